This design comes from an exercise in tuning for a short achievable clock period and few clock cycles on the open sky130 flow, not from production work.
RTL that was checked went through simulation tests only; none was proved equivalent to the original.
The runs stand in the order in which they began. Some may have run side by side, so a run need not build on the results above it, and the first need not be the original design.
Not every run is shown, and edits may drop behaviour that the tests do not exercise.
Function not checked in runs 5, 8 and 9: the RTL went through the layout flow alone.

<file path="flow/config.mk">
export PLATFORM = sky130hd
export DESIGN_NAME = proj1
export DESIGN_NICKNAME = proj1
export VERILOG_FILES = /design/flow/design.v
export SDC_FILE = /design/flow/constraint.sdc
export NUM_CORES = 4
export LEC_CHECK = 0
export CAP_MARGIN = 20
export CORE_MARGIN = 2
export CORE_UTILIZATION = 40
export SLEW_MARGIN = 20
</file>
<file path="flow/run.sh">
#!/bin/bash
# synth_recipe.tcl (not shown) runs the flow's synth.tcl, then flattens the netlist and writes it again
# the make line also repeats each setting of config.mk as NAME=value (left out here)
make -C /OpenROAD-flow-scripts/flow DESIGN_CONFIG=/design/flow/config.mk WORK_HOME=/design/flow/orfs CLKGATE_MAP_FILE= SYNTH_SCRIPT=/design/flow/synth_recipe.tcl finish
</file>
<file path="flow/design.v">
module alu(input [15:0]A, input [15:0]B, input [1:0]opALU, output reg [15:0]Rout, input Clk, input Rst, input mulStart, output mulDone);
wire [15:0]Rout_temp;
wire Cout, Done;
assign mulDone = Done;
my8bitmultiplier m1(Rout_temp, Done, Cout, A[7:0], B[7:0], mulStart, Clk, Rst, (1'b0));
always@(*)
begin
case(opALU)
	0:begin
	  Rout = A | B;
	  end
	1:begin
	  Rout = A + B;
	  end
	2:begin
	  Rout = Rout_temp;
	  end
	3:begin
	  Rout = ~A;
	  end
	endcase
end
endmodule
module half_adder(A, B, S, C);
    input A;
    input B;
    output S;
    output C;
     xor x1(S,A,B);  
     and a1(C,A,B);  
 endmodule
module full_adder( A, B, Cin, S, Cout);  
    input A;
    input B;
    input Cin;
    output S;
    output Cout;
    wire Sa1, Ca1, Ca2;    
     half_adder a1(.A(A),.B(B),.S(Sa1),.C(Ca1));  
     half_adder a2(.A(Sa1),.B(Cin),.S(S),.C(Ca2));
     or  o1(Cout,Ca1,Ca2);
 endmodule
module my16bitadder(output [15:0] O, output c, input [15:0] A, B, input S);
	wire Cout0in1, Cout1in2, Cout2in3, Cout3in4, Cout4in5, Cout5in6, Cout6in7, Cout7in8,
 	Cout8in9, Cout9in10, Cout10in11, Cout11in12, Cout12in13, Cout13in14, Cout14in15;
	full_adder Add0 ( A[0], B[0], S, O[0], Cout0in1); 
	full_adder Add1 ( A[1], B[1], Cout0in1, O[1], Cout1in2); 
	full_adder Add2 ( A[2], B[2], Cout1in2, O[2], Cout2in3); 
	full_adder Add3 ( A[3], B[3], Cout2in3, O[3], Cout3in4); 
	full_adder Add4 ( A[4], B[4], Cout3in4, O[4], Cout4in5); 
	full_adder Add5 ( A[5], B[5], Cout4in5, O[5], Cout5in6); 
	full_adder Add6 ( A[6], B[6], Cout5in6, O[6], Cout6in7); 
	full_adder Add7 ( A[7], B[7], Cout6in7, O[7], Cout7in8); 
	full_adder Add8 ( A[8], B[8], Cout7in8, O[8], Cout8in9); 
	full_adder Add9 ( A[9], B[9], Cout8in9, O[9], Cout9in10); 
	full_adder Add10 ( A[10], B[10], Cout9in10, O[10], Cout10in11); 
	full_adder Add11 ( A[11], B[11], Cout10in11, O[11], Cout11in12);
	full_adder Add12 ( A[12], B[12], Cout11in12, O[12], Cout12in13); 
	full_adder Add13 ( A[13], B[13], Cout12in13, O[13], Cout13in14); 
	full_adder Add14 ( A[14], B[14], Cout13in14, O[14], Cout14in15);  
	full_adder Add15 ( A[15], B[15], Cout14in15, O[15], c);
endmodule
module my8bitmultiplier(output reg[15:0] O, output reg Done, output Cout, input [7:0] A, B, input Load,Clk,Reset,Cin);
reg[1:0] state;
reg[15:0] A_reg, B_reg, A_temp, O_reg, B_temp;
wire[15:0] O_temp;
my16bitadder dut1(O_temp, Cout, A_temp, B_temp, Cin);
always@(posedge Clk)
begin
if(Reset)
	begin
	state <= 0;
	Done <= 0;
	end
else
case(state)
	0: if(Load)begin
		A_reg <= {8'b0, A};
		B_reg <= {8'b0, B};
		O_reg <= 0;
		state <= 1;
                Done <= 0;
                O <= 0;
		end
	1: begin
		A_temp <= A_reg; 
		B_temp <= O_reg; 
		if(B_reg == 0) begin
			state <= 3;
			Done <= 1;
			O <= O_reg;
			end
		else begin
			B_reg <= B_reg - 1; 
			state <= 2;
			end
		end
	2: begin
		O_reg <= O_temp;
		state <= 1;
		end
	3: begin
		Done <= 0; 
		state <= 0;
		end
endcase
end
endmodule
module registers(Clk, Rst, PC_reg, PC_next, IR_reg, IR_next, ACC_reg, ACC_next, MDR_reg, MDR_next, MAR_reg, MAR_next, Zflag_reg, Zflag_next);
input wire Clk;
input wire Rst;
output reg [7:0]PC_reg;
input wire [7:0]PC_next;
output reg [15:0]IR_reg;
input wire [15:0]IR_next;
output reg [15:0]ACC_reg;
input wire [15:0]ACC_next;
output reg [15:0]MDR_reg;
input wire [15:0]MDR_next;
output reg [7:0]MAR_reg;
input wire [7:0]MAR_next;
output reg Zflag_reg;
input wire Zflag_next;
always @(posedge Clk)
begin
	if(Rst)
		begin
		PC_reg <= 0;
		IR_reg <= 0;
		ACC_reg <= 0;
		MDR_reg <= 0;
		MAR_reg <= 0;
		Zflag_reg <= 0;
		end
	else
		begin
		PC_reg <= PC_next;
		IR_reg <= IR_next;
		ACC_reg <= ACC_next;
		MDR_reg <= MDR_next;
		MAR_reg <= MAR_next;
		Zflag_reg <= Zflag_next;
		end
	end
endmodule
module datapath(Clk, Rst, muxPC, muxMAR, muxACC, loadMAR, loadPC, loadACC, loadMDR, loadIR, opALU, mulStart, Zflag, mulDone, opcode, MemAddr, MemD, MemQ);
input Clk;
input  Rst;
input  muxPC;
input  muxMAR;
input  muxACC;
input  loadMAR;
input  loadPC;
input  loadACC;
input  loadMDR;
input  loadIR;
input [1:0]opALU; 
input mulStart;
output mulDone;
output reg Zflag;
output reg[7:0]opcode;
output reg[7:0]MemAddr;
output reg[15:0]MemD;
input	[15:0]MemQ;
reg  [7:0]PC_next;
reg  [15:0]IR_next;  
reg  [15:0]ACC_next;  
reg  [15:0]MDR_next;  
reg  [7:0]MAR_next;  
reg Zflag_next;
wire  [7:0]PC_reg;
wire  [15:0]IR_reg;  
wire  [15:0]ACC_reg;  
wire  [15:0]MDR_reg;  
wire  [7:0]MAR_reg;  
wire Zflag_reg;
wire  [15:0]ALU_out;  
registers m1(Clk, Rst, PC_reg, PC_next, IR_reg, IR_next, ACC_reg, ACC_next, MDR_reg, MDR_next, MAR_reg, MAR_next, Zflag_reg, Zflag_next);
alu m2(ACC_reg, MDR_reg, opALU, ALU_out, Clk, Rst, mulStart, mulDone);
always @(*)
begin
if(loadPC)
	begin
	PC_next = muxPC ? IR_reg[15:8] : (1 + PC_reg);
	end
else
	begin
	PC_next = PC_reg;
	end
if(loadIR)
	begin
	IR_next = MDR_reg;
	end
else
	begin
	IR_next = IR_reg;
	end
if(loadACC)
	begin
	ACC_next = muxACC ? MDR_reg : ALU_out; 
	end
else
	begin
	ACC_next = ACC_reg;
	end
if(loadMDR)
	begin
	MDR_next = MemQ;
	end
else
	begin
	MDR_next = MDR_reg;
	end
if(loadMAR)
	begin
	MAR_next = muxMAR ? IR_reg[15:8] : PC_reg;
	end
else
	begin
	MAR_next = MAR_reg;
	end
if(ACC_reg == 0)						 
	begin
	Zflag_next = 0;
	end
else
	begin
	Zflag_next = 1;
	end
Zflag = (ACC_reg == 0);
opcode=IR_reg[7:0];
MemAddr = MAR_reg;
MemD = ACC_reg;
end
endmodule
module ctr(Clk, Rst, Zflag, opcode, mulDone, muxPC, muxMAR, muxACC, loadMAR, loadPC, loadACC, loadMDR, loadIR, opALU, MemRW, mulStart);
input Clk;
input Rst;
input Zflag;
input [7:0]opcode;
input mulDone;
output reg muxPC;
output reg muxMAR;
output reg muxACC;
output reg loadMAR;
output reg loadPC;
output reg loadACC;
output reg loadMDR;
output reg loadIR;
output reg [1:0]opALU;
output reg MemRW;
output reg mulStart;
reg [3:0] cur_state;
reg [3:0] next_state;
parameter op_add=8'b001;
parameter op_or= 8'b010;
parameter op_jump=8'b011;
parameter op_jumpz=8'b100;
parameter op_load=8'b101;
parameter op_store=8'b110;
parameter op_mull=8'b1001;
parameter op_neg=8'b1010;
always @(posedge Clk)
begin
	if(Rst)
		begin
		cur_state <= 4'b0000;
		end
	else
		begin
		cur_state <= next_state;
		end
end
always@(*)  
begin
	case(cur_state)
	4'b0000:			 
		next_state = 4'b0001;
	4'b0001:			 
		next_state = 4'b0010;
	4'b0010:			 
		next_state = 4'b0011;
	4'b0011:			 
		begin
		case(opcode)
		op_add:
			next_state = 4'b0100;
		op_or:
			next_state = 4'b0110;
		op_jump:
			next_state = 4'b1111;
		op_jumpz:
			begin
			if(Zflag)
				begin
				next_state = 4'b1111;
				end
			else
				begin
				next_state = 4'b0000;
				end
			end
		op_load:
			next_state = 4'b1100;
		op_store:
			next_state = 4'b1110;
		op_mull:
			next_state = 4'b1000;
		op_neg:
			next_state = 4'b1010;
		default:			 
			next_state = 4'b0000;
		endcase
		end
	4'b0100:			 
		next_state = 4'b0101;
	4'b0101:			 
		next_state = 4'b0000;
	4'b0110:			 
		next_state = 4'b0111;
	4'b0111:			 
		next_state = 4'b0000;
	4'b1000:			 
		next_state = 4'b1001;
	4'b1001:			 
		next_state = mulDone ? 4'b0000 : 4'b1001;
	4'b1010:			 
		next_state = 4'b1011;
	4'b1011:			 
		next_state = 4'b0000;
	4'b1100:			 
		next_state = 4'b1101;
	4'b1101:			 
		next_state = 4'b0000;
	4'b1110:			 
		next_state = 4'b0000;
	4'b1111:			 
		next_state = 4'b0000;
	endcase
end
always@(*)
begin
mulStart = 0;
muxPC = 0; 
muxMAR = 0; 
muxACC = 0; 
loadMAR = 0; 
loadPC = 0; 
loadACC = 0; 
loadMDR = 0; 
loadIR = 0; 
opALU = 0; 
MemRW = 0; 
case(cur_state)
	4'b0000:		 
		begin
		muxPC = 0; 
		muxMAR = 0; 
		muxACC = 0; 
		loadMAR = 1; 
		loadPC = 1; 
		loadACC = 0; 
		loadMDR = 0; 
		loadIR = 0; 
		opALU = 0; 
		MemRW = 0; 
		end
	4'b0001:		 
		begin
		muxPC = 0; 
		muxMAR = 0; 
		muxACC = 0; 
		loadMAR = 0; 
		loadPC = 0; 
		loadACC = 0; 
		loadMDR = 1; 
		loadIR = 0; 
		opALU = 0; 
		MemRW = 0; 
		end
	4'b0010:		 
		begin
		muxPC = 0; 
		muxMAR = 0; 
		muxACC = 0; 
		loadMAR = 0; 
		loadPC = 0; 
		loadACC = 0; 
		loadMDR = 0; 
		loadIR = 1; 
		opALU = 0; 
		MemRW = 0; 
		end
	4'b0011:		 
		begin
		muxPC = 0; 
		muxMAR = 1; 
		muxACC = 0; 
		loadMAR = 1; 
		loadPC = 0; 
		loadACC = 0; 
		loadMDR = 0; 
		loadIR = 0; 
		opALU = 0; 
		MemRW = 0; 
		end
	4'b0100:		 
		begin
		muxPC = 0; 
		muxMAR = 0; 
		muxACC = 0; 
		loadMAR = 0; 
		loadPC = 0; 
		loadACC = 0; 
		loadMDR = 1; 
		loadIR = 0; 
		opALU = 0; 
		MemRW = 0; 
		end
	4'b0101:		 
		begin
		muxPC = 0; 
		muxMAR = 0; 
		muxACC = 0; 
		loadMAR = 0; 
		loadPC = 0; 
		loadACC = 1; 
		loadMDR = 0; 
		loadIR = 0; 
		opALU = 1; 
		MemRW = 0; 
		end
	4'b0110:		 
		begin
		muxPC = 0; 
		muxMAR = 0; 
		muxACC = 0; 
		loadMAR = 0; 
		loadPC = 0; 
		loadACC = 0; 
		loadMDR = 1; 
		loadIR = 0; 
		opALU = 0; 
		MemRW = 0; 
		end
	4'b0111:		 
		begin
		muxPC = 0; 
		muxMAR = 0; 
		muxACC = 0; 
		loadMAR = 0; 
		loadPC = 0; 
		loadACC = 1; 
		loadMDR = 0; 
		loadIR = 0; 
		opALU = 0; 
		MemRW = 0; 
		end
	4'b1000:		 
		begin
		muxPC = 0; 
		muxMAR = 0; 
		muxACC = 0; 
		loadMAR = 0; 
		loadPC = 0; 
		loadACC = 0; 
		loadMDR = 1; 
		loadIR = 0; 
		opALU = 0; 
		MemRW = 0; 
		end
	4'b1001:		 
		begin
		muxPC = 0; 
		muxMAR = 0; 
		muxACC = 0; 
		loadMAR = 0; 
		loadPC = 0; 
		loadACC = mulDone; 
		loadMDR = 0; 
		loadIR = 0; 
		opALU = 2; 
		MemRW = 0; 
		mulStart = 1;
		end
	4'b1010:		 
		begin
		muxPC = 0; 
		muxMAR = 0; 
		muxACC = 0; 
		loadMAR = 0; 
		loadPC = 0; 
		loadACC = 0; 
		loadMDR = 1; 
		loadIR = 0; 
		opALU = 0; 
		MemRW = 0; 
		end
	4'b1011:		 
		begin
		muxPC = 0; 
		muxMAR = 0; 
		muxACC = 0; 
		loadMAR = 0; 
		loadPC = 0; 
		loadACC = 1; 
		loadMDR = 0; 
		loadIR = 0; 
		opALU = 3; 
		MemRW = 0; 
		end
	4'b1100:		 
		begin
		muxPC = 0; 
		muxMAR = 0; 
		muxACC = 0; 
		loadMAR = 0; 
		loadPC = 0; 
		loadACC = 0; 
		loadMDR = 1; 
		loadIR = 0; 
		opALU = 0; 
		MemRW = 0; 
		end
	4'b1101:		 
		begin
		muxPC = 0; 
		muxMAR = 0; 
		muxACC = 1; 
		loadMAR = 0; 
		loadPC = 0; 
		loadACC = 1; 
		loadMDR = 0; 
		loadIR = 0; 
		opALU = 0; 
		MemRW = 0; 
		end
	4'b1110:		 
		begin
		muxPC = 0; 
		muxMAR = 0; 
		muxACC = 0; 
		loadMAR = 0; 
		loadPC = 0; 
		loadACC = 0; 
		loadMDR = 0; 
		loadIR = 0; 
		opALU = 0; 
		MemRW = 1; 
		end
	4'b1111:		 
		begin
		muxPC = 1; 
		muxMAR = 0; 
		muxACC = 0; 
		loadMAR = 0; 
		loadPC = 1; 
		loadACC = 0; 
		loadMDR = 0; 
		loadIR = 0; 
		opALU = 0; 
		MemRW = 0; 
		end
	endcase
end
endmodule
module proj1(Clk, Rst, MemQ_IO, MemRW_IO, MemAddr_IO,  MemD_IO);
input Clk;
input Rst;
input [15:0]MemQ_IO;
output MemRW_IO;
output [7:0]MemAddr_IO;
output [15:0]MemD_IO;
wire [7:0]opcode;
wire [7:0]MemAddr;
wire [15:0]MemD;
wire [15:0]MemQ;
wire Zflag, muxPC, muxMAR, muxACC, loadMAR, loadPC, loadACC, loadMDR, loadIR, MemRW;
wire [1:0]opALU;
wire mulStart, mulDone;
ctr cont1(Clk, Rst, Zflag, opcode, mulDone, muxPC, muxMAR, muxACC, loadMAR, loadPC, loadACC, loadMDR, loadIR, opALU, MemRW, mulStart);
datapath data1(Clk, Rst, muxPC, muxMAR, muxACC, loadMAR, loadPC, loadACC, loadMDR, loadIR, opALU, mulStart, Zflag, mulDone, opcode, MemAddr, MemD, MemQ);
assign MemQ = MemQ_IO;
assign MemAddr_IO = MemAddr;
assign MemD_IO = MemD;
assign MemRW_IO = MemRW;
endmodule
</file>
<file path="flow/constraint.sdc">
create_clock -name core_clock -period 7.0 [get_ports {Clk}]
set_input_delay 1.4000 -clock core_clock [delete_from_list [all_inputs] [get_ports {Clk}]]
set_output_delay 1.4000 -clock core_clock [all_outputs]
set_load 0.01 [all_outputs]
</file>
==> impl_metrics.ini, run 1 <==
[outcome]
status = complete, no violations

[global_routing]
overflow = 0
grt_usage_pct = 19.1
antenna_found_initial = 0
grt_pass1_vias = 5629
grt_pass1_wl_um = 30600
grt_max_degree = 69

[min_path]
holdPathEnd = data1.m2.m1.A_temp[4]
hold_path.class = flip-flop to flip-flop
hold_start = data1.m2.m1.A_reg[4]
hold_depth = 0

[clocking]
cts_made_buffers = 17
ctsResizeCount = 0
holdBufCountCts = 0
tritoncts = yes
clkSlewWorstSetupHoldPaths_ns = 0.07
clk_path_buf_depth = 2
cts.sinks = 151
ctsHtreeMaxLevel = 4
insertion_delay_ns = 0.43
clockRootBuffer = clkbuf_16
post_cts_buffers = 0

[timing]
hold_violations = 0
rsz0062_at_grt = false
tns_ns = 0
timing.slew.headroom_pct = 31.4
period_share_pct = 82.0
slew_violations = 0
worst_pin_slew_ns = 1.03
setup_viol = 0
fin_worst_skew_ns = 0.00985
finalCriticalPeriod_ns = 5.74
max_freq_ghz = 0.174

[logic_synthesis]
yosys.area_share.simple_pct = 17.2
synth.avg_cell_area_um2 = 9.79
ys_seq_elements = 151
yosysUniqueCellTypes = 64
synth_fa_ha_area_share_pct = 9.11
seq_area_frac_synth_pct = 48.2
syn_nets = 882
synth.area.mux_share_pct = 2.79
synth-compound-area-share_pct = 16.5
synthXorXnorAreaFrac_pct = 2.21
synthArstFlopShare_pct = 0
synthesis.area_um2 = 7940
yosys_warnings = 5
synth_top_family_by_area = simple AND/OR/NAND/NOR gates
synth-edff-count = 80
syn_inst = 811
synth_ff_type = edfxtp_1

[floorplan]
start_util_pct = 40.8
dieArea_um2 = 21000
die_h_um = 145
ios = 43
core_area_um2 = 19500
rows = 51
die_width_um = 145

[route]
ant_nets = 0
drt-initial-drc-count = 422
finalWirelength_um = 19100
viasPerCell = 5.42
routed-via-count = 6082
drc = 0
first_pass_iters = 5
detail_route.wl_per_cell_um = 17.0

[critical_path]
crit-reg2reg-launch = data1.m2.m1.B_temp[0]
worstReg2RegEnd = data1.m2.m1.O_reg[15]
path_max_fanout = 1
crit_path_end_kind = flip-flop
criticalPathCategory = flip-flop to flip-flop
critPathArrivalTime_ns = 5.93
crit_required_ns = 7.19
worstRegToRegCells = 17
start_kind = flip-flop
r2r_setup_slack_ns = 1.26

[finish]
largest_register_ff_count = 32
drive_above_1_share_pct = 6.65
area_growth_syn_to_layout_pct = 16.1
nets = 915
diodes = 0

[placement]
place.gp.congestion = 0.816
io_buffers = 42
place_hpwl_um = 13100

[flow_run]
max_cap_violations = 0
cells in the final DEF (no fill, tap or decap), drive strengths merged, types with 4 or more instances in the layout:
master and count:
o22ai 10, and2 40, ha 45, a311oi 8
a21o 9, nand3 11, buf 13, clkbuf 18
nor4 11, fa 8, xor2 9, and3 10
nand2b 7, nor2b 7, a21oi 71, o21ai 32
mux2i 21, a211oi 11, edfxtp 80, dfxtp 71
nand3b 4, a221oi 9, or3 7, nor2 81
o22a 5, inv 52, nand2 79, a22oi 6
o221ai 4, o211ai 7, nor3 10, xnor2 11
clkdlybuf4s50 41, a31oi 5
worst max path at each step:
stage | from | endpoint | slack (ns) | cells after the start
finish | data1.m2.m1.B_temp[0] | data1.m2.m1.O_reg[15] | 1.26 | 17
global route | data1.m2.m1.B_temp[0] | data1.m2.m1.O_reg[15] | 0.99 | 17
CTS | data1.m2.m1.B_temp[0] | data1.m2.m1.O_reg[15] | 1.21 | 17
detailed placement | data1.m2.m1.B_temp[0] | data1.m2.m1.O_reg[15] | 1.19 | 17
global placement | data1.m2.m1.B_temp[0] | data1.m2.m1.O_reg[15] | 1.25 | 17
floorplan | data1.m2.m1.B_temp[0] | data1.m2.m1.O_reg[15] | 1.43 | 17
cells in the mapped netlist, types with 8 or more instances:
master	count	area share [%]
clkbuf_1	31	1.5
nand2_1	79	3.7
o21ai_0	31	2.0
fa_1	8	2.0
nor2_1	81	3.8
xnor2_1	11	1.2
ha_1	45	7.1
a21oi_1	71	4.5
o22ai_1	10	0.79
a221oi_1	9	0.99
mux2i_1	21	2.6
dfxtp_1	71	18
and3_1	10	0.79
edfxtp_1	80	30
nor4_1	10	0.79
nor3_1	9	0.57
inv_1	43	2.0
a21o_1	9	0.85
a311oi_1	8	0.88
nand3_1	11	0.69
xor2_1	9	0.99
a211oi_1	11	1.0
and2_1	40	3.2
metrics by stage:
stage	hold WS (ns)	std cells	util [%]	setup WS (ns)	instance area, um^2
after global placement	0.404	1090	44.3	1.25	8630
after global routing	0.428	1122	47.4	0.993	9220
after detailed placement	0.406	1090	44.3	1.19	8630
final	0.420	1122	47.4	1.26	9220
after CTS	0.423	1122	47.4	1.21	9220
after floorplan	0.400	811	-	1.43	7940
cell families (layout without fill, tap and decap cells):
kind of cell    count (synthesis)  after routing
simple gates                  279            279
compound gates                203            203
xor+xnor                       20             20
flops                         151            151
buf+inv                        83            129
fa+ha+maj                      53             53
mux                            22             22
layer usage:
metal | up-vias | track usage [%] | wire length, um
met1 | 2928 | 27.5 | 9350
met3 | 16 | 4.11 | 867
li1 | 2994 | - | -
met5 | - | 0 | 0
met2 | 144 | 29.1 | 8670
met4 | 0 | 4.75 | 226
area by class of cell:
cell class,instances,area (um^2)
fillers,1850,10200
well taps,265,332
flip-flops and latches,151,3820
repair buffers,54,505
clock inverters,14,153
inverters,43,161
clock buffers,18,439
multi-input cells,577,3800
worst max-delay path, cell delays in order (launching register included):
cell and delay [ns]:
edfxtp_1 0.37, ha_1 0.23, fa_1 0.46, fa_1 0.47, fa_1 0.46, fa_1 0.46, fa_1 0.46, fa_1 0.46
fa_1 0.43, ha_1 0.21, ha_1 0.20, ha_1 0.20, ha_1 0.20, ha_1 0.20, ha_1 0.19, ha_1 0.20
xor2_1 0.16, and2_1 0.16
Testbench counts, summed over its fixed seeds: cycles 101,271.
Power of run 1 is not shown: the default activity estimate is doubtful for this run.
==> run 2: changes to the inputs <==
==> flow/design.v (replaced) <==
module proj1(Clk, Rst, MemQ_IO, MemRW_IO, MemAddr_IO, MemD_IO);
input Clk;
input Rst;
input [15:0] MemQ_IO;
output MemRW_IO;
output [7:0] MemAddr_IO;
output [15:0] MemD_IO;
reg [7:0]  pc;         
reg [7:0]  addr;       
reg        we;         
reg        opc;        
reg [15:0] acc;
reg [15:0] mdr;        
reg m_add, m_or, m_ld, m_mul;
reg x_add, x_or, x_ld, x_mul, x_neg;
reg [191:0] mt;       
assign MemAddr_IO = addr;
assign MemRW_IO = we;
assign MemD_IO = acc;
wire [11:0] t_lo = mt[12*mdr[3:0] +: 12];
wire [11:0] t_hi = mt[12*mdr[7:4] +: 12];
wire [15:0] prod = {t_lo[11:4] + t_hi, t_lo[3:0]};
wire [15:0] sum = acc + mdr;
wire idle = ~(x_add | x_or | x_ld | x_mul | x_neg);
wire [15:0] acc_nx = ({16{x_add}} & sum) | ({16{x_or}} & (acc | mdr)) | ({16{x_ld}} & mdr) |
                     ({16{x_mul}} & prod) | ({16{x_neg}} & ~acc) | ({16{idle}} & acc);
wire [15:0] cz = {acc[14:0] | mdr[14:0], 1'b0};
wire add_z = ((acc ^ mdr) == cz);
wire z = (idle & (acc == 16'd0)) | (x_neg & (acc == 16'hFFFF)) | (x_ld & (mdr == 16'd0)) |
         (x_or & ((acc | mdr) == 16'd0)) | (x_mul & ((acc[7:0] == 8'd0) | (mdr[7:0] == 8'd0))) |
         (x_add & add_z);
wire [7:0] op = MemQ_IO[7:0];
wire [7:0] a  = MemQ_IO[15:8];
wire hi0    = (op[7:4] == 4'd0);
wire d_add  = hi0 & (op[3:0] == 4'd1);
wire d_or   = hi0 & (op[3:0] == 4'd2);
wire d_jmp  = hi0 & (op[3:0] == 4'd3);
wire d_jz   = hi0 & (op[3:0] == 4'd4);
wire d_ld   = hi0 & (op[3:0] == 4'd5);
wire d_st   = hi0 & (op[3:0] == 4'd6);
wire d_mul  = hi0 & (op[3:0] == 4'd9);
wire d_neg  = hi0 & (op[3:0] == 4'd10);
wire d_mem  = d_add | d_or | d_ld | d_mul;
wire take   = d_jmp | (d_jz & z);
wire [7:0] pc1 = pc + 8'd1;
wire fetch  = ~opc & ~we;
integer j;
always @(posedge Clk) begin
	mdr <= MemQ_IO;
	for (j = 0; j < 16; j = j + 1)
		mt[12*j +: 12] <= acc[7:0] * j;
	m_add <= d_add;
	m_or  <= d_or;
	m_ld  <= d_ld;
	m_mul <= d_mul;
	if (Rst) begin
		pc <= 8'd0;
		addr <= 8'd0;
		we <= 1'b0;
		opc <= 1'b0;
		acc <= 16'd0;
		{x_add, x_or, x_ld, x_mul, x_neg} <= 5'd0;
	end else begin
		acc <= acc_nx;
		if (fetch) begin
			pc <= take ? a : pc1;
			addr <= (d_mem | d_st | take) ? a : pc1;
			opc <= d_mem;
			we <= d_st;
			{x_add, x_or, x_ld, x_mul, x_neg} <= {4'd0, d_neg};
		end else begin
			addr <= pc;
			opc <= 1'b0;
			we <= 1'b0;
			{x_add, x_or, x_ld, x_mul, x_neg} <= opc ? {m_add, m_or, m_ld, m_mul, 1'b0} : 5'd0;
		end
	end
end
endmodule
==> run 2 against run 1 <==
Effect of this change:
- register-to-register slack better by 1.5 ns
- first-iteration DRC count grew 61%
- setup slack improved by 1.5 ns
- final area rose by 29%
- global-route usage is 2.4 points higher
- still clean on timing, DRC and antenna
- synthesized cell count up 32%
- utilization decreased by 1.6 points
- routed wire length grew 54%
- via count up 38%
- largest cell class is now multi-input gates
- critical path type unchanged
==> impl_metrics.ini, run 2 <==
[logic_synthesis]
synth_fa_ha_area_share_pct = 20.2
yosys.area.top_type = dfxtp_1
synth.area.top_cells = dfxtp_1 25%, ha_1 13%, mux4_2 13%
synth.avg_cell_area_um2 = 9.88
synthXorXnorAreaFrac_pct = 6.46
synth_top_family_by_area = adder cells
synth_common_cells = 130 x dfxtp_1, 113 x ha_1, 81 x inv_1
yosys_warnings = 1
yosys.area.top_type_share_pct = 24.6
syn_inst = 1070
yosysMostFrequentCell = dfxtp_1
synth_ff_type = dfxtp_1
synth-edff-count = 0
synth-compound-area-share_pct = 15.5
synthesis.area_um2 = 10600
seq_area_frac_synth_pct = 24.6
syn_nets = 1237
synth.area.mux_share_pct = 15.5
synthArstFlopShare_pct = 0
yosys.area_share.simple_pct = 12.2
yosysUniqueCellTypes = 81
ys_seq_elements = 130

[timing]
timing.slew.headroom_pct = 31.7
hold_violations = 0
period_share_pct = 60.7
finalCriticalPeriod_ns = 4.25
rsz0062_at_grt = false
hold_slack_ns = 0.438
slew_violations = 0
worst_pin_slew_ns = 1.02
max_freq_ghz = 0.235
fin_worst_skew_ns = 0.00990
fin_ws_ns = 2.75
tns_ns = 0
setup_viol = 0

[global_routing]
grt_pass1_wl_um = 46800
grt_max_degree = 43
grt_usage_pct = 21.5
grt_pass1_vias = 8352
antenna_found_initial = 0
overflow = 0

[placement]
place.gp.congestion = 0.855
place_hpwl_um = 22200
postPlaceCellArea_um2 = 11300
dp_slack_ns = 2.81
io_buffers = 42

[floorplan]
start_util_pct = 40.7
die_width_um = 167
core_area_um2 = 26000
rows = 59
ios = 43
dieArea_um2 = 27700
die_h_um = 167

[critical_path]
path_delay_family = compound AO/OA/AOI/OAI gates
start_kind = flip-flop
critPathArrivalTime_ns = 4.56
path_max_fanout = 42
crit_path_end_kind = flip-flop
criticalPathCategory = flip-flop to flip-flop
critical_path.slowest_cell = nor2_1
worstPathCellList = buf_4 > inv_1 > nor2_1 > nand2_1 > o21ai_0 > mux4_2 > ha_1 > inv_1 > fa_1 > nor2b_1 > o31a_1 > o21ai_0 > a2111oi_2 > xnor2_1 > nor2_1 > o41a_1
critPathBufInv = 3
cpPeakStageDelay_ns = 0.51
crit_required_ns = 7.31

[finish]
final_common_cell = dfxtp_1
nets = 1270
drive_above_1_share_pct = 12.2
diodes = 0
largest_register_ff_count = 71
top_regs = mt (71), acc (16), mdr (16)
mostFrequentLayoutCells = 127 x dfxtp_1, 113 x ha_1, 81 x inv_1
num-fill-cells = 2483
regMostFlops = mt
area_growth_syn_to_layout_pct = 12.5
fin_area_um2 = 11900

[outcome]
status = complete, no violations

[min_path]
hold_path.class = flip-flop to flip-flop

[route]
ant_nets = 0
first_pass_iters = 5
drc = 0
routed-via-count = 8416
finalWirelength_um = 29500
viasPerCell = 5.80
drt-initial-drc-count = 679
detail_route.wl_per_cell_um = 20.3

[clocking]
insertion_delay_ns = 0.43
ctsHtreeMaxLevel = 4
clk_path_buf_depth = 2
cts_made_buffers = 17
holdBufCountCts = 0
clockRootBuffer = clkbuf_16
clkSlewWorstSetupHoldPaths_ns = 0.06
post_cts_buffers = 0
ctsResizeCount = 0
cts.sinks = 130
tritoncts = yes

[flow_run]
max_cap_violations = 0
-- run 2: cell types whose count changed in the layout (fill, tap and decap cells not counted), moves of 37 or more --
cell,before,now
dfxtp_1,71,127
xnor2_1,11,48
ha_1,45,113
mux4_2,0,59
inv_1,43,81
edfxtp_1,80,0
-- run 2: per-layer routing --
metal | up-vias | part of all wire, % | global-route usage, %
li1 | 3967 | - | -
met1 | 4147 | 45 | 28.6
met2 | 261 | 47 | 35.5
met3 | 41 | 5.6 | 3.87
met4 | 0 | 2.4 | 6.67
met5 | - | 0 | 0
-- run 2: final cells by class --
cell class	count	area (um^2)	share of cell area, %
clock inverters	14	199	1.67
multi-input cells	814	7380	62.1
inverters	83	312	2.62
repair buffers	57	533	4.48
flip-flops and latches	130	2610	21.9
well taps	335	419	3.53
clock buffers	18	439	3.69
-- run 2: worst paths after layout --
check             to  slack [ns]    from  depth (start not counted)
max          acc[14]        2.75  mdr[1]                         16
min            x_add        0.44   m_add                          1
min reg2reg    x_add        0.44   m_add                          1
max reg2reg  acc[14]        2.75  mdr[1]                         16
-- run 2: kinds of logic (layout without fill, tap and decap cells) --
family | Yosys count | count (layout)
xor+xnor | 78 | 78
simple gates | 257 | 257
fa+ha+maj | 149 | 149
flops | 130 | 130
mux | 89 | 89
buf+inv | 126 | 172
compound gates | 241 | 241
-- run 2: per-stage QoR --
stage / utilization [%] / cells
after floorplan: - / 1070
after global placement: 43.3 / 1419
after detailed placement: 43.3 / 1419
after CTS: 45.8 / 1451
after global routing: 45.8 / 1451
final: 45.8 / 1451
Testbench counts for the RTL of run 2, summed over its fixed seeds: cycles 14,256.
Power of run 2 is not shown: the default activity estimate is doubtful for this run.
==> run 3: changes to the inputs <==
--- a/flow/config.mk
+++ b/flow/config.mk
@@ -6,6 +6,9 @@
 export NUM_CORES = 4
 export LEC_CHECK = 0
+export ABC_CLOCK_PERIOD_IN_PS = 2000
 export CAP_MARGIN = 20
 export CORE_MARGIN = 2
 export CORE_UTILIZATION = 40
+export SETUP_SLACK_MARGIN = 5
 export SLEW_MARGIN = 20
+export TNS_END_PERCENT = 100
==> run 3 against run 2 <==
Effect of this change:
- still clean
- worst hold slack improved by 0.011 ns
- synthesized cell count did not move
- register-to-register slack improved by 0.76 ns
- routed wire length rose by 27%
- synthesized area did not move
- die area did not move
- setup slack improved by 0.76 ns
- first-iteration DRC count rose by 27%
- via count rose by 15%
- critical endpoint is now acc[12]
==> impl_metrics.ini, run 3 <==
[logic_synthesis]
yosysMostFrequentCell = dfxtp_1
yosys_warnings = 1
seq_area_frac_synth_pct = 24.6
synthArstFlopShare_pct = 0
yosys.area.top_type = dfxtp_1
ys_seq_elements = 130
synthesis.area_um2 = 10600
synth_common_cells = 130 x dfxtp_1, 113 x ha_1, 81 x inv_1
synth_ff_type = dfxtp_1
synth.area.top_cells = dfxtp_1 25%, ha_1 13%, mux4_2 13%
syn_inst = 1070
syn_nets = 1237
yosysUniqueCellTypes = 81
yosys.area.top_type_share_pct = 24.6
synth-edff-count = 0
synth.avg_cell_area_um2 = 9.88

[finish]
top_regs = mt (71), acc (16), mdr (16)
num-fill-cells = 2150
diodes = 0
largest_register_ff_count = 71
nets = 1441
area_growth_syn_to_layout_pct = 41.4
final_common_cell = buf_4
regArea_um2 = 2690
multi_input_area_um2 = 8630
drive_above_1_share_pct = 43.0
mostFrequentLayoutCells = 116 x buf_4, 104 x dfxtp_1, 72 x ha_1
regMostFlops = mt

[clocking]
clkSlewWorstSetupHoldPaths_ns = 0.07
cts_made_buffers = 17
ctsHtreeMaxLevel = 4
clk_path_buf_depth = 2
holdBufCountCts = 0
tritoncts = yes
cts.sinks = 130
insertion_delay_ns = 0.44
clockRootBuffer = clkbuf_16

[global_routing]
grt_usage_pct = 26.1
grt_pass1_vias = 9788
grt_max_degree = 22
antenna_found_initial = 0
grt_pass1_wl_um = 56100
overflow = 0

[floorplan]
ios = 43
rows = 59
start_util_pct = 40.7
die_width_um = 167
dieArea_um2 = 27700
core_area_um2 = 26000
die_h_um = 167

[placement]
place_hpwl_um = 22700
place.gp.congestion = 0.882
io_buffers = 42

[timing]
finalCriticalPeriod_ns = 3.49
rsz0062_at_grt = true
max_freq_ghz = 0.287
period_share_pct = 49.8
hold_violations = 0
slew_violations = 0
worst_pin_slew_ns = 0.915
tns_ns = 0
setup_viol = 0
timing.slew.headroom_pct = 38.9
fin_worst_skew_ns = 0.00971

[critical_path]
critical_path.slowest_cell = mux4_2
crit_top_cell = mux4_2
cpPeakStageDelay_ns = 0.52
path_max_fanout = 6
start_kind = flip-flop
critPathArrivalTime_ns = 3.81
crit_path_end_kind = flip-flop
crit_required_ns = 7.32
criticalPathCategory = flip-flop to flip-flop
worstPathCellList = buf_12 > buf_4 > mux4_2 > mux4_2 > ha_4 > nor2b_4 > o31a_1 > o21ai_2 > a21oi_2 > xnor2_1 > and2_1 > o41a_1

[min_path]
hold_path.class = flip-flop to flip-flop

[route]
first_pass_iters = 5
drc = 0
routed-via-count = 9653
drt-initial-drc-count = 865
finalWirelength_um = 37400
viasPerCell = 5.95
detail_route.wl_per_cell_um = 23.1
ant_nets = 0

[flow_run]
max_cap_violations = 0

[outcome]
status = complete, no violations
## run 3: cell counts after synthesis
Identical to the previous run, type by type.
## run 3: cell type report
cell class / count / area share [%]
multi-input combinational: 816 / 57.8
sequential: 130 / 18.0
clock inverter: 14 / 1.03
timing repair buffer: 226 / 15.1
tap: 335 / 2.80
inverter: 83 / 2.44
clock buffer: 18 / 2.94
## run 3: timing repair
| item | in CTS | in global routing |
|---|---|---|
| gates resized for setup | 311 | 100 |
| pin swaps | 99 | 69 |
| setup endpoints to repair | 109 | 113 |
| buffers inserted | 136 | 36 |
| cloned | 8 | 0 |
## run 3: kinds of logic (layout without fill, tap and decap cells)
group           after synthesis  count (layout)  synth area share [%]
buf+inv                     126             341                  5.55
xor+xnor                     78              78                  6.46
flops                       130             130                  24.6
mux                          89              89                  15.5
simple gates                257             257                  12.2
compound gates              241             243                  15.5
fa+ha+maj                   149             149                  20.2
## run 3: worst max-delay path, delay by kind of cell (launching register included)
kind | cells | cell delay, ns
AOI/OAI and AO/OA | 4 | 1.00
xor gates and xnor gates | 1 | 0.14
adders and majority gates | 1 | 0.27
buffers and inverters | 2 | 0.25
DFF | 1 | 0.39
muxes | 2 | 1.02
and+or+nand+nor | 2 | 0.30
## run 3: stage by stage
| step | area, um^2 | utilization [%] | std cells | hold slack (ns) | setup WS [ns] |
|---|---|---|---|---|---|
| floorplan | 11100 | - | 1070 | 0.406 | 3.57 |
| global placement | 11600 | 44.6 | 1410 | 0.412 | 3.11 |
| detailed placement | 11600 | 44.6 | 1410 | 0.420 | 3.06 |
| CTS | 14200 | 54.8 | 1586 | 0.433 | 3.59 |
| global route | 14900 | 57.5 | 1622 | 0.461 | 3.41 |
| finish | 14900 | 57.5 | 1622 | 0.449 | 3.51 |
## run 3: metal layers
metal	GRT usage, %	wire length (um)	vias up
met5	0	0	-
met2	43.6	18200	444
met4	10.5	1450	0
li1	-	-	4318
met3	4.94	2630	99
met1	33.4	15100	4792
## run 3: final timing paths
check | from | to | slack, ns | cells past startpoint
worst max-delay path | mdr[0] | acc[12] | 3.51 | 12
worst max register to register | mdr[0] | acc[12] | 3.51 | 12
worst min-delay path | m_mul | x_mul | 0.45 | 1
worst min register to register | m_mul | x_mul | 0.45 | 1
Power of run 3 is not shown: the default activity estimate is doubtful for this run.
==> run 4: changes to the inputs <==
--- a/flow/config.mk
+++ b/flow/config.mk
@@ -6,9 +6,9 @@
 export NUM_CORES = 4
 export LEC_CHECK = 0
-export ABC_CLOCK_PERIOD_IN_PS = 2000
+export ABC_CLOCK_PERIOD_IN_PS = 2500
 export CAP_MARGIN = 20
 export CORE_MARGIN = 2
 export CORE_UTILIZATION = 40
-export SETUP_SLACK_MARGIN = 5
+export SETUP_SLACK_MARGIN = 4.5
 export SLEW_MARGIN = 20
 export TNS_END_PERCENT = 100
==> run 4 against run 3 <==
Effect of this change:
- die area is the same
- via count fell by 4.7%
- count of clock-buffer cells in the layout is the same
- still clean
- sequential cell count unchanged
- critical path depth rose by 1
- first-iteration DRC count is 5.4% lower
- register-to-register slack improved by 0.07 ns
- final cell count down 3.0%
- fmax rose by 2.1%
- final area shrank 5.3%
==> impl_metrics.ini, run 4 <==
[logic_synthesis]
synth.area.top_cells = dfxtp_1 25%, ha_1 13%, mux4_2 13%
yosys.area.top_type_share_pct = 24.6
syn_nets = 1237
yosysMostFrequentCell = dfxtp_1
ys_seq_elements = 130
synth_ff_type = dfxtp_1
seq_area_frac_synth_pct = 24.6
synthArstFlopShare_pct = 0
yosysUniqueCellTypes = 81
synth_common_cells = 130 x dfxtp_1, 113 x ha_1, 81 x inv_1
synthesis.area_um2 = 10600
syn_inst = 1070
synth.avg_cell_area_um2 = 9.88
synth-edff-count = 0
yosys_warnings = 1
yosys.area.top_type = dfxtp_1

[finish]
area_growth_syn_to_layout_pct = 33.9
final_common_cell = dfxtp_1
mostFrequentLayoutCells = 107 x dfxtp_1, 91 x buf_4, 80 x ha_1
diodes = 0
fin_area_um2 = 14100
nets = 1393
top_regs = mt (71), acc (16), mdr (16)
largest_register_ff_count = 71
drive_above_1_share_pct = 35.2
regMostFlops = mt
finalNonFillerCells = 1573

[timing]
hold_slack_ns = 0.446
tns_ns = 0
period_share_pct = 48.8
slew_violations = 0
finalCriticalPeriod_ns = 3.42
max_freq_ghz = 0.293
fin_worst_skew_ns = 0.0102
timing.slew.headroom_pct = 39.3
worst_pin_slew_ns = 0.909
rsz0062_at_grt = true
setup_viol = 0
hold_violations = 0

[placement]
dp.cells = 1413
io_buffers = 42
place_hpwl_um = 22200
place.gp.congestion = 0.886
postPlaceCellArea_um2 = 11500

[route]
first_pass_iters = 5
ant_nets = 0
detail_route.wl_per_cell_um = 22.3
viasPerCell = 5.85
drc = 0
finalWirelength_um = 35100
routed-via-count = 9199
drt-initial-drc-count = 818

[global_routing]
grt_max_degree = 29
antenna_found_initial = 0
grt_usage_pct = 25.2
overflow = 0
grt_pass1_wl_um = 54100
grt_pass1_vias = 9400

[flow_run]
max_cap_violations = 0

[clocking]
holdBufCountCts = 0
insertion_delay_ns = 0.43
clockRootBuffer = clkbuf_16
cts.sinks = 130
tritoncts = yes
clkSlewWorstSetupHoldPaths_ns = 0.06
cts_made_buffers = 17
clk_path_buf_depth = 2
ctsHtreeMaxLevel = 4

[floorplan]
die_width_um = 167
start_util_pct = 40.7
ios = 43
dieArea_um2 = 27700
die_h_um = 167
rows = 59
core_area_um2 = 26000

[critical_path]
crit_path_end_kind = flip-flop
start_kind = flip-flop
worstRegToRegCells = 13
worstPathCellList = buf_12 > mux4_2 > mux4_2 > ha_4 > inv_2 > fa_2 > nor2b_2 > o31a_1 > o21a_1 > or3_1 > a31oi_1 > o22ai_1 > a41o_1
criticalPathCategory = flip-flop to flip-flop
critical_path.slowest_cell = mux4_2
critPathArrivalTime_ns = 3.74
path_max_fanout = 7
crit_required_ns = 7.32
crit_top_cell = mux4_2
cpPeakStageDelay_ns = 0.51

[outcome]
status = complete, no violations

[min_path]
hold_depth = 1
hold_path.class = flip-flop to flip-flop
[run 4: cell count changes in the layout (fill, tap and decap cells not counted), moves of 8 or more]
cell | previous run | this run
buf_6 | 68 | 28
buf_4 | 116 | 91
ha_4 | 39 | 30
dlygate4sd2_1 | 1 | 9
ha_1 | 72 | 80
inv_1 | 55 | 63
[run 4: worst max-delay path: cells and delay by family (launching register included)]
family,cells,cell delay [ns]
mux,2,1.01
compound gates,5,0.95
flops,1,0.40
fa+ha+maj,2,0.38
simple gates,2,0.36
buf+inv,2,0.20
[run 4: cell type report]
class | count | area, um^2
fill | 2255 | 11800
multi-input combinational | 815 | 8310
sequential | 130 | 2680
inverter | 83 | 360
clock buffer | 18 | 429
clock inverter | 13 | 136
timing repair buffer | 179 | 1820
tap | 335 | 419
[run 4: path summary, 6_finish.rpt]
path / from / to / slack (ns)
max: mdr[0] / acc[10] / 3.58
min: m_ld / x_ld / 0.45
max reg2reg: mdr[0] / acc[10] / 3.58
min reg2reg: m_ld / x_ld / 0.45
[run 4: cells by family after synthesis]
family,after synthesis,synth area share [%]
AND/OR/NAND/NOR,257,12.2
flip-flops,130,24.6
XOR/XNOR,78,6.46
buffers and inverters,126,5.55
multiplexers,89,15.5
AO/OA/AOI/OAI,241,15.5
adder cells (fa/ha/maj),149,20.2
[run 4: metrics by stage]
stage	setup WS (ns)	utilization, %
6_report	3.58	54.4
5_1_grt	3.47	54.4
4_1_cts	3.60	51.8
3_5_place_dp	3.00	44.2
3_3_place_gp	3.07	44.2
2_1_floorplan	3.57	-
[run 4: metal layers]
| layer | share of wire, % | global-route usage (%) | vias up |
|---|---|---|---|
| met4 | 3.4 | 9.48 | 0 |
| met2 | 47 | 40.6 | 359 |
| li1 | - | - | 4226 |
| met3 | 7.5 | 5.70 | 84 |
| met5 | 0 | 0 | - |
| met1 | 42 | 33.0 | 4530 |
[run 4: what timing repair did]
action	in CTS	in global routing
setup endpoints to repair	78	69
gates resized for setup	185	110
pin swaps	77	80
gates cloned	5	3
setup buffers	95	26
Power of run 4 is not shown: the default activity estimate is doubtful for this run.
==> run 5: changes to the inputs <==
==> flow/design.v (replaced) <==
module proj1(Clk, Rst, MemQ_IO, MemRW_IO, MemAddr_IO, MemD_IO);
input Clk;
input Rst;
input [15:0] MemQ_IO;
output MemRW_IO;
output [7:0] MemAddr_IO;
output [15:0] MemD_IO;
localparam CACHE = 0;    
localparam NE = 8;       
reg [7:0]  pc;         
reg [7:0]  addr;       
reg        we;         
reg        opc;        
reg [15:0] acc;
reg [15:0] mdr;        
reg m_add, m_or, m_ld, m_mul;
reg x_add, x_or, x_ld, x_mul, x_neg;
reg x_m;               
reg [11:0] pp_lo, pp_hi;   
reg [8*NE-1:0]  c_tag;
reg [16*NE-1:0] c_dat;
reg [NE-1:0] c_val;
reg [NE-1:0] c_sel;    
reg        c_hit;
reg [NE-1:0] c_sel_st;  
reg [NE-1:0] c_ptr;    
assign MemAddr_IO = addr;
assign MemRW_IO = we;
assign MemD_IO = acc;
integer k;
reg [15:0] opnd;
always @(*) begin
	opnd = {16{x_m}} & mdr;
	for (k = 0; k < NE; k = k + 1)
		opnd = opnd | ({16{c_sel[k]}} & c_dat[16*k +: 16]);
end
wire [15:0] prod = {pp_lo[11:4] + pp_hi, pp_lo[3:0]};
wire [15:0] sum = acc + opnd;
wire idle = ~(x_add | x_or | x_ld | x_mul | x_neg);
wire [15:0] acc_nx = ({16{x_add}} & sum) | ({16{x_or}} & (acc | opnd)) | ({16{x_ld}} & opnd) |
                     ({16{x_mul}} & prod) | ({16{x_neg}} & ~acc) | ({16{idle}} & acc);
wire [15:0] cz = {acc[14:0] | opnd[14:0], 1'b0};
wire add_z = ((acc ^ opnd) == cz);
wire z = (idle & (acc == 16'd0)) | (x_neg & (acc == 16'hFFFF)) | (x_ld & (opnd == 16'd0)) |
         (x_or & ((acc | opnd) == 16'd0)) | (x_mul & ((pp_lo == 12'd0) & (pp_hi == 12'd0))) |
         (x_add & add_z);
reg [11:0] mt [0:15];
reg [15:0] nlo, nhi;
reg [11:0] plo, phi;
always @(*) begin
	for (k = 0; k < 16; k = k + 1) begin
		mt[k] = acc[7:0] * k;
		nlo[k] = (MemQ_IO[3:0] == k);
		nhi[k] = (MemQ_IO[7:4] == k);
	end
	plo = 12'd0;
	phi = 12'd0;
	for (k = 1; k < 16; k = k + 1) begin
		plo = plo | ({12{nlo[k]}} & mt[k]);
		phi = phi | ({12{nhi[k]}} & mt[k]);
	end
end
wire [7:0] op = MemQ_IO[7:0];
wire [7:0] a  = MemQ_IO[15:8];
wire hi0    = (op[7:4] == 4'd0);
wire d_add  = hi0 & (op[3:0] == 4'd1);
wire d_or   = hi0 & (op[3:0] == 4'd2);
wire d_jmp  = hi0 & (op[3:0] == 4'd3);
wire d_jz   = hi0 & (op[3:0] == 4'd4);
wire d_ld   = hi0 & (op[3:0] == 4'd5);
wire d_st   = hi0 & (op[3:0] == 4'd6);
wire d_mul  = hi0 & (op[3:0] == 4'd9);
wire d_neg  = hi0 & (op[3:0] == 4'd10);
wire [7:0] pc1 = pc + 8'd1;
wire fetch  = ~opc & ~we;
reg [NE-1:0] hitv;
always @(*)
	for (k = 0; k < NE; k = k + 1)
		hitv[k] = (CACHE != 0) & c_val[k] & (c_tag[8*k +: 8] == a);
wire hit = |hitv;
wire d_hit  = (d_add | d_or | d_ld) & hit;
wire d_miss = ((d_add | d_or | d_ld) & ~hit) | d_mul;
wire take   = d_jmp | (d_jz & z);
wire sel_a  = d_miss | d_st | take;
always @(posedge Clk) begin
	mdr <= MemQ_IO;
	pp_lo <= plo;
	pp_hi <= phi;
	m_add <= d_add;
	m_or  <= d_or;
	m_ld  <= d_ld;
	m_mul <= d_mul;
	c_sel <= (fetch & d_hit) ? hitv : {NE{1'b0}};
	c_hit <= hit;
	for (k = 0; k < NE; k = k + 1) begin
		if (opc & ~c_hit & c_ptr[k]) begin
			c_tag[8*k +: 8] <= addr;
			c_dat[16*k +: 16] <= MemQ_IO;
		end
		if (we & (c_hit ? c_sel_st[k] : c_ptr[k])) begin
			c_tag[8*k +: 8] <= addr;
			c_dat[16*k +: 16] <= acc;
		end
	end
	c_sel_st <= hitv;
	if (Rst) begin
		pc <= 8'd0;
		addr <= 8'd0;
		we <= 1'b0;
		opc <= 1'b0;
		acc <= 16'd0;
		{x_add, x_or, x_ld, x_mul, x_neg} <= 5'd0;
		x_m <= 1'b0;
		c_val <= {NE{1'b0}};
		c_ptr <= {{(NE-1){1'b0}}, 1'b1};
	end else begin
		acc <= acc_nx;
		if ((opc | we) & ~c_hit) begin
			c_val <= c_val | c_ptr;
			c_ptr <= {c_ptr[NE-2:0], c_ptr[NE-1]};
		end
		if (fetch) begin
			pc <= take ? a : pc1;
			addr <= sel_a ? a : pc1;
			opc <= d_miss;
			we <= d_st;
			{x_add, x_or, x_ld, x_mul, x_neg} <= {d_add & hit, d_or & hit, d_ld & hit, 1'b0, d_neg};
			x_m <= 1'b0;
		end else begin
			addr <= pc;
			opc <= 1'b0;
			we <= 1'b0;
			{x_add, x_or, x_ld, x_mul, x_neg} <= opc ? {m_add, m_or, m_ld, m_mul, 1'b0} : 5'd0;
			x_m <= opc;
		end
	end
end
endmodule
--- a/flow/config.mk
+++ b/flow/config.mk
@@ -10,5 +10,5 @@
 export CORE_MARGIN = 2
 export CORE_UTILIZATION = 40
-export SETUP_SLACK_MARGIN = 4.5
+export SETUP_SLACK_MARGIN = 4.6
 export SLEW_MARGIN = 20
 export TNS_END_PERCENT = 100
==> run 5 against run 4 <==
Effect of this change:
- still clean
- setup slack worse by 0.44 ns
- count of clock-buffer cells in the layout shrank 9
- clock skew up 0.0044 ns
- final area down 4.1%
- critical path type unchanged
- critical endpoint is now pp_hi[11]
- largest cell class unchanged
==> impl_metrics.ini, run 5 <==
[outcome]
status = complete, no violations

[floorplan]
start_util_pct = 41.1
die_width_um = 160
rows = 56
dieArea_um2 = 25500
die_h_um = 160
ios = 43
core_area_um2 = 23600

[critical_path]
cpPeakStageDelay_ns = 0.56
worstPathCellList = fa_1 > inv_1 > fa_1 > inv_2 > ha_4 > a21oi_2 > o211ai_1 > o41ai_2 > buf_4 > buf_6 > buf_6 > buf_6 > buf_6 > buf_6 > o21ai_4 > xor2_2 > a22oi_2 > o211ai_1
crit_required_ns = 7.22
criticalPathCategory = flip-flop to flip-flop
path_max_fanout = 4
critPathArrivalTime_ns = 4.08
critical_path.slowest_cell = fa_1
crit_path_end_kind = flip-flop
crit_top_cell = buf_6
start_kind = flip-flop

[timing]
timing.slew.headroom_pct = 41.6
finalCriticalPeriod_ns = 3.86
tns_ns = 0
slew_violations = 0
rsz0062_at_grt = true
hold_violations = 0
worst_pin_slew_ns = 0.869
period_share_pct = 55.1
setup_viol = 0
max_freq_ghz = 0.259
fin_worst_skew_ns = 0.0146

[flow_run]
max_cap_violations = 0

[route]
drt-initial-drc-count = 1614
drc = 0
finalWirelength_um = 44100
detail_route.wl_per_cell_um = 25.7
viasPerCell = 6.37
routed-via-count = 10900
ant_nets = 0
first_pass_iters = 8

[min_path]
hold_path.class = flip-flop to flip-flop

[logic_synthesis]
synth-compound-area-share_pct = 26.7
synth.area.top_cells = dfxtp_1 17%, ha_1 15%, fa_1 7.4%
yosys_warnings = 2
synth-edff-count = 0
yosysMostFrequentCell = ha_1
synthXorXnorAreaFrac_pct = 7.13
yosys.area.top_type_share_pct = 17.3
synth_top_family_by_area = compound AO/OA/AOI/OAI gates
yosysUniqueCellTypes = 76
synthesis.area_um2 = 9700
syn_inst = 1228
synthArstFlopShare_pct = 0
synth_fa_ha_area_share_pct = 22.1
synth_common_cells = 114 x ha_1, 111 x nand2_1, 92 x nor2_1
ys_seq_elements = 84
yosys.area_share.simple_pct = 18.7
syn_nets = 1396
yosys.area.top_type = dfxtp_1
synth.avg_cell_area_um2 = 7.90
synth_ff_type = dfxtp_1
seq_area_frac_synth_pct = 17.3
synth.area.mux_share_pct = 2.21

[clocking]
tritoncts = yes
clockRootBuffer = clkbuf_16
clkSlewWorstSetupHoldPaths_ns = 0.07
cts.sinks = 84
insertion_delay_ns = 0.36
clk_path_buf_depth = 2
cts_made_buffers = 9
ctsHtreeMaxLevel = 3

[global_routing]
grt_max_degree = 44
grt_usage_pct = 33.3
use_met2_pct = 49.1
antenna_found_initial = 0
busiest_layer = met2
overflow = 0
use_met1_pct = 44.1
grt_pass1_wl_um = 64500
grt_pass1_vias = 10200
gr-usage-met3_pct = 10.7

[finish]
drive_above_1_share_pct = 30.5
num-fill-cells = 2103
area_growth_syn_to_layout_pct = 39.8
diodes = 0
nets = 1562
top_regs = acc (16), mdr (16)
mostFrequentLayoutCells = 102 x nand2_1, 102 x buf_4, 90 x ha_1

[placement]
io_buffers = 42
place_hpwl_um = 29000
place.gp.congestion = 1.02
-- run 5: cell types whose count changed after synthesis, moves of 12 or more --
cell and change:
mux2i_1 -14, clkbuf_1 +22, dfxtp_1 -46, nor2b_1 +12, o211ai_1 +12, nor2_1 +37, nand3_1 +20, a221oi_1 +15
a22oi_1 +28, mux4_2 -57, a21oi_1 +16, nor3_1 +21, nand2_1 +36, o22ai_1 +12
-- run 5: critical path, delay by kind of cell (launching register included) --
family	cells	cell delay (ns)
XOR/XNOR	1	0.18
AO/OA/AOI/OAI	6	1.08
flip-flops	1	0.38
adder cells (fa/ha/maj)	3	1.29
buffers and inverters	8	0.76
-- run 5: stage by stage --
stage	cell area (um^2)	setup slack, ns	utilization (%)	hold WS [ns]	std cells
CTS	12800	3.29	54.3	0.441	1676
global route	13600	3.05	57.4	0.456	1718
global placement	10700	2.73	45.5	0.417	1547
detailed placement	10700	2.72	45.5	0.417	1547
floorplan	10200	3.51	-	0.406	1228
finish	13600	3.14	57.4	0.439	1718
-- run 5: kinds of logic (layout without fill, tap and decap cells) --
group	after synthesis	in the layout
buffers and inverters	144	315
AOI/OAI and AO/OA	372	372
DFF	84	84
muxes	18	18
and+or+nand+nor	381	381
adders and majority gates	150	150
xor gates and xnor gates	79	79
-- run 5: final timing paths --
kind,slack [ns],endpoint,from,depth (start not counted)
worst max-delay path,3.14,pp_hi[11],acc[0],18
worst min-delay path,0.44,x_mul,m_mul,1
worst max register to register,3.14,pp_hi[11],acc[0],18
worst min register to register,0.44,x_mul,m_mul,1
-- run 5: metal layers --
layer / up-vias / wire length, um / part of all wire [%]
met5: - / 31 / 0.070
met2: 703 / 18300 / 41
li1: 4848 / - / -
met3: 175 / 5190 / 12
met1: 5213 / 17900 / 41
met4: 2 / 2740 / 6.2
-- run 5: area by class of cell --
class / instances / area (um^2) / share of cell area (%)
sequential: 84 / 1740 / 12.9
multi-input combinational: 1000 / 8600 / 63.4
inverter: 89 / 379 / 2.80
tap: 319 / 399 / 2.94
clock inverter: 7 / 88.8 / 0.655
clock buffer: 9 / 225 / 1.66
timing repair buffer: 210 / 2130 / 15.7
-- run 5: what timing repair did --
action / CTS / global route
setup endpoints to repair: 82 / 65
buffers inserted: 108 / 42
hold buffers: 0 / 0
gates resized for setup: 271 / 120
pin swaps: 69 / 67
gates cloned: 5 / 0
Power of run 5 is not shown: the default activity estimate is doubtful for this run.
==> run 6: changes to the inputs <==
--- a/flow/design.v
+++ b/flow/design.v
@@ -6,5 +6,5 @@
 output [7:0] MemAddr_IO;
 output [15:0] MemD_IO;
-localparam CACHE = 0;    
+localparam CACHE = 1;    
 localparam NE = 8;       
 reg [7:0]  pc;         
--- a/flow/config.mk
+++ b/flow/config.mk
@@ -6,5 +6,5 @@
 export NUM_CORES = 4
 export LEC_CHECK = 0
-export ABC_CLOCK_PERIOD_IN_PS = 2500
+export ABC_CLOCK_PERIOD_IN_PS = 300
 export CAP_MARGIN = 20
 export CORE_MARGIN = 2
==> run 6 against run 5 <==
Effect of this change:
- still clean on timing, DRC and antenna
- worst hold slack improved by 0.017 ns
- routed wire length increased by 76%
- sequential share of layout area up 19 points
- utilization shrank 4.1 points
- final area is 88% higher
- via count rose by 60%
- highest routed layer is now met4
==> impl_metrics.ini, run 6 <==
[outcome]
status = complete, no violations

[logic_synthesis]
yosysUniqueCellTypes = 74
yosys.area.top_type_share_pct = 29.8
synth_fa_ha_area_share_pct = 11.0
synth-compound-area-share_pct = 19.1
synth.area.mux_share_pct = 2.32
yosys.area.top_type = edfxtp_1
synth_ff_type = edfxtp_1
yosysMostFrequentCell = nand2_1
syn_nets = 2204
synth_top_family_by_area = compound AO/OA/AOI/OAI gates
synthesis.area_um2 = 19300
seq_area_frac_synth_pct = 41.9
synth.avg_cell_area_um2 = 9.49
synthXorXnorAreaFrac_pct = 6.48
synth.area.top_cells = edfxtp_1 30%, dfxtp_1 12%, ha_1 7.3%
synth-edff-count = 192
yosys_warnings = 2
synth_common_cells = 269 x nand2_1, 193 x o21ai_0, 192 x edfxtp_1
synthArstFlopShare_pct = 0
ys_seq_elements = 309
yosys.area_share.simple_pct = 14.2
syn_inst = 2037

[timing]
worst_pin_slew_ns = 1.13
hold_violations = 0
setup_viol = 0
hold_slack_ns = 0.455
tns_ns = 0
timing.slew.headroom_pct = 24.4
max_freq_ghz = 0.267
rsz0062_at_grt = true
finalCriticalPeriod_ns = 3.74
fin_worst_skew_ns = 0.0289
period_share_pct = 53.4
slew_violations = 0

[critical_path]
path_max_fanout = 6
critical_path.slowest_cell = fa_1
crit_start = acc[1]
r2r_setup_slack_ns = 3.26
crit-reg2reg-launch = acc[1]
crit_required_ns = 7.40
critPathBufInv = 4
crit_path_end_kind = flip-flop
worstPathCellList = fa_1 > inv_2 > fa_1 > inv_1 > ha_1 > a21o_1 > a21oi_4 > o21ai_4 > buf_4 > buf_6 > a21oi_4 > xnor2_2 > mux2i_2 > a211oi_2 > a211o_1
start_kind = flip-flop
worstRegToRegCells = 15
worstReg2RegEnd = pp_lo[7]
cpPeakStageDelay_ns = 0.60
criticalPathCategory = flip-flop to flip-flop
critPathArrivalTime_ns = 4.14
path_delay_family = adder cells

[clocking]
clkSlewWorstSetupHoldPaths_ns = 0.06
tritoncts = yes
holdBufCountCts = 0
clockRootBuffer = clkbuf_16
clk_path_buf_depth = 3
ctsHtreeMaxLevel = 2
cts.sinks = 309
insertion_delay_ns = 0.54
cts_made_buffers = 34

[route]
top_layer = met4
dr_wl_met3_um = 6180
drc = 0
dr_wl_met2_um = 36400
finalWirelength_um = 77500
first_pass_iters = 7
routed-via-count = 17500
wl_met1_um = 30100
viasPerCell = 6.16
drt-initial-drc-count = 2205
detail_route.wl_per_cell_um = 27.3
ant_nets = 0

[floorplan]
die_width_um = 224
core_area_um2 = 47700
dieArea_um2 = 50100
rows = 80
die_h_um = 224
ios = 43
start_util_pct = 40.5

[finish]
mostFrequentLayoutCells = 253 x nand2_1, 192 x edfxtp_1, 166 x o21ai_0
top_regs = c_dat (128), c_tag (64)
utilization_pct = 53.3
drive_above_1_share_pct = 29.1
nets = 2368
final_common_cell = nand2_1
largest_register_ff_count = 128
area_growth_syn_to_layout_pct = 31.6
diodes = 0
regMostFlops = c_dat

[flow_run]
max_cap_violations = 0

[global_routing]
antenna_found_initial = 0
grt_pass1_wl_um = 113000
grt_max_degree = 51
overflow = 0
grt_pass1_vias = 17100
grt_usage_pct = 30.3

[placement]
io_buffers = 42
place.gp.congestion = 1.06
place_hpwl_um = 48400

[min_path]
hold_path.class = flip-flop to flip-flop
holdPathEnd = x_ld
hold_depth = 1
hold_start = m_ld
## run 6: per-stage QoR
stage	instance area [um^2]	setup slack, ns	instances
2_1_floorplan	20000	3.30	2037
3_3_place_gp	20600	2.08	2596
3_5_place_dp	20600	1.98	2596
4_1_cts	24300	3.38	2799
5_1_grt	25500	3.19	2842
6_report	25500	3.26	2842
## run 6: layer usage
layer,global-route usage [%],vias to the layer above
li1,-,7773
met1,38.6,8607
met2,50.1,895
met3,4.12,224
met4,16.7,0
met5,0,-
## run 6: how the worst max path moves through the flow
| stage | endpoint | slack [ns] | cells after the start |
|---|---|---|---|
| 2_1_floorplan | addr[3] | 3.30 | 10 |
| 3_3_place_gp | addr[5] | 2.08 | 9 |
| 3_5_place_dp | addr[4] | 1.98 | 9 |
| 4_1_cts | pp_hi[11] | 3.38 | 14 |
| 5_1_grt | pp_hi[11] | 3.19 | 14 |
| 6_report | pp_lo[7] | 3.26 | 15 |
## run 6: cell families (layout without fill, tap and decap cells)
logic type	Yosys count	after routing
compound gates	565	565
xor+xnor	143	143
fa+ha+maj	149	149
buf+inv	235	425
flops	309	309
mux	40	40
simple gates	596	596
## run 6: final cells by class
type | count | area, um^2
clock buffer | 47 | 961
sequential | 309 | 8230
clock inverter | 15 | 224
timing repair buffer | 263 | 2800
inverter | 100 | 390
multi-input combinational | 1493 | 12100
fill | 4206 | 22300
tap | 615 | 769
## run 6: what timing repair did
action                     CTS  global route
setup buffers              132            42
setup endpoints to repair  330           108
pin swaps                  100            95
resized for setup          523           159
cloned                       9             1
## run 6: worst register-to-register path: cells and delay by family (launching register included)
family | cells | cell delay, ns
adder cells (fa/ha/maj) | 3 | 1.44
XOR/XNOR | 1 | 0.10
buffers and inverters | 4 | 0.37
flip-flops | 1 | 0.41
AO/OA/AOI/OAI | 6 | 1.04
multiplexers | 1 | 0.27
Testbench counts for the RTL of run 6, summed over its fixed seeds: cycles 12,651.
Power of run 6 is not shown: the default activity estimate is doubtful for this run.
==> run 7: changes to the inputs <==
--- a/flow/config.mk
+++ b/flow/config.mk
@@ -6,5 +6,5 @@
 export NUM_CORES = 4
 export LEC_CHECK = 0
-export ABC_CLOCK_PERIOD_IN_PS = 300
+export ABC_CLOCK_PERIOD_IN_PS = 1000
 export CAP_MARGIN = 20
 export CORE_MARGIN = 2
==> run 7 against run 6 <==
Effect of this change:
- critical path depth did not move
- utilization did not move
- clock skew did not move
- final cell count did not move
- synthesized cell count did not move
- synthesized area did not move
- via count did not move
- register-to-register slack barely moved
- worst hold slack did not move
==> impl_metrics.ini, run 7 <==
[critical_path]
cp.depth = 15
crit_path_end_kind = flip-flop
start_kind = flip-flop
worstPathCellList = fa_1 > inv_2 > fa_1 > inv_1 > ha_1 > a21o_1 > a21oi_4 > o21ai_4 > buf_4 > buf_6 > a21oi_4 > xnor2_2 > mux2i_2 > a211oi_2 > a211o_1
critPathArrivalTime_ns = 4.14
crit_required_ns = 7.40
criticalPathCategory = flip-flop to flip-flop
cpPeakStageDelay_ns = 0.60
r2r_setup_slack_ns = 3.26
critPathBufInv = 4
path_delay_family = adder cells
worstRegToRegCells = 15
crit-reg2reg-launch = acc[1]
worstReg2RegEnd = pp_lo[7]
critical_path.slowest_cell = fa_1
path_max_fanout = 6

[logic_synthesis]
synthArstFlopShare_pct = 0
synth_ff_type = edfxtp_1
yosysUniqueCellTypes = 74
yosys.area.top_type = edfxtp_1
synthesis.area_um2 = 19300
syn_nets = 2204
yosys_warnings = 2
synth.area.top_cells = edfxtp_1 30%, dfxtp_1 12%, ha_1 7.3%
syn_inst = 2037
yosys.area.top_type_share_pct = 29.8
ys_seq_elements = 309
seq_area_frac_synth_pct = 41.9
synth-edff-count = 192
synth.avg_cell_area_um2 = 9.49
yosysMostFrequentCell = nand2_1
synth_common_cells = 269 x nand2_1, 193 x o21ai_0, 192 x edfxtp_1

[min_path]
hold_start = m_ld
hold_path.class = flip-flop to flip-flop
holdPathEnd = x_ld
hold_depth = 1

[timing]
finalCriticalPeriod_ns = 3.74
fin_worst_skew_ns = 0.0289
slew_violations = 0
rsz0062_at_grt = true
timing.slew.headroom_pct = 24.4
worst_pin_slew_ns = 1.13
period_share_pct = 53.4
setup_viol = 0
tns_ns = 0
max_freq_ghz = 0.267
hold_violations = 0

[clocking]
holdBufCountCts = 0
cts.sinks = 309
ctsHtreeMaxLevel = 2
tritoncts = yes
clkSlewWorstSetupHoldPaths_ns = 0.06
cts_made_buffers = 34
insertion_delay_ns = 0.54
clockRootBuffer = clkbuf_16
clk_path_buf_depth = 3

[global_routing]
grt_usage_pct = 30.3
antenna_found_initial = 0
grt_pass1_wl_um = 113000
overflow = 0
grt_max_degree = 51
use_met1_pct = 38.6
grt_pass1_vias = 17100
use_met2_pct = 50.1
gr-usage-met3_pct = 4.12
busiest_layer = met2

[placement]
io_buffers = 42
place.gp.congestion = 1.06
place_hpwl_um = 48400

[finish]
largest_register_ff_count = 128
diodes = 0
final_common_cell = nand2_1
nets = 2368
drive_above_1_share_pct = 29.1
top_regs = c_dat (128), c_tag (64)
mostFrequentLayoutCells = 253 x nand2_1, 192 x edfxtp_1, 166 x o21ai_0
regMostFlops = c_dat
area_growth_syn_to_layout_pct = 31.6
utilization_pct = 53.3
num-fill-cells = 4206

[flow_run]
max_cap_violations = 0

[floorplan]
rows = 80
dieArea_um2 = 50100
core_area_um2 = 47700
die_width_um = 224
ios = 43
start_util_pct = 40.5
die_h_um = 224

[outcome]
status = complete, no violations

[route]
viasPerCell = 6.16
detail_route.wl_per_cell_um = 27.3
ant_nets = 0
drc = 0
routed-via-count = 17500
finalWirelength_um = 77500
drt-initial-drc-count = 2205
first_pass_iters = 7
## run 7: layer usage
metal	vias to the layer above	wire, um
li1	7773	-
met1	8607	30100
met5	-	0
met3	224	6180
met2	895	36400
met4	0	4700
## run 7: worst reg2reg max path, stage by stage (launching register included)
cell and delay (ns):
dfxtp_4 0.41, fa_1 0.61, inv_2 0.05, fa_1 0.52, inv_1 0.06, ha_1 0.31
a21o_1 0.21, a21oi_4 0.18, o21ai_4 0.10, buf_4 0.15, buf_6 0.11, a21oi_4 0.16
xnor2_2 0.10, mux2i_2 0.27, a211oi_2 0.12, a211o_1 0.27
## run 7: worst max path at each step
stage	start	end
6_report	acc[1]	pp_lo[7]
5_1_grt	acc[1]	pp_hi[11]
4_1_cts	acc[1]	pp_hi[11]
3_5_place_dp	MemQ_IO[1]	addr[4]
3_3_place_gp	MemQ_IO[1]	addr[5]
2_1_floorplan	MemQ_IO[6]	addr[3]
## run 7: cell families after synthesis
group                    count (synthesis)  synth area share, %
AND/OR/NAND/NOR                        596                 14.2
buffers and inverters                  235                 4.94
XOR/XNOR                               143                 6.48
multiplexers                            40                 2.32
AO/OA/AOI/OAI                          565                 19.1
flip-flops                             309                 41.9
adder cells (fa/ha/maj)                149                 11.0
## run 7: layout make-up
type	instances	area, um^2	share of cell area, %
clock inverters	15	224	0.880
flip-flops and latches	309	8230	32.3
repair buffers	263	2800	11.0
multi-input cells	1493	12100	47.4
inverters	100	390	1.53
well taps	615	769	3.02
clock buffers	47	961	3.77
## run 7: repair_timing
item | in CTS | in global routing
gates resized for setup | 523 | 159
buffers inserted | 132 | 42
pin swaps | 100 | 95
endpoints found under the setup margin | 330 | 108
gates cloned | 9 | 1
## run 7: per-stage QoR
step	hold WS [ns]	area [um^2]	std cells	setup WS, ns
finish	0.455	25500	2842	3.26
global route	0.473	25500	2842	3.19
CTS	0.453	24300	2799	3.38
detailed placement	0.453	20600	2596	1.98
global placement	0.452	20600	2596	2.08
floorplan	0.406	20000	2037	3.30
Power of run 7 is not shown: the default activity estimate is doubtful for this run.
==> run 8: changes to the inputs <==
==> flow/design.v (replaced) <==
module proj1(Clk, Rst, MemQ_IO, MemRW_IO, MemAddr_IO, MemD_IO);
input Clk;
input Rst;
input [15:0] MemQ_IO;
output MemRW_IO;
output [7:0] MemAddr_IO;
output [15:0] MemD_IO;
localparam NE = 8;       
localparam CACHE = 1;    
integer k;
reg [7:0]  addr;       
reg        we;         
reg        bf;         
reg        bo;         
reg [7:0]  npc;        
reg [15:0] iq0, iq1, iq2;
reg [1:0]  qn;         
reg e1_add, e1_or, e1_ld, e1_mul, e1_neg, e1_st, e1_jz, e1_hit;
reg [NE-1:0] e1_sel;
reg [7:0]  e1_a;
reg x_add, x_or, x_ld, x_mul, x_neg;
reg [15:0] od;         
reg x_mul2;
reg [11:0] pp_lo, pp_hi;
reg [15:0] acc;
reg [8*NE-1:0]  c_tag;
reg [16*NE-1:0] c_dat;
reg [NE-1:0] c_val;
reg [NE-1:0] c_ptr;    
assign MemAddr_IO = addr;
assign MemRW_IO = we;
assign MemD_IO = acc;
wire [15:0] prod = {pp_lo[11:4] + pp_hi, pp_lo[3:0]};
wire [15:0] sum = acc + od;
wire idle = ~(x_add | x_or | x_ld | x_neg | x_mul2);
wire [15:0] acc_nx = ({16{x_add}} & sum) | ({16{x_or}} & (acc | od)) | ({16{x_ld}} & od) |
                     ({16{x_mul2}} & prod) | ({16{x_neg}} & ~acc) | ({16{idle}} & acc);
reg [11:0] mt [0:15];
reg [11:0] plo, phi;
always @(*) begin
	plo = 12'd0;
	phi = 12'd0;
	for (k = 1; k < 16; k = k + 1) begin
		mt[k] = acc[7:0] * k;
		plo = plo | ({12{od[3:0] == k}} & mt[k]);
		phi = phi | ({12{od[7:4] == k}} & mt[k]);
	end
end
wire [15:0] cz = {acc[14:0] | od[14:0], 1'b0};
wire add_z = ((acc ^ od) == cz);
wire z = (idle & ~x_mul & (acc == 16'd0)) | (x_neg & (acc == 16'hFFFF)) | (x_ld & (od == 16'd0)) |
         (x_or & ((acc | od) == 16'd0)) | (x_add & add_z) |
         (x_mul & ((acc[7:0] == 8'd0) | (od[7:0] == 8'd0))) |
         (x_mul2 & (pp_lo == 12'd0) & (pp_hi == 12'd0));
wire redir = e1_jz & z;
reg [NE-1:0] s_hit;
reg [15:0] c_rd;
always @(*) begin
	c_rd = 16'd0;
	for (k = 0; k < NE; k = k + 1) begin
		s_hit[k] = c_val[k] & (c_tag[8*k +: 8] == addr);
		c_rd = c_rd | ({16{e1_sel[k]}} & c_dat[16*k +: 16]);
	end
end
wire c_alloc = bo | (we & ~(|s_hit));
wire [7:0] op = iq0[7:0];
wire [7:0] a  = iq0[15:8];
wire hi0    = (op[7:4] == 4'd0);
wire d_add  = hi0 & (op[3:0] == 4'd1);
wire d_or   = hi0 & (op[3:0] == 4'd2);
wire d_jz   = hi0 & (op[3:0] == 4'd4);
wire d_ld   = hi0 & (op[3:0] == 4'd5);
wire d_st   = hi0 & (op[3:0] == 4'd6);
wire d_mul  = hi0 & (op[3:0] == 4'd9);
wire d_neg  = hi0 & (op[3:0] == 4'd10);
wire d_mem  = d_add | d_or | d_ld | d_mul;
reg [NE-1:0] hitv;
always @(*)
	for (k = 0; k < NE; k = k + 1)
		hitv[k] = (CACHE != 0) & c_val[k] & (c_tag[8*k +: 8] == a) & ~(c_alloc & c_ptr[k]);
wire hit = |hitv;
wire blocked = (e1_st & (d_mem | d_st)) | (e1_mul & ~d_jz);
wire dec = (qn != 2'd0) & ~blocked & ~redir;
wire d_o = dec & d_mem & ~hit;      
wire        jmp_in = bf & (MemQ_IO[7:0] == 8'd3);    
wire [7:0]  ja     = MemQ_IO[15:8];
wire [7:0]  ja1    = ja + 8'd1;
wire [7:0]  npc1   = npc + 8'd1;
wire [7:0]  ra1    = e1_a + 8'd1;
wire        enq    = bf & ~redir & ~jmp_in;
wire [2:0]  qn_after = {1'b0, qn} - {2'b0, dec} + {2'b0, bf};
wire        may_fetch = (qn_after <= 3'd2) | redir;
wire        n_st  = e1_st;                  
wire        n_o   = ~n_st & d_o;
wire        n_f   = ~n_st & ~n_o & may_fetch;
always @(posedge Clk) begin
	if (Rst | redir) begin
		qn <= 2'd0;
	end else begin
		case ({dec, enq})
		2'b10: begin iq0 <= iq1; iq1 <= iq2; qn <= qn - 2'd1; end
		2'b01: begin
			if (qn == 2'd0) iq0 <= MemQ_IO;
			if (qn == 2'd1) iq1 <= MemQ_IO;
			if (qn == 2'd2) iq2 <= MemQ_IO;
			qn <= qn + 2'd1;
		end
		2'b11: begin
			iq0 <= (qn == 2'd1) ? MemQ_IO : iq1;
			iq1 <= (qn == 2'd2) ? MemQ_IO : iq2;
			iq2 <= MemQ_IO;
		end
		default: ;
		endcase
	end
	e1_a <= a;
	e1_sel <= hitv;
	e1_hit <= hit;
	if (Rst) begin
		{e1_add, e1_or, e1_ld, e1_mul, e1_neg, e1_st, e1_jz} <= 7'd0;
	end else begin
		{e1_add, e1_or, e1_ld, e1_mul, e1_neg, e1_st, e1_jz} <=
			{7{dec}} & {d_add, d_or, d_ld, d_mul, d_neg, d_st, d_jz};
	end
	od <= e1_hit ? c_rd : MemQ_IO;
	pp_lo <= plo;
	pp_hi <= phi;
	if (Rst) begin
		{x_add, x_or, x_ld, x_mul, x_neg, x_mul2} <= 6'd0;
		acc <= 16'd0;
	end else begin
		{x_add, x_or, x_ld, x_mul, x_neg} <= {e1_add, e1_or, e1_ld, e1_mul, e1_neg};
		x_mul2 <= x_mul;
		acc <= acc_nx;
	end
	if (Rst) begin
		addr <= 8'd0;
		npc <= 8'd1;
		we <= 1'b0;
		bo <= 1'b0;
		bf <= 1'b1;
	end else begin
		we <= n_st;
		bo <= n_o;
		bf <= n_f;
		if (n_st)
			addr <= e1_a;
		else if (n_o)
			addr <= a;
		else if (redir)
			addr <= e1_a;
		else if (jmp_in)
			addr <= ja;
		else
			addr <= npc;
		if (redir)
			npc <= n_f ? ra1 : e1_a;
		else if (jmp_in)
			npc <= n_f ? ja1 : ja;
		else if (n_f)
			npc <= npc1;
	end
	for (k = 0; k < NE; k = k + 1) begin
		if (c_alloc & c_ptr[k]) begin
			c_tag[8*k +: 8] <= addr;
			c_dat[16*k +: 16] <= bo ? MemQ_IO : acc;
		end
		if (we & s_hit[k])
			c_dat[16*k +: 16] <= acc;
	end
	if (Rst) begin
		c_val <= {NE{1'b0}};
		c_ptr <= {{(NE-1){1'b0}}, 1'b1};
	end else if (c_alloc) begin
		c_val <= c_val | c_ptr;
		c_ptr <= {c_ptr[NE-2:0], c_ptr[NE-1]};
	end
end
endmodule
--- a/flow/config.mk
+++ b/flow/config.mk
@@ -6,5 +6,5 @@
 export NUM_CORES = 4
 export LEC_CHECK = 0
-export ABC_CLOCK_PERIOD_IN_PS = 1000
+export ABC_CLOCK_PERIOD_IN_PS = 2500
 export CAP_MARGIN = 20
 export CORE_MARGIN = 2
==> run 8 against run 7 <==
Effect of this change:
- die area is 21% higher
- sequential share of layout area is 1.3 points lower
- critical path depth is 6 higher
- worst hold slack worse by 0.018 ns
- sequential cell count is 54 higher
- final area is 24% higher
- first-iteration DRC count is 17% higher
- setup slack worse by 0.51 ns
- via count is 25% higher
- critical path type unchanged
- synthesized area is 22% higher
- register-to-register slack worse by 0.51 ns
==> impl_metrics.ini, run 8 <==
[outcome]
status = complete, no violations

[clocking]
cts_made_buffers = 43
clockRootBuffer = clkbuf_16
cts.sinks = 363
tritoncts = yes
clkSlewWorstSetupHoldPaths_ns = 0.07
insertion_delay_ns = 0.60
clk_path_buf_depth = 3
ctsHtreeMaxLevel = 2
holdBufCountCts = 0

[floorplan]
ios = 43
dieArea_um2 = 60700
rows = 88
die_h_um = 246
die_width_um = 246
start_util_pct = 40.6
core_area_um2 = 57900

[finish]
drive_above_1_share_pct = 28.7
mostFrequentLayoutCells = 257 x nor2_1, 240 x edfxtp_1, 214 x a21oi_1
final_common_cell = nor2_1
diodes = 0
largest_register_ff_count = 128
finalNonFillerCells = 3521
area_growth_syn_to_layout_pct = 34.4
top_regs = c_dat (128), c_tag (64)
nets = 2899
regMostFlops = c_dat

[route]
drc = 0
first_pass_iters = 8
viasPerCell = 6.20
routed-via-count = 21800
drt-initial-drc-count = 2590
finalWirelength_um = 94800
detail_route.wl_per_cell_um = 26.9
ant_nets = 0

[timing]
setup_viol = 0
finalCriticalPeriod_ns = 4.25
period_share_pct = 60.8
timing.slew.headroom_pct = 21.2
worst_pin_slew_ns = 1.17
fin_ws_ns = 2.75
slew_violations = 0
tns_ns = 0
max_freq_ghz = 0.235
hold_violations = 0
fin_worst_skew_ns = 0.0306
rsz0062_at_grt = true

[logic_synthesis]
synth.avg_cell_area_um2 = 9.45
synthesis.area_um2 = 23500
syn_nets = 2665
synth-edff-count = 240
yosys.area.top_type_share_pct = 30.7
yosys_warnings = 2
synth.area.top_cells = edfxtp_1 31%, dfxtp_1 10%, ha_1 6.5%
synth_ff_type = edfxtp_1
yosys.area.top_type = edfxtp_1
synthArstFlopShare_pct = 0
synth_common_cells = 269 x nor2_1, 240 x edfxtp_1, 239 x a21oi_1
yosysMostFrequentCell = nor2_1
seq_area_frac_synth_pct = 41.1
yosysUniqueCellTypes = 88
ys_seq_elements = 363
syn_inst = 2487

[flow_run]
max_cap_violations = 0

[critical_path]
criticalPathCategory = flip-flop to flip-flop
crit_path_end_kind = flip-flop
crit_required_ns = 7.49
path_max_fanout = 6
start_kind = flip-flop
critPathArrivalTime_ns = 4.74

[min_path]
hold_path.class = flip-flop to flip-flop

[placement]
place.gp.congestion = 1.05
dp_slack_ns = 1.59
place_hpwl_um = 55800
io_buffers = 42
dp.cells = 3165

[global_routing]
grt_pass1_vias = 20600
overflow = 0
grt_usage_pct = 29.5
antenna_found_initial = 1
grt_max_degree = 64
grt_pass1_wl_um = 134000
## run 8: changes by cell type in the layout (fill, tap and decap cells not counted), sizes merged, moves of 39 or more
| cell | delta |
|---|---|
| nor2 | +173 |
| o21ai | -138 |
| a21oi | +136 |
| xnor2 | +58 |
| buf | +50 |
| edfxtp | +48 |
| mux2 | +39 |
## run 8: stage by stage
stage	instance area, um^2	hold slack, ns	utilization (%)
after detailed placement	24900	0.451	42.9
final	31600	0.437	54.5
after floorplan	24100	0.343	-
after global routing	31600	0.450	54.5
after CTS	30000	0.446	51.9
after global placement	24900	0.436	42.9
## run 8: kinds of logic after synthesis
logic type               synth area share [%]
XOR/XNOR                                 8.27
multiplexers                             3.77
AND/OR/NAND/NOR                          14.6
flip-flops                               41.1
AO/OA/AOI/OAI                            18.0
adder cells (fa/ha/maj)                  9.70
buffers and inverters                    4.59
## run 8: cell type report
type	count	area (um^2)
timing repair buffer	333	3950
fill	5010	26300
inverter	119	538
multi-input combinational	1858	14900
clock buffer	54	1180
tap	765	957
clock inverter	26	284
timing repair inverter	3	22.5
sequential	363	9790
## run 8: worst paths after layout
path | startpoint | endpoint | slack (ns) | cells after the start
worst max-delay path | acc[5] | npc[2] | 2.75 | 21
worst min-delay path | e1_add | x_add | 0.44 | 1
worst max register to register | acc[5] | npc[2] | 2.75 | 21
worst min register to register | e1_add | x_add | 0.44 | 1
## run 8: what timing repair did
item,4_1_cts,5_1_grt
hold endpoints to repair,0,0
resized for setup,467,185
setup endpoints to repair,477,483
buffers inserted,201,50
cloned,11,14
pin swaps,108,70
## run 8: layer usage
metal	up-vias	global-route usage [%]	wire, um
met5	-	0	8
li1	9525	-	-
met3	276	5.39	9300
met2	1328	48.3	44200
met1	10700	37.9	35900
met4	2	13.1	5430
## run 8: critical path, stage by stage, from the launching register on
cell,delay (ns)
dfxtp_4,0.38
clkinvlp_4,0.21
ha_4,0.30
xnor2_1,0.12
or4_4,0.49
nor4_4,0.23
o31ai_4,0.08
buf_6,0.14
inv_4,0.06
nor2_4,0.04
ha_4,0.26
inv_2,0.04
ha_4,0.14
inv_2,0.05
fa_2,0.46
o21ai_4,0.20
a21oi_2,0.10
o21ai_4,0.17
buf_6,0.17
o211ai_1,0.07
a21boi_2,0.19
a221oi_1,0.25
Power of run 8 is not shown: the default activity estimate is doubtful for this run.
==> run 9: changes to the inputs <==
--- a/flow/design.v
+++ b/flow/design.v
@@ -8,4 +8,5 @@
 localparam NE = 8;       
 localparam CACHE = 1;    
+localparam NI = 16;      
 integer k;
 reg [7:0]  addr;       
@@ -28,4 +29,8 @@
 reg [NE-1:0] c_val;
 reg [NE-1:0] c_ptr;    
+reg [8*NI-1:0]  i_tag;
+reg [16*NI-1:0] i_dat;
+reg [NI-1:0] i_val;
+reg [NI-1:0] i_ptr;    
 assign MemAddr_IO = addr;
 assign MemRW_IO = we;
@@ -53,5 +58,6 @@
          (x_mul & ((acc[7:0] == 8'd0) | (od[7:0] == 8'd0))) |
          (x_mul2 & (pp_lo == 12'd0) & (pp_hi == 12'd0));
-wire redir = e1_jz & z;
+reg        redir;
+reg [7:0]  jz_a;
 reg [NE-1:0] s_hit;
 reg [15:0] c_rd;
@@ -64,4 +70,5 @@
 end
 wire c_alloc = bo | (we & ~(|s_hit));
+wire c_busy = bo | we;     
 wire [7:0] op = iq0[7:0];
 wire [7:0] a  = iq0[15:8];
@@ -78,18 +85,36 @@
 always @(*)
 	for (k = 0; k < NE; k = k + 1)
-		hitv[k] = (CACHE != 0) & c_val[k] & (c_tag[8*k +: 8] == a) & ~(c_alloc & c_ptr[k]);
+		hitv[k] = (CACHE != 0) & c_val[k] & (c_tag[8*k +: 8] == a) & ~(c_busy & c_ptr[k]);
 wire hit = |hitv;
-wire blocked = (e1_st & (d_mem | d_st)) | (e1_mul & ~d_jz);
+wire blocked = (e1_st & d_mem & ~(hit & (a != e1_a))) | (e1_mul & ~d_jz);
 wire dec = (qn != 2'd0) & ~blocked & ~redir;
 wire d_o = dec & d_mem & ~hit;      
+reg [NI-1:0] ih_n, ih_r, ih_a;
+reg [15:0] iw;
+always @(*) begin
+	iw = 16'd0;
+	for (k = 0; k < NI; k = k + 1) begin
+		ih_n[k] = i_val[k] & (i_tag[8*k +: 8] == npc);     
+		ih_r[k] = i_val[k] & (i_tag[8*k +: 8] == jz_a);    
+		ih_a[k] = i_val[k] & (i_tag[8*k +: 8] == addr);    
+		iw = iw | ({16{ih_n[k]}} & i_dat[16*k +: 16]);
+	end
+end
+wire i_fill = bf & ~(|ih_a);
+wire i_jmp = (iw[7:0] == 8'd3);
 wire        jmp_in = bf & (MemQ_IO[7:0] == 8'd3);    
 wire [7:0]  ja     = MemQ_IO[15:8];
 wire [7:0]  ja1    = ja + 8'd1;
 wire [7:0]  npc1   = npc + 8'd1;
-wire [7:0]  ra1    = e1_a + 8'd1;
-wire        enq    = bf & ~redir & ~jmp_in;
-wire [2:0]  qn_after = {1'b0, qn} - {2'b0, dec} + {2'b0, bf};
-wire        may_fetch = (qn_after <= 3'd2) | redir;
-wire        n_st  = e1_st;                  
+wire [7:0]  ra1    = jz_a + 8'd1;
+wire        ie     = ~bf & (|ih_n) & ~redir & ((qn != 2'd3) | dec);
+wire        enq    = (bf & ~redir & ~jmp_in) | (ie & ~i_jmp);
+wire [15:0] qw     = bf ? MemQ_IO : iw;
+wire        room0  = (qn[1] == 1'b0) | ((qn == 2'd2) & ~bf);    
+wire        room1  = (qn != 2'd3) | ~bf;                         
+wire        room   = dec ? room1 : room0;
+wire        f_hit  = redir ? (|ih_r) : (~jmp_in & (|ih_n));
+wire        may_fetch = (room | redir) & ~ie & ~f_hit;
+wire        n_st  = e1_st & ~redir;         
 wire        n_o   = ~n_st & d_o;
 wire        n_f   = ~n_st & ~n_o & may_fetch;
@@ -101,17 +126,22 @@
 		2'b10: begin iq0 <= iq1; iq1 <= iq2; qn <= qn - 2'd1; end
 		2'b01: begin
-			if (qn == 2'd0) iq0 <= MemQ_IO;
-			if (qn == 2'd1) iq1 <= MemQ_IO;
-			if (qn == 2'd2) iq2 <= MemQ_IO;
+			if (qn == 2'd0) iq0 <= qw;
+			if (qn == 2'd1) iq1 <= qw;
+			if (qn == 2'd2) iq2 <= qw;
 			qn <= qn + 2'd1;
 		end
 		2'b11: begin
-			iq0 <= (qn == 2'd1) ? MemQ_IO : iq1;
-			iq1 <= (qn == 2'd2) ? MemQ_IO : iq2;
-			iq2 <= MemQ_IO;
+			iq0 <= (qn == 2'd1) ? qw : iq1;
+			iq1 <= (qn == 2'd2) ? qw : iq2;
+			iq2 <= qw;
 		end
 		default: ;
 		endcase
 	end
+	jz_a <= e1_a;
+	if (Rst)
+		redir <= 1'b0;
+	else
+		redir <= e1_jz & z & ~redir;
 	e1_a <= a;
 	e1_sel <= hitv;
@@ -130,5 +160,5 @@
 		acc <= 16'd0;
 	end else begin
-		{x_add, x_or, x_ld, x_mul, x_neg} <= {e1_add, e1_or, e1_ld, e1_mul, e1_neg};
+		{x_add, x_or, x_ld, x_mul, x_neg} <= {5{~redir}} & {e1_add, e1_or, e1_ld, e1_mul, e1_neg};
 		x_mul2 <= x_mul;
 		acc <= acc_nx;
@@ -149,5 +179,5 @@
 			addr <= a;
 		else if (redir)
-			addr <= e1_a;
+			addr <= jz_a;
 		else if (jmp_in)
 			addr <= ja;
@@ -155,7 +185,9 @@
 			addr <= npc;
 		if (redir)
-			npc <= n_f ? ra1 : e1_a;
+			npc <= n_f ? ra1 : jz_a;
 		else if (jmp_in)
 			npc <= n_f ? ja1 : ja;
+		else if (ie)
+			npc <= i_jmp ? iw[15:8] : npc1;
 		else if (n_f)
 			npc <= npc1;
@@ -169,4 +201,17 @@
 			c_dat[16*k +: 16] <= acc;
 	end
+	for (k = 0; k < NI; k = k + 1)
+		if (i_fill & i_ptr[k]) begin
+			i_tag[8*k +: 8] <= addr;
+			i_dat[16*k +: 16] <= MemQ_IO;
+		end
+	if (Rst) begin
+		i_val <= {NI{1'b0}};
+		i_ptr <= {{(NI-1){1'b0}}, 1'b1};
+	end else if (i_fill) begin
+		i_val <= i_val | i_ptr;
+		i_ptr <= {i_ptr[NI-2:0], i_ptr[NI-1]};
+	end else if (we)
+		i_val <= i_val & ~ih_a;
 	if (Rst) begin
 		c_val <= {NE{1'b0}};
==> run 9 against run 8 <==
Effect of this change:
- via count grew 71%
- non-clock buffer count rose by 403
- final area increased by 89%
- utilization grew 2.2 points
- clock skew grew 0.033 ns
- still clean on timing, DRC and antenna
- count of clock-buffer cells in the layout rose by 60
- sequential share of layout area increased by 6.0 points
- register-to-register slack gained 0.32 ns
- synthesized cell count grew 53%
- die area up 80%
- fmax increased by 8.2%
==> impl_metrics.ini, run 9 <==
[route]
viasPerCell = 6.34
routed-via-count = 37400
ant_nets = 0
detail_route.wl_per_cell_um = 31.5
drc = 0
first_pass_iters = 18
drt-initial-drc-count = 5440
finalWirelength_um = 186000

[finish]
area_growth_syn_to_layout_pct = 40.5
largest_register_ff_count = 256
mostFrequentLayoutCells = 624 x edfxtp_1, 426 x xnor2_1, 274 x buf_4
regArea_um2 = 22200
drive_above_1_share_pct = 34.1
finalNonFillerCells = 5900
top_regs = i_dat (256), c_dat (128), i_tag (128)
nets = 4612
num-fill-cells = 8226
final_common_cell = edfxtp_1
multi_input_area_um2 = 23100
fin_area_um2 = 59800
regMostFlops = i_dat

[floorplan]
core_area_um2 = 105000
ios = 43
start_util_pct = 40.4
dieArea_um2 = 109000
die_width_um = 330
die_h_um = 330
rows = 119

[critical_path]
crit_required_ns = 7.43
critPathArrivalTime_ns = 4.36
r2r_setup_slack_ns = 3.07
criticalPathCategory = flip-flop to flip-flop
path_max_fanout = 7
start_kind = flip-flop
crit_path_end_kind = flip-flop

[logic_synthesis]
ys_seq_elements = 788
synth-edff-count = 624
syn_inst = 3815
synth.avg_cell_area_um2 = 11.2
synth.area.top_cells = edfxtp_1 44%, xnor2_1 9.4%, dfxtp_1 7.7%
yosys.area.top_type_share_pct = 44.0
yosys_warnings = 2
syn_nets = 3991
yosys.area.top_type = edfxtp_1
yosysUniqueCellTypes = 83
seq_area_frac_synth_pct = 51.7
synth_ff_type = edfxtp_1
synthesis.area_um2 = 42600
yosysMostFrequentCell = edfxtp_1
synthArstFlopShare_pct = 0
synth_common_cells = 624 x edfxtp_1, 457 x xnor2_1, 343 x nor2_1

[global_routing]
grt_pass1_vias = 34800
antenna_found_initial = 9
grt_pass1_wl_um = 246000
grt_max_degree = 65
overflow = 0
grt_usage_pct = 31.0

[timing]
tns_ns = 0
period_share_pct = 56.2
slew_violations = 0
fin_worst_skew_ns = 0.0637
hold_violations = 0
max_freq_ghz = 0.254
timing.slew.headroom_pct = 16.4
finalCriticalPeriod_ns = 3.93
fin_ws_ns = 3.07
rsz0062_at_grt = true
setup_viol = 0
worst_pin_slew_ns = 1.25

[clocking]
insertion_delay_ns = 0.71
holdBufCountCts = 0
cts.sinks = 788
clk_path_buf_depth = 3
clkSlewWorstSetupHoldPaths_ns = 0.06
ctsHtreeMaxLevel = 3
cts_made_buffers = 85
clockRootBuffer = clkbuf_16
tritoncts = yes

[outcome]
status = complete, no violations

[placement]
dp_slack_ns = 1.65
dp.cells = 5129
postPlaceCellArea_um2 = 45400
io_buffers = 42
place_hpwl_um = 89800
place.gp.congestion = 0.929

[flow_run]
max_cap_violations = 0

[min_path]
hold_path.class = flip-flop to flip-flop
run 9: cell count changes after synthesis, moves of 34 or more:
cell and delta:
a22oi_1 +116, dfxtp_1 +41, edfxtp_1 +384, mux2i_1 +34
nand4_1 +81, nor2_1 +74, xnor2_1 +300, xor2_1 +97
run 9: repair_timing:
item                                    CTS  global route
pin swaps                               170           188
gates resized for setup                 803           524
hold endpoints to repair                  0             0
cloned                                   68            37
buffers inserted                        401           105
endpoints found under the setup margin  935           930
run 9: layout make-up:
cell class	count	share of cell area [%]
diodes	3	0.0125
repair buffers	736	16.1
flip-flops and latches	788	37.0
clock inverters	43	0.621
multi-input cells	2680	38.6
clock buffers	114	3.74
inverters	145	1.05
well taps	1391	2.91
run 9: path summary, 6_finish.rpt:
kind         startpoint  endpoint  cells past startpoint
min reg2reg     e1_a[4]   jz_a[4]                      0
max              npc[6]   iq1[13]                     22
min             e1_a[4]   jz_a[4]                      0
max reg2reg      npc[6]   iq1[13]                     22
run 9: layer usage:
layer	part of all wire (%)	GRT usage [%]	vias up
li1	-	-	15300
met1	35	39.9	18400
met2	44	48.7	2910
met3	12	6.92	811
met4	7.6	16.8	4
met5	0.013	0	-
run 9: critical path, cell delays in order (launching register included):
cell,delay (ns)
dfxtp_4,0.35
buf_12,0.14
buf_12,0.14
buf_6,0.11
xnor2_2,0.12
nand4_1,0.16
nor4_4,0.08
buf_12,0.16
a22oi_1,0.16
nand2_1,0.14
or4_4,0.53
nor4b_4,0.16
nand2_1,0.10
nand2_2,0.07
o21ai_4,0.12
ha_4,0.26
buf_6,0.13
nor2_4,0.04
buf_12,0.13
buf_4,0.13
buf_6,0.11
a22oi_2,0.19
o21ai_1,0.10
run 9: kinds of logic (layout without fill, tap and decap cells):
kind of cell,after synthesis,count (layout),synth area share [%]
AO/OA/AOI/OAI,812,812,12.8
XOR/XNOR,619,619,12.7
adder cells (fa/ha/maj),158,158,5.28
buffers and inverters,366,1038,3.78
flip-flops,788,788,51.7
multiplexers,110,110,2.81
other,0,3,0
AND/OR/NAND/NOR,962,981,10.8
run 9: per-stage QoR:
| stage | utilization [%] | hold slack [ns] |
|---|---|---|
| after floorplan | - | 0.349 |
| after global placement | 43.0 | 0.369 |
| after detailed placement | 43.1 | 0.370 |
| after CTS | 53.1 | 0.338 |
| after global routing | 56.8 | 0.363 |
| final | 56.8 | 0.349 |
Power of run 9 is not shown: the default activity estimate is doubtful for this run.
==> run 10: changes to the inputs <==
==> flow/design.v: back to that of run 6 <==
==> run 10 against run 9 <==
Effect of this change:
- final cell count is 52% lower
- setup slack better by 0.19 ns
- die area is 54% lower
- critical path type unchanged
- worst hold slack better by 0.11 ns
- synthesized area is 55% lower
- routed wire length is 58% lower
- largest cell class unchanged
- count of clock-buffer cells in the layout is 67 lower
==> impl_metrics.ini, run 10 <==
[placement]
place_hpwl_um = 48400
place.gp.congestion = 1.06
postPlaceCellArea_um2 = 20600
io_buffers = 42
dp.cells = 2596
dp_slack_ns = 1.98

[route]
first_pass_iters = 7
drt-initial-drc-count = 2205
detail_route.wl_per_cell_um = 27.3
routed-via-count = 17500
drc = 0
finalWirelength_um = 77500
ant_nets = 0
viasPerCell = 6.16

[timing]
timing.slew.headroom_pct = 24.4
max_freq_ghz = 0.267
fin_ws_ns = 3.26
rsz0062_at_grt = true
hold_violations = 0
worst_pin_slew_ns = 1.13
slew_violations = 0
finalCriticalPeriod_ns = 3.74
setup_viol = 0
period_share_pct = 53.4
tns_ns = 0
fin_worst_skew_ns = 0.0289

[logic_synthesis]
synth.avg_cell_area_um2 = 9.49
ys_seq_elements = 309
synth-edff-count = 192
seq_area_frac_synth_pct = 41.9
synthesis.area_um2 = 19300
synth.area.top_cells = edfxtp_1 30%, dfxtp_1 12%, ha_1 7.3%
yosys.area.top_type_share_pct = 29.8
synth_common_cells = 269 x nand2_1, 193 x o21ai_0, 192 x edfxtp_1
syn_inst = 2037
yosysMostFrequentCell = nand2_1
synthArstFlopShare_pct = 0
synth_ff_type = edfxtp_1
yosys_warnings = 2
yosysUniqueCellTypes = 74
syn_nets = 2204
yosys.area.top_type = edfxtp_1

[critical_path]
r2r_setup_slack_ns = 3.26
criticalPathCategory = flip-flop to flip-flop
worstRegToRegCells = 15
crit_required_ns = 7.40
worstReg2RegEnd = pp_lo[7]
critPathArrivalTime_ns = 4.14
crit-reg2reg-launch = acc[1]
path_max_fanout = 6
crit_path_end_kind = flip-flop
endpoint = pp_lo[7]
crit_start = acc[1]
start_kind = flip-flop

[floorplan]
dieArea_um2 = 50100
rows = 80
start_util_pct = 40.5
core_area_um2 = 47700
die_h_um = 224
ios = 43
die_width_um = 224

[clocking]
clk_path_buf_depth = 3
cts.sinks = 309
ctsHtreeMaxLevel = 2
cts_made_buffers = 34
holdBufCountCts = 0
tritoncts = yes
clkSlewWorstSetupHoldPaths_ns = 0.06
insertion_delay_ns = 0.54
clockRootBuffer = clkbuf_16

[global_routing]
grt_max_degree = 51
antenna_found_initial = 0
grt_pass1_wl_um = 113000
grt_usage_pct = 30.3
overflow = 0
grt_pass1_vias = 17100

[finish]
mostFrequentLayoutCells = 253 x nand2_1, 192 x edfxtp_1, 166 x o21ai_0
fin_area_um2 = 25500
regMostFlops = c_dat
largest_register_ff_count = 128
num-fill-cells = 4206
top_regs = c_dat (128), c_tag (64)
area_growth_syn_to_layout_pct = 31.6
drive_above_1_share_pct = 29.1
nets = 2368
regArea_um2 = 8230
diodes = 0
finalNonFillerCells = 2842
multi_input_area_um2 = 12100
final_common_cell = nand2_1

[flow_run]
max_cap_violations = 0

[min_path]
hold_path.class = flip-flop to flip-flop

[outcome]
status = complete, no violations
-- run 10: cell count changes after synthesis, moves of 47 or more --
cell / change
edfxtp_1: -432
xnor2_1: -358
nor2_1: -244
a21oi_1: -141
a22oi_1: -118
xor2_1: -118
o21ai_0: +104
nand4_1: -94
dfxtp_1: -47
-- run 10: cell families (layout without fill, tap and decap cells) --
group / Yosys count / after routing / share of synthesized area (%)
AO/OA/AOI/OAI: 565 / 565 / 19.1
XOR/XNOR: 143 / 143 / 6.48
adder cells (fa/ha/maj): 149 / 149 / 11.0
buffers and inverters: 235 / 425 / 4.94
flip-flops: 309 / 309 / 41.9
multiplexers: 40 / 40 / 2.32
AND/OR/NAND/NOR: 596 / 596 / 14.2
-- run 10: worst min path at each step --
stage	startpoint	endpoint	depth (start not counted)
global route	m_ld	x_ld	1
finish	m_ld	x_ld	1
global placement	c_val[5]	c_val[5]	2
detailed placement	m_ld	x_ld	1
CTS	m_ld	x_ld	1
floorplan	m_mul	x_mul	1
-- run 10: cell type report --
| class | count | area share, % |
|---|---|---|
| clock buffers | 47 | 3.77 |
| clock inverters | 15 | 0.880 |
| inverters | 100 | 1.53 |
| multi-input cells | 1493 | 47.4 |
| flip-flops and latches | 309 | 32.3 |
| well taps | 615 | 3.02 |
| repair buffers | 263 | 11.0 |
-- run 10: layer usage --
layer | track usage (%) | up-vias | part of all wire, %
met5 | 0 | - | 0
met4 | 16.7 | 0 | 6.1
met3 | 4.12 | 224 | 8.0
met2 | 50.1 | 895 | 47
met1 | 38.6 | 8607 | 39
li1 | - | 7773 | -
-- run 10: worst max-delay path, cell delays in order (launching register included) --
cell	delay, ns
dfxtp_4	0.41
fa_1	0.60
inv_2	0.04
fa_1	0.52
inv_1	0.06
ha_1	0.31
a21o_1	0.21
a21oi_4	0.18
o21ai_4	0.10
buf_4	0.15
buf_6	0.11
a21oi_4	0.16
xnor2_2	0.10
mux2i_2	0.27
a211oi_2	0.12
a211o_1	0.27
-- run 10: timing repair --
action / in CTS / in global routing
pin swaps: 100 / 95
hold endpoints to repair: 0 / 0
cloned: 9 / 1
setup endpoints to repair: 330 / 108
resized for setup: 523 / 159
setup buffers: 132 / 42
-- run 10: stage by stage --
step / utilization, % / hold WS (ns)
global placement: 43.1 / 0.452
finish: 53.3 / 0.455
CTS: 51.0 / 0.453
detailed placement: 43.1 / 0.453
floorplan: - / 0.406
global route: 53.3 / 0.473
Testbench counts for the RTL of run 10, summed over its fixed seeds: cycles 12,651.
Power of run 10 is not shown: the default activity estimate is doubtful for this run.
==> run 11: changes to the inputs <==
--- a/flow/design.v
+++ b/flow/design.v
@@ -8,4 +8,5 @@
 localparam CACHE = 1;    
 localparam NE = 8;       
+localparam NI = 16;      
 reg [7:0]  pc;         
 reg [7:0]  addr;       
@@ -25,4 +26,10 @@
 reg [NE-1:0] c_sel_st;  
 reg [NE-1:0] c_ptr;    
+reg [8*NI-1:0]  i_tag;
+reg [16*NI-1:0] i_dat;
+reg [NI-1:0] i_val;
+reg [NI-1:0] i_ptr;    
+reg [15:0] iword;      
+reg        fi;         
 assign MemAddr_IO = addr;
 assign MemRW_IO = we;
@@ -61,6 +68,20 @@
 	end
 end
-wire [7:0] op = MemQ_IO[7:0];
-wire [7:0] a  = MemQ_IO[15:8];
+wire [7:0] pc1 = pc + 8'd1;
+reg [NI-1:0] ih1, ih0, isn;
+reg [15:0] iw1;
+always @(*) begin
+	iw1 = 16'd0;
+	for (k = 0; k < NI; k = k + 1) begin
+		ih1[k] = i_val[k] & (i_tag[8*k +: 8] == pc1);    
+		ih0[k] = i_val[k] & (i_tag[8*k +: 8] == pc);     
+		isn[k] = i_val[k] & (i_tag[8*k +: 8] == addr);   
+		iw1 = iw1 | ({16{ih1[k]}} & i_dat[16*k +: 16]);
+	end
+end
+wire ifill = ~opc & ~we & ~(|ih0);    
+wire [15:0] instr = fi ? iword : MemQ_IO;
+wire [7:0] op = instr[7:0];
+wire [7:0] a  = instr[15:8];
 wire hi0    = (op[7:4] == 4'd0);
 wire d_add  = hi0 & (op[3:0] == 4'd1);
@@ -72,10 +93,9 @@
 wire d_mul  = hi0 & (op[3:0] == 4'd9);
 wire d_neg  = hi0 & (op[3:0] == 4'd10);
-wire [7:0] pc1 = pc + 8'd1;
-wire fetch  = ~opc & ~we;
+wire fetch  = ~opc & (~we | fi);
 reg [NE-1:0] hitv;
 always @(*)
 	for (k = 0; k < NE; k = k + 1)
-		hitv[k] = (CACHE != 0) & c_val[k] & (c_tag[8*k +: 8] == a);
+		hitv[k] = (CACHE != 0) & c_val[k] & (c_tag[8*k +: 8] == a) & ~(we & ~c_hit & c_ptr[k]);
 wire hit = |hitv;
 wire d_hit  = (d_add | d_or | d_ld) & hit;
@@ -104,5 +124,14 @@
 	end
 	c_sel_st <= hitv;
+	iword <= iw1;
+	for (k = 0; k < NI; k = k + 1)
+		if (ifill & i_ptr[k]) begin
+			i_tag[8*k +: 8] <= pc;
+			i_dat[16*k +: 16] <= MemQ_IO;
+		end
 	if (Rst) begin
+		i_val <= {NI{1'b0}};
+		i_ptr <= {{(NI-1){1'b0}}, 1'b1};
+		fi <= 1'b0;
 		pc <= 8'd0;
 		addr <= 8'd0;
@@ -116,4 +145,9 @@
 	end else begin
 		acc <= acc_nx;
+		if (ifill) begin
+			i_val <= i_val | i_ptr;
+			i_ptr <= {i_ptr[NI-2:0], i_ptr[NI-1]};
+		end else if (we)
+			i_val <= i_val & ~isn;
 		if ((opc | we) & ~c_hit) begin
 			c_val <= c_val | c_ptr;
@@ -125,4 +159,5 @@
 			opc <= d_miss;
 			we <= d_st;
+			fi <= d_st & (|ih1);
 			{x_add, x_or, x_ld, x_mul, x_neg} <= {d_add & hit, d_or & hit, d_ld & hit, 1'b0, d_neg};
 			x_m <= 1'b0;
@@ -131,4 +166,5 @@
 			opc <= 1'b0;
 			we <= 1'b0;
+			fi <= 1'b0;
 			{x_add, x_or, x_ld, x_mul, x_neg} <= opc ? {m_add, m_or, m_ld, m_mul, 1'b0} : 5'd0;
 			x_m <= opc;
==> run 11 against run 10 <==
Effect of this change:
- still clean
- first-iteration DRC count is 110% higher
- die area is 98% higher
- register-to-register slack better by 0.05 ns
- non-clock buffer count is 301 higher
- final cell count is 81% higher
- utilization is 0.37 points higher
- setup slack better by 0.054 ns
- critical path type unchanged
==> impl_metrics.ini, run 11 <==
[outcome]
status = complete, no violations

[route]
finalWirelength_um = 151000
detail_route.wl_per_cell_um = 29.5
first_pass_iters = 8
routed-via-count = 31600
drt-initial-drc-count = 4524
viasPerCell = 6.15
drc = 0
ant_nets = 0

[clocking]
cts.sinks = 742
ctsHtreeMaxLevel = 3
clk_path_buf_depth = 3
clkSlewWorstSetupHoldPaths_ns = 0.06
tritoncts = yes
insertion_delay_ns = 0.64
cts_made_buffers = 79
clockRootBuffer = clkbuf_16

[timing]
slew_violations = 0
fin_worst_skew_ns = 0.0307
tns_ns = 0
setup_viol = 0
period_share_pct = 52.7
timing.slew.headroom_pct = 16.4
hold_violations = 0
worst_pin_slew_ns = 1.24
max_freq_ghz = 0.271
rsz0062_at_grt = true
finalCriticalPeriod_ns = 3.69

[critical_path]
start_kind = flip-flop
critical_path.slowest_cell = fa_1
crit_path_end_kind = flip-flop
crit-reg2reg-launch = acc[1]
worstRegToRegCells = 15
critPathArrivalTime_ns = 4.13
crit_required_ns = 7.44
criticalPathCategory = flip-flop to flip-flop
worstReg2RegEnd = pp_hi[11]
r2r_setup_slack_ns = 3.31
path_max_fanout = 4
cpPeakStageDelay_ns = 0.56
worstPathCellList = fa_1 > inv_1 > fa_1 > inv_1 > ha_1 > a21o_1 > a21oi_4 > o21ai_4 > a2111oi_4 > buf_4 > o31ai_2 > xnor2_1 > nand2_1 > o2111ai_1 > o211ai_1

[floorplan]
die_width_um = 315
ios = 43
core_area_um2 = 96300
rows = 114
dieArea_um2 = 99200
start_util_pct = 40.2
die_h_um = 315

[placement]
io_buffers = 42
place_hpwl_um = 73900
dp.cells = 4501
place.gp.congestion = 0.928

[finish]
area_growth_syn_to_layout_pct = 33.6
largest_register_ff_count = 256
drive_above_1_share_pct = 30.3
final_common_cell = edfxtp_1
top_regs = i_dat (256), c_dat (128), i_tag (128)
regMostFlops = i_dat
finalNonFillerCells = 5139
mostFrequentLayoutCells = 576 x edfxtp_1, 261 x nand2_1, 257 x buf_4
nets = 3963

[logic_synthesis]
syn_inst = 3313
yosys.area.top_type = edfxtp_1
yosysMostFrequentCell = edfxtp_1
synth_common_cells = 576 x edfxtp_1, 304 x xnor2_1, 273 x nand2_1
yosys_warnings = 2
synth.avg_cell_area_um2 = 11.7
synth.area.top_cells = edfxtp_1 45%, dfxtp_1 8.6%, xnor2_1 6.9%
synth_ff_type = edfxtp_1
yosys.area.top_type_share_pct = 44.7
ys_seq_elements = 742
syn_nets = 3480
synthesis.area_um2 = 38700
synth-edff-count = 576
synthArstFlopShare_pct = 0
seq_area_frac_synth_pct = 53.3
yosysUniqueCellTypes = 82

[global_routing]
grt_max_degree = 62
grt_pass1_wl_um = 212000
grt_pass1_vias = 29800
grt_usage_pct = 29.5
overflow = 0
antenna_found_initial = 5

[min_path]
hold_depth = 1
hold_start = m_add
holdPathEnd = x_add
hold_path.class = flip-flop to flip-flop

[flow_run]
max_cap_violations = 0
[run 11: cell count changes in the layout (fill, tap and decap cells not counted), sizes merged, moves of 21 or more]
cell,before,now
and2,7,54
xor2,44,207
nor4,16,77
clkbuf,49,111
xnor2,99,310
clkinv,9,30
nand4,25,90
a22o,16,80
a221oi,40,103
nor2,99,126
buf,255,551
dfxtp,117,166
edfxtp,192,576
[run 11: layout make-up]
class	count	area, um^2
inverter	118	484
sequential	742	20800
tap	1276	1600
antenna	1	2.50
clock buffer	109	2250
multi-input combinational	2291	19300
timing repair buffer	564	6960
fill	7865	44600
clock inverter	38	342
[run 11: worst max-delay path, delay by kind of cell (launching register included)]
kind	cells	cell delay, ns
buffers and inverters	3	0.27
AND/OR/NAND/NOR	1	0.08
flip-flops	1	0.38
XOR/XNOR	1	0.24
AO/OA/AOI/OAI	7	1.20
adder cells (fa/ha/maj)	3	1.33
[run 11: cell families (layout without fill, tap and decap cells)]
| group | count (synthesis) | after routing | synth area share (%) |
|---|---|---|---|
| simple gates | 794 | 827 | 10.6 |
| flops | 742 | 742 | 53.3 |
| compound gates | 736 | 736 | 13.2 |
| xor+xnor | 517 | 517 | 12.0 |
| buf+inv | 315 | 829 | 3.42 |
| fa+ha+maj | 149 | 149 | 5.52 |
| mux | 60 | 62 | 1.92 |
| other cells | 0 | 1 | 0 |
[run 11: worst max path at each step]
stage | startpoint | to | slack [ns] | cells after the start
5_1_grt | acc[1] | pp_hi[9] | 3.14 | 14
3_3_place_gp | MemQ_IO[14] | addr[4] | 1.82 | 10
3_5_place_dp | MemQ_IO[14] | addr[4] | 1.76 | 10
2_1_floorplan | MemQ_IO[11] | addr[3] | 3.68 | 11
6_report | acc[1] | pp_hi[11] | 3.31 | 15
4_1_cts | acc[1] | pp_hi[9] | 3.31 | 14
[run 11: per-stage QoR]
stage / cell area (um^2) / util, % / hold WS (ns) / setup slack, ns
final: 51700 / 53.7 / 0.456 / 3.31
after global routing: 51700 / 53.7 / 0.481 / 3.14
after CTS: 50300 / 52.3 / 0.455 / 3.31
after detailed placement: 40900 / 42.5 / 0.441 / 1.76
after global placement: 40900 / 42.5 / 0.431 / 1.82
after floorplan: 39800 / - / 0.406 / 3.68
[run 11: per-layer routing]
metal | up-vias | share of wire (%) | GRT usage, %
met3 | 537 | 11 | 5.70
met4 | 8 | 6.0 | 14.8
li1 | 13400 | - | -
met5 | - | 0.049 | 0
met1 | 15500 | 39 | 40.3
met2 | 2243 | 44 | 44.5
[run 11: what timing repair did]
action	4_1_cts	5_1_grt
endpoints found under the setup margin	728	533
pin swaps	168	113
buffers inserted	367	63
endpoints found under the hold margin	0	0
gates resized for setup	682	169
cloned	58	2
hold buffers	0	0
Testbench counts for the RTL of run 11, summed over its fixed seeds: cycles 11,485.
Power of run 11 is not shown: the default activity estimate is doubtful for this run.
==> run 12: changes to the inputs <==
==> flow/design.v (replaced) <==
module proj1(Clk, Rst, MemQ_IO, MemRW_IO, MemAddr_IO, MemD_IO);
input Clk;
input Rst;
input [15:0] MemQ_IO;
output MemRW_IO;
output [7:0] MemAddr_IO;
output [15:0] MemD_IO;
localparam NE = 8;       
localparam NI = 16;      
integer k;
function [15:0] pdec;
	input [15:0] w;
	reg hi0;
	begin
		hi0 = (w[7:4] == 4'd0);
		pdec = {w[15:8],
		        hi0 & (w[3:0] == 4'd1), hi0 & (w[3:0] == 4'd2), hi0 & (w[3:0] == 4'd5),
		        hi0 & (w[3:0] == 4'd9), hi0 & (w[3:0] == 4'd10), hi0 & (w[3:0] == 4'd6),
		        hi0 & (w[3:0] == 4'd4), hi0 & (w[3:0] == 4'd3)};
	end
endfunction
function [15:0] add16;
	input [15:0] x, y;
	reg [15:0] g, p, gn, pn;
	integer i, d;
	begin
		g = x & y;
		p = x ^ y;
		for (d = 1; d < 16; d = d * 2) begin
			gn = g;
			pn = p;
			for (i = d; i < 16; i = i + 1) begin
				gn[i] = g[i] | (p[i] & g[i-d]);
				pn[i] = p[i] & p[i-d];
			end
			g = gn;
			p = pn;
		end
		add16 = x ^ y ^ {g[14:0], 1'b0};
	end
endfunction
function [11:0] add12;
	input [11:0] x, y;
	input c;
	reg [12:0] g, p, gn, pn;
	integer i, d;
	begin
		g = {x & y, c};
		p = {x ^ y, 1'b0};
		for (d = 1; d < 13; d = d * 2) begin
			gn = g;
			pn = p;
			for (i = d; i < 13; i = i + 1) begin
				gn[i] = g[i] | (p[i] & g[i-d]);
				pn[i] = p[i] & p[i-d];
			end
			g = gn;
			p = pn;
		end
		add12 = x ^ y ^ g[11:0];
	end
endfunction
reg [7:0]  addr;       
reg        we;         
reg        bf;         
reg        bo;         
reg [7:0]  npc;        
reg [15:0] iq0, iq1, iq2;
reg [1:0]  qn;         
reg e1_add, e1_or, e1_ld, e1_mul, e1_neg, e1_st, e1_jz, e1_hit;
reg [NE-1:0] e1_sel;
reg [7:0]  e1_a;
reg x_add, x_or, x_ld, x_mul, x_neg;
reg [15:0] od;         
reg x_mul2;
reg [179:0] mt;        
reg [15:0] oh_lo, oh_hi;   
reg        mz;         
reg [15:0] acc;
reg        redir;
reg [7:0]  jz_a;
reg [8*NE-1:0]  c_tag;
reg [16*NE-1:0] c_dat;
reg [NE-1:0] c_val;
reg [NE-1:0] c_ptr;    
reg [8*NI-1:0]  i_tag;
reg [16*NI-1:0] i_dat;
reg [NI-1:0] i_val;
reg [NI-1:0] i_ptr;    
assign MemAddr_IO = addr;
assign MemRW_IO = we;
assign MemD_IO = acc;
reg [11:0] plo, phi;
always @(*) begin
	plo = 12'd0;
	phi = 12'd0;
	for (k = 1; k < 16; k = k + 1) begin
		plo = plo | ({12{oh_lo[k]}} & mt[12*(k-1) +: 12]);
		phi = phi | ({12{oh_hi[k]}} & mt[12*(k-1) +: 12]);
	end
end
wire [15:0] prod = {add12({4'd0, plo[11:4]}, phi, 1'b0), plo[3:0]};
wire [15:0] sum = add16(acc, od);
wire idle = ~(x_add | x_or | x_ld | x_neg | x_mul2);
wire [15:0] acc_nx = ({16{x_add}} & sum) | ({16{x_or}} & (acc | od)) | ({16{x_ld}} & od) |
                     ({16{x_mul2}} & prod) | ({16{x_neg}} & ~acc) | ({16{idle}} & acc);
wire [11:0] a1 = {4'd0, acc[7:0]};
wire [11:0] a2 = {a1[10:0], 1'b0};
wire [11:0] a4 = {a1[9:0], 2'b0};
wire [11:0] a8 = {a1[8:0], 3'b0};
wire [11:0] m3 = add12(a2, a1, 1'b0);
wire [11:0] m5 = add12(a4, a1, 1'b0);
wire [11:0] m6 = add12(a4, a2, 1'b0);
wire [11:0] m7 = add12(a8, ~a1, 1'b1);
wire [11:0] m9 = add12(a8, a1, 1'b0);
wire [11:0] m10 = add12(a8, a2, 1'b0);
wire [11:0] m11s = a8 ^ a2 ^ a1;                                    
wire [11:0] m11c = {((a8 & a2) | (a8 & a1) | (a2 & a1)), 1'b0};
wire [11:0] m11 = add12(m11s, m11c[11:0], 1'b0);
wire [11:0] m12 = add12(a8, a4, 1'b0);
wire [11:0] m13s = a8 ^ a4 ^ a1;                                    
wire [11:0] m13c = {((a8 & a4) | (a8 & a1) | (a4 & a1)), 1'b0};
wire [11:0] m13 = add12(m13s, m13c[11:0], 1'b0);
wire [11:0] m14 = add12({a8[10:0], 1'b0}, ~a2, 1'b1);
wire [11:0] m15 = add12({a8[10:0], 1'b0}, ~a1, 1'b1);
wire [179:0] mt_nx = {m15, m14, m13, m12, m11, m10, m9, a8, m7, m6, m5, a4, m3, a2, a1};
wire [15:0] cz = {acc[14:0] | od[14:0], 1'b0};
wire add_z = ((acc ^ od) == cz);
wire mz_nx = (acc[7:0] == 8'd0) | (od[7:0] == 8'd0);
wire z = (idle & ~x_mul & (acc == 16'd0)) | (x_neg & (acc == 16'hFFFF)) | (x_ld & (od == 16'd0)) |
         (x_or & ((acc | od) == 16'd0)) | (x_add & add_z) | (x_mul & mz_nx) | (x_mul2 & mz);
reg [NE-1:0] s_hit;
reg [15:0] c_rd;
always @(*) begin
	c_rd = 16'd0;
	for (k = 0; k < NE; k = k + 1) begin
		s_hit[k] = c_val[k] & (c_tag[8*k +: 8] == addr);
		c_rd = c_rd | ({16{e1_sel[k]}} & c_dat[16*k +: 16]);
	end
end
wire c_alloc = bo | (we & ~(|s_hit));
wire c_busy = bo | we;     
wire [7:0] a = iq0[15:8];
wire d_add = iq0[7];
wire d_or  = iq0[6];
wire d_ld  = iq0[5];
wire d_mul = iq0[4];
wire d_neg = iq0[3];
wire d_st  = iq0[2];
wire d_jz  = iq0[1];
wire d_mem = d_add | d_or | d_ld | d_mul;
reg [NE-1:0] hitv;
always @(*)
	for (k = 0; k < NE; k = k + 1)
		hitv[k] = c_val[k] & (c_tag[8*k +: 8] == a) & ~(c_busy & c_ptr[k]);
wire hit = |hitv;
wire blocked = (e1_st & d_mem & ~(hit & (a != e1_a))) | (e1_mul & ~d_jz);
wire dec = (qn != 2'd0) & ~blocked & ~redir;
wire d_o = dec & d_mem & ~hit;      
reg [NI-1:0] ih_n, ih_r, ih_a;
reg [15:0] iw;
always @(*) begin
	iw = 16'd0;
	for (k = 0; k < NI; k = k + 1) begin
		ih_n[k] = i_val[k] & (i_tag[8*k +: 8] == npc);     
		ih_r[k] = i_val[k] & (i_tag[8*k +: 8] == jz_a);    
		ih_a[k] = i_val[k] & (i_tag[8*k +: 8] == addr);    
		iw = iw | ({16{ih_n[k]}} & i_dat[16*k +: 16]);
	end
end
wire i_fill = bf & ~(|ih_a);
wire i_jmp = iw[0];
wire [15:0] pq     = pdec(MemQ_IO);
wire        jmp_in = bf & pq[0];           
wire [7:0]  ja     = pq[15:8];
wire [7:0]  ja1    = ja + 8'd1;
wire [7:0]  npc1   = npc + 8'd1;
wire [7:0]  ra1    = jz_a + 8'd1;
wire        ie     = ~bf & (|ih_n) & ~redir & ((qn != 2'd3) | dec);
wire        enq    = (bf & ~redir & ~jmp_in) | (ie & ~i_jmp);
wire [15:0] qw     = bf ? pq : iw;
wire        room0  = (qn[1] == 1'b0) | ((qn == 2'd2) & ~bf);    
wire        room1  = (qn != 2'd3) | ~bf;                         
wire        room   = dec ? room1 : room0;
wire        f_hit  = redir ? (|ih_r) : (~jmp_in & (|ih_n));
wire        may_fetch = (room | redir) & ~ie & ~f_hit;
wire        n_st  = e1_st & ~redir;         
wire        n_o   = ~n_st & d_o;
wire        n_f   = ~n_st & ~n_o & may_fetch;
always @(posedge Clk) begin
	if (dec) begin
		iq0 <= (qn == 2'd1) ? qw : iq1;
		iq1 <= (qn == 2'd2) ? qw : iq2;
		iq2 <= qw;
	end else begin
		if (qn == 2'd0) iq0 <= qw;
		if (qn == 2'd1) iq1 <= qw;
		if (qn == 2'd2) iq2 <= qw;
	end
	if (Rst | redir)
		qn <= 2'd0;
	else
		case ({dec, enq})
		2'b10: qn <= (qn == 2'd1) ? 2'd0 : (qn == 2'd2) ? 2'd1 : 2'd2;
		2'b01: qn <= (qn == 2'd0) ? 2'd1 : (qn == 2'd1) ? 2'd2 : 2'd3;
		default: ;
		endcase
	jz_a <= e1_a;
	if (Rst)
		redir <= 1'b0;
	else
		redir <= e1_jz & z & ~redir;
	e1_a <= a;
	e1_sel <= hitv;
	e1_hit <= hit;
	if (Rst) begin
		{e1_add, e1_or, e1_ld, e1_mul, e1_neg, e1_st, e1_jz} <= 7'd0;
	end else begin
		{e1_add, e1_or, e1_ld, e1_mul, e1_neg, e1_st, e1_jz} <=
			{7{dec}} & {d_add, d_or, d_ld, d_mul, d_neg, d_st, d_jz};
	end
	od <= e1_hit ? c_rd : MemQ_IO;
	mt <= mt_nx;
	mz <= mz_nx;
	for (k = 0; k < 16; k = k + 1) begin
		oh_lo[k] <= (od[3:0] == k);
		oh_hi[k] <= (od[7:4] == k);
	end
	if (Rst) begin
		{x_add, x_or, x_ld, x_mul, x_neg, x_mul2} <= 6'd0;
		acc <= 16'd0;
	end else begin
		{x_add, x_or, x_ld, x_mul, x_neg} <= {5{~redir}} & {e1_add, e1_or, e1_ld, e1_mul, e1_neg};
		x_mul2 <= x_mul;
		acc <= acc_nx;
	end
	if (Rst) begin
		addr <= 8'd0;
		npc <= 8'd1;
		we <= 1'b0;
		bo <= 1'b0;
		bf <= 1'b1;
	end else begin
		we <= n_st;
		bo <= n_o;
		bf <= n_f;
		if (n_st)
			addr <= e1_a;
		else if (n_o)
			addr <= a;
		else if (redir)
			addr <= jz_a;
		else if (jmp_in)
			addr <= ja;
		else
			addr <= npc;
		if (redir)
			npc <= n_f ? ra1 : jz_a;
		else if (jmp_in)
			npc <= n_f ? ja1 : ja;
		else if (ie)
			npc <= i_jmp ? iw[15:8] : npc1;
		else if (n_f)
			npc <= npc1;
	end
	for (k = 0; k < NE; k = k + 1) begin
		if (c_alloc & c_ptr[k]) begin
			c_tag[8*k +: 8] <= addr;
			c_dat[16*k +: 16] <= bo ? MemQ_IO : acc;
		end
		if (we & s_hit[k])
			c_dat[16*k +: 16] <= acc;
	end
	if (Rst) begin
		c_val <= {NE{1'b0}};
		c_ptr <= {{(NE-1){1'b0}}, 1'b1};
	end else if (c_alloc) begin
		c_val <= c_val | c_ptr;
		c_ptr <= {c_ptr[NE-2:0], c_ptr[NE-1]};
	end
	for (k = 0; k < NI; k = k + 1)
		if (i_fill & i_ptr[k]) begin
			i_tag[8*k +: 8] <= addr;
			i_dat[16*k +: 16] <= pq;
		end
	if (Rst) begin
		i_val <= {NI{1'b0}};
		i_ptr <= {{(NI-1){1'b0}}, 1'b1};
	end else if (i_fill) begin
		i_val <= i_val | i_ptr;
		i_ptr <= {i_ptr[NI-2:0], i_ptr[NI-1]};
	end else if (we)
		i_val <= i_val & ~ih_a;
end
endmodule
==> run 12 against run 11 <==
Effect of this change:
- still clean on timing, DRC and antenna
- synthesized area rose by 11%
- routed wire length rose by 15%
- setup slack improved by 0.35 ns
- first-iteration DRC count fell by 0.93%
- final area rose by 16%
- count of clock-buffer cells in the layout rose by 15
- fmax rose by 11%
==> impl_metrics.ini, run 12 <==
[outcome]
status = complete, no violations

[timing]
finalCriticalPeriod_ns = 3.34
fin_ws_ns = 3.66
hold_violations = 0
max_freq_ghz = 0.300
timing.slew.headroom_pct = 20.3
setup_viol = 0
worst_pin_slew_ns = 1.16
slew_violations = 0
period_share_pct = 47.7
rsz0062_at_grt = true
tns_ns = 0
fin_worst_skew_ns = 0.0913

[critical_path]
crit_path_end_kind = flip-flop
crit-reg2reg-launch = iq0[10]
start_kind = flip-flop
worstPathCellList = buf_12 > buf_4 > xnor2_1 > nand4_1 > nor3_2 > nor4_4 > a311oi_4 > buf_4 > nor2_4 > mux2i_1 > buf_6 > buf_4 > o31ai_2 > nand3_1 > a32o_1
critical_path.slowest_cell = edfxtp_1
path_max_fanout = 14
crit_required_ns = 7.61
critPathArrivalTime_ns = 3.95
criticalPathCategory = flip-flop to flip-flop
crit_start = iq0[10]
cpPeakStageDelay_ns = 0.42
crit_top_cell = buf_4

[route]
ant_nets = 0
first_pass_iters = 9
viasPerCell = 6.19
drc = 0
finalWirelength_um = 175000
drt-initial-drc-count = 4482
routed-via-count = 35800
detail_route.wl_per_cell_um = 30.2

[logic_synthesis]
yosys_warnings = 1
ys_seq_elements = 864
yosys.area.top_type = edfxtp_1
yosysUniqueCellTypes = 81
synthArstFlopShare_pct = 0
synth.area.top_cells = edfxtp_1 41%, dfxtp_1 13%, xnor2_1 8.6%
synth-edff-count = 591
synth_ff_type = edfxtp_1
yosys.area.top_type_share_pct = 41.4
synth_common_cells = 591 x edfxtp_1, 421 x xnor2_1, 330 x nor2_1
yosysMostFrequentCell = edfxtp_1
seq_area_frac_synth_pct = 54.1
synth.avg_cell_area_um2 = 11.5
syn_inst = 3742
syn_nets = 3876
synthesis.area_um2 = 42900

[flow_run]
max_cap_violations = 0

[clocking]
clk_path_buf_depth = 3
cts_made_buffers = 97
holdBufCountCts = 0
clkSlewWorstSetupHoldPaths_ns = 0.07
tritoncts = yes
clockRootBuffer = clkbuf_16
insertion_delay_ns = 0.73
ctsHtreeMaxLevel = 3
cts.sinks = 864

[finish]
nets = 4432
num-fill-cells = 8319
top_regs = i_dat (256), c_dat (128), i_tag (128)
mostFrequentLayoutCells = 591 x edfxtp_1, 373 x xnor2_1, 259 x buf_4
area_growth_syn_to_layout_pct = 39.8
drive_above_1_share_pct = 35.4
final_common_cell = edfxtp_1
largest_register_ff_count = 256
fin_area_um2 = 60000
diodes = 0
utilization_pct = 56.2
regMostFlops = i_dat

[global_routing]
grt_usage_pct = 28.8
overflow = 0
use_met1_pct = 36.2
grt_pass1_vias = 33300
busiest_layer = met2
grt_pass1_wl_um = 234000
grt_max_degree = 55
use_met2_pct = 47.3
gr-usage-met3_pct = 5.45
antenna_found_initial = 2

[min_path]
hold_start = e1_a[0]
hold_path.class = flip-flop to flip-flop

[placement]
place.gp.congestion = 0.920
place_hpwl_um = 82100
io_buffers = 42
dp_slack_ns = 2.10
postPlaceCellArea_um2 = 45300

[floorplan]
die_h_um = 331
rows = 120
die_width_um = 331
core_area_um2 = 107000
start_util_pct = 40.2
ios = 43
dieArea_um2 = 110000
==> run 12: kinds of logic (layout without fill, tap and decap cells) <==
logic type / after synthesis / count (layout) / share of synthesized area (%)
xor gates and xnor gates: 610 / 610 / 12.5
buffers and inverters: 371 / 981 / 3.90
muxes: 77 / 77 / 1.92
adders and majority gates: 116 / 116 / 3.70
AOI/OAI and AO/OA: 806 / 808 / 13.2
and+or+nand+nor: 898 / 923 / 10.7
DFF: 864 / 864 / 54.1
==> run 12: layout make-up <==
cell class | instances | area [um^2] | area share [%]
Timing Repair Buffer | 675 | 8680 | 14.5
Clock inverter | 56 | 667 | 1.11
Clock buffer | 124 | 2720 | 4.54
Inverter | 126 | 528 | 0.881
Tap cell | 1403 | 1760 | 2.93
Sequential cell | 864 | 23400 | 39.0
Multi-Input combinational cell | 2534 | 22200 | 37.0
==> run 12: final timing paths <==
| path | depth (start not counted) | slack, ns | to |
|---|---|---|---|
| worst max-delay path | 15 | 3.66 | npc[5] |
| worst min-delay path | 0 | 0.37 | jz_a[0] |
| worst max register to register | 15 | 3.66 | npc[5] |
| worst min register to register | 0 | 0.37 | jz_a[0] |
==> run 12: through the flow <==
step	hold WS (ns)	cells
after global routing	0.390	5782
final	0.372	5782
after detailed placement	0.375	5019
after floorplan	0.361	3742
after global placement	0.380	5017
after CTS	0.383	5647
==> run 12: metal layers <==
layer | share of wire, % | vias up | wire length (um)
met4 | 7.2 | 2 | 12700
met5 | 0.0074 | - | 13
met1 | 36 | 17600 | 63600
li1 | - | 15000 | -
met3 | 10 | 749 | 18200
met2 | 46 | 2402 | 80300
==> run 12: worst max-delay path, delay by kind of cell, from the launching register on <==
family	cells	cell delay [ns]
AOI/OAI and AO/OA	3	0.87
xor gates and xnor gates	1	0.19
buffers and inverters	5	0.82
DFF	1	0.42
muxes	1	0.17
and+or+nand+nor	5	0.80
==> run 12: what timing repair did <==
item	in CTS	in global routing
setup endpoints to repair	1036	910
pin swaps	190	151
gates cloned	57	37
buffers inserted	391	98
resized for setup	829	493
Testbench counts for the RTL of run 12, summed over its fixed seeds: cycles 12,374.
Power of run 12 is not shown: the default activity estimate is doubtful for this run.
==> run 13: changes to the inputs <==
--- a/flow/design.v
+++ b/flow/design.v
@@ -8,5 +8,5 @@
 localparam NE = 8;       
 localparam NI = 16;      
-integer k;
+integer k, j;
 function [15:0] pdec;
 	input [15:0] w;
@@ -62,10 +62,18 @@
 endfunction
 reg [7:0]  addr;       
+reg [7:0]  o_addr;     
+reg [15:0] o_md;       
 reg        we;         
 reg        bf;         
+reg        bp;         
+reg [7:0]  hi;         
+reg [7:0]  pf;         
+reg        pfk;        
+reg        pfc;        
 reg        bo;         
-reg [7:0]  npc;        
+reg [7:0]  fa;         
 reg [15:0] iq0, iq1, iq2;
 reg [1:0]  qn;         
+reg [NE-1:0] hq0, hq1, hq2;
 reg e1_add, e1_or, e1_ld, e1_mul, e1_neg, e1_st, e1_jz, e1_hit;
 reg [NE-1:0] e1_sel;
@@ -73,5 +81,6 @@
 reg x_add, x_or, x_ld, x_mul, x_neg;
 reg [15:0] od;         
-reg x_mul2;
+reg x_mul2, x_mul3;
+reg [11:0] pp_lo, pp_hi;
 reg [179:0] mt;        
 reg [15:0] oh_lo, oh_hi;   
@@ -88,7 +97,12 @@
 reg [NI-1:0] i_val;
 reg [NI-1:0] i_ptr;    
-assign MemAddr_IO = addr;
+reg [NI-1:0] nh;       
+reg [NI-1:0] rh;       
+reg [NI*NI-1:0] th;    
+reg [NI-1:0] tc;       
+reg [NE*NI-1:0] dh;    
+assign MemAddr_IO = o_addr;
 assign MemRW_IO = we;
-assign MemD_IO = acc;
+assign MemD_IO = o_md;
 reg [11:0] plo, phi;
 always @(*) begin
@@ -100,9 +114,9 @@
 	end
 end
-wire [15:0] prod = {add12({4'd0, plo[11:4]}, phi, 1'b0), plo[3:0]};
+wire [15:0] prod = {add12({4'd0, pp_lo[11:4]}, pp_hi, 1'b0), pp_lo[3:0]};
 wire [15:0] sum = add16(acc, od);
-wire idle = ~(x_add | x_or | x_ld | x_neg | x_mul2);
+wire idle = ~(x_add | x_or | x_ld | x_neg | x_mul3);
 wire [15:0] acc_nx = ({16{x_add}} & sum) | ({16{x_or}} & (acc | od)) | ({16{x_ld}} & od) |
-                     ({16{x_mul2}} & prod) | ({16{x_neg}} & ~acc) | ({16{idle}} & acc);
+                     ({16{x_mul3}} & prod) | ({16{x_neg}} & ~acc) | ({16{idle}} & acc);
 wire [11:0] a1 = {4'd0, acc[7:0]};
 wire [11:0] a2 = {a1[10:0], 1'b0};
@@ -128,6 +142,6 @@
 wire add_z = ((acc ^ od) == cz);
 wire mz_nx = (acc[7:0] == 8'd0) | (od[7:0] == 8'd0);
-wire z = (idle & ~x_mul & (acc == 16'd0)) | (x_neg & (acc == 16'hFFFF)) | (x_ld & (od == 16'd0)) |
-         (x_or & ((acc | od) == 16'd0)) | (x_add & add_z) | (x_mul & mz_nx) | (x_mul2 & mz);
+wire z = (idle & ~x_mul & ~x_mul2 & (acc == 16'd0)) | (x_neg & (acc == 16'hFFFF)) | (x_ld & (od == 16'd0)) |
+         (x_or & ((acc | od) == 16'd0)) | (x_add & add_z) | (x_mul & mz_nx) | ((x_mul2 | x_mul3) & mz);
 reg [NE-1:0] s_hit;
 reg [15:0] c_rd;
@@ -150,43 +164,107 @@
 wire d_jz  = iq0[1];
 wire d_mem = d_add | d_or | d_ld | d_mul;
-reg [NE-1:0] hitv;
-always @(*)
-	for (k = 0; k < NE; k = k + 1)
-		hitv[k] = c_val[k] & (c_tag[8*k +: 8] == a) & ~(c_busy & c_ptr[k]);
+wire [NE-1:0] hitv = hq0;
 wire hit = |hitv;
-wire blocked = (e1_st & d_mem & ~(hit & (a != e1_a))) | (e1_mul & ~d_jz);
+wire blocked = (e1_st & d_mem & ~(hit & (a != e1_a))) | ((e1_mul | x_mul) & ~d_jz);
 wire dec = (qn != 2'd0) & ~blocked & ~redir;
 wire d_o = dec & d_mem & ~hit;      
-reg [NI-1:0] ih_n, ih_r, ih_a;
+wire jz_ok = ~(e1_add | e1_or | e1_ld | e1_mul | e1_neg);
+wire jz_now = dec & d_jz & jz_ok;
+wire [7:0]  fa1    = fa + 8'd1;
+reg [NI-1:0] ih_1, ih_e, ih_d, ih_a, thw;
+reg [NE-1:0] dhw;
 reg [15:0] iw;
 always @(*) begin
 	iw = 16'd0;
 	for (k = 0; k < NI; k = k + 1) begin
-		ih_n[k] = i_val[k] & (i_tag[8*k +: 8] == npc);     
-		ih_r[k] = i_val[k] & (i_tag[8*k +: 8] == jz_a);    
+		ih_1[k] = i_val[k] & (i_tag[8*k +: 8] == fa1);    
+		ih_e[k] = i_val[k] & (i_tag[8*k +: 8] == e1_a);    
+		ih_d[k] = i_val[k] & (i_tag[8*k +: 8] == a);       
 		ih_a[k] = i_val[k] & (i_tag[8*k +: 8] == addr);    
-		iw = iw | ({16{ih_n[k]}} & i_dat[16*k +: 16]);
+		iw = iw | ({16{nh[k]}} & i_dat[16*k +: 16]);
+	end
+	dhw = {NE{1'b0}};
+	thw = {NI{1'b0}};
+	for (k = 0; k < NI; k = k + 1) begin
+		dhw = dhw | ({NE{nh[k]}} & dh[NE*k +: NE]);
+		thw = thw | ({NI{nh[k]}} & th[NI*k +: NI]);
 	end
 end
-wire i_fill = bf & ~(|ih_a);
+wire i_fill = bf | bp;     
 wire i_jmp = iw[0];
+wire [NI-1:0] i_gone = (i_fill ? i_ptr : {NI{1'b0}}) | (we ? ih_a : {NI{1'b0}});
 wire [15:0] pq     = pdec(MemQ_IO);
 wire        jmp_in = bf & pq[0];           
 wire [7:0]  ja     = pq[15:8];
-wire [7:0]  ja1    = ja + 8'd1;
-wire [7:0]  npc1   = npc + 8'd1;
-wire [7:0]  ra1    = jz_a + 8'd1;
-wire        ie     = ~bf & (|ih_n) & ~redir & ((qn != 2'd3) | dec);
+wire        ie     = ~bf & (|nh) & ~redir & ((qn != 2'd3) | dec);
+wire        arr    = bf | ie;              
 wire        enq    = (bf & ~redir & ~jmp_in) | (ie & ~i_jmp);
 wire [15:0] qw     = bf ? pq : iw;
-wire        room0  = (qn[1] == 1'b0) | ((qn == 2'd2) & ~bf);    
-wire        room1  = (qn != 2'd3) | ~bf;                         
+wire [7:0]  fn     = redir ? jz_a : bf ? (jmp_in ? ja : fa1) : ie ? (i_jmp ? iw[15:8] : fa1) : fa;
+wire [NI-1:0] fnh  = redir ? rh : bf ? (jmp_in ? {NI{1'b0}} : ih_1) : ie ? (i_jmp ? thw : ih_1) : nh;
+wire        room0  = (qn[1] == 1'b0) | ((qn == 2'd2) & ~arr);   
+wire        room1  = (qn != 2'd3) | ~arr;                        
 wire        room   = dec ? room1 : room0;
-wire        f_hit  = redir ? (|ih_r) : (~jmp_in & (|ih_n));
-wire        may_fetch = (room | redir) & ~ie & ~f_hit;
+reg [NI-1:0] jb;
+always @(*)
+	for (k = 0; k < NI; k = k + 1)
+		jb[k] = i_dat[16*k];
+wire        fh_e   = redir ? (|rh) : bf ? (|ih_1) :
+                     ie ? ((|(nh & jb & tc)) | ((|(nh & ~jb)) & (|ih_1))) : (|nh);
+wire        may_fetch = (room | redir) & (~fh_e | (bf & ~redir & jmp_in));
 wire        n_st  = e1_st & ~redir;         
 wire        n_o   = ~n_st & d_o;
-wire        n_f   = ~n_st & ~n_o & may_fetch;
+localparam PD = 6;
+wire [7:0]  pfd   = pf - hi;
+wire        pf_ok = pfk & ~pfc & (pfd != 8'd0) & (pfd <= PD) & ~redir & (|nh) & ~bf;
+wire        n_p   = ~n_st & ~n_o & pf_ok;
+wire        n_f   = ~n_st & ~n_o & ~pf_ok & may_fetch;
+reg [NI-1:0] ih_p;
+always @(*)
+	for (k = 0; k < NI; k = k + 1)
+		ih_p[k] = i_val[k] & (i_tag[8*k +: 8] == pf);
+wire [NE-1:0] c_new = c_busy ? c_ptr : {NE{1'b0}};
+wire [NE-1:0] c_set = bo ? c_ptr : {NE{1'b0}};
+reg  [NE-1:0] hbus;
+always @(*)
+	for (k = 0; k < NE; k = k + 1)
+		hbus[k] = (c_val[k] & (c_tag[8*k +: 8] == pq[15:8]) & ~c_new[k]) |
+		          (c_set[k] & (pq[15:8] == addr));
+wire [NE-1:0] hin = bf ? hbus : (dhw & ~c_new);
+reg  [NI*NI-1:0] th_nx;
+always @(*)
+	for (k = 0; k < NI; k = k + 1)
+		for (j = 0; j < NI; j = j + 1)
+			th_nx[NI*k + j] = ~(i_fill & i_ptr[k]) &
+			                  ((i_val[j] & (i_tag[8*j +: 8] == i_dat[16*k+8 +: 8]) & ~i_gone[j]) |
+			                   (i_fill & i_ptr[j] & (addr == i_dat[16*k+8 +: 8])));
+reg  [NE*NI-1:0] dh_nx;
+always @(*)
+	for (k = 0; k < NI; k = k + 1)
+		if (i_fill & i_ptr[k])
+			dh_nx[NE*k +: NE] = hbus;
+		else
+			for (j = 0; j < NE; j = j + 1)
+				dh_nx[NE*k + j] = (c_val[j] & (c_tag[8*j +: 8] == i_dat[16*k+8 +: 8]) & ~c_new[j]) |
+				                  (c_set[j] & (i_dat[16*k+8 +: 8] == addr));
+wire [NE-1:0] hq0u = (hq0 & ~c_new) | ((iq0[15:8] == addr) ? c_set : {NE{1'b0}});
+wire [NE-1:0] hq1u = (hq1 & ~c_new) | ((iq1[15:8] == addr) ? c_set : {NE{1'b0}});
+wire [NE-1:0] hq2u = (hq2 & ~c_new) | ((iq2[15:8] == addr) ? c_set : {NE{1'b0}});
+wire [NE-1:0] c_ptr_n = c_alloc ? {c_ptr[NE-2:0], c_ptr[NE-1]} : c_ptr;
+wire [NE-1:0] pm = (n_o | n_st) ? c_ptr_n : {NE{1'b0}};
 always @(posedge Clk) begin
+	dh <= dh_nx;
+	th <= th_nx;
+	for (k = 0; k < NI; k = k + 1)
+		tc[k] <= |th_nx[NI*k +: NI];
+	if (dec) begin
+		hq0 <= ((qn == 2'd1) ? hin : hq1u) & ~pm;
+		hq1 <= ((qn == 2'd2) ? hin : hq2u) & ~pm;
+		hq2 <= hin & ~pm;
+	end else begin
+		hq0 <= ((qn == 2'd0) ? hin : hq0u) & ~pm;
+		hq1 <= ((qn == 2'd1) ? hin : hq1u) & ~pm;
+		hq2 <= ((qn == 2'd2) ? hin : hq2u) & ~pm;
+	end
 	if (dec) begin
 		iq0 <= (qn == 2'd1) ? qw : iq1;
@@ -206,9 +284,9 @@
 		default: ;
 		endcase
-	jz_a <= e1_a;
+	jz_a <= e1_jz ? e1_a : a;      
 	if (Rst)
 		redir <= 1'b0;
 	else
-		redir <= e1_jz & z & ~redir;
+		redir <= ((e1_jz | jz_now) & z) & ~redir;
 	e1_a <= a;
 	e1_sel <= hitv;
@@ -218,9 +296,12 @@
 	end else begin
 		{e1_add, e1_or, e1_ld, e1_mul, e1_neg, e1_st, e1_jz} <=
-			{7{dec}} & {d_add, d_or, d_ld, d_mul, d_neg, d_st, d_jz};
+			{7{dec}} & {d_add, d_or, d_ld, d_mul, d_neg, d_st, d_jz & ~jz_ok};
 	end
 	od <= e1_hit ? c_rd : MemQ_IO;
 	mt <= mt_nx;
-	mz <= mz_nx;
+	if (x_mul)
+		mz <= mz_nx;
+	pp_lo <= plo;
+	pp_hi <= phi;
 	for (k = 0; k < 16; k = k + 1) begin
 		oh_lo[k] <= (od[3:0] == k);
@@ -228,40 +309,65 @@
 	end
 	if (Rst) begin
-		{x_add, x_or, x_ld, x_mul, x_neg, x_mul2} <= 6'd0;
+		{x_add, x_or, x_ld, x_mul, x_neg, x_mul2, x_mul3} <= 7'd0;
 		acc <= 16'd0;
 	end else begin
 		{x_add, x_or, x_ld, x_mul, x_neg} <= {5{~redir}} & {e1_add, e1_or, e1_ld, e1_mul, e1_neg};
 		x_mul2 <= x_mul;
+		x_mul3 <= x_mul2;
 		acc <= acc_nx;
 	end
 	if (Rst) begin
 		addr <= 8'd0;
-		npc <= 8'd1;
+		o_addr <= 8'd0;
+		fa <= 8'd0;
 		we <= 1'b0;
 		bo <= 1'b0;
 		bf <= 1'b1;
+		bp <= 1'b0;
+		hi <= 8'd0;
+		pf <= 8'd1;
+		pfk <= 1'b0;
+		pfc <= 1'b0;
 	end else begin
 		we <= n_st;
 		bo <= n_o;
 		bf <= n_f;
+		bp <= n_p;
 		if (n_st)
 			addr <= e1_a;
 		else if (n_o)
 			addr <= a;
-		else if (redir)
-			addr <= jz_a;
-		else if (jmp_in)
-			addr <= ja;
+		else if (pf_ok)
+			addr <= pf;
 		else
-			addr <= npc;
-		if (redir)
-			npc <= n_f ? ra1 : jz_a;
-		else if (jmp_in)
-			npc <= n_f ? ja1 : ja;
-		else if (ie)
-			npc <= i_jmp ? iw[15:8] : npc1;
+			addr <= fn;
+		if (n_st)
+			o_addr <= e1_a;
+		else if (n_o)
+			o_addr <= a;
+		else if (n_p)
+			o_addr <= pf;
 		else if (n_f)
-			npc <= npc1;
+			o_addr <= fn;
+		if (n_st)
+			o_md <= acc_nx;
+		fa <= fn;
+		if ((bf | ie) & ~redir & (fa > hi))
+			hi <= fa;
+		if ((pfd == 8'd0) | (pfd > PD)) begin
+			pf <= hi + 8'd1;
+			pfk <= 1'b0;
+		end else if (n_p | (pfk & pfc)) begin
+			pf <= pf + 8'd1;
+			pfk <= 1'b0;
+		end else
+			pfk <= 1'b1;
+		pfc <= |(ih_p & ~i_gone);
 	end
+	if (Rst)
+		nh <= {NI{1'b0}};
+	else
+		nh <= fnh & ~i_gone;
+	rh <= (e1_jz ? ih_e : ih_d) & ~i_gone;
 	for (k = 0; k < NE; k = k + 1) begin
 		if (c_alloc & c_ptr[k]) begin
==> run 13 against run 12 <==
Effect of this change:
- the flow now stops in global routing (5_1_grt)
- synthesized area increased by 140%
- synthesized cell count rose to 3.1 times the previous value
==> impl_metrics.ini, run 13 <==
[outcome]
status = did not finish
lastStage = global routing (5_1_grt)
first-error = [ERROR GRT-0232] Routing congestion too high. Check the congestion heatmap in the GUI.

[placement]
dp_slack_ns = 2.41
place.gp.congestion = 1.20
io_buffers = 42
place_hpwl_um = 426000

[global_routing]
grt_usage_pct = 55.1
overflow = 2
grt_max_degree = 75

[logic_synthesis]
synth.area.top_cells = xor2_1 21%, edfxtp_1 18%, dfxtp_1 15%
yosys_warnings = 1
synthArstFlopShare_pct = 0
syn_nets = 11600
synth.avg_cell_area_um2 = 9.05
synthesis.area_um2 = 104000
seq_area_frac_synth_pct = 32.6
synth_ff_type = dfxtp_1
synth_common_cells = 2478 x xor2_1, 1491 x xnor2_1, 989 x clkbuf_1
ys_seq_elements = 1388
yosysUniqueCellTypes = 86
yosys.area.top_type = xor2_1
synth-edff-count = 608
syn_inst = 11500
yosysMostFrequentCell = xor2_1
yosys.area.top_type_share_pct = 20.9

[clocking]
cts_made_buffers = 167
ctsHtreeMaxLevel = 4
cts.sinks = 1388
clockRootBuffer = clkbuf_16
clk_path_buf_depth = 3
holdBufCountCts = 0

[floorplan]
die_width_um = 513
ios = 43
rows = 187
start_util_pct = 40.1
die_h_um = 513
==> run 13: cell types whose count changed after synthesis, sizes merged, moves of 240 or more <==
cell	previous run	this run
a32oi	0	240
nand4	121	382
xor2	188	2478
nor4	62	746
buf	83	333
clkbuf	162	989
xnor2	422	1494
dfxtp	273	780
nor2	331	625
==> run 13: how the worst max path moves through the flow <==
stage / from / end / slack (ns) / depth (start not counted)
CTS: fa[0] / o_addr[5] / 3.60 / 14
detailed placement: addr[3] / c_dat[17] / 2.41 / 10
global placement: addr[6] / tc[4] / 2.14 / 10
floorplan: acc[1] / o_md[15] / 3.80 / 13
==> run 13: cell families after synthesis <==
logic type,count (synthesis),share of synthesized area (%)
fa+ha+maj,131,1.72
mux,67,0.697
buf+inv,1479,5.49
simple gates,2621,13.3
flops,1388,32.6
compound gates,1814,12.5
xor+xnor,3974,33.6
==> run 13: timing repair <==
action,CTS
endpoints found under the hold margin,0
pin swaps,373
resized for setup,1987
cloned,82
setup buffers,655
setup endpoints to repair,1365
==> run 13: per-layer routing <==
metal  GRT usage, %  GRT overflow
met2           68.6             1
met4           45.2             0
met1           59.9             1
met5           23.0             0
met3           39.8             0
==> run 13: through the flow <==
step | area [um^2] | util (%) | hold WS (ns) | instances
2_1_floorplan | 105000 | - | 0.343 | 11500
3_3_place_gp | 110000 | 42.4 | 0.359 | 14300
3_5_place_dp | 110000 | 42.4 | 0.362 | 14300
4_1_cts | 132000 | 51.0 | 0.375 | 15300
Testbench counts for the RTL of run 13, summed over its fixed seeds: cycles 12,046.
==> run 14: changes to the inputs <==
--- a/flow/design.v
+++ b/flow/design.v
@@ -76,4 +76,5 @@
 reg [1:0]  qn;         
 reg [NE-1:0] hq0, hq1, hq2;
+reg        sa_eq;      
 reg e1_add, e1_or, e1_ld, e1_mul, e1_neg, e1_st, e1_jz, e1_hit;
 reg [NE-1:0] e1_sel;
@@ -166,5 +167,5 @@
 wire [NE-1:0] hitv = hq0;
 wire hit = |hitv;
-wire blocked = (e1_st & d_mem & ~(hit & (a != e1_a))) | ((e1_mul | x_mul) & ~d_jz);
+wire blocked = (e1_st & d_mem & ~(hit & ~sa_eq)) | ((e1_mul | x_mul) & ~d_jz);
 wire dec = (qn != 2'd0) & ~blocked & ~redir;
 wire d_o = dec & d_mem & ~hit;      
@@ -262,4 +263,5 @@
 		hq1 <= ((qn == 2'd2) ? hin : hq2u) & ~pm;
 		hq2 <= hin & ~pm;
+		sa_eq <= (((qn == 2'd1) ? qw[15:8] : iq1[15:8]) == a);
 	end else begin
 		hq0 <= ((qn == 2'd0) ? hin : hq0u) & ~pm;
--- a/flow/config.mk
+++ b/flow/config.mk
@@ -9,5 +9,5 @@
 export CAP_MARGIN = 20
 export CORE_MARGIN = 2
-export CORE_UTILIZATION = 40
+export CORE_UTILIZATION = 30
 export SETUP_SLACK_MARGIN = 4.6
 export SLEW_MARGIN = 20
==> run 14 against run 13 <==
Effect of this change:
- the run again fails in global routing (5_1_grt)
- synthesized area is 0.30% higher
- synthesized cell count hardly changed
==> impl_metrics.ini, run 14 <==
[floorplan]
die_width_um = 593
die_h_um = 593
ios = 43
start_util_pct = 30.1
rows = 216

[placement]
place.gp.congestion = 1.20
dp_slack_ns = 2.07
place_hpwl_um = 379000
io_buffers = 42

[clocking]
clk_path_buf_depth = 4
cts_made_buffers = 172
holdBufCountCts = 0
clockRootBuffer = clkbuf_16
cts.sinks = 1389
ctsHtreeMaxLevel = 4

[logic_synthesis]
synth.area.top_cells = xor2_1 21%, edfxtp_1 18%, dfxtp_1 15%
synth_common_cells = 2552 x xor2_1, 1408 x xnor2_1, 1000 x clkbuf_1
yosys.area.top_type = xor2_1
yosysMostFrequentCell = xor2_1
yosysUniqueCellTypes = 93
seq_area_frac_synth_pct = 32.6
synth-edff-count = 609
synth_ff_type = dfxtp_1
synth.avg_cell_area_um2 = 9.07
synthArstFlopShare_pct = 0
ys_seq_elements = 1389
yosys.area.top_type_share_pct = 21.5
yosys_warnings = 1
syn_nets = 11600
synthesis.area_um2 = 104000
syn_inst = 11500

[global_routing]
grt_usage_pct = 36.3
overflow = 2
grt_max_degree = 65

[outcome]
status = did not finish
lastStage = global routing (5_1_grt)
first-error = [ERROR GRT-0232] Routing congestion too high. Check the congestion heatmap in the GUI.
## run 14: cell count changes after synthesis, sizes merged, moves of 31 or more
cell / delta
xor2: +74
a22oi: -91
a221oi: +31
xnor2: -84
nor3: -67
a22o: +42
o32ai: +32
## run 14: worst max path at each step
stage,cells after the start,end,slack (ns),startpoint
detailed placement,10,o_addr[0],2.07,MemQ_IO[4]
CTS,15,pf[6],3.79,pf[0]
global placement,10,o_addr[0],2.09,MemQ_IO[4]
floorplan,9,o_addr[1],3.78,MemQ_IO[5]
## run 14: cells by family after synthesis
family	after synthesis	synth area share [%]
mux	102	1.04
flops	1389	32.6
simple gates	2607	13.2
buf+inv	1490	5.51
xor+xnor	3969	33.5
fa+ha+maj	131	1.71
compound gates	1788	12.5
## run 14: layer usage
layer,GRT overflow,track usage (%)
met1,0,39.6
met3,0,26.1
met4,2,28.9
met5,0,15.4
met2,0,45.4
## run 14: what timing repair did
item / 4_1_cts
pin swaps: 312
resized for setup: 1785
cloned: 50
endpoints found under the setup margin: 1427
setup buffers: 614
## run 14: metrics by stage
stage          instance area [um^2]  instances
4_1_cts                      131000      16400
3_5_place_dp                 111000      15400
2_1_floorplan                106000      11500
3_3_place_gp                 111000      15400
Testbench counts for the RTL of run 14, summed over its fixed seeds: cycles 12,046.

==> what the ideal ports hide <==
How much do the figures lean on ideal ports? The routed layouts below were timed once more, with nothing changed but the port constraints.
Step 1 sets driving cells, clkbuf_16 on the clock port and buf_2 on the other inputs (assumed; they add their load-dependent delay and slew).
Step 2 adds t to the input delays and takes it off the output delays; t is the mean of the earliest and latest rising clock arrival at the registers after step 1. Input paths then give back, and output paths get back, about the clock's delay inside the block.
Three values: no drivers, after step 1, after step 2; two values: the first two.
| run | t, ns | slack for setup (ns) | clock arrival spread, ns | worst slew at a driven data input, ns | pins driven straight from the clock port |
|---|---|---|---|---|---|
| run 1 | 0.469 | 1.260 / 1.260 / 1.260 | 0.009 / 0.010 | 0.04 | 1 |
| run 2 | 0.475 | 2.752 / 2.752 / 2.752 | 0.015 / 0.014 | 0.03 | 1 |
| run 3 | 0.482 | 3.514 / 3.514 / 3.514 | 0.012 / 0.012 | 0.04 | 1 |
| run 4 | 0.476 | 3.584 / 3.584 / 3.584 | 0.011 / 0.011 | 0.04 | 1 |
| run 5 | 0.403 | 3.144 / 3.144 / 3.144 | 0.015 / 0.015 | 0.05 | 1 |
| run 6 | 0.581 | 3.260 / 3.260 / 2.939 | 0.030 / 0.030 | 0.10 | 1 |
| run 7 | 0.581 | 3.260 / 3.260 / 2.939 | 0.030 / 0.030 | 0.10 | 1 |
| run 8 | 0.644 | 2.747 / 2.747 / 2.747 | 0.031 / 0.032 | 0.08 | 1 |
| run 9 | 0.742 | 3.069 / 3.069 / 2.794 | 0.064 / 0.063 | 0.15 | 1 |
| run 10 | 0.581 | 3.260 / 3.260 / 2.939 | 0.030 / 0.030 | 0.10 | 1 |
| run 11 | 0.691 | 3.313 / 3.313 / 3.043 | 0.031 / 0.031 | 0.15 | 1 |
| run 12 | 0.758 | 3.664 / 3.664 / 3.151 | 0.096 / 0.096 | 0.05 | 1 |
After both steps every run listed still meets setup and hold. The setup slack of run 12, which loses most, moves by 0.000 ns with the drivers and by -0.513 ns with both steps.
